This is an optimization exercise on Yosys and OpenROAD, whose aim is few clock cycles, not a production implementation.
Where RTL was checked, it was by simulation tests only, not by an equivalence proof against the original.
Order is by start time. A run may have started before the one above it ended, and the first run may already hold edits.
Not every run is shown, and edits may drop behaviour that the tests do not exercise.
The RTL of run 1 was laid out without a check of its function.

[flow/constraint.sdc]
create_clock -name core_clock -period 7.5 [get_ports {clk}]
set_input_delay 1.5000 -clock core_clock [delete_from_list [all_inputs] [get_ports {clk}]]
set_output_delay 1.5000 -clock core_clock [all_outputs]
set_load 0.01 [all_outputs]
[flow/design.v]
module regfile (
    input clk,
    input [4:0] rs1_address,
    input [4:0] rs2_address,
    output reg [31:0] rs1_data,
    output reg [31:0] rs2_data,
    input [4:0] rd_address,
    input [31:0] rd_data
);
    reg [31:0] registers [0:31];
    always @(*) begin
        rs1_data = registers[rs1_address];
    end
    always @(*) begin
        rs2_data = registers[rs2_address];
    end
    always @(posedge clk) begin
        registers[rd_address] <= rd_data;
    end
endmodule
module alu (
    input clk,
    input stall,
    input [31:0] input_a,
    input [31:0] input_b,
    input [2:0] function_select,
    input function_modifier,
    output [31:0] add_result,
    output reg [31:0] result
);
localparam ALU_ADD_SUB = 3'b000;
localparam ALU_SLL     = 3'b001;
localparam ALU_SLT     = 3'b010;
localparam ALU_SLTU    = 3'b011;
localparam ALU_XOR     = 3'b100;
localparam ALU_SRL_SRA = 3'b101;
localparam ALU_OR      = 3'b110;
localparam ALU_AND_CLR = 3'b111;
/*verilator lint_off UNUSED*/  
wire [32:0] tmp_shifted = $signed({function_modifier ? input_a[31] : 1'b0, input_a}) >>> input_b[4:0];
/*verilator lint_on UNUSED*/
assign add_result = result_add_sub;
reg [31:0] result_add_sub;
reg [31:0] result_sll;
reg [31:0] result_slt;
reg [31:0] result_xor;
reg [31:0] result_srl_sra;
reg [31:0] result_or;
reg [31:0] result_and_clr;
reg [2:0] old_function;
always @(posedge clk) begin
    if (!stall) begin
        old_function <= function_select;
        result_add_sub <= input_a + (function_modifier ? -input_b : input_b);
        result_sll <= input_a << input_b[4:0];
        result_slt <= {
            {31{1'b0}},
            (
                $signed({function_select[0] ? 1'b0 : input_a[31], input_a})
                < $signed({function_select[0] ? 1'b0 : input_b[31], input_b})
            )
        }; 
        result_xor <= input_a ^ input_b;
        result_srl_sra <= tmp_shifted[31:0];
        result_or <= input_a | input_b;
        result_and_clr <= (function_modifier ? ~input_a : input_a) & input_b;
    end
end
always @(*) begin
    case (old_function)
        ALU_ADD_SUB: result = result_add_sub;
        ALU_SLL:     result = result_sll;
        ALU_SLT,
        ALU_SLTU:    result = result_slt; 
        ALU_XOR:     result = result_xor;
        ALU_SRL_SRA: result = result_srl_sra;
        ALU_OR:      result = result_or;
        ALU_AND_CLR: result = result_and_clr;
    endcase
end
endmodule
module cmp (
    input clk,
    input stall,
    input [31:0] input_a,
    input [31:0] input_b,
    input [2:0] function_select,
    output result
);
reg quasi_result;
reg negate;
wire usign = function_select[1];
wire less = function_select[2];
wire is_equal = (input_a == input_b);
wire is_less = ($signed({usign ? 1'b0 : input_a[31], input_a}) < $signed({usign ? 1'b0 : input_b[31], input_b}));
always @(posedge clk) begin
    if (!stall) begin
        negate <= function_select[0];
        quasi_result <= less ? is_less : is_equal;
    end
end
assign result = negate ? !quasi_result : quasi_result;
endmodule
module csr (
    input clk,
    input reset,
    input meip,
    input [11:0] read_address,
    output reg [31:0] read_data,
    output reg readable,
    output reg writeable,
    input write_enable,
    input [11:0] write_address,
    input [31:0] write_data,
    input retired,
    input traped,
    input mret,
    input [31:0] ecp,
    input [3:0] trap_cause,
    input interupt,
    output eip,
    output tip,
    output sip,
    output [31:0] trap_vector,
    output [31:0] mret_vector
);
reg [63:0] cycle;
reg [63:0] instret;
reg pie;
reg ie;
reg meie;
reg msie;
reg msip;
reg mtie;
reg mtip;
reg [31:0] mtvec;
reg [31:0] mscratch;
reg [31:0] mecp;
reg [3:0] mcause;
reg minterupt;
reg [63:0] mtimecmp;
assign eip = ie && meie && meip;
assign tip = ie && mtie && mtip;
assign sip = ie && msie && msip;
assign trap_vector = mtvec;
assign mret_vector = mecp;
always @(*) begin
    casez (read_address)
        12'hc00, 12'hc01: begin  
            read_data = cycle[31:0];
            readable = 1;
            writeable = 0;
        end
        12'hc02: begin  
            read_data = instret[31:0];
            readable = 1;
            writeable = 0;
        end
        12'hc80, 12'hc81: begin  
            read_data = cycle[63:32];
            readable = 1;
            writeable = 0;
        end
        12'hc82: begin  
            read_data = instret[63:32];
            readable = 1;
            writeable = 0;
        end
        12'hc03, 12'hc04, 12'hc05, 12'hc06, 12'hc07, 12'hc08, 12'hc09, 12'hc0a, 12'hc0b, 12'hc0c, 12'hc0d, 12'hc0e, 12'hc0f, 12'hc1?,
        12'hc83, 12'hc84, 12'hc85, 12'hc86, 12'hc87, 12'hc88, 12'hc89, 12'hc8a, 12'hc8b, 12'hc8c, 12'hc8d, 12'hc8e, 12'hc8f,
        12'hc9?: begin  
            read_data = 0;
            readable = 1;
            writeable = 0;
        end
        12'hf11, 12'hf12, 12'hf13, 12'hf14: begin  
            read_data = 0;
            readable = 1;
            writeable = 0;
        end
        12'h300: begin  
            read_data = {1'b0, 8'b0, 1'b0, 1'b0, 1'b0, 1'b0, 1'b0, 1'b0, 2'b0, 2'b0, 2'b0, 2'b0, 1'b0, pie, 1'b0, 1'b0, 1'b0, ie, 1'b0, 1'b0, 1'b0};
            readable = 1;
            writeable = 1;
        end
        12'h301: begin  
            read_data = {2'b1, 4'b0, 26'b00000000000000000100000000};
            readable = 1;
            writeable = 1;
        end
        12'h344: begin  
            read_data = {20'b0, meip, 1'b0, 1'b0, 1'b0, mtip, 1'b0, 1'b0, 1'b0, msip, 1'b0, 1'b0, 1'b0};
            readable = 1;
            writeable = 1;
        end
        12'h304: begin  
            read_data = {20'b0, meie, 1'b0, 1'b0, 1'b0, mtie, 1'b0, 1'b0, 1'b0, msie, 1'b0, 1'b0, 1'b0};
            readable = 1;
            writeable = 1;
        end
        12'h305: begin  
            read_data = {mtvec[31:2], 2'b00};
            readable = 1;
            writeable = 1;
        end
        12'h340: begin  
            read_data = mscratch;
            readable = 1;
            writeable = 1;
        end
        12'h341: begin  
            read_data = mecp;
            readable = 1;
            writeable = 1;
        end
        12'h342: begin  
            read_data = {minterupt, 27'b0, mcause};
            readable = 1;
            writeable = 1;
        end
        12'h343: begin  
            read_data = 0;
            readable = 1;
            writeable = 1;
        end
        12'hb00, 12'hb01: begin  
            read_data = cycle[31:0];
            readable = 1;
            writeable = 1;
        end
        12'hb02: begin  
            read_data = instret[31:0];
            readable = 1;
            writeable = 1;
        end
        12'hb80, 12'hb81: begin  
            read_data = cycle[63:32];
            readable = 1;
            writeable = 1;
        end
        12'hb82: begin  
            read_data = instret[63:32];
            readable = 1;
            writeable = 1;
        end
        12'hb03, 12'hb04, 12'hb05, 12'hb06, 12'hb07, 12'hb08, 12'hb09, 12'hb0a, 12'hb0b, 12'hb0c, 12'hb0d, 12'hb0e, 12'hb0f, 12'hb1?,
        12'hb83, 12'hb84, 12'hb85, 12'hb86, 12'hb87, 12'hb88, 12'hb89, 12'hb8a, 12'hb8b, 12'hb8c, 12'hb8d, 12'hb8e, 12'hb8f,
        12'hb9?: begin  
            read_data = 0;
            readable = 1;
            writeable = 1;
        end
        12'h32?, 12'h33?: begin  
            read_data = 0;
            readable = 1;
            writeable = 1;
        end
        12'hbc0: begin  
            read_data = mtimecmp[31:0];
            readable = 1;
            writeable = 1;
        end
        12'hbc1: begin  
            read_data = mtimecmp[63:32];
            readable = 1;
            writeable = 1;
        end
        default: begin
            read_data = 0;
            readable = 0;
            writeable = 0;
        end
    endcase
end
always @(posedge clk) begin
    if (traped) begin
        pie <= ie;
        ie <= 0;
        mecp <= ecp;
        minterupt <= interupt;
        mcause <= trap_cause;
    end else if (mret) begin
        ie <= pie;
        pie <= 1;
    end
    cycle <= cycle + 1;
    if (retired) begin
        instret <= instret + 1;
    end
    if (write_enable) begin
        casez (write_address)
            12'h300: begin  
                ie <= write_data[3];
                pie <= write_data[7];
            end
            12'h344: begin  
                msip <= write_data[3];
            end
            12'h304: begin  
                msie <= write_data[3];
                mtie <= write_data[7];
                meie <= write_data[11];
            end
            12'h305: begin  
                mtvec <= {write_data[31:2], 2'b00};
            end
            12'h340: begin  
                mscratch <= write_data;
            end
            12'h341: begin  
                mecp <= write_data;
            end
            12'h342: begin  
                minterupt <= write_data[31];
                mcause <= write_data[3:0];
            end
            12'hb00, 12'hb01: begin  
                cycle[31:0] <= write_data;
            end
            12'hb02: begin  
                instret[31:0] <= write_data;
            end
            12'hb80, 12'hb81: begin  
                cycle[63:32] <= write_data;
            end
            12'hb82: begin  
                instret[63:32] <= write_data;
            end
            12'hbc0: begin  
                mtimecmp[31:0] <= write_data;
            end
            12'hbc1: begin  
                mtimecmp[63:32] <= write_data;
            end
            default: begin
            end
        endcase
    end
    if (reset) begin
        ie <= 0;
        pie <= 0;
        mcause <= 0;
        minterupt <= 0;
        cycle <= 0;
        instret <= 0;
    end
    mtip <= cycle >= mtimecmp;
end
endmodule
module hazard (
    input reset,
    input valid_decode,
    input [4:0] rs1_address_decode,
    input [4:0] rs2_address_decode,
    input uses_rs1,
    input uses_rs2,
    input uses_csr,
    input valid_execute,
    input [4:0] rd_address_execute,
    input csr_write_execute,
    input valid_memory,
    input [4:0] rd_address_memory,
    input csr_write_memory,
    input branch_taken,
    input mret_memory,
    input load_store,
    input bypass_memory,
    input valid_writeback,
    input csr_write_writeback,
    input mret_writeback,
    input wfi,
    input traped,
    input fetch_ready,
    input mem_ready,
    output stall_fetch,
    output invalidate_fetch,
    output stall_decode,
    output invalidate_decode,
    output stall_execute,
    output invalidate_execute,
    output stall_memory,
    output invalidate_memory
);
assign stall_fetch = stall_decode || data_hazard;
assign stall_decode = stall_execute;
assign stall_execute = stall_memory
    || (!mem_ready && load_store)
    || (valid_memory && mret_memory);
assign stall_memory = wfi;
wire trap_invalidate = mret_writeback || traped;
wire branch_invalidate = branch_taken || trap_invalidate;
wire data_hazard = valid_decode && (
    (valid_execute && rd_address_execute != 0 && (
        uses_rs1 && rs1_address_decode == rd_address_execute
        || uses_rs2 && rs2_address_decode == rd_address_execute
    ))
    || (valid_memory && rd_address_memory != 0 && !bypass_memory && (
        uses_rs1 && rs1_address_decode == rd_address_memory
        || uses_rs2 && rs2_address_decode == rd_address_memory
    ))
    || uses_csr && (
        csr_write_execute && valid_execute
        || csr_write_memory && valid_memory
        || csr_write_writeback && valid_writeback
    ));
assign invalidate_fetch = reset || branch_invalidate || (!fetch_ready && !stall_fetch);
assign invalidate_decode = reset || branch_invalidate || (data_hazard && !stall_decode);
assign invalidate_execute = reset || branch_invalidate;
assign invalidate_memory = reset || trap_invalidate || (!mem_ready && load_store);
endmodule
module busio (
    output ext_valid,
    output ext_instruction,
    input ext_ready,
    output [31:0] ext_address,
    output [31:0] ext_write_data,
    output reg [3:0] ext_write_strobe,
    input [31:0] ext_read_data,
    input [31:0] fetch_address,
    output [31:0] fetch_data,
    output fetch_ready,
    output reg [31:0] mem_load_data,
    output mem_ready,
    input [31:0] mem_address,
    input [31:0] mem_store_data,
    input [1:0] mem_size,
    input mem_signed,
    input mem_load,
    input mem_store
);
assign ext_valid = 1;
assign ext_instruction = !(mem_load || mem_store);
assign ext_address = ((mem_load || mem_store) ? mem_address : fetch_address) & 32'hffff_fffc;
assign ext_write_data = mem_store_data << (8 * mem_address[1:0]);
always @(*) begin
    if (!mem_store) begin
        ext_write_strobe = 0;
    end else if (mem_size == 0) begin
        ext_write_strobe = (4'b0001 << mem_address[1:0]);
    end else if (mem_size == 1) begin
        ext_write_strobe = (4'b0011 << mem_address[1:0]);
    end else if (mem_size == 2) begin
        ext_write_strobe = 4'b1111;
    end else begin
        ext_write_strobe = 0;
    end
end
assign fetch_data = ext_read_data;
assign fetch_ready = (ext_ready && ext_instruction);
assign mem_ready = (ext_ready && !ext_instruction);
wire [31:0] tmp_load_data = (ext_read_data >> (mem_address[1:0] * 8));
always @(*) begin
    if (mem_size == 0) begin
        if (mem_signed) begin
            mem_load_data = {{24{tmp_load_data[7]}}, tmp_load_data[7:0]};
        end else begin
            mem_load_data = {24'b0, tmp_load_data[7:0]};
        end
    end else if (mem_size == 1) begin
        if (mem_signed) begin
            mem_load_data = {{16{tmp_load_data[15]}}, tmp_load_data[15:0]};
        end else begin
            mem_load_data = {16'b0, tmp_load_data[15:0]};
        end
    end else if (mem_size == 2) begin
        mem_load_data = tmp_load_data;
    end else begin
        mem_load_data = 0;
    end
end
endmodule
module fetch #(
    parameter RESET_VECTOR = 32'h8000_0000
) (
    input clk,
    input reset,
    input branch,
    input [31:0] branch_vector,
    input trap,
    input mret,
    input [31:0] trap_vector,
    input [31:0] mret_vector,
    input stall,
    input invalidate,
    output [31:0] fetch_address,
    input [31:0] fetch_data,
    output reg [31:0] pc_out,
    output reg [31:0] next_pc_out,
    output reg [31:0] instruction_out,
    output reg valid_out
);
reg [31:0] pc;
assign fetch_address = pc;
wire [31:0] next_pc = pc + 4;
always @(posedge clk) begin
    if (reset) begin
        pc <= RESET_VECTOR;
    end else if (trap) begin
        pc <= trap_vector;
    end else if (mret) begin
        pc <= mret_vector;
    end else if (branch) begin
        pc <= branch_vector;
    end else begin
        pc <= (stall || invalidate) ? pc : next_pc;
    end
end
always @(posedge clk) begin
    valid_out <= (stall ? valid_out : 1) && !invalidate;
    if (!stall) begin
        pc_out <= pc;
        next_pc_out <= next_pc;
        instruction_out <= fetch_data;
    end
end
endmodule
module decode (
    input clk,
    input [31:0] pc_in,
    input [31:0] next_pc_in,
    input [31:0] instruction_in,
    input valid_in,
    input stall,
    input invalidate,
    output reg uses_rs1,
    output reg uses_rs2,
    output reg uses_csr,
    output [4:0] rs1_address,
    output [4:0] rs2_address,
    input [31:0] rs1_data,
    input [31:0] rs2_data,
    output [11:0] csr_address,
    input [31:0] csr_data,
    input csr_readable,
    input csr_writeable,
    input [4:0] bypass_memory_address,
    input [31:0] bypass_memory_data,
    input [4:0] bypass_writeback_address,
    input [31:0] bypass_writeback_data,
    output reg [31:0] pc_out,
    output reg [31:0] next_pc_out,
    output reg [31:0] rs1_data_out,
    output reg [31:0] rs2_data_out,
    output reg [31:0] rs1_bypass_out,
    output reg [31:0] rs2_bypass_out,
    output reg rs1_bypassed_out,
    output reg rs2_bypassed_out,
    output reg [31:0] csr_data_out,
    output reg [31:0] imm_data_out,
    output reg [2:0] alu_function_out,
    output reg alu_function_modifier_out,
    output reg [1:0] alu_select_a_out,
    output reg [1:0] alu_select_b_out,
    output reg [2:0] cmp_function_out,
    output reg jump_out,
    output reg branch_out,
    output reg csr_read_out,
    output reg csr_write_out,
    output reg csr_readable_out,
    output reg csr_writeable_out,
    output reg load_out,
    output reg store_out,
    output reg [1:0] load_store_size_out,
    output reg load_signed_out,
    output reg bypass_memory_out,
    output reg [1:0] write_select_out,
    output reg [4:0] rd_address_out,
    output reg [11:0] csr_address_out,
    output reg mret_out,
    output reg wfi_out,
    output reg valid_out,
    output reg [3:0] ecause_out,
    output reg exception_out
);
localparam ALU_ADD_SUB = 3'b000;
localparam ALU_OR      = 3'b110;
localparam ALU_AND_CLR = 3'b111;
localparam ALU_SEL_REG = 2'b00;
localparam ALU_SEL_IMM = 2'b01;
localparam ALU_SEL_PC  = 2'b10;
localparam ALU_SEL_CSR = 2'b11;
localparam WRITE_SEL_ALU     = 2'b00;
localparam WRITE_SEL_CSR     = 2'b01;
localparam WRITE_SEL_LOAD    = 2'b10;
localparam WRITE_SEL_NEXT_PC = 2'b11;
wire [31:0] instr = instruction_in;
assign rs1_address = instr[19:15];
assign rs2_address = instr[24:20];
assign csr_address = instr[31:20];
always @(*) begin
    case (instr[6:0])
        7'b1100111,  
        7'b0000011,  
        7'b0010011:  
        begin 
            uses_rs1 = valid_in;
            uses_rs2 = 0;
            uses_csr = 0;
        end
        7'b1100011,  
        7'b0100011,  
        7'b0110011:  
        begin 
            uses_rs1 = valid_in;
            uses_rs2 = valid_in;
            uses_csr = 0;
        end
        7'b1110011 : begin  
            uses_rs2 = 0;
            case (instr[14:12])
                3'b001: begin  
                    uses_rs1 = valid_in;
                    uses_csr = valid_in && (rd_address != 0);
                end
                3'b010,  
                3'b011:  
                begin 
                    uses_rs1 = valid_in;
                    uses_csr = valid_in;
                end
                3'b101: begin  
                    uses_rs1 = 0;
                    uses_csr = valid_in && (rd_address != 0);
                end
                3'b110,  
                3'b111:  
                begin 
                    uses_rs1 = 0;
                    uses_csr = valid_in;
                end
                default: begin
                    uses_rs1 = 0;
                    uses_csr = 0;
                end
            endcase
        end
        default : begin
            uses_rs1 = 0;
            uses_rs2 = 0;
            uses_csr = 0;
        end
    endcase
end
wire [4:0] rd_address = instr[11:7];
wire [31:0] u_type_imm_data = {instr[31:12], 12'b0};
wire [31:0] j_type_imm_data = {{12{instr[31]}}, instr[19:12], instr[20], instr[30:21], 1'b0};
wire [31:0] i_type_imm_data = {{20{instr[31]}}, instr[31:20]};
wire [31:0] s_type_imm_data = {{20{instr[31]}}, instr[31:25], instr[11:7]};
wire [31:0] b_type_imm_data = {{20{instr[31]}}, instr[7], instr[30:25], instr[11:8], 1'b0};
wire [31:0] csr_type_imm_data = {27'b0, rs1_address};
always @(posedge clk) begin
    valid_out <= (stall ? valid_out : valid_in) && !invalidate;
    if (!stall) begin
        pc_out <= pc_in;
        next_pc_out <= next_pc_in;
        rs1_data_out <= rs1_data;
        rs2_data_out <= rs2_data;
        csr_data_out <= csr_data;
        imm_data_out <= 0;
        csr_address_out <= csr_address;
        csr_readable_out <= csr_readable;
        csr_writeable_out <= csr_writeable;
        alu_function_out <= ALU_OR;
        alu_function_modifier_out <= 0;
        alu_select_a_out <= ALU_SEL_IMM;
        alu_select_b_out <= ALU_SEL_IMM;
        write_select_out <= WRITE_SEL_ALU;
        jump_out <= 0;
        branch_out <= 0;
        load_out <= 0;
        store_out <= 0;
        rd_address_out <= 0;
        bypass_memory_out <= 0;
        csr_read_out <= 0;
        csr_write_out <= 0;
        mret_out <= 0;
        wfi_out <= 0;
        ecause_out <= 0;
        exception_out <= 0;
        cmp_function_out <= instr[14:12];
        load_store_size_out <= instr[13:12];
        load_signed_out <= !instr[14];
        case (instr[6:0])
            7'b0110111 : begin  
                imm_data_out <= u_type_imm_data;
                rd_address_out <= rd_address;
                bypass_memory_out <= 1;
            end
            7'b0010111 : begin  
                alu_function_out <= ALU_ADD_SUB;
                alu_select_a_out <= ALU_SEL_PC;
                imm_data_out <= u_type_imm_data;
                rd_address_out <= rd_address;
                bypass_memory_out <= 1;
            end
            7'b1101111 : begin  
                alu_function_out <= ALU_ADD_SUB;
                alu_select_a_out <= ALU_SEL_PC;
                imm_data_out <= j_type_imm_data;
                write_select_out <= WRITE_SEL_NEXT_PC;
                branch_out <= 1;
                jump_out <= 1;
                rd_address_out <= rd_address;
            end
            7'b1100111 : begin  
                alu_function_out <= ALU_ADD_SUB;
                alu_select_a_out <= ALU_SEL_REG;
                imm_data_out <= i_type_imm_data;
                write_select_out <= WRITE_SEL_NEXT_PC;
                branch_out <= 1;
                jump_out <= 1;
                rd_address_out <= rd_address;
                if (instr[14:12] != 0) begin
                    ecause_out <= 2;
                    exception_out <= 1;
                end
            end
            7'b1100011 : begin  
                alu_function_out <= ALU_ADD_SUB;
                alu_select_a_out <= ALU_SEL_PC;
                imm_data_out <= b_type_imm_data;
                branch_out <= 1;
                if (instr[14:13] == 2'b01) begin
                    ecause_out <= 2;
                    exception_out <= 1;
                end
            end
            7'b0000011 : begin  
                alu_function_out <= ALU_ADD_SUB;
                alu_select_a_out <= ALU_SEL_REG;
                imm_data_out <= i_type_imm_data;
                write_select_out <= WRITE_SEL_LOAD;
                load_out <= 1;
                rd_address_out <= rd_address;
                if (instr[13:12] == 2'b11 || (instr[14] && instr[13:12] == 2'b10)) begin
                    ecause_out <= 2;
                    exception_out <= 1;
                end
            end
            7'b0100011 : begin  
                alu_function_out <= ALU_ADD_SUB;
                alu_select_a_out <= ALU_SEL_REG;
                imm_data_out <= s_type_imm_data;
                store_out <= 1;
                if (instr[13:12] == 2'b11 || instr[14]) begin
                    ecause_out <= 2;
                    exception_out <= 1;
                end
            end
            7'b0010011 : begin  
                alu_function_out <= instr[14:12];
                alu_function_modifier_out <= (instr[14:12] == 3'b101 && instr[30]);
                alu_select_a_out <= ALU_SEL_REG;
                imm_data_out <= i_type_imm_data;
                write_select_out <= WRITE_SEL_ALU;
                rd_address_out <= rd_address;
                bypass_memory_out <= 1;
                if (
                    (instr[14:12] == 3'b001 && instr[31:25] != 0)
                    || (instr[14:12] == 3'b101 && (instr[31] != 0 || instr[29:25] != 0))
                ) begin
                    ecause_out <= 2;
                    exception_out <= 1;
                end
            end
            7'b0110011 : begin  
                alu_function_out <= instr[14:12];
                alu_function_modifier_out <= instr[30];
                alu_select_a_out <= ALU_SEL_REG;
                alu_select_b_out <= ALU_SEL_REG;
                write_select_out <= WRITE_SEL_ALU;
                rd_address_out <= rd_address;
                bypass_memory_out <= 1;
                if (instr[31:25] != 0 && (instr[31:25] != 7'b0100000 || (instr[14:12] != 0 && instr[14:12] != 3'b101))) begin
                    ecause_out <= 2;
                    exception_out <= 1;
                end
            end
            7'b0001111 : begin  
                if (instr[14:13] != 0) begin
                    ecause_out <= 2;
                    exception_out <= 1;
                end
            end
            7'b1110011 : begin  
                case (instr[14:12])
                    3'b000: begin  
                        case (instr[24:20])
                            5'b00000: begin  
                                ecause_out <= 11;
                                exception_out <= 1;
                                if (instr[31:25] != 0 || instr[19:15] != 0 || instr[11:7] != 0) begin
                                    ecause_out <= 2;
                                end
                            end
                            5'b00001: begin  
                                ecause_out <= 3;
                                exception_out <= 1;
                                if (instr[31:25] != 0 || instr[19:15] != 0 || instr[11:7] != 0) begin
                                    ecause_out <= 2;
                                end
                            end
                            5'b00010: begin  
                                mret_out <= 1;
                                if (instr[31:25] != 7'b0011000 || instr[19:15] != 0 || instr[11:7] != 0) begin
                                    ecause_out <= 2;
                                    exception_out <= 1;
                                end
                            end
                            5'b00101: begin  
                                wfi_out <= 1;
                                if (instr[31:25] != 7'b0001000 || instr[19:15] != 0 || instr[11:7] != 0) begin
                                    ecause_out <= 2;
                                    exception_out <= 1;
                                end
                            end
                            default: begin
                                ecause_out <= 2;
                                exception_out <= 1;
                            end
                        endcase
                    end
                    3'b001: begin  
                        rd_address_out <= rd_address;
                        bypass_memory_out <= 1;
                        alu_select_a_out <= ALU_SEL_REG;
                        csr_read_out <= (rd_address != 0);
                        csr_write_out <= 1;
                        write_select_out <= WRITE_SEL_CSR;
                    end
                    3'b010: begin  
                        rd_address_out <= rd_address;
                        bypass_memory_out <= 1;
                        alu_select_a_out <= ALU_SEL_REG;
                        alu_select_b_out <= ALU_SEL_CSR;
                        csr_read_out <= 1;
                        csr_write_out <= (rs1_address != 0);
                        write_select_out <= WRITE_SEL_CSR;
                    end
                    3'b011: begin  
                        rd_address_out <= rd_address;
                        bypass_memory_out <= 1;
                        alu_function_out <= ALU_AND_CLR;
                        alu_function_modifier_out <= 1;
                        alu_select_a_out <= ALU_SEL_REG;
                        alu_select_b_out <= ALU_SEL_CSR;
                        csr_read_out <= 1;
                        csr_write_out <= (rs1_address != 0);
                        write_select_out <= WRITE_SEL_CSR;
                    end
                    3'b101: begin  
                        rd_address_out <= rd_address;
                        bypass_memory_out <= 1;
                        imm_data_out <= csr_type_imm_data;
                        csr_read_out <= (rd_address != 0);
                        csr_write_out <= 1;
                        write_select_out <= WRITE_SEL_CSR;
                    end
                    3'b110: begin  
                        rd_address_out <= rd_address;
                        bypass_memory_out <= 1;
                        alu_select_b_out <= ALU_SEL_CSR;
                        imm_data_out <= csr_type_imm_data;
                        csr_read_out <= 1;
                        csr_write_out <= (rs1_address != 0);
                        write_select_out <= WRITE_SEL_CSR;
                    end
                    3'b111: begin  
                        rd_address_out <= rd_address;
                        bypass_memory_out <= 1;
                        alu_function_out <= ALU_AND_CLR;
                        alu_function_modifier_out <= 1;
                        alu_select_b_out <= ALU_SEL_CSR;
                        imm_data_out <= csr_type_imm_data;
                        csr_read_out <= 1;
                        csr_write_out <= (rs1_address != 0);
                        write_select_out <= WRITE_SEL_CSR;
                    end
                    default: begin
                        ecause_out <= 2;
                        exception_out <= 1;
                    end
                endcase
            end
            default : begin
                ecause_out <= 2;
                exception_out <= 1;
            end
        endcase
        case (rs1_address)
            0: begin
                rs1_bypassed_out <= 1;
                rs1_bypass_out <= 0;
            end
            bypass_memory_address: begin
                rs1_bypassed_out <= 1;
                rs1_bypass_out <= bypass_memory_data;
            end
            bypass_writeback_address: begin
                rs1_bypassed_out <= 1;
                rs1_bypass_out <= bypass_writeback_data;
            end
            default: begin
                rs1_bypassed_out <= 0;
                rs1_bypass_out <= 0;
            end
        endcase 
        case (rs2_address)
            0: begin
                rs2_bypassed_out <= 1;
                rs2_bypass_out <= 0;
            end
            bypass_memory_address: begin
                rs2_bypassed_out <= 1;
                rs2_bypass_out <= bypass_memory_data;
            end
            bypass_writeback_address: begin
                rs2_bypassed_out <= 1;
                rs2_bypass_out <= bypass_writeback_data;
            end
            default: begin
                rs2_bypassed_out <= 0;
                rs2_bypass_out <= 0;
            end
        endcase 
    end
end
endmodule
module execute (
    input clk,
    input [31:0] pc_in,
    input [31:0] next_pc_in,
    input [31:0] rs1_data_in,
    input [31:0] rs2_data_in,
    input [31:0] rs1_bypass_in,
    input [31:0] rs2_bypass_in,
    input rs1_bypassed_in,
    input rs2_bypassed_in,
    input [31:0] csr_data_in,
    input [31:0] imm_data_in,
    input [2:0] alu_function_in,
    input alu_function_modifier_in,
    input [1:0] alu_select_a_in,
    input [1:0] alu_select_b_in,
    input [2:0] cmp_function_in,
    input jump_in,
    input branch_in,
    input csr_read_in,
    input csr_write_in,
    input csr_readable_in,
    input csr_writeable_in,
    input load_in,
    input store_in,
    input [1:0] load_store_size_in,
    input load_signed_in,
    input bypass_memory_in,
    input [1:0] write_select_in,
    input [4:0] rd_address_in,
    input [11:0] csr_address_in,
    input mret_in,
    input wfi_in,
    input valid_in,
    input [3:0] ecause_in,
    input exception_in,
    input stall,
    input invalidate,
    output reg [31:0] pc_out,
    output reg [31:0] next_pc_out,
    output [31:0] alu_data_out,
    output [31:0] alu_addition_out,
    output reg [31:0] rs2_data_out,
    output reg [31:0] csr_data_out,
    output reg branch_out,
    output reg jump_out,
    output cmp_output_out,
    output reg load_out,
    output reg store_out,
    output reg [1:0] load_store_size_out,
    output reg load_signed_out,
    output reg bypass_memory_out,
    output reg [1:0] write_select_out,
    output reg [4:0] rd_address_out,
    output reg [11:0] csr_address_out,
    output reg csr_write_out,
    output reg mret_out,
    output reg wfi_out,
    output reg valid_out,
    output reg [3:0] ecause_out,
    output reg exception_out
);
localparam ALU_SEL_REG = 2'b00;
localparam ALU_SEL_IMM = 2'b01;
localparam ALU_SEL_PC  = 2'b10;
localparam ALU_SEL_CSR = 2'b11;
wire [31:0] acctual_rs1 = rs1_bypassed_in ? rs1_bypass_in : rs1_data_in;
wire [31:0] acctual_rs2 = rs2_bypassed_in ? rs2_bypass_in : rs2_data_in;
cmp ex_cmp (
    .clk(clk),
    .stall(stall),
    .input_a(acctual_rs1),
    .input_b(acctual_rs2),
    .function_select(cmp_function_in),
    .result(cmp_output_out)
);
reg [31:0] alu_input_a;
reg [31:0] alu_input_b;
always @(*) begin
    case (alu_select_a_in)
        ALU_SEL_REG : alu_input_a = acctual_rs1;
        ALU_SEL_IMM : alu_input_a = imm_data_in;
        ALU_SEL_PC  : alu_input_a = pc_in;
        ALU_SEL_CSR : alu_input_a = csr_data_in;
    endcase
    case (alu_select_b_in)
        ALU_SEL_REG : alu_input_b = acctual_rs2;
        ALU_SEL_IMM : alu_input_b = imm_data_in;
        ALU_SEL_PC  : alu_input_b = pc_in;
        ALU_SEL_CSR : alu_input_b = csr_data_in;
    endcase
end
alu ex_alu (
    .clk(clk),
    .stall(stall),
    .input_a(alu_input_a),
    .input_b(alu_input_b),
    .function_select(alu_function_in),
    .function_modifier(alu_function_modifier_in),
    .add_result(alu_addition_out),
    .result(alu_data_out)
);
wire csr_exception = ((csr_read_in && !csr_readable_in) || (csr_write_in && !csr_writeable_in));
always @(posedge clk) begin
    valid_out <= (stall ? valid_out : valid_in) && !invalidate;
    if (!stall) begin
        pc_out <= pc_in;
        next_pc_out <= next_pc_in;
        rs2_data_out <= acctual_rs2;
        csr_data_out <= csr_data_in;
        branch_out <= branch_in;
        jump_out <= jump_in;
        load_out <= load_in;
        store_out <= store_in;
        load_store_size_out <= load_store_size_in;
        load_signed_out <= load_signed_in;
        write_select_out <= write_select_in;
        rd_address_out <= rd_address_in;
        bypass_memory_out <= bypass_memory_in;
        csr_address_out <= csr_address_in;
        csr_write_out <= csr_write_in;
        mret_out <= mret_in;
        wfi_out <= wfi_in;
        if (!exception_in && csr_exception) begin
            ecause_out <= 2;
            exception_out <= 1;
        end else begin
            ecause_out <= ecause_in;
            exception_out <= exception_in;
        end
    end
end
endmodule
module memory (
    input clk,
    input [31:0] pc_in,
    input [31:0] next_pc_in,
    input [31:0] alu_data_in,
    input [31:0] alu_addition_in,
    input [31:0] rs2_data_in,
    input [31:0] csr_data_in,
    input branch_in,
    input jump_in,
    input cmp_output_in,
    input load_in,
    input store_in,
    input [1:0] load_store_size_in,
    input load_signed_in,
    input bypass_memory_in,
    input [1:0] write_select_in,
    input [4:0] rd_address_in,
    input [11:0] csr_address_in,
    input csr_write_in,
    input mret_in,
    input wfi_in,
    input valid_in,
    input [3:0] ecause_in,
    input exception_in,
    input stall,
    input invalidate,
    input trap,
    output [4:0] bypass_address,
    output [31:0] bypass_data,
    output [31:0] mem_address,
    output [31:0] mem_store_data,
    output [1:0] mem_size,
    output mem_signed,
    output mem_load,
    output mem_store,
    input [31:0] mem_load_data,
    output branch_taken,
    output [31:0] branch_address,
    output reg [31:0] pc_out,
    output reg [31:0] next_pc_out,
    output reg [31:0] alu_data_out,
    output reg [31:0] csr_data_out,
    output reg [31:0] load_data_out,
    output reg [1:0] write_select_out,
    output reg [4:0] rd_address_out,
    output reg [11:0] csr_address_out,
    output reg csr_write_out,
    output reg mret_out,
    output reg wfi_out,
    output reg valid_out,
    output reg [3:0] ecause_out,
    output reg exception_out
);
wire to_execute = !exception_in && valid_in && !trap;
assign bypass_address = (valid_in && bypass_memory_in) ? rd_address_in : 5'h0;
assign bypass_data = write_select_in[0] ? csr_data_in : alu_data_in;
wire valid_branch_address = (alu_addition_in[1:0] == 0);
reg valid_mem_address;
always @(*) begin
    case (load_store_size_in)
        2'b00: valid_mem_address = 1;
        2'b01: valid_mem_address = (alu_addition_in[0] == 0);
        2'b10: valid_mem_address = (alu_addition_in[1:0] == 0);
        2'b11: valid_mem_address = 0;
    endcase
end
wire should_branch = branch_in && (jump_in || cmp_output_in);
assign branch_taken = valid_in && valid_branch_address && should_branch;
assign branch_address = alu_addition_in;
assign mem_load = to_execute && valid_mem_address && load_in;
assign mem_store = to_execute && valid_mem_address && store_in;
assign mem_size = load_store_size_in;
assign mem_signed = load_signed_in;
assign mem_address = alu_addition_in;
assign mem_store_data = rs2_data_in;
always @(posedge clk) begin
    valid_out <= (stall ? valid_out : valid_in) && !invalidate;
    if (!stall) begin
        pc_out <= pc_in;
        next_pc_out <= next_pc_in;
        alu_data_out <= alu_data_in;
        csr_data_out <= csr_data_in;
        load_data_out <= mem_load_data;
        write_select_out <= write_select_in;
        rd_address_out <= rd_address_in;
        csr_address_out <= csr_address_in;
        csr_write_out <= csr_write_in;
        mret_out <= mret_in;
        wfi_out <= wfi_in;
        if (!exception_in && should_branch && !valid_branch_address) begin
            ecause_out <= 0;
            exception_out <= 1;
        end else if (!exception_in && (load_in || store_in) && !valid_mem_address) begin
            ecause_out <= load_in ? 4'h4 : 4'h6;
            exception_out <= 1;
        end else begin
            ecause_out <= ecause_in;
            exception_out <= exception_in;
        end
    end
end
endmodule
module writeback (
    input [31:0] pc_in,
    input [31:0] next_pc_in,
    input [31:0] alu_data_in,
    input [31:0] csr_data_in,
    input [31:0] load_data_in,
    input [1:0] write_select_in,
    input [4:0] rd_address_in,
    input [11:0] csr_address_in,
    input csr_write_in,
    input mret_in,
    input wfi_in,
    input valid_in,
    input [3:0] ecause_in,
    input exception_in,
    input sip,
    input tip,
    input eip,
    output [4:0] rd_address,
    output reg [31:0] rd_data,
    output csr_write,
    output [11:0] csr_address,
    output [31:0] csr_data,
    output traped,
    output mret,
    output wfi,
    output retired,
    output [31:0] ecp,
    output reg [3:0] ecause,
    output reg interupt
);
localparam WRITE_SEL_ALU     = 2'b00;
localparam WRITE_SEL_CSR     = 2'b01;
localparam WRITE_SEL_LOAD    = 2'b10;
localparam WRITE_SEL_NEXT_PC = 2'b11;
wire exception = exception_in && valid_in;
assign traped = (sip || tip || eip || exception);
assign ecp = wfi_in ? next_pc_in : pc_in;
assign wfi = valid_in && wfi_in;
assign retired = valid_in && !traped && !wfi;
assign mret = valid_in && mret_in;
always @(*) begin
    if (eip) begin
        ecause = 11;
        interupt = 1;
    end else if (tip) begin
        ecause = 7;
        interupt = 1;
    end else if (sip) begin
        ecause = 3;
        interupt = 1;
    end else if (exception_in) begin
        ecause = ecause_in;
        interupt = 0;
    end else begin
        ecause = 0;
        interupt = 0;
    end
end
assign rd_address = (!valid_in || traped) ? 5'h0 : rd_address_in;
always @(*) begin
    case (write_select_in)
        WRITE_SEL_ALU: rd_data = alu_data_in;
        WRITE_SEL_CSR: rd_data = csr_data_in;
        WRITE_SEL_LOAD: rd_data = load_data_in;
        WRITE_SEL_NEXT_PC: rd_data = next_pc_in;
    endcase
end
assign csr_write = valid_in && !traped && csr_write_in;
assign csr_address = csr_address_in;
assign csr_data = alu_data_in;
endmodule
module pipeline #(
    parameter RESET_VECTOR = 32'h8000_0000
) (
    input clk,
    input reset,
    input meip,
    input [31:0] fetch_data,
    input [31:0] mem_load_data,
    input fetch_ready,
    input mem_ready,
    output [31:0] fetch_address,
    output [31:0] mem_address,
    output [31:0] mem_store_data,
    output [1:0] mem_size,
    output mem_signed,
    output mem_load,
    output mem_store
);
csr pipeline_csr (
    .clk(clk),
    .reset(reset),
    .meip(meip),
    .read_address(decode_to_csr_read_address),
    .read_data(csr_to_decode_read_data),
    .readable(csr_to_decode_readable),
    .writeable(csr_to_decode_writable),
    .write_enable(writeback_to_csr_write_enable),
    .write_address(writeback_to_csr_write_address),
    .write_data(writeback_to_csr_write_data),
    .retired(writeback_to_csr_retired),
    .traped(global_traped),
    .mret(global_mret),
    .ecp(writeback_to_csr_ecp),
    .trap_cause(writeback_to_csr_trap_cause),
    .interupt(writeback_to_csr_interupt),
    .eip(csr_to_writeback_eip),
    .tip(csr_to_writeback_tip),
    .sip(csr_to_writeback_sip),
    .trap_vector(csr_to_fetch_trap_vector),
    .mret_vector(csr_to_fetch_mret_vector)
);
wire [11:0] decode_to_csr_read_address;
wire [31:0] csr_to_decode_read_data;
wire csr_to_decode_readable;
wire csr_to_decode_writable;
wire writeback_to_csr_write_enable;
wire [11:0] writeback_to_csr_write_address;
wire [31:0] writeback_to_csr_write_data;
wire writeback_to_csr_retired;
wire [31:0] writeback_to_csr_ecp;
wire [3:0] writeback_to_csr_trap_cause;
wire writeback_to_csr_interupt;
wire csr_to_writeback_eip;
wire csr_to_writeback_tip;
wire csr_to_writeback_sip;
wire [31:0] csr_to_fetch_trap_vector;
wire [31:0] csr_to_fetch_mret_vector;
wire global_traped;
wire global_mret;
wire global_wfi;
regfile pipeline_registers (
    .clk(clk),
    .rs1_address(decode_to_regfile_rs1_address),
    .rs2_address(decode_to_regfile_rs2_address),
    .rs1_data(regfile_to_decode_rs1_data),
    .rs2_data(regfile_to_decode_rs2_data),
    .rd_address(writeback_to_regfile_rd_address),
    .rd_data(writeback_to_regfile_rd_data)
);
wire [4:0] decode_to_regfile_rs1_address;
wire [4:0] decode_to_regfile_rs2_address;
wire [31:0] regfile_to_decode_rs1_data;
wire [31:0] regfile_to_decode_rs2_data;
wire [4:0] writeback_to_regfile_rd_address;
wire [31:0] writeback_to_regfile_rd_data;
hazard pipeline_hazard (
    .reset(reset),
    .valid_decode(fetch_to_decode_valid),
    .rs1_address_decode(decode_to_regfile_rs1_address),
    .rs2_address_decode(decode_to_regfile_rs2_address),
    .uses_rs1(decode_to_hazaed_uses_rs1),
    .uses_rs2(decode_to_hazaed_uses_rs2),
    .uses_csr(decode_to_hazaed_uses_csr),
    .valid_execute(decode_to_execute_valid),
    .rd_address_execute(decode_to_execute_rd_address),
    .csr_write_execute(decode_to_execute_csr_write),
    .valid_memory(execute_to_memory_valid),
    .rd_address_memory(execute_to_memory_rd_address),
    .csr_write_memory(execute_to_memory_csr_write),
    .branch_taken(global_branch_taken),
    .mret_memory(execute_to_memory_mret),
    .load_store(mem_load || mem_store),
    .bypass_memory(memory_to_decode_bypass_address != 0),
    .valid_writeback(memory_to_writeback_valid),
    .csr_write_writeback(writeback_to_csr_write_enable),
    .mret_writeback(global_mret),
    .traped(global_traped),
    .wfi(global_wfi),
    .fetch_ready(fetch_ready),
    .mem_ready(mem_ready),
    .stall_fetch(hazard_to_fetch_stall),
    .invalidate_fetch(hazard_to_fetch_invalidate),
    .stall_decode(hazard_to_decode_stall),
    .invalidate_decode(hazard_to_decode_invalidate),
    .stall_execute(hazard_to_execute_stall),
    .invalidate_execute(hazard_to_execute_invalidate),
    .stall_memory(hazard_to_memory_stall),
    .invalidate_memory(hazard_to_memory_invalidate)
);
wire decode_to_hazaed_uses_rs1;
wire decode_to_hazaed_uses_rs2;
wire decode_to_hazaed_uses_csr;
wire hazard_to_fetch_stall;
wire hazard_to_fetch_invalidate;
wire hazard_to_decode_stall;
wire hazard_to_decode_invalidate;
wire hazard_to_execute_stall;
wire hazard_to_execute_invalidate;
wire hazard_to_memory_stall;
wire hazard_to_memory_invalidate;
wire global_branch_taken;
fetch #(
    .RESET_VECTOR(RESET_VECTOR)
) pipeline_fetch (
    .clk(clk),
    .reset(reset),
    .branch(global_branch_taken),
    .branch_vector(memory_to_fetch_branch_address),
    .trap(global_traped),
    .mret(global_mret),
    .trap_vector(csr_to_fetch_trap_vector),
    .mret_vector(csr_to_fetch_mret_vector),
    .stall(hazard_to_fetch_stall),
    .invalidate(hazard_to_fetch_invalidate),
    .fetch_address(fetch_address),
    .fetch_data(fetch_data),
    .pc_out(fetch_to_decode_pc),
    .next_pc_out(fetch_to_decode_next_pc),
    .instruction_out(fetch_to_decode_instruction),
    .valid_out(fetch_to_decode_valid)
);
wire [31:0] memory_to_fetch_branch_address;
wire [31:0] fetch_to_decode_pc;
wire [31:0] fetch_to_decode_next_pc;
wire [31:0] fetch_to_decode_instruction;
wire fetch_to_decode_valid;
decode pipeline_decode (
    .clk(clk),
    .pc_in(fetch_to_decode_pc),
    .next_pc_in(fetch_to_decode_next_pc),
    .instruction_in(fetch_to_decode_instruction),
    .valid_in(fetch_to_decode_valid),
    .stall(hazard_to_decode_stall),
    .invalidate(hazard_to_decode_invalidate),
    .uses_rs1(decode_to_hazaed_uses_rs1),
    .uses_rs2(decode_to_hazaed_uses_rs2),
    .uses_csr(decode_to_hazaed_uses_csr),
    .rs1_address(decode_to_regfile_rs1_address),
    .rs2_address(decode_to_regfile_rs2_address),
    .rs1_data(regfile_to_decode_rs1_data),
    .rs2_data(regfile_to_decode_rs2_data),
    .csr_address(decode_to_csr_read_address),
    .csr_data(csr_to_decode_read_data),
    .csr_readable(csr_to_decode_readable),
    .csr_writeable(csr_to_decode_writable),
    .bypass_memory_address(memory_to_decode_bypass_address),
    .bypass_memory_data(memory_to_decode_bypass_data),
    .bypass_writeback_address(writeback_to_regfile_rd_address),
    .bypass_writeback_data(writeback_to_regfile_rd_data),
    .pc_out(decode_to_execute_pc),
    .next_pc_out(decode_to_execute_next_pc),
    .rs1_data_out(decode_to_execute_rs1_data),
    .rs2_data_out(decode_to_execute_rs2_data),
    .rs1_bypass_out(decode_to_execute_rs1_bypass),
    .rs2_bypass_out(decode_to_execute_rs2_bypass),
    .rs1_bypassed_out(decode_to_execute_rs1_bypassed),
    .rs2_bypassed_out(decode_to_execute_rs2_bypassed),
    .csr_data_out(decode_to_execute_csr_data),
    .imm_data_out(decode_to_execute_imm_data),
    .alu_function_out(decode_to_execute_alu_function),
    .alu_function_modifier_out(decode_to_execute_alu_function_modifier),
    .alu_select_a_out(decode_to_execute_alu_select_a),
    .alu_select_b_out(decode_to_execute_alu_select_b),
    .cmp_function_out(decode_to_execute_cmp_function),
    .jump_out(decode_to_execute_jump),
    .branch_out(decode_to_execute_branch),
    .csr_read_out(decode_to_execute_csr_read),
    .csr_write_out(decode_to_execute_csr_write),
    .csr_readable_out(decode_to_execute_csr_readable),
    .csr_writeable_out(decode_to_execute_csr_writeable),
    .load_out(decode_to_execute_load),
    .store_out(decode_to_execute_store),
    .load_store_size_out(decode_to_execute_load_store_size),
    .load_signed_out(decode_to_execute_load_signed),
    .bypass_memory_out(decode_to_execute_bypass_memory),
    .write_select_out(decode_to_execute_write_select),
    .rd_address_out(decode_to_execute_rd_address),
    .csr_address_out(decode_to_execute_csr_address),
    .mret_out(decode_to_execute_mret),
    .wfi_out(decode_to_execute_wfi),
    .valid_out(decode_to_execute_valid),
    .ecause_out(decode_to_execute_ecause),
    .exception_out(decode_to_execute_exception)
);
wire [4:0] memory_to_decode_bypass_address;
wire [31:0] memory_to_decode_bypass_data;
wire [31:0] decode_to_execute_pc;
wire [31:0] decode_to_execute_next_pc;
wire [31:0] decode_to_execute_rs1_data;
wire [31:0] decode_to_execute_rs2_data;
wire [31:0] decode_to_execute_rs1_bypass;
wire [31:0] decode_to_execute_rs2_bypass;
wire decode_to_execute_rs1_bypassed;
wire decode_to_execute_rs2_bypassed;
wire [31:0] decode_to_execute_csr_data;
wire [31:0] decode_to_execute_imm_data;
wire [2:0] decode_to_execute_alu_function;
wire decode_to_execute_alu_function_modifier;
wire [1:0] decode_to_execute_alu_select_a;
wire [1:0] decode_to_execute_alu_select_b;
wire [2:0] decode_to_execute_cmp_function;
wire decode_to_execute_jump;
wire decode_to_execute_branch;
wire decode_to_execute_csr_read;
wire decode_to_execute_csr_write;
wire decode_to_execute_csr_readable;
wire decode_to_execute_csr_writeable;
wire decode_to_execute_load;
wire decode_to_execute_store;
wire [1:0] decode_to_execute_load_store_size;
wire decode_to_execute_load_signed;
wire decode_to_execute_bypass_memory;
wire [1:0] decode_to_execute_write_select;
wire [4:0] decode_to_execute_rd_address;
wire [11:0] decode_to_execute_csr_address;
wire decode_to_execute_mret;
wire decode_to_execute_wfi;
wire decode_to_execute_valid;
wire [3:0] decode_to_execute_ecause;
wire decode_to_execute_exception;
execute pipeline_execute (
    .clk(clk),
    .pc_in(decode_to_execute_pc),
    .next_pc_in(decode_to_execute_next_pc),
    .rs1_data_in(decode_to_execute_rs1_data),
    .rs2_data_in(decode_to_execute_rs2_data),
    .rs1_bypass_in(decode_to_execute_rs1_bypass),
    .rs2_bypass_in(decode_to_execute_rs2_bypass),
    .rs1_bypassed_in(decode_to_execute_rs1_bypassed),
    .rs2_bypassed_in(decode_to_execute_rs2_bypassed),
    .csr_data_in(decode_to_execute_csr_data),
    .imm_data_in(decode_to_execute_imm_data),
    .alu_function_in(decode_to_execute_alu_function),
    .alu_function_modifier_in(decode_to_execute_alu_function_modifier),
    .alu_select_a_in(decode_to_execute_alu_select_a),
    .alu_select_b_in(decode_to_execute_alu_select_b),
    .cmp_function_in(decode_to_execute_cmp_function),
    .jump_in(decode_to_execute_jump),
    .branch_in(decode_to_execute_branch),
    .csr_read_in(decode_to_execute_csr_read),
    .csr_write_in(decode_to_execute_csr_write),
    .csr_readable_in(decode_to_execute_csr_readable),
    .csr_writeable_in(decode_to_execute_csr_writeable),
    .load_in(decode_to_execute_load),
    .store_in(decode_to_execute_store),
    .load_store_size_in(decode_to_execute_load_store_size),
    .load_signed_in(decode_to_execute_load_signed),
    .bypass_memory_in(decode_to_execute_bypass_memory),
    .write_select_in(decode_to_execute_write_select),
    .rd_address_in(decode_to_execute_rd_address),
    .csr_address_in(decode_to_execute_csr_address),
    .mret_in(decode_to_execute_mret),
    .wfi_in(decode_to_execute_wfi),
    .valid_in(decode_to_execute_valid),
    .ecause_in(decode_to_execute_ecause),
    .exception_in(decode_to_execute_exception),
    .stall(hazard_to_execute_stall),
    .invalidate(hazard_to_execute_invalidate),
    .pc_out(execute_to_memory_pc),
    .next_pc_out(execute_to_memory_next_pc),
    .alu_data_out(execute_to_memory_alu_data),
    .alu_addition_out(execute_to_memory_alu_addition),
    .rs2_data_out(execute_to_memory_rs2_data),
    .csr_data_out(execute_to_memory_csr_data),
    .branch_out(execute_to_memory_branch),
    .jump_out(execute_to_memory_jump),
    .cmp_output_out(execute_to_memory_cmp_output),
    .load_out(execute_to_memory_load),
    .store_out(execute_to_memory_store),
    .load_store_size_out(execute_to_memory_load_store_size),
    .load_signed_out(execute_to_memory_load_signed),
    .bypass_memory_out(execute_to_memory_bypass_memory),
    .write_select_out(execute_to_memory_write_select),
    .rd_address_out(execute_to_memory_rd_address),
    .csr_address_out(execute_to_memory_csr_address),
    .csr_write_out(execute_to_memory_csr_write),
    .mret_out(execute_to_memory_mret),
    .wfi_out(execute_to_memory_wfi),
    .valid_out(execute_to_memory_valid),
    .ecause_out(execute_to_memory_ecause),
    .exception_out(execute_to_memory_exception)
);
wire [31:0] execute_to_memory_pc;
wire [31:0] execute_to_memory_next_pc;
wire [31:0] execute_to_memory_alu_data;
wire [31:0] execute_to_memory_alu_addition;
wire [31:0] execute_to_memory_rs2_data;
wire [31:0] execute_to_memory_csr_data;
wire execute_to_memory_branch;
wire execute_to_memory_jump;
wire execute_to_memory_cmp_output;
wire execute_to_memory_load;
wire execute_to_memory_store;
wire [1:0] execute_to_memory_load_store_size;
wire execute_to_memory_load_signed;
wire execute_to_memory_bypass_memory;
wire [1:0] execute_to_memory_write_select;
wire [4:0] execute_to_memory_rd_address;
wire [11:0] execute_to_memory_csr_address;
wire execute_to_memory_csr_write;
wire execute_to_memory_mret;
wire execute_to_memory_wfi;
wire execute_to_memory_valid;
wire [3:0] execute_to_memory_ecause;
wire execute_to_memory_exception;
memory pipeline_memory (
    .clk(clk),
    .pc_in(execute_to_memory_pc),
    .next_pc_in(execute_to_memory_next_pc),
    .alu_data_in(execute_to_memory_alu_data),
    .alu_addition_in(execute_to_memory_alu_addition),
    .rs2_data_in(execute_to_memory_rs2_data),
    .csr_data_in(execute_to_memory_csr_data),
    .branch_in(execute_to_memory_branch),
    .jump_in(execute_to_memory_jump),
    .cmp_output_in(execute_to_memory_cmp_output),
    .load_in(execute_to_memory_load),
    .store_in(execute_to_memory_store),
    .load_store_size_in(execute_to_memory_load_store_size),
    .load_signed_in(execute_to_memory_load_signed),
    .bypass_memory_in(execute_to_memory_bypass_memory),
    .write_select_in(execute_to_memory_write_select),
    .rd_address_in(execute_to_memory_rd_address),
    .csr_address_in(execute_to_memory_csr_address),
    .csr_write_in(execute_to_memory_csr_write),
    .mret_in(execute_to_memory_mret),
    .wfi_in(execute_to_memory_wfi),
    .valid_in(execute_to_memory_valid),
    .ecause_in(execute_to_memory_ecause),
    .exception_in(execute_to_memory_exception),
    .stall(hazard_to_memory_stall),
    .invalidate(hazard_to_memory_invalidate),
    .trap(global_traped),
    .bypass_address(memory_to_decode_bypass_address),
    .bypass_data(memory_to_decode_bypass_data),
    .mem_address(mem_address),
    .mem_store_data(mem_store_data),
    .mem_size(mem_size),
    .mem_signed(mem_signed),
    .mem_load(mem_load),
    .mem_store(mem_store),
    .mem_load_data(mem_load_data),
    .branch_taken(global_branch_taken),
    .branch_address(memory_to_fetch_branch_address),
    .pc_out(memory_to_writeback_pc),
    .next_pc_out(memory_to_writeback_next_pc),
    .alu_data_out(memory_to_writeback_alu_data),
    .csr_data_out(memory_to_writeback_csr_data),
    .load_data_out(memory_to_writeback_load_data),
    .write_select_out(memory_to_writeback_write_select),
    .rd_address_out(memory_to_writeback_rd_address),
    .csr_address_out(memory_to_writeback_csr_address),
    .csr_write_out(memory_to_writeback_csr_write),
    .mret_out(memory_to_writeback_mret),
    .wfi_out(memory_to_writeback_wfi),
    .valid_out(memory_to_writeback_valid),
    .ecause_out(memory_to_writeback_ecause),
    .exception_out(memory_to_writeback_exception)
);
wire [31:0] memory_to_writeback_pc;
wire [31:0] memory_to_writeback_next_pc;
wire [31:0] memory_to_writeback_alu_data;
wire [31:0] memory_to_writeback_csr_data;
wire [31:0] memory_to_writeback_load_data;
wire [1:0] memory_to_writeback_write_select;
wire [4:0] memory_to_writeback_rd_address;
wire [11:0] memory_to_writeback_csr_address;
wire memory_to_writeback_csr_write;
wire memory_to_writeback_mret;
wire memory_to_writeback_wfi;
wire memory_to_writeback_valid;
wire [3:0] memory_to_writeback_ecause;
wire memory_to_writeback_exception;
writeback pipeline_writeback (
    .pc_in(memory_to_writeback_pc),
    .next_pc_in(memory_to_writeback_next_pc),
    .alu_data_in(memory_to_writeback_alu_data),
    .csr_data_in(memory_to_writeback_csr_data),
    .load_data_in(memory_to_writeback_load_data),
    .write_select_in(memory_to_writeback_write_select),
    .rd_address_in(memory_to_writeback_rd_address),
    .csr_address_in(memory_to_writeback_csr_address),
    .csr_write_in(memory_to_writeback_csr_write),
    .mret_in(memory_to_writeback_mret),
    .wfi_in(memory_to_writeback_wfi),
    .valid_in(memory_to_writeback_valid),
    .ecause_in(memory_to_writeback_ecause),
    .exception_in(memory_to_writeback_exception),
    .sip(csr_to_writeback_sip),
    .tip(csr_to_writeback_tip),
    .eip(csr_to_writeback_eip),
    .rd_address(writeback_to_regfile_rd_address),
    .rd_data(writeback_to_regfile_rd_data),
    .csr_write(writeback_to_csr_write_enable),
    .csr_address(writeback_to_csr_write_address),
    .csr_data(writeback_to_csr_write_data),
    .traped(global_traped),
    .mret(global_mret),
    .wfi(global_wfi),
    .retired(writeback_to_csr_retired),
    .ecp(writeback_to_csr_ecp),
    .ecause(writeback_to_csr_trap_cause),
    .interupt(writeback_to_csr_interupt)
);
endmodule
module core #(
    parameter RESET_VECTOR = 32'h8000_0000
) (
    input clk,
    input reset,
    input meip,
    output ext_valid,
    output ext_instruction,
    input ext_ready,
    output [31:0] ext_address,
    output [31:0] ext_write_data,
    output [3:0] ext_write_strobe,
    input [31:0] ext_read_data
);
pipeline #(
    .RESET_VECTOR(RESET_VECTOR)
) core_pipeline (
    .clk(clk),
    .reset(reset),
    .meip(meip),
    .fetch_data(fetch_data),
    .mem_load_data(mem_load_data),
    .fetch_ready(fetch_ready),
    .mem_ready(mem_ready),
    .fetch_address(fetch_address),
    .mem_address(mem_address),
    .mem_store_data(mem_store_data),
    .mem_size(mem_size),
    .mem_signed(mem_signed),
    .mem_load(mem_load),
    .mem_store(mem_store)
);
wire [31:0] fetch_data;
wire [31:0] fetch_address;
wire fetch_ready;
wire [31:0] mem_load_data;
wire [31:0] mem_address;
wire [31:0] mem_store_data;
wire [1:0] mem_size;
wire mem_signed;
wire mem_load;
wire mem_store;
wire mem_ready;
busio core_busio (
    .ext_valid(ext_valid),
    .ext_instruction(ext_instruction),
    .ext_ready(ext_ready),
    .ext_address(ext_address),
    .ext_write_data(ext_write_data),
    .ext_write_strobe(ext_write_strobe),
    .ext_read_data(ext_read_data),
    .fetch_address(fetch_address),
    .fetch_data(fetch_data),
    .fetch_ready(fetch_ready),
    .mem_load_data(mem_load_data),
    .mem_ready(mem_ready),
    .mem_address(mem_address),
    .mem_store_data(mem_store_data),
    .mem_size(mem_size),
    .mem_signed(mem_signed),
    .mem_load(mem_load),
    .mem_store(mem_store)
);
endmodule
[flow/run.sh]
#!/bin/bash
# synth_recipe.tcl (not shown) runs the flow's synth.tcl, then flattens the netlist and writes it again
# the make line also repeats each setting of config.mk as NAME=value (left out here)
make -C /OpenROAD-flow-scripts/flow DESIGN_CONFIG=/design/flow/config.mk WORK_HOME=/design/flow/orfs CLKGATE_MAP_FILE= SYNTH_SCRIPT=/design/flow/synth_recipe.tcl finish
[flow/config.mk]
export PLATFORM = sky130hd
export DESIGN_NAME = core
export DESIGN_NICKNAME = core
export VERILOG_FILES = /design/flow/design.v
export SDC_FILE = /design/flow/constraint.sdc
export NUM_CORES = 4
export LEC_CHECK = 0
export CAP_MARGIN = 20
export CORE_MARGIN = 2
export CORE_UTILIZATION = 40
export SLEW_MARGIN = 20
==> results of run 1 <==
-- cell type report --
type / count / area [um^2]
Antenna cell: 9 / 22.5
Inverter: 285 / 1080
Clock buffer: 308 / 6560
Multi-Input combinational cell: 4357 / 41500
Sequential cell: 2295 / 66900
Clock inverter: 140 / 1200
Fill cell: 24200 / 152000
Timing Repair Buffer: 258 / 2420
Tap cell: 3705 / 4640
-- flip-flops by register name, summed over array words and instances, names as in the netlist, 64 cells and up --
signal                                      cells
core_pipeline.pipeline_csr.cycle               64
core_pipeline.pipeline_csr.mtimecmp            64
core_pipeline.pipeline_csr.instret             64
core_pipeline.pipeline_registers.registers   1024
-- worst reg2reg max path: stages (launching register included) --
cell	delay, ns
edfxtp_1	0.63
inv_1	0.46
o311ai_0	0.24
nand4_1	0.22
buf_4	0.30
clkinv_1	0.66
nand3_1	0.40
o21ai_0	0.16
xnor2_1	0.18
ha_1	0.39
nand3_1	0.16
nor2_1	0.21
a31o_2	0.20
a2bb2oi_1	0.09
o21ai_0	0.58
a21oi_1	0.27
o31ai_1	0.69
nand3_1	0.14
o311ai_0	0.32
-- stage by stage --
stage	hold slack (ns)	setup WS [ns]	cell area [um^2]	setup TNS, ns	instances
global route	0.406	0.548	124000	0	11400
global placement	0.401	1.25	116000	0	10900
finish	0.393	0.993	124000	0	11400
detailed placement	0.405	1.15	117000	0	10900
floorplan	0.400	-5.69	111000	-3769.94	7409
CTS	0.391	1.11	124000	0	11300
-- layer usage --
layer	share of wire (%)	up-vias	global-route usage (%)	wire length, um
met4	6.2	12	14.4	23500
met5	0.021	-	0	79
met3	9.0	772	4.27	34400
met1	38	36800	35.4	145000
li1	-	29200	-	-
met2	47	3944	42.6	179000
-- logic make-up (layout without fill, tap and decap cells) --
kind of cell	count (synthesis)	count (layout)	synth area share, %
compound gates	1064	1064	6.30
xor+xnor	253	253	2.00
fa+ha+maj	204	204	2.31
buf+inv	757	991	2.61
flops	2295	2295	60.3
mux	1230	1230	19.9
other cells	2	12	0.00677
simple gates	1603	1603	6.55
-- synth_stat cells, types with 7 or more instances --
master	n
nor2_1	643
mux4_2	762
nand3_1	138
a22oi_1	41
o21bai_1	13
clkbuf_1	349
xor2_1	94
dfxtp_1	204
a222oi_1	44
and2_1	32
buf_1	99
o31ai_1	17
o22ai_1	8
nand4_1	57
a311oi_1	22
a21oi_1	227
o21ai_0	275
o211ai_1	25
or3_1	34
edfxtp_1	2091
mux2i_1	306
nand2b_1	32
nand2_1	427
xnor2_1	159
a211oi_1	178
nor2b_1	50
a221o_1	7
nor4_1	22
nor3_1	59
nand3b_1	10
and3_1	33
or2_2	15
inv_1	273
mux2_2	158
a221oi_1	11
ha_1	203
a21o_1	81
inv_2	11
buf_2	19
and4_1	20
a31oi_1	21
o21a_1	15
-- worst max-delay path by stage --
| stage | from | to | slack [ns] | depth (start not counted) |
|---|---|---|---|---|
| detailed placement | flip-flop | flip-flop | 1.15 | 18 |
| global route | flip-flop | flip-flop | 0.55 | 18 |
| global placement | flip-flop | flip-flop | 1.25 | 18 |
| finish | flip-flop | flip-flop | 0.99 | 18 |
| floorplan | meip | flip-flop | -5.69 | 9 |
| CTS | flip-flop | flip-flop | 1.11 | 18 |
==> metrics.cfg, run 1 <==
[run_status]
status = timing/DRC/antenna clean

[cts]
htree_levels = 4
clkTransAtPathRegs_ns = 0.07
cts-root-buf = clkbuf_16
cts_inserted_buffers = 247
hold_buffers = 0
clk_latency_ns = 0.95
cts_tree = yes
ctsResizeCount = 0
clock_path_buffers = 4
clock_sinks = 2295
cts_setup_buffers = 0

[yosys]
synth_top_area_share_pct = 56.6
ys_types = 92
synth_edf_count = 2091
async_flop_share_pct = 0
syn_inst = 7408
synth_top_area_cell = edfxtp_1
synth_flop_cell = edfxtp_1
syn_area_um2 = 111000
synth.avg_cell_area_um2 = 15.0
synth-seq-area-share_pct = 60.3
ys_top_cells_by_area = edfxtp_1 57%, mux4_2 15%, dfxtp_1 3.7%
yosys_warnings = 10
ys_ff_latch = 2295

[timing]
timing.final.crit_share_pct = 86.8
slew_headroom_pct = 16.9
skew_ns = 0.0767
max_freq_mhz = 154
fin_crit_ns = 6.51
tightestPinTransition_ns = 1.23
final_max_slew_viol_count = 0
hold_viol = 0
rsz0062_at_grt = no
finalSetupViolCount = 0

[worst_setup_path]
critPathKind = reg -> reg
cp_common_cell = nand3_1
crit_required_ns = 8.20
arrival_ns = 7.21
crit_slowest_cell = o31ai_1
r2r_cells = 18
reg2reg_slack_ns = 0.99
path_buf_inv = 3
path_cells = inv_1 > o311ai_0 > nand4_1 > buf_4 > clkinv_1 > nand3_1 > o21ai_0 > xnor2_1 > ha_1 > nand3_1 > nor2_1 > a31o_2 > a2bb2oi_1 > o21ai_0 > a21oi_1 > o31ai_1 > nand3_1 > o311ai_0
critPathLaunchType = flip-flop
slowest_delay_ns = 0.69
crit_fanout = 17
cp-end-kind = flip-flop
crit_family = compound AO/OA/AOI/OAI gates

[drt]
first_iter_violations = 9820
post-route-drc-count = 0
final_antenna_net_count = 0
routed_wl_mm = 381
via_count = 70700
dr.pass1.iters = 10
wl_per_cell_um = 33.6
via_per_inst = 6.23

[floorplan]
core_um2 = 276000
die_w_um = 530
ios = 106
initial_core_util_pct = 40.2
die_area_um2 = 281000
fp-row-count = 193
die_y_um = 530

[grt]
overflow = 0
grt_pass1_vias = 68800
grt_pass1_wl_mm = 532
grtUsageTotal_pct = 26.8
grt_start_max_net_pins = 168
antenna_found_initial = 43

[final_layout]
final_cell_mix = 2091 x edfxtp_1, 762 x mux4_2, 605 x nor2_1
final_common_cell = edfxtp_1
num-nets-final = 7684
synthToLayoutAreaGrowth_pct = 12.2
drive_above_1_share_pct = 20.2
final_core_util_pct = 45.0

[min_path]
min_path_cells = 0
worstHoldEndpoint = core_pipeline.pipeline_memory.csr_data_out[30]
hold_class = reg -> reg
hp-start = core_pipeline.pipeline_execute.csr_data_out[30]

[placed_design]
dp_hpwl_mm = 261
globalplace.congestion = 0.958
portBuffers = 102

[job]
cap_violations = 0

Power of run 1 is not shown: the default activity estimate is doubtful for this run.
==> run 2, diff against run 1 <==
==> flow/design.v (replaced) <==
module regfile (
    input clk,
    input [4:0] rs1_address,
    input [4:0] rs2_address,
    output reg [31:0] rs1_data,
    output reg [31:0] rs2_data,
    input [4:0] rd_address,
    input [31:0] rd_data
);
    reg [31:0] registers [1:31];
    integer i;
    always @(*) begin
        rs1_data = 0;
        rs2_data = 0;
        for (i = 1; i < 32; i = i + 1) begin
            rs1_data = rs1_data | ({32{rs1_address == i}} & registers[i]);
            rs2_data = rs2_data | ({32{rs2_address == i}} & registers[i]);
        end
    end
    always @(posedge clk) begin
        for (i = 1; i < 32; i = i + 1) begin
            if (rd_address == i) begin
                registers[i] <= rd_data;
            end
        end
    end
endmodule
module alu (
    input [31:0] input_a,
    input [31:0] input_b,
    input [2:0] function_select,
    input function_modifier,
    output [31:0] add_result,
    output reg [31:0] result
);
localparam ALU_ADD_SUB = 3'b000;
localparam ALU_SLL     = 3'b001;
localparam ALU_SLT     = 3'b010;
localparam ALU_SLTU    = 3'b011;
localparam ALU_XOR     = 3'b100;
localparam ALU_SRL_SRA = 3'b101;
localparam ALU_OR      = 3'b110;
localparam ALU_AND_CLR = 3'b111;
/*verilator lint_off UNUSED*/  
wire [32:0] tmp_shifted = $signed({function_modifier ? input_a[31] : 1'b0, input_a}) >>> input_b[4:0];
/*verilator lint_on UNUSED*/
assign add_result = input_a + (function_modifier ? -input_b : input_b);
wire slt = $signed({function_select[0] ? 1'b0 : input_a[31], input_a})
         < $signed({function_select[0] ? 1'b0 : input_b[31], input_b});
always @(*) begin
    case (function_select)
        ALU_ADD_SUB: result = add_result;
        ALU_SLL:     result = input_a << input_b[4:0];
        ALU_SLT,
        ALU_SLTU:    result = {31'b0, slt};
        ALU_XOR:     result = input_a ^ input_b;
        ALU_SRL_SRA: result = tmp_shifted[31:0];
        ALU_OR:      result = input_a | input_b;
        ALU_AND_CLR: result = (function_modifier ? ~input_a : input_a) & input_b;
    endcase
end
endmodule
module cmp (
    input [31:0] input_a,
    input [31:0] input_b,
    input [2:0] function_select,
    output result
);
wire usign = function_select[1];
wire less = function_select[2];
wire is_equal = (input_a == input_b);
wire is_less = ($signed({usign ? 1'b0 : input_a[31], input_a}) < $signed({usign ? 1'b0 : input_b[31], input_b}));
wire quasi_result = less ? is_less : is_equal;
assign result = function_select[0] ? !quasi_result : quasi_result;
endmodule
module csr (
    input clk,
    input reset,
    input meip,
    input [11:0] read_address,
    output reg [31:0] read_data,
    output reg readable,
    output reg writeable,
    input write_enable,
    input [11:0] write_address,
    input [31:0] write_data,
    input retired,
    input traped,
    input mret,
    input [31:0] ecp,
    input [3:0] trap_cause,
    input interupt,
    output eip,
    output tip,
    output sip,
    output [31:0] trap_vector,
    output [31:0] mret_vector
);
reg [63:0] cycle;
reg [63:0] instret;
reg pie;
reg ie;
reg meie;
reg msie;
reg msip;
reg mtie;
reg mtip;
reg [31:0] mtvec;
reg [31:0] mscratch;
reg [31:0] mecp;
reg [3:0] mcause;
reg minterupt;
reg [63:0] mtimecmp;
reg meip_sampled;
always @(posedge clk) begin
    meip_sampled <= meip;
end
assign eip = ie && meie && meip_sampled;
assign tip = ie && mtie && mtip;
assign sip = ie && msie && msip;
assign trap_vector = mtvec;
assign mret_vector = mecp;
always @(*) begin
    casez (read_address)
        12'hc00, 12'hc01: begin  
            read_data = cycle[31:0];
            readable = 1;
            writeable = 0;
        end
        12'hc02: begin  
            read_data = instret[31:0];
            readable = 1;
            writeable = 0;
        end
        12'hc80, 12'hc81: begin  
            read_data = cycle[63:32];
            readable = 1;
            writeable = 0;
        end
        12'hc82: begin  
            read_data = instret[63:32];
            readable = 1;
            writeable = 0;
        end
        12'hc03, 12'hc04, 12'hc05, 12'hc06, 12'hc07, 12'hc08, 12'hc09, 12'hc0a, 12'hc0b, 12'hc0c, 12'hc0d, 12'hc0e, 12'hc0f, 12'hc1?,
        12'hc83, 12'hc84, 12'hc85, 12'hc86, 12'hc87, 12'hc88, 12'hc89, 12'hc8a, 12'hc8b, 12'hc8c, 12'hc8d, 12'hc8e, 12'hc8f,
        12'hc9?: begin  
            read_data = 0;
            readable = 1;
            writeable = 0;
        end
        12'hf11, 12'hf12, 12'hf13, 12'hf14: begin  
            read_data = 0;
            readable = 1;
            writeable = 0;
        end
        12'h300: begin  
            read_data = {1'b0, 8'b0, 1'b0, 1'b0, 1'b0, 1'b0, 1'b0, 1'b0, 2'b0, 2'b0, 2'b0, 2'b0, 1'b0, pie, 1'b0, 1'b0, 1'b0, ie, 1'b0, 1'b0, 1'b0};
            readable = 1;
            writeable = 1;
        end
        12'h301: begin  
            read_data = {2'b1, 4'b0, 26'b00000000000000000100000000};
            readable = 1;
            writeable = 1;
        end
        12'h344: begin  
            read_data = {20'b0, meip, 1'b0, 1'b0, 1'b0, mtip, 1'b0, 1'b0, 1'b0, msip, 1'b0, 1'b0, 1'b0};
            readable = 1;
            writeable = 1;
        end
        12'h304: begin  
            read_data = {20'b0, meie, 1'b0, 1'b0, 1'b0, mtie, 1'b0, 1'b0, 1'b0, msie, 1'b0, 1'b0, 1'b0};
            readable = 1;
            writeable = 1;
        end
        12'h305: begin  
            read_data = {mtvec[31:2], 2'b00};
            readable = 1;
            writeable = 1;
        end
        12'h340: begin  
            read_data = mscratch;
            readable = 1;
            writeable = 1;
        end
        12'h341: begin  
            read_data = mecp;
            readable = 1;
            writeable = 1;
        end
        12'h342: begin  
            read_data = {minterupt, 27'b0, mcause};
            readable = 1;
            writeable = 1;
        end
        12'h343: begin  
            read_data = 0;
            readable = 1;
            writeable = 1;
        end
        12'hb00, 12'hb01: begin  
            read_data = cycle[31:0];
            readable = 1;
            writeable = 1;
        end
        12'hb02: begin  
            read_data = instret[31:0];
            readable = 1;
            writeable = 1;
        end
        12'hb80, 12'hb81: begin  
            read_data = cycle[63:32];
            readable = 1;
            writeable = 1;
        end
        12'hb82: begin  
            read_data = instret[63:32];
            readable = 1;
            writeable = 1;
        end
        12'hb03, 12'hb04, 12'hb05, 12'hb06, 12'hb07, 12'hb08, 12'hb09, 12'hb0a, 12'hb0b, 12'hb0c, 12'hb0d, 12'hb0e, 12'hb0f, 12'hb1?,
        12'hb83, 12'hb84, 12'hb85, 12'hb86, 12'hb87, 12'hb88, 12'hb89, 12'hb8a, 12'hb8b, 12'hb8c, 12'hb8d, 12'hb8e, 12'hb8f,
        12'hb9?: begin  
            read_data = 0;
            readable = 1;
            writeable = 1;
        end
        12'h32?, 12'h33?: begin  
            read_data = 0;
            readable = 1;
            writeable = 1;
        end
        12'hbc0: begin  
            read_data = mtimecmp[31:0];
            readable = 1;
            writeable = 1;
        end
        12'hbc1: begin  
            read_data = mtimecmp[63:32];
            readable = 1;
            writeable = 1;
        end
        default: begin
            read_data = 0;
            readable = 0;
            writeable = 0;
        end
    endcase
end
always @(posedge clk) begin
    if (traped) begin
        pie <= ie;
        ie <= 0;
        mecp <= ecp;
        minterupt <= interupt;
        mcause <= trap_cause;
    end else if (mret) begin
        ie <= pie;
        pie <= 1;
    end
    cycle <= cycle + 1;
    if (retired) begin
        instret <= instret + 1;
    end
    if (write_enable) begin
        casez (write_address)
            12'h300: begin  
                ie <= write_data[3];
                pie <= write_data[7];
            end
            12'h344: begin  
                msip <= write_data[3];
            end
            12'h304: begin  
                msie <= write_data[3];
                mtie <= write_data[7];
                meie <= write_data[11];
            end
            12'h305: begin  
                mtvec <= {write_data[31:2], 2'b00};
            end
            12'h340: begin  
                mscratch <= write_data;
            end
            12'h341: begin  
                mecp <= write_data;
            end
            12'h342: begin  
                minterupt <= write_data[31];
                mcause <= write_data[3:0];
            end
            12'hb00, 12'hb01: begin  
                cycle[31:0] <= write_data;
            end
            12'hb02: begin  
                instret[31:0] <= write_data;
            end
            12'hb80, 12'hb81: begin  
                cycle[63:32] <= write_data;
            end
            12'hb82: begin  
                instret[63:32] <= write_data;
            end
            12'hbc0: begin  
                mtimecmp[31:0] <= write_data;
            end
            12'hbc1: begin  
                mtimecmp[63:32] <= write_data;
            end
            default: begin
            end
        endcase
    end
    if (reset) begin
        ie <= 0;
        pie <= 0;
        mcause <= 0;
        minterupt <= 0;
        cycle <= 0;
        instret <= 0;
    end
    mtip <= cycle >= mtimecmp;
end
endmodule
module hazard (
    input uses_csr,
    input csr_write_execute,
    input csr_write_memory,
    input csr_write_writeback,
    input mem_request,
    input mem_ready,
    input wfi,
    input load_branch_hazard,
    output data_hazard,
    output hold_memory,
    output hold_execute,
    output hold_decode
);
assign data_hazard = uses_csr && (csr_write_execute || csr_write_memory || csr_write_writeback);
assign hold_memory = (mem_request && !mem_ready) || wfi;
assign hold_execute = hold_memory || load_branch_hazard;
assign hold_decode = hold_execute || data_hazard;
endmodule
module busio (
    output ext_valid,
    output ext_instruction,
    input ext_ready,
    output [31:0] ext_address,
    output [31:0] ext_write_data,
    output reg [3:0] ext_write_strobe,
    input [31:0] ext_read_data,
    input [31:0] fetch_address,
    input mem_request,
    input [31:0] mem_address,
    input [31:0] mem_store_data,
    input [1:0] mem_size,
    input mem_store,
    output bus_ready,
    output [31:0] bus_read_data
);
wire store = mem_request && mem_store;
assign ext_valid = 1;
assign ext_instruction = !mem_request;
assign ext_address = (mem_request ? mem_address : fetch_address) & 32'hffff_fffc;
assign ext_write_data = mem_store_data << (8 * mem_address[1:0]);
always @(*) begin
    if (!store) begin
        ext_write_strobe = 0;
    end else if (mem_size == 0) begin
        ext_write_strobe = (4'b0001 << mem_address[1:0]);
    end else if (mem_size == 1) begin
        ext_write_strobe = (4'b0011 << mem_address[1:0]);
    end else if (mem_size == 2) begin
        ext_write_strobe = 4'b1111;
    end else begin
        ext_write_strobe = 0;
    end
end
assign bus_ready = ext_ready;
assign bus_read_data = ext_read_data;
endmodule
module fetch #(
    parameter RESET_VECTOR = 32'h8000_0000,
    parameter INDEX_BITS = 6,
    parameter PREFETCH_WINDOW = 32,
    parameter BHT_BITS = 6
) (
    input clk,
    input reset,
    input redirect,
    input [31:0] redirect_pc,
    input hold,
    input bht_update,
    input [31:0] bht_update_pc,
    input bht_disagree,
    input bus_free,
    input bus_ready,
    input [31:0] bus_data,
    output [31:0] fetch_address,
    output reg [31:0] pc_out,
    output reg [31:0] instruction_out,
    output reg predicted_out,
    output reg hint_out,
    output reg valid_out
);
localparam ENTRIES = 1 << INDEX_BITS;
localparam TAG_BITS = 30 - INDEX_BITS;
localparam BHT_ENTRIES = 1 << BHT_BITS;
reg [31:0] pc;
reg [31:0] pf;
reg [31:0] ba;
reg [31:0] cache_data [0:ENTRIES-1];
reg [29:0] cache_target [0:ENTRIES-1];
reg [ENTRIES-1:0] cache_jump;
reg [ENTRIES-1:0] cache_branch;
reg [ENTRIES-1:0] cache_hint;
reg [TAG_BITS-1:0] cache_tag [0:ENTRIES-1];
reg [ENTRIES-1:0] cache_valid;
reg [1:0] bht [0:BHT_ENTRIES-1];
wire [INDEX_BITS-1:0] pc_index = pc[INDEX_BITS+1:2];
wire hit = cache_valid[pc_index] && cache_tag[pc_index] == pc[31:INDEX_BITS+2];
wire [INDEX_BITS-1:0] pf_index = pf[INDEX_BITS+1:2];
wire pf_hit = cache_valid[pf_index] && cache_tag[pf_index] == pf[31:INDEX_BITS+2];
wire [31:0] pf_distance = pf - pc;
wire pf_behind = pf_distance[31];
wire pf_in_window = pf_distance[31:2] < PREFETCH_WINDOW;
wire [31:0] ba_distance = ba - pc;
wire ba_in_window = ba_distance[31:2] < PREFETCH_WINDOW;
wire ba_is_pc = ba[31:2] == pc[31:2];
wire bus_done = bus_free && bus_ready;
wire from_bus = bus_done && ba_is_pc;
wire fetched = hit || from_bus;
wire fill = bus_done && (ba_is_pc || ba_in_window);
assign fetch_address = ba;
wire bus_is_jal = bus_data[6:0] == 7'b1101111;
wire bus_is_branch = bus_data[6:0] == 7'b1100011;
wire [31:0] bus_j_imm = {{12{bus_data[31]}}, bus_data[19:12], bus_data[20], bus_data[30:21], 1'b0};
wire [31:0] bus_b_imm = {{20{bus_data[31]}}, bus_data[7], bus_data[30:25], bus_data[11:8], 1'b0};
wire [31:0] bus_imm = bus_is_jal ? bus_j_imm : bus_b_imm;
wire [31:0] bus_target = {ba[31:2], 2'b00} + bus_imm;
wire bus_jump = bus_is_jal && !bus_imm[1];
wire bus_branch = bus_is_branch && !bus_imm[1];
wire bus_hint = bus_b_imm[31] || bus_data[14:12] == 3'b001 || bus_data[14:12] == 3'b101 || bus_data[14:12] == 3'b111;
wire [31:0] instr = from_bus ? bus_data : cache_data[pc_index];
wire [29:0] target = from_bus ? bus_target[31:2] : cache_target[pc_index];
wire is_jump = from_bus ? bus_jump : cache_jump[pc_index];
wire is_branch = from_bus ? bus_branch : cache_branch[pc_index];
wire hint = from_bus ? bus_hint : cache_hint[pc_index];
wire [1:0] counter = bht[pc[BHT_BITS+1:2]];
wire predict_taken = pc[1:0] == 0 && (is_jump || (is_branch && (hint ^ counter[1])));
wire [31:0] next_pc = predict_taken ? {target, 2'b00} : pc + 4;
wire advance = !hold && fetched;
always @(posedge clk) begin
    if (reset) begin
        pc <= RESET_VECTOR;
    end else if (redirect) begin
        pc <= redirect_pc;
    end else if (advance) begin
        pc <= next_pc;
    end
end
reg [31:0] pf_next;
always @(*) begin
    if (from_bus && !hit) begin
        pf_next = pc + 4;
    end else if (pf_behind) begin
        pf_next = pc + 4;
    end else if (pf_in_window && (pf_hit || (bus_done && ba[31:2] == pf[31:2]))) begin
        pf_next = pf + 4;
    end else begin
        pf_next = pf;
    end
end
always @(posedge clk) begin
    if (reset) begin
        pf <= RESET_VECTOR + 4;
    end else begin
        pf <= pf_next;
    end
end
always @(posedge clk) begin
    if (reset) begin
        ba <= RESET_VECTOR;
    end else if (redirect) begin
        ba <= redirect_pc;
    end else if (!fetched) begin
        ba <= pc;
    end else if (from_bus && !hit && !hold) begin
        ba <= next_pc;
    end else if (pf_in_window && !pf_behind) begin
        ba <= pf_next;
    end else begin
        ba <= advance ? next_pc : pc;
    end
end
always @(posedge clk) begin
    if (fill) begin
        cache_data[ba[INDEX_BITS+1:2]] <= bus_data;
        cache_target[ba[INDEX_BITS+1:2]] <= bus_target[31:2];
        cache_tag[ba[INDEX_BITS+1:2]] <= ba[31:INDEX_BITS+2];
    end
end
always @(posedge clk) begin
    if (reset) begin
        cache_valid <= 0;
    end else if (fill) begin
        cache_valid[ba[INDEX_BITS+1:2]] <= 1'b1;
    end
    if (fill) begin
        cache_jump[ba[INDEX_BITS+1:2]] <= bus_jump;
        cache_branch[ba[INDEX_BITS+1:2]] <= bus_branch;
        cache_hint[ba[INDEX_BITS+1:2]] <= bus_hint;
    end
end
integer i;
always @(posedge clk) begin
    if (reset) begin
        for (i = 0; i < BHT_ENTRIES; i = i + 1) begin
            bht[i] <= 2'b00;
        end
    end else if (bht_update) begin
        if (bht_disagree) begin
            if (bht[bht_update_pc[BHT_BITS+1:2]] != 2'b11) begin
                bht[bht_update_pc[BHT_BITS+1:2]] <= bht[bht_update_pc[BHT_BITS+1:2]] + 1;
            end
        end else begin
            if (bht[bht_update_pc[BHT_BITS+1:2]] != 2'b00) begin
                bht[bht_update_pc[BHT_BITS+1:2]] <= bht[bht_update_pc[BHT_BITS+1:2]] - 1;
            end
        end
    end
end
always @(posedge clk) begin
    if (reset || redirect) begin
        valid_out <= 0;
    end else if (!hold) begin
        valid_out <= fetched;
    end
    if (!hold) begin
        pc_out <= pc;
        instruction_out <= instr;
        predicted_out <= predict_taken;
        hint_out <= hint;
    end
end
endmodule
module decode (
    input [31:0] instr,
    input valid_in,
    output reg uses_rs1,
    output reg uses_rs2,
    output reg uses_csr,
    output [4:0] rs1_address,
    output [4:0] rs2_address,
    output [11:0] csr_address,
    output reg [31:0] imm,
    output reg [2:0] alu_fn,
    output reg alu_mod,
    output reg [1:0] sel_a,
    output reg [1:0] sel_b,
    output [2:0] cmp_fn,
    output reg jump,
    output reg branch,
    output reg csr_read,
    output reg csr_write,
    output reg load,
    output reg store,
    output [1:0] ls_size,
    output ls_signed,
    output reg bypass_memory,
    output reg [1:0] wsel,
    output reg [4:0] rd,
    output reg mret,
    output reg wfi,
    output reg [3:0] ecause,
    output reg exception
);
localparam ALU_ADD_SUB = 3'b000;
localparam ALU_OR      = 3'b110;
localparam ALU_AND_CLR = 3'b111;
localparam ALU_SEL_REG = 2'b00;
localparam ALU_SEL_IMM = 2'b01;
localparam ALU_SEL_PC  = 2'b10;
localparam ALU_SEL_CSR = 2'b11;
localparam WRITE_SEL_ALU     = 2'b00;
localparam WRITE_SEL_CSR     = 2'b01;
localparam WRITE_SEL_LOAD    = 2'b10;
localparam WRITE_SEL_NEXT_PC = 2'b11;
assign rs1_address = instr[19:15];
assign rs2_address = instr[24:20];
assign csr_address = instr[31:20];
assign cmp_fn = instr[14:12];
assign ls_size = instr[13:12];
assign ls_signed = !instr[14];
wire [4:0] rd_address = instr[11:7];
always @(*) begin
    case (instr[6:0])
        7'b1100111,  
        7'b0000011,  
        7'b0010011:  
        begin 
            uses_rs1 = valid_in;
            uses_rs2 = 0;
            uses_csr = 0;
        end
        7'b1100011,  
        7'b0100011,  
        7'b0110011:  
        begin 
            uses_rs1 = valid_in;
            uses_rs2 = valid_in;
            uses_csr = 0;
        end
        7'b1110011 : begin  
            uses_rs2 = 0;
            case (instr[14:12])
                3'b001: begin  
                    uses_rs1 = valid_in;
                    uses_csr = valid_in && (rd_address != 0);
                end
                3'b010,  
                3'b011:  
                begin 
                    uses_rs1 = valid_in;
                    uses_csr = valid_in;
                end
                3'b101: begin  
                    uses_rs1 = 0;
                    uses_csr = valid_in && (rd_address != 0);
                end
                3'b110,  
                3'b111:  
                begin 
                    uses_rs1 = 0;
                    uses_csr = valid_in;
                end
                default: begin
                    uses_rs1 = 0;
                    uses_csr = 0;
                end
            endcase
        end
        default : begin
            uses_rs1 = 0;
            uses_rs2 = 0;
            uses_csr = 0;
        end
    endcase
end
wire [31:0] u_type_imm_data = {instr[31:12], 12'b0};
wire [31:0] j_type_imm_data = {{12{instr[31]}}, instr[19:12], instr[20], instr[30:21], 1'b0};
wire [31:0] i_type_imm_data = {{20{instr[31]}}, instr[31:20]};
wire [31:0] s_type_imm_data = {{20{instr[31]}}, instr[31:25], instr[11:7]};
wire [31:0] b_type_imm_data = {{20{instr[31]}}, instr[7], instr[30:25], instr[11:8], 1'b0};
wire [31:0] csr_type_imm_data = {27'b0, rs1_address};
always @(*) begin
        imm = 0;
        alu_fn = ALU_OR;
        alu_mod = 0;
        sel_a = ALU_SEL_IMM;
        sel_b = ALU_SEL_IMM;
        wsel = WRITE_SEL_ALU;
        jump = 0;
        branch = 0;
        load = 0;
        store = 0;
        rd = 0;
        bypass_memory = 0;
        csr_read = 0;
        csr_write = 0;
        mret = 0;
        wfi = 0;
        ecause = 0;
        exception = 0;
        case (instr[6:0])
            7'b0110111 : begin  
                imm = u_type_imm_data;
                rd = rd_address;
                bypass_memory = 1;
            end
            7'b0010111 : begin  
                alu_fn = ALU_ADD_SUB;
                sel_a = ALU_SEL_PC;
                imm = u_type_imm_data;
                rd = rd_address;
                bypass_memory = 1;
            end
            7'b1101111 : begin  
                alu_fn = ALU_ADD_SUB;
                sel_a = ALU_SEL_PC;
                imm = j_type_imm_data;
                wsel = WRITE_SEL_NEXT_PC;
                branch = 1;
                jump = 1;
                rd = rd_address;
            end
            7'b1100111 : begin  
                alu_fn = ALU_ADD_SUB;
                sel_a = ALU_SEL_REG;
                imm = i_type_imm_data;
                wsel = WRITE_SEL_NEXT_PC;
                branch = 1;
                jump = 1;
                rd = rd_address;
                if (instr[14:12] != 0) begin
                    ecause = 2;
                    exception = 1;
                end
            end
            7'b1100011 : begin  
                alu_fn = ALU_ADD_SUB;
                sel_a = ALU_SEL_PC;
                imm = b_type_imm_data;
                branch = 1;
                if (instr[14:13] == 2'b01) begin
                    ecause = 2;
                    exception = 1;
                end
            end
            7'b0000011 : begin  
                alu_fn = ALU_ADD_SUB;
                sel_a = ALU_SEL_REG;
                imm = i_type_imm_data;
                wsel = WRITE_SEL_LOAD;
                load = 1;
                rd = rd_address;
                if (instr[13:12] == 2'b11 || (instr[14] && instr[13:12] == 2'b10)) begin
                    ecause = 2;
                    exception = 1;
                end
            end
            7'b0100011 : begin  
                alu_fn = ALU_ADD_SUB;
                sel_a = ALU_SEL_REG;
                imm = s_type_imm_data;
                store = 1;
                if (instr[13:12] == 2'b11 || instr[14]) begin
                    ecause = 2;
                    exception = 1;
                end
            end
            7'b0010011 : begin  
                alu_fn = instr[14:12];
                alu_mod = (instr[14:12] == 3'b101 && instr[30]);
                sel_a = ALU_SEL_REG;
                imm = i_type_imm_data;
                wsel = WRITE_SEL_ALU;
                rd = rd_address;
                bypass_memory = 1;
                if (
                    (instr[14:12] == 3'b001 && instr[31:25] != 0)
                    || (instr[14:12] == 3'b101 && (instr[31] != 0 || instr[29:25] != 0))
                ) begin
                    ecause = 2;
                    exception = 1;
                end
            end
            7'b0110011 : begin  
                alu_fn = instr[14:12];
                alu_mod = instr[30];
                sel_a = ALU_SEL_REG;
                sel_b = ALU_SEL_REG;
                wsel = WRITE_SEL_ALU;
                rd = rd_address;
                bypass_memory = 1;
                if (instr[31:25] != 0 && (instr[31:25] != 7'b0100000 || (instr[14:12] != 0 && instr[14:12] != 3'b101))) begin
                    ecause = 2;
                    exception = 1;
                end
            end
            7'b0001111 : begin  
                if (instr[14:13] != 0) begin
                    ecause = 2;
                    exception = 1;
                end
            end
            7'b1110011 : begin  
                case (instr[14:12])
                    3'b000: begin  
                        case (instr[24:20])
                            5'b00000: begin  
                                ecause = 11;
                                exception = 1;
                                if (instr[31:25] != 0 || instr[19:15] != 0 || instr[11:7] != 0) begin
                                    ecause = 2;
                                end
                            end
                            5'b00001: begin  
                                ecause = 3;
                                exception = 1;
                                if (instr[31:25] != 0 || instr[19:15] != 0 || instr[11:7] != 0) begin
                                    ecause = 2;
                                end
                            end
                            5'b00010: begin  
                                mret = 1;
                                if (instr[31:25] != 7'b0011000 || instr[19:15] != 0 || instr[11:7] != 0) begin
                                    ecause = 2;
                                    exception = 1;
                                end
                            end
                            5'b00101: begin  
                                wfi = 1;
                                if (instr[31:25] != 7'b0001000 || instr[19:15] != 0 || instr[11:7] != 0) begin
                                    ecause = 2;
                                    exception = 1;
                                end
                            end
                            default: begin
                                ecause = 2;
                                exception = 1;
                            end
                        endcase
                    end
                    3'b001: begin  
                        rd = rd_address;
                        bypass_memory = 1;
                        sel_a = ALU_SEL_REG;
                        csr_read = (rd_address != 0);
                        csr_write = 1;
                        wsel = WRITE_SEL_CSR;
                    end
                    3'b010: begin  
                        rd = rd_address;
                        bypass_memory = 1;
                        sel_a = ALU_SEL_REG;
                        sel_b = ALU_SEL_CSR;
                        csr_read = 1;
                        csr_write = (rs1_address != 0);
                        wsel = WRITE_SEL_CSR;
                    end
                    3'b011: begin  
                        rd = rd_address;
                        bypass_memory = 1;
                        alu_fn = ALU_AND_CLR;
                        alu_mod = 1;
                        sel_a = ALU_SEL_REG;
                        sel_b = ALU_SEL_CSR;
                        csr_read = 1;
                        csr_write = (rs1_address != 0);
                        wsel = WRITE_SEL_CSR;
                    end
                    3'b101: begin  
                        rd = rd_address;
                        bypass_memory = 1;
                        imm = csr_type_imm_data;
                        csr_read = (rd_address != 0);
                        csr_write = 1;
                        wsel = WRITE_SEL_CSR;
                    end
                    3'b110: begin  
                        rd = rd_address;
                        bypass_memory = 1;
                        sel_b = ALU_SEL_CSR;
                        imm = csr_type_imm_data;
                        csr_read = 1;
                        csr_write = (rs1_address != 0);
                        wsel = WRITE_SEL_CSR;
                    end
                    3'b111: begin  
                        rd = rd_address;
                        bypass_memory = 1;
                        alu_fn = ALU_AND_CLR;
                        alu_mod = 1;
                        sel_b = ALU_SEL_CSR;
                        imm = csr_type_imm_data;
                        csr_read = 1;
                        csr_write = (rs1_address != 0);
                        wsel = WRITE_SEL_CSR;
                    end
                    default: begin
                        ecause = 2;
                        exception = 1;
                    end
                endcase
            end
            default : begin
                ecause = 2;
                exception = 1;
            end
        endcase
end
endmodule
module execute (
    input [31:0] pc,
    input [31:0] rs1,
    input [31:0] rs2,
    input [31:0] branch_rs1,
    input [31:0] branch_rs2,
    input [31:0] csr_data,
    input [31:0] imm,
    input [2:0] alu_function,
    input alu_function_modifier,
    input [1:0] alu_select_a,
    input [1:0] alu_select_b,
    input [2:0] cmp_function,
    input jump,
    input branch,
    input [1:0] size,
    input [1:0] write_select,
    output [31:0] alu_add,
    output [31:0] branch_target,
    output [31:0] alu_result,
    output should_branch,
    output valid_branch_address,
    output taken,
    output reg valid_mem_address,
    output reg [31:0] rd_data
);
localparam ALU_SEL_REG = 2'b00;
localparam ALU_SEL_IMM = 2'b01;
localparam ALU_SEL_PC  = 2'b10;
localparam ALU_SEL_CSR = 2'b11;
localparam WRITE_SEL_ALU     = 2'b00;
localparam WRITE_SEL_CSR     = 2'b01;
localparam WRITE_SEL_LOAD    = 2'b10;
localparam WRITE_SEL_NEXT_PC = 2'b11;
wire cmp_out;
reg [31:0] alu_a, alu_b;
always @(*) begin
    case (alu_select_a)
        ALU_SEL_REG : alu_a = rs1;
        ALU_SEL_IMM : alu_a = imm;
        ALU_SEL_PC  : alu_a = pc;
        ALU_SEL_CSR : alu_a = csr_data;
    endcase
    case (alu_select_b)
        ALU_SEL_REG : alu_b = rs2;
        ALU_SEL_IMM : alu_b = imm;
        ALU_SEL_PC  : alu_b = pc;
        ALU_SEL_CSR : alu_b = csr_data;
    endcase
end
alu ex_alu (
    .input_a(alu_a),
    .input_b(alu_b),
    .function_select(alu_function),
    .function_modifier(alu_function_modifier),
    .add_result(alu_add),
    .result(alu_result)
);
cmp ex_cmp (
    .input_a(branch_rs1),
    .input_b(branch_rs2),
    .function_select(cmp_function),
    .result(cmp_out)
);
wire [31:0] next_pc = pc + 4;
assign should_branch = branch && (jump || cmp_out);
assign branch_target = ((alu_select_a == ALU_SEL_REG) ? branch_rs1 : pc) + imm;
assign valid_branch_address = branch_target[1:0] == 0;
assign taken = should_branch && valid_branch_address;
always @(*) begin
    case (size)
        2'b00: valid_mem_address = 1;
        2'b01: valid_mem_address = (alu_add[0] == 0);
        2'b10: valid_mem_address = (alu_add[1:0] == 0);
        2'b11: valid_mem_address = 0;
    endcase
end
always @(*) begin
    case (write_select)
        WRITE_SEL_CSR: rd_data = csr_data;
        WRITE_SEL_NEXT_PC: rd_data = next_pc;
        default: rd_data = alu_result;
    endcase
end
endmodule
module memory (
    input [31:0] read_data,
    input [3:0] offset,
    input byte_load,
    input half_load,
    input signed_load,
    output [31:0] load_data
);
wire [7:0] byte_data = ({8{offset[0]}} & read_data[7:0]) | ({8{offset[1]}} & read_data[15:8])
    | ({8{offset[2]}} & read_data[23:16]) | ({8{offset[3]}} & read_data[31:24]);
wire [15:0] half_data = offset[2] ? read_data[31:16] : read_data[15:0];
wire byte_sign = signed_load && byte_data[7];
wire half_sign = signed_load && half_data[15];
assign load_data[7:0] = byte_load ? byte_data : half_data[7:0];
assign load_data[15:8] = byte_load ? {8{byte_sign}} : half_data[15:8];
assign load_data[31:16] = byte_load ? {16{byte_sign}} : (half_load ? {16{half_sign}} : read_data[31:16]);
endmodule
module writeback (
    input [31:0] pc_in,
    input [31:0] rd_data_in,
    input [31:0] csr_data_in,
    input [4:0] rd_address_in,
    input [11:0] csr_address_in,
    input csr_write_in,
    input mret_in,
    input wfi_in,
    input valid_in,
    input [3:0] ecause_in,
    input exception_in,
    input sip,
    input tip,
    input eip,
    output [4:0] rd_address,
    output [31:0] rd_data,
    output csr_write,
    output [11:0] csr_address,
    output [31:0] csr_data,
    output traped,
    output mret,
    output wfi,
    output retired,
    output [31:0] ecp,
    output reg [3:0] ecause,
    output reg interupt
);
wire exception = exception_in && valid_in;
assign traped = (sip || tip || eip || exception);
assign ecp = wfi_in ? pc_in + 4 : pc_in;
assign wfi = valid_in && wfi_in;
assign retired = valid_in && !traped && !wfi;
assign mret = valid_in && mret_in;
always @(*) begin
    if (eip) begin
        ecause = 11;
        interupt = 1;
    end else if (tip) begin
        ecause = 7;
        interupt = 1;
    end else if (sip) begin
        ecause = 3;
        interupt = 1;
    end else if (exception_in) begin
        ecause = ecause_in;
        interupt = 0;
    end else begin
        ecause = 0;
        interupt = 0;
    end
end
assign rd_address = (!valid_in || traped) ? 5'h0 : rd_address_in;
assign rd_data = rd_data_in;
assign csr_write = valid_in && !traped && csr_write_in;
assign csr_address = csr_address_in;
assign csr_data = csr_data_in;
endmodule
module pipeline #(
    parameter RESET_VECTOR = 32'h8000_0000
) (
    input clk,
    input reset,
    input meip,
    input bus_ready,
    input [31:0] bus_read_data,
    output [31:0] fetch_address,
    output mem_request,
    output [31:0] mem_address,
    output [31:0] mem_store_data,
    output [1:0] mem_size,
    output mem_store
);
localparam ALU_SEL_REG = 2'b00;
localparam ALU_SEL_IMM = 2'b01;
localparam ALU_SEL_PC  = 2'b10;
localparam ALU_SEL_CSR = 2'b11;
localparam WRITE_SEL_ALU     = 2'b00;
localparam WRITE_SEL_CSR     = 2'b01;
localparam WRITE_SEL_LOAD    = 2'b10;
localparam WRITE_SEL_NEXT_PC = 2'b11;
wire wb_traped;
wire wb_mret;
wire wb_wfi;
wire flush_all = wb_traped || wb_mret;
wire mispredict;
wire [31:0] ex_redirect_pc;
wire [31:0] csr_trap_vector;
wire [31:0] csr_mret_vector;
wire redirect = flush_all || mispredict;
wire [31:0] redirect_pc = wb_traped ? csr_trap_vector : (wb_mret ? csr_mret_vector : ex_redirect_pc);
wire hold_m;
wire hold_e;
wire hold_d;
wire d_hazard;
wire lb_hazard;
wire [31:0] d_pc;
wire [31:0] d_instr;
wire d_pred;
wire d_hint;
wire d_valid;
fetch #(
    .RESET_VECTOR(RESET_VECTOR)
) pipeline_fetch (
    .clk(clk),
    .reset(reset),
    .redirect(redirect),
    .redirect_pc(redirect_pc),
    .hold(hold_d),
    .bht_update(e_valid && e_branch && !e_jump && !hold_e),
    .bht_update_pc(e_pc),
    .bht_disagree(ex_taken != e_hint),
    .bus_free(!mem_request),
    .bus_ready(bus_ready),
    .bus_data(bus_read_data),
    .fetch_address(fetch_address),
    .pc_out(d_pc),
    .instruction_out(d_instr),
    .predicted_out(d_pred),
    .hint_out(d_hint),
    .valid_out(d_valid)
);
wire dec_uses_rs1, dec_uses_rs2, dec_uses_csr;
wire [4:0] dec_rs1a, dec_rs2a;
wire [11:0] dec_csr_address;
wire [31:0] dec_imm;
wire [2:0] dec_alu_fn;
wire dec_alu_mod;
wire [1:0] dec_sel_a, dec_sel_b;
wire [2:0] dec_cmp_fn;
wire dec_jump, dec_branch, dec_csr_read, dec_csr_write, dec_load, dec_store;
wire [1:0] dec_size;
wire dec_signed;
wire dec_bypass_memory;
wire [1:0] dec_wsel;
wire [4:0] dec_rd;
wire dec_mret, dec_wfi;
wire [3:0] dec_ecause;
wire dec_exception;
decode pipeline_decode (
    .instr(d_instr),
    .valid_in(d_valid),
    .uses_rs1(dec_uses_rs1),
    .uses_rs2(dec_uses_rs2),
    .uses_csr(dec_uses_csr),
    .rs1_address(dec_rs1a),
    .rs2_address(dec_rs2a),
    .csr_address(dec_csr_address),
    .imm(dec_imm),
    .alu_fn(dec_alu_fn),
    .alu_mod(dec_alu_mod),
    .sel_a(dec_sel_a),
    .sel_b(dec_sel_b),
    .cmp_fn(dec_cmp_fn),
    .jump(dec_jump),
    .branch(dec_branch),
    .csr_read(dec_csr_read),
    .csr_write(dec_csr_write),
    .load(dec_load),
    .store(dec_store),
    .ls_size(dec_size),
    .ls_signed(dec_signed),
    .bypass_memory(dec_bypass_memory),
    .wsel(dec_wsel),
    .rd(dec_rd),
    .mret(dec_mret),
    .wfi(dec_wfi),
    .ecause(dec_ecause),
    .exception(dec_exception)
);
wire [31:0] rf_rs1, rf_rs2;
wire [4:0] wb_rd;
wire [31:0] wb_rd_data;
regfile pipeline_registers (
    .clk(clk),
    .rs1_address(dec_rs1a),
    .rs2_address(dec_rs2a),
    .rs1_data(rf_rs1),
    .rs2_data(rf_rs2),
    .rd_address(wb_rd),
    .rd_data(wb_rd_data)
);
wire [31:0] d_rs1 = (wb_rd != 0 && wb_rd == dec_rs1a) ? wb_rd_data : rf_rs1;
wire [31:0] d_rs2 = (wb_rd != 0 && wb_rd == dec_rs2a) ? wb_rd_data : rf_rs2;
wire [31:0] csr_read_data;
wire csr_readable, csr_writeable;
wire csr_exception = (dec_csr_read && !csr_readable) || (dec_csr_write && !csr_writeable);
wire d_exception = dec_exception || csr_exception;
wire [3:0] d_ecause = dec_exception ? dec_ecause : 4'd2;
reg e_valid;
reg [31:0] e_pc;
reg [31:0] e_rs1, e_rs2;
reg [4:0] e_rs1a, e_rs2a;
reg [31:0] e_csr_data;
reg [31:0] e_imm;
reg [2:0] e_alu_fn;
reg e_alu_mod;
reg [1:0] e_sel_a, e_sel_b;
reg [2:0] e_cmp_fn;
reg e_jump, e_branch, e_pred, e_hint;
reg e_uses_rs1, e_uses_rs2;
reg e_load, e_store;
reg [1:0] e_size;
reg e_signed;
reg [1:0] e_wsel;
reg [4:0] e_rd;
reg [11:0] e_csr_address;
reg e_csr_write;
reg e_mret, e_wfi;
reg [3:0] e_ecause;
reg e_exception;
reg m_valid;
reg [31:0] m_pc;
reg [31:0] m_address;
reg [31:0] m_alu;
reg [31:0] m_rd_data;
reg [31:0] m_store_data;
reg m_load, m_store;
reg [1:0] m_size;
reg m_signed;
reg [3:0] m_offset;
reg m_byte, m_half;
reg [4:0] m_rd;
reg [11:0] m_csr_address;
reg m_csr_write;
reg m_mret, m_wfi;
reg [3:0] m_ecause;
reg m_exception;
reg w_valid;
reg [31:0] w_pc;
reg [31:0] w_alu;
reg [31:0] w_rd_data;
reg [4:0] w_rd;
reg [11:0] w_csr_address;
reg w_csr_write;
reg w_mret, w_wfi;
reg [3:0] w_ecause;
reg w_exception;
hazard pipeline_hazard (
    .uses_csr(dec_uses_csr),
    .csr_write_execute(e_valid && e_csr_write),
    .csr_write_memory(m_valid && m_csr_write),
    .csr_write_writeback(w_valid && w_csr_write),
    .mem_request(mem_request),
    .mem_ready(bus_ready),
    .wfi(wb_wfi),
    .load_branch_hazard(lb_hazard),
    .data_hazard(d_hazard),
    .hold_memory(hold_m),
    .hold_execute(hold_e),
    .hold_decode(hold_d)
);
wire [31:0] m_forward;
wire fwd1_m = e_rs1a != 0 && m_valid && m_rd == e_rs1a;
wire fwd1_w = e_rs1a != 0 && w_valid && w_rd == e_rs1a;
wire fwd2_m = e_rs2a != 0 && m_valid && m_rd == e_rs2a;
wire fwd2_w = e_rs2a != 0 && w_valid && w_rd == e_rs2a;
wire [31:0] ex_rs1 = fwd1_m ? m_forward : (fwd1_w ? w_rd_data : e_rs1);
wire [31:0] ex_rs2 = fwd2_m ? m_forward : (fwd2_w ? w_rd_data : e_rs2);
wire [31:0] br_rs1 = fwd1_m ? m_rd_data : (fwd1_w ? w_rd_data : e_rs1);
wire [31:0] br_rs2 = fwd2_m ? m_rd_data : (fwd2_w ? w_rd_data : e_rs2);
assign lb_hazard = e_valid && e_branch && m_load && ((e_uses_rs1 && fwd1_m) || (e_uses_rs2 && fwd2_m));
wire [31:0] alu_add;
wire [31:0] branch_target;
wire [31:0] alu_result;
wire should_branch;
wire valid_branch_address;
wire ex_taken;
wire valid_mem_address;
wire [31:0] ex_rd_data;
execute pipeline_execute (
    .pc(e_pc),
    .rs1(ex_rs1),
    .rs2(ex_rs2),
    .branch_rs1(br_rs1),
    .branch_rs2(br_rs2),
    .csr_data(e_csr_data),
    .imm(e_imm),
    .alu_function(e_alu_fn),
    .alu_function_modifier(e_alu_mod),
    .alu_select_a(e_sel_a),
    .alu_select_b(e_sel_b),
    .cmp_function(e_cmp_fn),
    .jump(e_jump),
    .branch(e_branch),
    .size(e_size),
    .write_select(e_wsel),
    .alu_add(alu_add),
    .branch_target(branch_target),
    .alu_result(alu_result),
    .should_branch(should_branch),
    .valid_branch_address(valid_branch_address),
    .taken(ex_taken),
    .valid_mem_address(valid_mem_address),
    .rd_data(ex_rd_data)
);
wire [31:0] e_next_pc = e_pc + 4;
assign mispredict = e_valid && !lb_hazard && (ex_taken != e_pred);
assign ex_redirect_pc = ex_taken ? branch_target : e_next_pc;
always @(posedge clk) begin
    if (reset || flush_all) begin
        e_valid <= 0;
    end else if (hold_e) begin
        e_valid <= e_valid;
    end else begin
        e_valid <= d_valid && !d_hazard && !mispredict;
    end
    if (hold_e) begin
        e_rs1 <= ex_rs1;
        e_rs2 <= ex_rs2;
        if (mispredict) begin
            e_pred <= ex_taken;
        end
    end else begin
        e_pc <= d_pc;
        e_rs1 <= d_rs1;
        e_rs2 <= d_rs2;
        e_rs1a <= dec_rs1a;
        e_rs2a <= dec_rs2a;
        e_csr_data <= csr_read_data;
        e_imm <= dec_imm;
        e_alu_fn <= dec_alu_fn;
        e_alu_mod <= dec_alu_mod;
        e_sel_a <= dec_sel_a;
        e_sel_b <= dec_sel_b;
        e_cmp_fn <= dec_cmp_fn;
        e_jump <= dec_jump;
        e_branch <= dec_branch;
        e_pred <= d_pred;
        e_uses_rs1 <= dec_uses_rs1;
        e_uses_rs2 <= dec_uses_rs2;
        e_hint <= d_hint;
        e_load <= dec_load;
        e_store <= dec_store;
        e_size <= dec_size;
        e_signed <= dec_signed;
        e_wsel <= dec_wsel;
        e_rd <= dec_rd;
        e_csr_address <= dec_csr_address;
        e_csr_write <= dec_csr_write;
        e_mret <= dec_mret;
        e_wfi <= dec_wfi;
        e_ecause <= d_ecause;
        e_exception <= d_exception;
    end
end
always @(posedge clk) begin
    if (reset || flush_all) begin
        m_valid <= 0;
    end else if (!hold_m) begin
        m_valid <= e_valid && !lb_hazard;
    end
    if (!hold_m) begin
        m_pc <= e_pc;
        m_address <= alu_add;
        m_alu <= alu_result;
        m_rd_data <= ex_rd_data;
        m_store_data <= ex_rs2;
        m_load <= e_load;
        m_store <= e_store;
        m_size <= e_size;
        m_offset <= 4'b0001 << alu_add[1:0];
        m_byte <= e_size == 2'b00;
        m_half <= e_size == 2'b01;
        m_signed <= e_signed;
        m_rd <= e_rd;
        m_csr_address <= e_csr_address;
        m_csr_write <= e_csr_write;
        m_mret <= e_mret;
        m_wfi <= e_wfi;
        if (!e_exception && should_branch && !valid_branch_address) begin
            m_ecause <= 0;
            m_exception <= 1;
        end else if (!e_exception && (e_load || e_store) && !valid_mem_address) begin
            m_ecause <= e_load ? 4'h4 : 4'h6;
            m_exception <= 1;
        end else begin
            m_ecause <= e_ecause;
            m_exception <= e_exception;
        end
    end
end
assign mem_request = m_valid && !m_exception && (m_load || m_store) && !wb_traped && !wb_mret && !wb_wfi;
assign mem_address = m_address;
assign mem_store_data = m_store_data;
assign mem_size = m_size;
assign mem_store = m_store;
wire [31:0] load_data;
memory pipeline_memory (
    .read_data(bus_read_data),
    .offset(m_offset),
    .byte_load(m_byte),
    .half_load(m_half),
    .signed_load(m_signed),
    .load_data(load_data)
);
assign m_forward = m_load ? load_data : m_rd_data;
wire m_wait = mem_request && !bus_ready;
always @(posedge clk) begin
    if (reset || flush_all) begin
        w_valid <= 0;
    end else if (wb_wfi) begin
        w_valid <= w_valid;
    end else begin
        w_valid <= m_valid && !m_wait;
    end
    if (!wb_wfi) begin
        w_pc <= m_pc;
        w_alu <= m_alu;
        w_rd_data <= m_forward;
        w_rd <= m_rd;
        w_csr_address <= m_csr_address;
        w_csr_write <= m_csr_write;
        w_mret <= m_mret;
        w_wfi <= m_wfi;
        w_ecause <= m_ecause;
        w_exception <= m_exception;
    end
end
wire csr_eip, csr_tip, csr_sip;
wire wb_csr_write;
wire [11:0] wb_csr_address;
wire [31:0] wb_csr_data;
wire wb_retired;
wire [31:0] wb_ecp;
wire [3:0] wb_ecause;
wire wb_interupt;
writeback pipeline_writeback (
    .pc_in(w_pc),
    .rd_data_in(w_rd_data),
    .csr_data_in(w_alu),
    .rd_address_in(w_rd),
    .csr_address_in(w_csr_address),
    .csr_write_in(w_csr_write),
    .mret_in(w_mret),
    .wfi_in(w_wfi),
    .valid_in(w_valid),
    .ecause_in(w_ecause),
    .exception_in(w_exception),
    .sip(csr_sip),
    .tip(csr_tip),
    .eip(csr_eip),
    .rd_address(wb_rd),
    .rd_data(wb_rd_data),
    .csr_write(wb_csr_write),
    .csr_address(wb_csr_address),
    .csr_data(wb_csr_data),
    .traped(wb_traped),
    .mret(wb_mret),
    .wfi(wb_wfi),
    .retired(wb_retired),
    .ecp(wb_ecp),
    .ecause(wb_ecause),
    .interupt(wb_interupt)
);
csr pipeline_csr (
    .clk(clk),
    .reset(reset),
    .meip(meip),
    .read_address(dec_csr_address),
    .read_data(csr_read_data),
    .readable(csr_readable),
    .writeable(csr_writeable),
    .write_enable(wb_csr_write),
    .write_address(wb_csr_address),
    .write_data(wb_csr_data),
    .retired(wb_retired),
    .traped(wb_traped),
    .mret(wb_mret),
    .ecp(wb_ecp),
    .trap_cause(wb_ecause),
    .interupt(wb_interupt),
    .eip(csr_eip),
    .tip(csr_tip),
    .sip(csr_sip),
    .trap_vector(csr_trap_vector),
    .mret_vector(csr_mret_vector)
);
endmodule
module core #(
    parameter RESET_VECTOR = 32'h8000_0000
) (
    input clk,
    input reset,
    input meip,
    output ext_valid,
    output ext_instruction,
    input ext_ready,
    output [31:0] ext_address,
    output [31:0] ext_write_data,
    output [3:0] ext_write_strobe,
    input [31:0] ext_read_data
);
wire bus_ready;
wire [31:0] bus_read_data;
wire [31:0] fetch_address;
wire mem_request;
wire [31:0] mem_address;
wire [31:0] mem_store_data;
wire [1:0] mem_size;
wire mem_store;
pipeline #(
    .RESET_VECTOR(RESET_VECTOR)
) core_pipeline (
    .clk(clk),
    .reset(reset),
    .meip(meip),
    .bus_ready(bus_ready),
    .bus_read_data(bus_read_data),
    .fetch_address(fetch_address),
    .mem_request(mem_request),
    .mem_address(mem_address),
    .mem_store_data(mem_store_data),
    .mem_size(mem_size),
    .mem_store(mem_store)
);
busio core_busio (
    .ext_valid(ext_valid),
    .ext_instruction(ext_instruction),
    .ext_ready(ext_ready),
    .ext_address(ext_address),
    .ext_write_data(ext_write_data),
    .ext_write_strobe(ext_write_strobe),
    .ext_read_data(ext_read_data),
    .fetch_address(fetch_address),
    .mem_request(mem_request),
    .mem_address(mem_address),
    .mem_store_data(mem_store_data),
    .mem_size(mem_size),
    .mem_store(mem_store),
    .bus_ready(bus_ready),
    .bus_read_data(bus_read_data)
);
endmodule
--- a/flow/config.mk
+++ b/flow/config.mk
@@ -9,3 +9,5 @@
 export CORE_MARGIN = 2
-export CORE_UTILIZATION = 40
+export CORE_UTILIZATION = 30
+export PLACE_DENSITY = 0.45
+export SETUP_SLACK_MARGIN = 0.2
 export SLEW_MARGIN = 20
==> metrics.cfg, run 2 <==
[cts]
cts_setup_buffers = 0
cts_tree = yes
clkTransAtPathRegs_ns = 0.06
htree_levels = 6
clock_sinks = 7879
cts-root-buf = clkbuf_16
clk_latency_ns = 1.22
cts_inserted_buffers = 864
hold_buffers = 0
clock_path_buffers = 5

[drt]
first_iter_violations = 37100
dr.pass1.iters = 9
post-route-drc-count = 0
via_count = 232000
routed_wl_mm = 1570
via_per_inst = 5.94
wl_per_cell_um = 40.2
final_antenna_net_count = 0

[job]
cap_violations = 0

[yosys]
ys_ff_latch = 7879
synth.avg_cell_area_um2 = 16.5
synth_most_common_cell = edfxtp_1
synth_edf_count = 7476
yosys_warnings = 10
synth-seq-area-share_pct = 66.3
async_flop_share_pct = 0
ys_types = 117
synth_top_area_share_pct = 64.0
syn_area_um2 = 351000
synth_top_area_cell = edfxtp_1
syn_inst = 21300
synth_flop_cell = edfxtp_1
ys_top_cells_by_area = edfxtp_1 64%, mux4_2 13%, dfxtp_1 2.3%
ys_top_cells_by_count = 7476 x edfxtp_1, 2031 x mux4_2, 1360 x nand2_1

[grt]
grt_pass1_wl_mm = 2080
grtUsageTotal_pct = 25.8
grt_pass1_vias = 225000
overflow = 0
antenna_found_initial = 160
grt_start_max_net_pins = 209

[worst_setup_path]
crit_fanout = 26
path_cells = inv_8 > ha_1 > nand4_1 > o221ai_2 > a221oi_2 > xor2_1 > o211ai_1 > nor4_1 > nand4_1 > or4_1 > a2111oi_0 > a41o_4 > nand4_1 > buf_4 > nor2_4 > buf_12
cp_common_cell = nand4_1
crit_required_ns = 8.28
arrival_ns = 8.04
slowest_delay_ns = 0.70
critPathLaunchType = flip-flop
cp-end-kind = flip-flop
critPathKind = reg -> reg
crit_slowest_cell = dfxtp_4

[floorplan]
die_y_mm = 1.09
die_w_mm = 1.09
core_um2 = 1170000
fp-row-count = 397
die_area_um2 = 1180000
ios = 106
initial_core_util_pct = 30.1

[timing]
hold_ws_ns = 0.369
timing.final.crit_share_pct = 96.8
tightestPinTransition_ns = 1.34
hold_viol = 0
slew_headroom_pct = 10.3
finalSetupViolCount = 0
max_freq_mhz = 138
rsz0062_at_grt = no
setup_tns_ns = 0
final_max_slew_viol_count = 0
skew_ns = 0.136
fin_crit_ns = 7.26

[final_layout]
seq_area_um2 = 233000
num-nets-final = 23000
drive_above_1_share_pct = 24.5
final_common_cell = edfxtp_1
n_fill_cell = 111000
largest_reg_flops = 2048
finalNonFillerCells = 39000
synthToLayoutAreaGrowth_pct = 17.6
final_cell_mix = 7476 x edfxtp_1, 2031 x mux4_2, 1472 x buf_4
multi_input_area_um2 = 113000

[placed_design]
dp_hpwl_mm = 1040
portBuffers = 102
dp_cells = 37400
globalplace.congestion = 0.964

[run_status]
status = timing/DRC/antenna clean

[min_path]
hold_class = reg -> reg

## run 2: cell types whose count changed after synthesis, sizes merged, moves of 238 or more
cell,change
edfxtp,+5385
nor2,+463
clkbuf,+424
o21ai,+456
nand3,+312
mux4,+1302
nand2,+934
a21oi,+276
buf,+484
a22o,+303
nand4,+238
mux2i,+291
a221oi,+311
a22oi,+619
## run 2: kinds of logic (layout without fill, tap and decap cells)
family | count (synthesis) | count (layout) | share of synthesized area, %
buffers and inverters | 1697 | 3787 | 2.22
flip-flops | 7879 | 7879 | 66.3
AO/OA/AOI/OAI | 3968 | 3968 | 8.03
XOR/XNOR | 494 | 494 | 1.24
other | 2 | 59 | 0.00214
AND/OR/NAND/NOR | 4095 | 4095 | 5.42
multiplexers | 2853 | 2853 | 15.6
adder cells (fa/ha/maj) | 333 | 333 | 1.19
## run 2: area by class of cell
type	count	share of cell area (%)
Clock buffer	1052	5.47
Tap cell	15600	4.72
Inverter	316	0.300
Clock inverter	550	1.46
Multi-Input combinational cell	11700	27.3
Antenna cell	55	0.0334
Timing Repair Buffer	1869	4.34
Sequential cell	7879	56.4
## run 2: worst max-delay path: cells and delay by family, from the launching register on
kind | cells | cell delay (ns)
simple gates | 6 | 2.34
fa+ha+maj | 1 | 0.42
flops | 1 | 0.70
xor+xnor | 1 | 0.28
buf+inv | 3 | 1.03
compound gates | 5 | 1.90
## run 2: metal layers
layer | up-vias | share of wire [%] | global-route usage [%]
met5 | - | 0.020 | 0
met4 | 48 | 5.3 | 11.4
met3 | 3089 | 9.7 | 5.55
met2 | 14300 | 44 | 39.0
met1 | 124000 | 41 | 35.7
li1 | 90400 | - | -
## run 2: per-stage QoR
stage | instance area, um^2 | setup WS, ns | utilization, %
2_1_floorplan | 351000 | 0.0124 | -
3_3_place_gp | 383000 | -1.57 | 32.8
3_5_place_dp | 384000 | -1.02 | 32.9
4_1_cts | 412000 | 0.228 | 35.3
5_1_grt | 412000 | 0.172 | 35.3
6_report | 412000 | 0.242 | 35.3
## run 2: path summary, 6_finish.rpt
check / start / to / slack [ns] / cells after the start
max: core_pipeline.pipeline_fetch.pc[5] / core_pipeline.pipeline_fetch.cache_data[63][4] / 0.24 / 16
min: core_pipeline.pipeline_fetch.pc_out[29] / core_pipeline.e_pc[29] / 0.37 / 0
max reg2reg: core_pipeline.pipeline_fetch.pc[5] / core_pipeline.pipeline_fetch.cache_data[63][4] / 0.24 / 16
min reg2reg: core_pipeline.pipeline_fetch.pc_out[29] / core_pipeline.e_pc[29] / 0.37 / 0
## run 2: what timing repair did
item / in CTS / in global routing
resized for setup: 7 / 26
pin swaps: 0 / 2
endpoints found under the setup margin: 24 / 99
Testbench counts for the RTL of run 2, summed over its fixed seeds: cycles 78,197.
Power of run 2 is not shown: the default activity estimate is doubtful for this run.
==> run 3, diff against run 2 <==
--- a/flow/design.v
+++ b/flow/design.v
@@ -4,6 +4,12 @@
     input [4:0] rs2_address,
+    input [4:0] rs3_address,
+    input [4:0] rs4_address,
     output reg [31:0] rs1_data,
     output reg [31:0] rs2_data,
+    output reg [31:0] rs3_data,
+    output reg [31:0] rs4_data,
     input [4:0] rd_address,
-    input [31:0] rd_data
+    input [31:0] rd_data,
+    input [4:0] rd2_address,
+    input [31:0] rd2_data
 );
@@ -14,2 +20,4 @@
         rs2_data = 0;
+        rs3_data = 0;
+        rs4_data = 0;
         for (i = 1; i < 32; i = i + 1) begin
@@ -17,2 +25,4 @@
             rs2_data = rs2_data | ({32{rs2_address == i}} & registers[i]);
+            rs3_data = rs3_data | ({32{rs3_address == i}} & registers[i]);
+            rs4_data = rs4_data | ({32{rs4_address == i}} & registers[i]);
         end
@@ -21,3 +31,5 @@
         for (i = 1; i < 32; i = i + 1) begin
-            if (rd_address == i) begin
+            if (rd2_address == i) begin
+                registers[i] <= rd2_data;
+            end else if (rd_address == i) begin
                 registers[i] <= rd_data;
@@ -46,5 +58,18 @@
 /*verilator lint_on UNUSED*/
-assign add_result = input_a + (function_modifier ? -input_b : input_b);
-wire slt = $signed({function_select[0] ? 1'b0 : input_a[31], input_a})
-         < $signed({function_select[0] ? 1'b0 : input_b[31], input_b});
+/*verilator lint_off PINCONNECTEMPTY*/
+prefix_add alu_adder (
+    .a(input_a),
+    .b(input_b ^ {32{function_modifier}}),
+    .carry_in(function_modifier),
+    .sum(add_result),
+    .carry_out()
+);
+/*verilator lint_on PINCONNECTEMPTY*/
+wire slt;
+less_than alu_less (
+    .a(input_a),
+    .b(input_b),
+    .unsigned_compare(function_select[0]),
+    .less(slt)
+);
 always @(*) begin
@@ -62,2 +87,52 @@
 endmodule
+module prefix_add (
+    input [31:0] a,
+    input [31:0] b,
+    input carry_in,
+    output [31:0] sum,
+    output carry_out
+);
+wire [31:0] p = a ^ b;
+wire [31:0] g = a & b;
+wire [32*6-1:0] gl;
+wire [32*6-1:0] pl;
+assign gl[31:0] = {g[31:1], g[0] | (p[0] & carry_in)};
+assign pl[31:0] = p;
+genvar l, i;
+generate
+    for (l = 0; l < 5; l = l + 1) begin : level
+        for (i = 0; i < 32; i = i + 1) begin : bits
+            if (i >= (1 << l)) begin : combine
+                assign gl[(l+1)*32+i] = gl[l*32+i] | (pl[l*32+i] & gl[l*32+i-(1<<l)]);
+                assign pl[(l+1)*32+i] = pl[l*32+i] & pl[l*32+i-(1<<l)];
+            end else begin : pass
+                assign gl[(l+1)*32+i] = gl[l*32+i];
+                assign pl[(l+1)*32+i] = pl[l*32+i];
+            end
+        end
+    end
+endgenerate
+wire [32:0] carry = {gl[5*32+31:5*32], carry_in};
+assign sum = p ^ carry[31:0];
+assign carry_out = carry[32];
+endmodule
+module less_than (
+    input [31:0] a,
+    input [31:0] b,
+    input unsigned_compare,
+    output less
+);
+wire [31:0] flip = {!unsigned_compare, 31'b0};
+wire no_borrow;
+/*verilator lint_off PINCONNECTEMPTY*/
+prefix_add compare_adder (
+    .a(a ^ flip),
+    .b(~(b ^ flip)),
+    .carry_in(1'b1),
+    .sum(),
+    .carry_out(no_borrow)
+);
+/*verilator lint_on PINCONNECTEMPTY*/
+assign less = !no_borrow;
+endmodule
 module cmp (
@@ -71,3 +146,9 @@
 wire is_equal = (input_a == input_b);
-wire is_less = ($signed({usign ? 1'b0 : input_a[31], input_a}) < $signed({usign ? 1'b0 : input_b[31], input_b}));
+wire is_less;
+less_than cmp_less (
+    .a(input_a),
+    .b(input_b),
+    .unsigned_compare(usign),
+    .less(is_less)
+);
 wire quasi_result = less ? is_less : is_equal;
@@ -87,2 +168,3 @@
     input retired,
+    input retired_b,
     input traped,
@@ -262,4 +344,4 @@
     cycle <= cycle + 1;
-    if (retired) begin
-        instret <= instret + 1;
+    if (retired || retired_b) begin
+        instret <= instret + ((retired && retired_b) ? 2 : 1);
     end
@@ -386,3 +468,4 @@
     parameter PREFETCH_WINDOW = 32,
-    parameter BHT_BITS = 6
+    parameter BHT_BITS = 6,
+    parameter BTI_BITS = 2
 ) (
@@ -403,2 +486,10 @@
     output reg predicted_out,
+    output reg jalr_predicted_out,
+    output reg [29:0] target_out,
+    output reg [31:0] instruction_b_out,
+    output reg valid_b_out,
+    output reg [31:0] pc_b_out,
+    output reg b_target_out,
+    output reg predicted_b_out,
+    output reg hint_b_out,
     output reg hint_out,
@@ -409,2 +500,3 @@
 localparam BHT_ENTRIES = 1 << BHT_BITS;
+localparam BTI_ENTRIES = 1 << BTI_BITS;
 reg [31:0] pc;
@@ -412,14 +504,69 @@
 reg [31:0] ba;
-reg [31:0] cache_data [0:ENTRIES-1];
-reg [29:0] cache_target [0:ENTRIES-1];
-reg [ENTRIES-1:0] cache_jump;
-reg [ENTRIES-1:0] cache_branch;
-reg [ENTRIES-1:0] cache_hint;
-reg [TAG_BITS-1:0] cache_tag [0:ENTRIES-1];
-reg [ENTRIES-1:0] cache_valid;
+localparam BANK_BITS = INDEX_BITS - 1;
+wire [31:0] pc4 = pc + 4;
+wire [BANK_BITS-1:0] pc_index = pc[INDEX_BITS+1:3];
+wire [BANK_BITS-1:0] pc4_index = pc4[INDEX_BITS+1:3];
+wire [BANK_BITS-1:0] pf_index = pf[INDEX_BITS+1:3];
+wire fill;
+wire bus_jump_fill;
+wire bus_jalr;
+wire bus_branch;
+wire bus_hint;
+wire [29:0] bus_predicted_target;
+wire [31:0] bank_data [0:1];
+wire [29:0] bank_target [0:1];
+wire [TAG_BITS-1:0] bank_tag [0:1];
+wire [1:0] bank_valid, bank_jump, bank_jalr, bank_branch, bank_hint;
+wire [TAG_BITS-1:0] bank_pf_tag [0:1];
+wire [1:0] bank_pf_valid;
+genvar g;
+generate
+    for (g = 0; g < 2; g = g + 1) begin : banks
+        icache_bank #(
+            .INDEX_BITS(BANK_BITS),
+            .TAG_BITS(TAG_BITS)
+        ) bank (
+            .clk(clk),
+            .reset(reset),
+            .read_index((g == 0 && pc[2]) ? pc4_index : pc_index),
+            .data(bank_data[g]),
+            .target(bank_target[g]),
+            .tag(bank_tag[g]),
+            .valid(bank_valid[g]),
+            .jump(bank_jump[g]),
+            .jalr(bank_jalr[g]),
+            .branch(bank_branch[g]),
+            .hint(bank_hint[g]),
+            .probe_index(pf_index),
+            .probe_tag(bank_pf_tag[g]),
+            .probe_valid(bank_pf_valid[g]),
+            .write(fill && ba[2] == g),
+            .write_index(ba[INDEX_BITS+1:3]),
+            .write_data(bus_data),
+            .write_target(bus_predicted_target),
+            .write_tag(ba[31:INDEX_BITS+2]),
+            .write_jump(bus_jump_fill),
+            .write_jalr(bus_jalr),
+            .write_branch(bus_branch),
+            .write_hint(bus_hint)
+        );
+    end
+endgenerate
+wire sel_a = pc[2];
+wire sel_b = !pc[2];
+wire [31:0] cache_a_data = bank_data[sel_a];
+wire [29:0] cache_a_target = bank_target[sel_a];
+wire cache_a_jump = bank_jump[sel_a];
+wire cache_a_jalr = bank_jalr[sel_a];
+wire cache_a_branch = bank_branch[sel_a];
+wire cache_a_hint = bank_hint[sel_a];
+wire [31:0] cache_b_data = bank_data[sel_b];
+wire [29:0] cache_b_target = bank_target[sel_b];
+wire cache_b_jump = bank_jump[sel_b];
+wire cache_b_jalr = bank_jalr[sel_b];
+wire cache_b_branch = bank_branch[sel_b];
+wire cache_b_hint = bank_hint[sel_b];
 reg [1:0] bht [0:BHT_ENTRIES-1];
-wire [INDEX_BITS-1:0] pc_index = pc[INDEX_BITS+1:2];
-wire hit = cache_valid[pc_index] && cache_tag[pc_index] == pc[31:INDEX_BITS+2];
-wire [INDEX_BITS-1:0] pf_index = pf[INDEX_BITS+1:2];
-wire pf_hit = cache_valid[pf_index] && cache_tag[pf_index] == pf[31:INDEX_BITS+2];
+wire hit = bank_valid[sel_a] && bank_tag[sel_a] == pc[31:INDEX_BITS+2];
+wire pf_hit = bank_pf_valid[pf[2]] && bank_pf_tag[pf[2]] == pf[31:INDEX_BITS+2];
 wire [31:0] pf_distance = pf - pc;
@@ -433,3 +580,3 @@
 wire fetched = hit || from_bus;
-wire fill = bus_done && (ba_is_pc || ba_in_window);
+assign fill = bus_done && (ba_is_pc || ba_in_window);
 assign fetch_address = ba;
@@ -440,14 +587,142 @@
 wire [31:0] bus_imm = bus_is_jal ? bus_j_imm : bus_b_imm;
-wire [31:0] bus_target = {ba[31:2], 2'b00} + bus_imm;
+wire [31:0] bus_target;
+/*verilator lint_off PINCONNECTEMPTY*/
+prefix_add bus_target_adder (
+    .a({ba[31:2], 2'b00}),
+    .b(bus_imm),
+    .carry_in(1'b0),
+    .sum(bus_target),
+    .carry_out()
+);
+/*verilator lint_on PINCONNECTEMPTY*/
 wire bus_jump = bus_is_jal && !bus_imm[1];
-wire bus_branch = bus_is_branch && !bus_imm[1];
-wire bus_hint = bus_b_imm[31] || bus_data[14:12] == 3'b001 || bus_data[14:12] == 3'b101 || bus_data[14:12] == 3'b111;
-wire [31:0] instr = from_bus ? bus_data : cache_data[pc_index];
-wire [29:0] target = from_bus ? bus_target[31:2] : cache_target[pc_index];
-wire is_jump = from_bus ? bus_jump : cache_jump[pc_index];
-wire is_branch = from_bus ? bus_branch : cache_branch[pc_index];
-wire hint = from_bus ? bus_hint : cache_hint[pc_index];
+assign bus_branch = bus_is_branch && !bus_imm[1];
+assign bus_hint = bus_b_imm[31] || bus_data[14:12] == 3'b001 || bus_data[14:12] == 3'b101 || bus_data[14:12] == 3'b111;
+reg last_auipc;
+reg [29:0] last_address;
+reg [4:0] last_rd;
+reg [31:0] last_value;
+wire bus_is_auipc = bus_data[6:0] == 7'b0010111;
+wire [31:0] bus_auipc_value = {ba[31:2], 2'b00} + {bus_data[31:12], 12'b0};
+wire bus_is_jalr = bus_data[6:0] == 7'b1100111 && bus_data[14:12] == 3'b000;
+wire [31:0] bus_jalr_target;
+/*verilator lint_off PINCONNECTEMPTY*/
+prefix_add bus_jalr_adder (
+    .a(last_value),
+    .b({{20{bus_data[31]}}, bus_data[31:20]}),
+    .carry_in(1'b0),
+    .sum(bus_jalr_target),
+    .carry_out()
+);
+/*verilator lint_on PINCONNECTEMPTY*/
+assign bus_jalr = bus_is_jalr && last_auipc && last_address + 1 == ba[31:2]
+    && last_rd == bus_data[19:15] && bus_jalr_target[1:0] == 0;
+always @(posedge clk) begin
+    if (reset) begin
+        last_auipc <= 0;
+    end else if (bus_done) begin
+        last_auipc <= bus_is_auipc && bus_data[11:7] != 0;
+    end
+    if (bus_done) begin
+        last_address <= ba[31:2];
+        last_rd <= bus_data[11:7];
+        last_value <= bus_auipc_value;
+    end
+end
+assign bus_jump_fill = bus_jump || bus_jalr;
+wire [31:0] instr = from_bus ? bus_data : cache_a_data;
+assign bus_predicted_target = bus_jalr ? bus_jalr_target[31:2] : bus_target[31:2];
+wire [29:0] target = from_bus ? bus_predicted_target : cache_a_target;
+wire is_jalr = from_bus ? bus_jalr : cache_a_jalr;
+wire is_jump = from_bus ? (bus_jump || bus_jalr) : cache_a_jump;
+wire is_branch = from_bus ? bus_branch : cache_a_branch;
+wire hint = from_bus ? bus_hint : cache_a_hint;
 wire [1:0] counter = bht[pc[BHT_BITS+1:2]];
 wire predict_taken = pc[1:0] == 0 && (is_jump || (is_branch && (hint ^ counter[1])));
-wire [31:0] next_pc = predict_taken ? {target, 2'b00} : pc + 4;
+wire hit4 = bank_valid[sel_b] && bank_tag[sel_b] == pc4[31:INDEX_BITS+2];
+wire [31:0] instr_b = cache_b_data;
+wire [6:0] a_op = instr[6:0];
+wire a_simple = a_op == 7'b0110011 || a_op == 7'b0010011 || a_op == 7'b0110111 || a_op == 7'b0010111
+    || a_op == 7'b0000011 || a_op == 7'b0100011 || a_op == 7'b1100011 || a_op == 7'b1101111
+    || a_op == 7'b1100111;
+wire a_writes = !(a_op == 7'b0100011 || a_op == 7'b1100011);
+wire [4:0] a_rd = instr[11:7];
+reg [BTI_ENTRIES-1:0] bti_valid;
+reg [29:0] bti_tag [0:BTI_ENTRIES-1];
+reg [31:0] bti_data [0:BTI_ENTRIES-1];
+reg [29:0] bti_pc [0:BTI_ENTRIES-1];
+reg [29:0] bti_next [0:BTI_ENTRIES-1];
+reg [BTI_ENTRIES-1:0] bti_match;
+reg [31:0] bti_word;
+reg [29:0] bti_word_pc;
+reg [29:0] bti_word_next;
+integer k;
+always @(*) begin
+    bti_word = 0;
+    bti_word_pc = 0;
+    bti_word_next = 0;
+    for (k = 0; k < BTI_ENTRIES; k = k + 1) begin
+        bti_match[k] = bti_valid[k] && bti_tag[k] == pc[31:2];
+        bti_word = bti_word | ({32{bti_match[k]}} & bti_data[k]);
+        bti_word_pc = bti_word_pc | ({30{bti_match[k]}} & bti_pc[k]);
+        bti_word_next = bti_word_next | ({30{bti_match[k]}} & bti_next[k]);
+    end
+end
+wire bti_hit = |bti_match;
+function second_ok;
+    input [31:0] w;
+    input a_is_mem;
+    reg [2:0] f3;
+    begin
+        f3 = w[14:12];
+        case (w[6:0])
+            7'b0110011: second_ok = w[31:25] == 0 || (w[31:25] == 7'b0100000 && (f3 == 3'b000 || f3 == 3'b101));
+            7'b0010011: second_ok = (f3 == 3'b001) ? w[31:25] == 0
+                : (f3 == 3'b101) ? (w[31] == 0 && w[29:25] == 0) : 1'b1;
+            7'b0110111, 7'b0010111: second_ok = 1;
+            7'b0000011: second_ok = !a_is_mem && f3 != 3'b011 && f3 != 3'b110 && f3 != 3'b111;
+            7'b0100011: second_ok = !a_is_mem && (f3 == 3'b000 || f3 == 3'b001 || f3 == 3'b010);
+            default: second_ok = 0;
+        endcase
+    end
+endfunction
+function second_reads;
+    input [31:0] w;
+    input [4:0] rd;
+    begin
+        case (w[6:0])
+            7'b0110011, 7'b0100011, 7'b1100011: second_reads = w[19:15] == rd || w[24:20] == rd;
+            7'b0010011, 7'b0000011: second_reads = w[19:15] == rd;
+            default: second_reads = 0;
+        endcase
+    end
+endfunction
+wire [6:0] b_op = instr_b[6:0];
+wire [2:0] b_f3 = instr_b[14:12];
+wire b_is_op = b_op == 7'b0110011;
+wire b_is_opimm = b_op == 7'b0010011;
+wire b_is_upper = b_op == 7'b0110111 || b_op == 7'b0010111;
+wire b_op_legal = instr_b[31:25] == 0 || (instr_b[31:25] == 7'b0100000 && (b_f3 == 3'b000 || b_f3 == 3'b101));
+wire b_opimm_legal = (b_f3 == 3'b001) ? instr_b[31:25] == 0
+    : (b_f3 == 3'b101) ? (instr_b[31] == 0 && instr_b[29:25] == 0) : 1'b1;
+wire b_is_load = b_op == 7'b0000011 && b_f3 != 3'b011 && b_f3 != 3'b110 && b_f3 != 3'b111;
+wire b_is_store = b_op == 7'b0100011 && (b_f3 == 3'b000 || b_f3 == 3'b001 || b_f3 == 3'b010);
+wire a_mem = a_op == 7'b0000011 || a_op == 7'b0100011;
+wire a_control = a_op == 7'b1100011 || a_op == 7'b1101111 || a_op == 7'b1100111;
+wire b_is_branch = cache_b_branch && b_f3[2:1] != 2'b01;
+wire b_is_jal = cache_b_jump && !cache_b_jalr;
+wire [1:0] b_counter = bht[pc4[BHT_BITS+1:2]];
+wire b_taken = b_is_jal || (b_is_branch && (cache_b_hint ^ b_counter[1]));
+wire b_ok = (b_is_op && b_op_legal) || (b_is_opimm && b_opimm_legal) || b_is_upper
+    || ((b_is_load || b_is_store) && !a_mem)
+    || ((b_is_branch || b_is_jal) && !a_control);
+wire b_dep = a_writes && a_rd != 0 && (
+    ((b_is_op || b_is_opimm || b_is_load || b_is_store || b_is_branch) && instr_b[19:15] == a_rd)
+    || ((b_is_op || b_is_store || b_is_branch) && instr_b[24:20] == a_rd));
+wire pair = hit4 && pc[1:0] == 0 && a_simple && !predict_taken && b_ok && !b_dep;
+wire predict_b_taken = b_taken && (b_is_branch || b_is_jal);
+wire pair_target = bti_hit && pc[1:0] == 0 && a_simple && second_ok(bti_word, 1'b0)
+    && !(a_writes && a_rd != 0 && second_reads(bti_word, a_rd));
+wire [31:0] next_pc = predict_taken ? (pair_target ? {bti_word_next, 2'b00} : {target, 2'b00})
+    : (pair ? (predict_b_taken ? {cache_b_target, 2'b00} : pc + 8) : pc4);
 wire advance = !hold && fetched;
@@ -496,20 +771,46 @@
 end
+reg insert_pending;
+reg [29:0] insert_tag;
+reg [29:0] insert_target;
+reg [BTI_BITS-1:0] insert_pointer;
 always @(posedge clk) begin
-    if (fill) begin
-        cache_data[ba[INDEX_BITS+1:2]] <= bus_data;
-        cache_target[ba[INDEX_BITS+1:2]] <= bus_target[31:2];
-        cache_tag[ba[INDEX_BITS+1:2]] <= ba[31:INDEX_BITS+2];
+    if (reset || redirect) begin
+        insert_pending <= 0;
+    end else if (advance) begin
+        insert_pending <= predict_taken && !bti_hit;
+    end else if (fetched) begin
+        insert_pending <= 0;
+    end
+    if (advance) begin
+        insert_tag <= pc[31:2];
+        insert_target <= target;
     end
 end
+wire insert = insert_pending && !redirect && fetched && pc[31:2] == insert_target;
 always @(posedge clk) begin
     if (reset) begin
-        cache_valid <= 0;
-    end else if (fill) begin
-        cache_valid[ba[INDEX_BITS+1:2]] <= 1'b1;
-    end
-    if (fill) begin
-        cache_jump[ba[INDEX_BITS+1:2]] <= bus_jump;
-        cache_branch[ba[INDEX_BITS+1:2]] <= bus_branch;
-        cache_hint[ba[INDEX_BITS+1:2]] <= bus_hint;
+        bti_valid <= 0;
+        insert_pointer <= 0;
+    end else if (insert) begin
+        bti_valid[insert_pointer] <= 1'b1;
+        insert_pointer <= insert_pointer + 1;
+    end
+    if (insert) begin
+        bti_tag[insert_pointer] <= insert_tag;
+        bti_data[insert_pointer] <= instr;
+        bti_pc[insert_pointer] <= pc[31:2];
+        bti_next[insert_pointer] <= pc4[31:2];
+    end
+end
+reg update_q;
+reg [BHT_BITS-1:0] update_index_q;
+reg disagree_q;
+always @(posedge clk) begin
+    if (reset) begin
+        update_q <= 0;
+    end else begin
+        update_q <= bht_update;
     end
+    update_index_q <= bht_update_pc[BHT_BITS+1:2];
+    disagree_q <= bht_disagree;
 end
@@ -521,10 +822,10 @@
         end
-    end else if (bht_update) begin
-        if (bht_disagree) begin
-            if (bht[bht_update_pc[BHT_BITS+1:2]] != 2'b11) begin
-                bht[bht_update_pc[BHT_BITS+1:2]] <= bht[bht_update_pc[BHT_BITS+1:2]] + 1;
+    end else if (update_q) begin
+        if (disagree_q) begin
+            if (bht[update_index_q] != 2'b11) begin
+                bht[update_index_q] <= bht[update_index_q] + 1;
             end
         end else begin
-            if (bht[bht_update_pc[BHT_BITS+1:2]] != 2'b00) begin
-                bht[bht_update_pc[BHT_BITS+1:2]] <= bht[bht_update_pc[BHT_BITS+1:2]] - 1;
+            if (bht[update_index_q] != 2'b00) begin
+                bht[update_index_q] <= bht[update_index_q] - 1;
             end
@@ -536,4 +837,6 @@
         valid_out <= 0;
+        valid_b_out <= 0;
     end else if (!hold) begin
         valid_out <= fetched;
+        valid_b_out <= fetched && (predict_taken ? pair_target : pair);
     end
@@ -543,2 +846,9 @@
         predicted_out <= predict_taken;
+        jalr_predicted_out <= predict_taken && is_jalr;
+        target_out <= target;
+        instruction_b_out <= predict_taken ? bti_word : instr_b;
+        pc_b_out <= predict_taken ? {bti_word_pc, 2'b00} : pc4;
+        b_target_out <= predict_taken;
+        predicted_b_out <= !predict_taken && predict_b_taken;
+        hint_b_out <= cache_b_hint;
         hint_out <= hint;
@@ -547,2 +857,68 @@
 endmodule
+module icache_bank #(
+    parameter INDEX_BITS = 6,
+    parameter TAG_BITS = 23
+) (
+    input clk,
+    input reset,
+    input [INDEX_BITS-1:0] read_index,
+    output [31:0] data,
+    output [29:0] target,
+    output [TAG_BITS-1:0] tag,
+    output valid,
+    output jump,
+    output jalr,
+    output branch,
+    output hint,
+    input [INDEX_BITS-1:0] probe_index,
+    output [TAG_BITS-1:0] probe_tag,
+    output probe_valid,
+    input write,
+    input [INDEX_BITS-1:0] write_index,
+    input [31:0] write_data,
+    input [29:0] write_target,
+    input [TAG_BITS-1:0] write_tag,
+    input write_jump,
+    input write_jalr,
+    input write_branch,
+    input write_hint
+);
+localparam ENTRIES = 1 << INDEX_BITS;
+reg [31:0] cache_data [0:ENTRIES-1];
+reg [29:0] cache_target [0:ENTRIES-1];
+reg [TAG_BITS-1:0] cache_tag [0:ENTRIES-1];
+reg [ENTRIES-1:0] cache_valid;
+reg [ENTRIES-1:0] cache_jump;
+reg [ENTRIES-1:0] cache_jalr;
+reg [ENTRIES-1:0] cache_branch;
+reg [ENTRIES-1:0] cache_hint;
+assign data = cache_data[read_index];
+assign target = cache_target[read_index];
+assign tag = cache_tag[read_index];
+assign valid = cache_valid[read_index];
+assign jump = cache_jump[read_index];
+assign jalr = cache_jalr[read_index];
+assign branch = cache_branch[read_index];
+assign hint = cache_hint[read_index];
+assign probe_tag = cache_tag[probe_index];
+assign probe_valid = cache_valid[probe_index];
+always @(posedge clk) begin
+    if (write) begin
+        cache_data[write_index] <= write_data;
+        cache_target[write_index] <= write_target;
+        cache_tag[write_index] <= write_tag;
+        cache_jump[write_index] <= write_jump;
+        cache_jalr[write_index] <= write_jalr;
+        cache_branch[write_index] <= write_branch;
+        cache_hint[write_index] <= write_hint;
+    end
+end
+always @(posedge clk) begin
+    if (reset) begin
+        cache_valid <= 0;
+    end else if (write) begin
+        cache_valid[write_index] <= 1'b1;
+    end
+end
+endmodule
 module decode (
@@ -886,4 +1262,4 @@
     input [31:0] pc,
-    input [31:0] rs1,
-    input [31:0] rs2,
+    input [31:0] alu_a,
+    input [31:0] alu_b,
     input [31:0] branch_rs1,
@@ -895,3 +1271,2 @@
     input [1:0] alu_select_a,
-    input [1:0] alu_select_b,
     input [2:0] cmp_function,
@@ -919,17 +1294,2 @@
 wire cmp_out;
-reg [31:0] alu_a, alu_b;
-always @(*) begin
-    case (alu_select_a)
-        ALU_SEL_REG : alu_a = rs1;
-        ALU_SEL_IMM : alu_a = imm;
-        ALU_SEL_PC  : alu_a = pc;
-        ALU_SEL_CSR : alu_a = csr_data;
-    endcase
-    case (alu_select_b)
-        ALU_SEL_REG : alu_b = rs2;
-        ALU_SEL_IMM : alu_b = imm;
-        ALU_SEL_PC  : alu_b = pc;
-        ALU_SEL_CSR : alu_b = csr_data;
-    endcase
-end
 alu ex_alu (
@@ -950,3 +1310,11 @@
 assign should_branch = branch && (jump || cmp_out);
-assign branch_target = ((alu_select_a == ALU_SEL_REG) ? branch_rs1 : pc) + imm;
+/*verilator lint_off PINCONNECTEMPTY*/
+prefix_add target_adder (
+    .a((alu_select_a == ALU_SEL_REG) ? branch_rs1 : pc),
+    .b(imm),
+    .carry_in(1'b0),
+    .sum(branch_target),
+    .carry_out()
+);
+/*verilator lint_on PINCONNECTEMPTY*/
 assign valid_branch_address = branch_target[1:0] == 0;
@@ -998,2 +1366,8 @@
     input exception_in,
+    input valid_b_in,
+    input [31:0] pc_b_in,
+    input [4:0] rd_address_b_in,
+    input [31:0] rd_data_b_in,
+    input [3:0] ecause_b_in,
+    input exception_b_in,
     input sip,
@@ -1003,2 +1377,5 @@
     output [31:0] rd_data,
+    output [4:0] rd_address_b,
+    output [31:0] rd_data_b,
+    output retired_b,
     output csr_write,
@@ -1015,6 +1392,9 @@
 wire exception = exception_in && valid_in;
-assign traped = (sip || tip || eip || exception);
-assign ecp = wfi_in ? pc_in + 4 : pc_in;
+wire exception_b = exception_b_in && valid_b_in;
+wire trap_a = sip || tip || eip || exception;
+assign traped = trap_a || exception_b;
+assign ecp = trap_a ? (wfi_in ? pc_in + 4 : pc_in) : pc_b_in;
 assign wfi = valid_in && wfi_in;
-assign retired = valid_in && !traped && !wfi;
+assign retired = valid_in && !trap_a && !wfi;
+assign retired_b = valid_b_in && !traped;
 assign mret = valid_in && mret_in;
@@ -1030,5 +1410,8 @@
         interupt = 1;
-    end else if (exception_in) begin
+    end else if (exception) begin
         ecause = ecause_in;
         interupt = 0;
+    end else if (exception_b) begin
+        ecause = ecause_b_in;
+        interupt = 0;
     end else begin
@@ -1038,4 +1421,6 @@
 end
-assign rd_address = (!valid_in || traped) ? 5'h0 : rd_address_in;
+assign rd_address = (!valid_in || trap_a) ? 5'h0 : rd_address_in;
 assign rd_data = rd_data_in;
+assign rd_address_b = (!valid_b_in || traped) ? 5'h0 : rd_address_b_in;
+assign rd_data_b = rd_data_b_in;
 assign csr_write = valid_in && !traped && csr_write_in;
@@ -1082,2 +1467,7 @@
 wire lb_hazard;
+wire mispredict_a;
+wire mispredict_b;
+wire bht_update;
+wire [31:0] bht_update_pc;
+wire bht_disagree;
 wire [31:0] d_pc;
@@ -1085,2 +1475,10 @@
 wire d_pred;
+wire d_jalr_pred;
+wire [29:0] d_target;
+wire [31:0] d_instr_b;
+wire d_valid_b;
+wire [31:0] d_pc_b;
+wire d_b_target;
+wire d_pred_b;
+wire d_hint_b;
 wire d_hint;
@@ -1095,5 +1493,5 @@
     .hold(hold_d),
-    .bht_update(e_valid && e_branch && !e_jump && !hold_e),
-    .bht_update_pc(e_pc),
-    .bht_disagree(ex_taken != e_hint),
+    .bht_update(bht_update),
+    .bht_update_pc(bht_update_pc),
+    .bht_disagree(bht_disagree),
     .bus_free(!mem_request),
@@ -1105,2 +1503,10 @@
     .predicted_out(d_pred),
+    .jalr_predicted_out(d_jalr_pred),
+    .target_out(d_target),
+    .instruction_b_out(d_instr_b),
+    .valid_b_out(d_valid_b),
+    .pc_b_out(d_pc_b),
+    .b_target_out(d_b_target),
+    .predicted_b_out(d_pred_b),
+    .hint_b_out(d_hint_b),
     .hint_out(d_hint),
@@ -1156,3 +1562,50 @@
 );
-wire [31:0] rf_rs1, rf_rs2;
+wire [4:0] decb_rs1a, decb_rs2a;
+wire [31:0] decb_imm;
+wire [2:0] decb_alu_fn;
+wire decb_alu_mod;
+wire [1:0] decb_sel_a, decb_sel_b;
+wire [4:0] decb_rd;
+wire decb_load, decb_store;
+wire decb_uses_rs1, decb_uses_rs2;
+wire [2:0] decb_cmp_fn;
+wire decb_jump, decb_branch;
+wire [1:0] decb_size;
+wire decb_signed;
+/*verilator lint_off PINCONNECTEMPTY*/
+decode pipeline_decode_b (
+    .instr(d_instr_b),
+    .valid_in(d_valid_b),
+    .uses_rs1(decb_uses_rs1),
+    .uses_rs2(decb_uses_rs2),
+    .uses_csr(),
+    .rs1_address(decb_rs1a),
+    .rs2_address(decb_rs2a),
+    .csr_address(),
+    .imm(decb_imm),
+    .alu_fn(decb_alu_fn),
+    .alu_mod(decb_alu_mod),
+    .sel_a(decb_sel_a),
+    .sel_b(decb_sel_b),
+    .cmp_fn(decb_cmp_fn),
+    .jump(decb_jump),
+    .branch(decb_branch),
+    .csr_read(),
+    .csr_write(),
+    .load(decb_load),
+    .store(decb_store),
+    .ls_size(decb_size),
+    .ls_signed(decb_signed),
+    .bypass_memory(),
+    .wsel(),
+    .rd(decb_rd),
+    .mret(),
+    .wfi(),
+    .ecause(),
+    .exception()
+);
+/*verilator lint_on PINCONNECTEMPTY*/
+wire [31:0] rf_rs1, rf_rs2, rf_rs3, rf_rs4;
+wire [4:0] wbb_rd;
+wire [31:0] wbb_rd_data;
 wire [4:0] wb_rd;
@@ -1163,11 +1616,61 @@
     .rs2_address(dec_rs2a),
+    .rs3_address(decb_rs1a),
+    .rs4_address(decb_rs2a),
     .rs1_data(rf_rs1),
     .rs2_data(rf_rs2),
+    .rs3_data(rf_rs3),
+    .rs4_data(rf_rs4),
     .rd_address(wb_rd),
-    .rd_data(wb_rd_data)
+    .rd_data(wb_rd_data),
+    .rd2_address(wbb_rd),
+    .rd2_data(wbb_rd_data)
 );
-wire [31:0] d_rs1 = (wb_rd != 0 && wb_rd == dec_rs1a) ? wb_rd_data : rf_rs1;
-wire [31:0] d_rs2 = (wb_rd != 0 && wb_rd == dec_rs2a) ? wb_rd_data : rf_rs2;
+function [31:0] wb_bypass;
+    input [4:0] address;
+    input [31:0] value;
+    input [4:0] rd_a;
+    input [31:0] data_a;
+    input [4:0] rd_b;
+    input [31:0] data_b;
+    begin
+        if (rd_b != 0 && rd_b == address) begin
+            wb_bypass = data_b;
+        end else if (rd_a != 0 && rd_a == address) begin
+            wb_bypass = data_a;
+        end else begin
+            wb_bypass = value;
+        end
+    end
+endfunction
+wire [31:0] d_rs1 = wb_bypass(dec_rs1a, rf_rs1, wb_rd, wb_rd_data, wbb_rd, wbb_rd_data);
+wire [31:0] d_rs2 = wb_bypass(dec_rs2a, rf_rs2, wb_rd, wb_rd_data, wbb_rd, wbb_rd_data);
+wire [31:0] d_rs3 = wb_bypass(decb_rs1a, rf_rs3, wb_rd, wb_rd_data, wbb_rd, wbb_rd_data);
+wire [31:0] d_rs4 = wb_bypass(decb_rs2a, rf_rs4, wb_rd, wb_rd_data, wbb_rd, wbb_rd_data);
 wire [31:0] csr_read_data;
 wire csr_readable, csr_writeable;
+function [31:0] operand;
+    input [1:0] select;
+    input [31:0] register;
+    input [31:0] immediate;
+    input [31:0] pc;
+    input [31:0] csr;
+    begin
+        case (select)
+            ALU_SEL_REG : operand = register;
+            ALU_SEL_IMM : operand = immediate;
+            ALU_SEL_PC  : operand = pc;
+            ALU_SEL_CSR : operand = csr;
+        endcase
+    end
+endfunction
+wire [31:0] d_opa = operand(dec_sel_a, d_rs1, dec_imm, d_pc, csr_read_data);
+wire [31:0] d_opb = operand(dec_sel_b, d_rs2, dec_imm, d_pc, csr_read_data);
+wire [4:0] d_opa_address = (dec_sel_a == ALU_SEL_REG) ? dec_rs1a : 5'd0;
+wire [4:0] d_opb_address = (dec_sel_b == ALU_SEL_REG) ? dec_rs2a : 5'd0;
+wire [31:0] d_opa_b = operand(decb_sel_a, d_rs3, decb_imm, d_pc_b, 32'h0);
+wire [31:0] d_opb_b = operand(decb_sel_b, d_rs4, decb_imm, d_pc_b, 32'h0);
+wire d_jalr = dec_jump && dec_sel_a == ALU_SEL_REG;
+wire d_b_target_ok = d_jalr ? ({d_target, 2'b00} == d_pc_b) : (d_pc + dec_imm == d_pc_b);
+wire [4:0] d_opa_b_address = (decb_sel_a == ALU_SEL_REG) ? decb_rs1a : 5'd0;
+wire [4:0] d_opb_b_address = (decb_sel_b == ALU_SEL_REG) ? decb_rs2a : 5'd0;
 wire csr_exception = (dec_csr_read && !csr_readable) || (dec_csr_write && !csr_writeable);
@@ -1178,2 +1681,4 @@
 reg [31:0] e_rs1, e_rs2;
+reg [31:0] e_opa, e_opb;
+reg [4:0] e_opa_address, e_opb_address;
 reg [4:0] e_rs1a, e_rs2a;
@@ -1187,2 +1692,5 @@
 reg e_uses_rs1, e_uses_rs2;
+reg e_jalr_pred;
+reg e_b_follow_bad;
+reg [31:0] e_jalr_rs1;
 reg e_load, e_store;
@@ -1197,2 +1705,33 @@
 reg e_exception;
+reg eb_valid;
+reg [31:0] eb_rs1, eb_rs2;
+reg [31:0] eb_opa, eb_opb;
+reg [4:0] eb_opa_address, eb_opb_address;
+reg [4:0] eb_rs1a, eb_rs2a;
+reg [31:0] eb_imm;
+reg [2:0] eb_alu_fn;
+reg eb_alu_mod;
+reg [1:0] eb_sel_a, eb_sel_b;
+reg [4:0] eb_rd;
+reg eb_load, eb_store;
+reg [31:0] eb_pc;
+reg [31:0] eb_target;
+reg [2:0] eb_cmp_fn;
+reg eb_jump, eb_branch, eb_pred, eb_hint;
+reg eb_uses_rs1, eb_uses_rs2;
+reg [1:0] eb_size;
+reg eb_signed;
+reg mb_valid;
+reg [31:0] mb_pc;
+reg [31:0] wb2_pc;
+reg [31:0] mb_rd_data;
+reg [4:0] mb_rd;
+reg mb_load, mb_store;
+reg [3:0] mb_ecause;
+reg mb_exception;
+reg wb2_valid;
+reg [31:0] wb2_rd_data;
+reg [4:0] wb2_rd;
+reg [3:0] wb2_ecause;
+reg wb2_exception;
 reg m_valid;
@@ -1239,11 +1778,73 @@
 wire [31:0] m_forward;
-wire fwd1_m = e_rs1a != 0 && m_valid && m_rd == e_rs1a;
-wire fwd1_w = e_rs1a != 0 && w_valid && w_rd == e_rs1a;
-wire fwd2_m = e_rs2a != 0 && m_valid && m_rd == e_rs2a;
-wire fwd2_w = e_rs2a != 0 && w_valid && w_rd == e_rs2a;
-wire [31:0] ex_rs1 = fwd1_m ? m_forward : (fwd1_w ? w_rd_data : e_rs1);
-wire [31:0] ex_rs2 = fwd2_m ? m_forward : (fwd2_w ? w_rd_data : e_rs2);
-wire [31:0] br_rs1 = fwd1_m ? m_rd_data : (fwd1_w ? w_rd_data : e_rs1);
-wire [31:0] br_rs2 = fwd2_m ? m_rd_data : (fwd2_w ? w_rd_data : e_rs2);
-assign lb_hazard = e_valid && e_branch && m_load && ((e_uses_rs1 && fwd1_m) || (e_uses_rs2 && fwd2_m));
+wire [31:0] mb_forward;
+reg [3:0] s_e_rs1, s_e_rs2, s_eb_rs1, s_eb_rs2, s_e_opa, s_e_opb, s_eb_opa, s_eb_opb;
+function [31:0] fwd;
+    input [3:0] select;
+    input [31:0] value;
+    input [31:0] mb_data;
+    input [31:0] ma_data;
+    input [31:0] wb_data;
+    input [31:0] wa_data;
+    begin
+        fwd = ({32{select[0]}} & mb_data) | ({32{select[1]}} & ma_data)
+            | ({32{select[2]}} & wb_data) | ({32{select[3]}} & wa_data)
+            | ({32{select == 4'b0000}} & value);
+    end
+endfunction
+wire [31:0] ex_rs1 = fwd(s_e_rs1, e_rs1, mb_forward, m_forward, wb2_rd_data, w_rd_data);
+wire [31:0] ex_rs2 = fwd(s_e_rs2, e_rs2, mb_forward, m_forward, wb2_rd_data, w_rd_data);
+wire [31:0] br_rs1 = fwd(s_e_rs1, e_rs1, mb_rd_data, m_rd_data, wb2_rd_data, w_rd_data);
+wire [31:0] br_rs2 = fwd(s_e_rs2, e_rs2, mb_rd_data, m_rd_data, wb2_rd_data, w_rd_data);
+function load_dependence;
+    input [4:0] address;
+    begin
+        if (address != 0 && mb_valid && mb_rd == address) begin
+            load_dependence = mb_load;
+        end else if (address != 0 && m_valid && m_rd == address) begin
+            load_dependence = m_load;
+        end else begin
+            load_dependence = 0;
+        end
+    end
+endfunction
+assign lb_hazard = (e_valid && e_branch && (
+    (e_uses_rs1 && load_dependence(e_rs1a)) || (e_uses_rs2 && load_dependence(e_rs2a))))
+    || (eb_valid && eb_branch && (
+    (eb_uses_rs1 && load_dependence(eb_rs1a)) || (eb_uses_rs2 && load_dependence(eb_rs2a))));
+wire [31:0] brb_rs1 = fwd(s_eb_rs1, eb_rs1, mb_rd_data, m_rd_data, wb2_rd_data, w_rd_data);
+wire [31:0] brb_rs2 = fwd(s_eb_rs2, eb_rs2, mb_rd_data, m_rd_data, wb2_rd_data, w_rd_data);
+wire cmp_b_result;
+cmp ex_cmp_b (
+    .input_a(brb_rs1),
+    .input_b(brb_rs2),
+    .function_select(eb_cmp_fn),
+    .result(cmp_b_result)
+);
+wire b_taken = eb_branch && (eb_jump || cmp_b_result);
+wire [31:0] alu_a = fwd(s_e_opa, e_opa, mb_forward, m_forward, wb2_rd_data, w_rd_data);
+wire [31:0] alu_b = fwd(s_e_opb, e_opb, mb_forward, m_forward, wb2_rd_data, w_rd_data);
+wire [31:0] alub_a = fwd(s_eb_opa, eb_opa, mb_forward, m_forward, wb2_rd_data, w_rd_data);
+wire [31:0] alub_b = fwd(s_eb_opb, eb_opb, mb_forward, m_forward, wb2_rd_data, w_rd_data);
+wire [31:0] exb_rs1 = fwd(s_eb_rs1, eb_rs1, mb_forward, m_forward, wb2_rd_data, w_rd_data);
+wire [31:0] exb_rs2 = fwd(s_eb_rs2, eb_rs2, mb_forward, m_forward, wb2_rd_data, w_rd_data);
+wire [31:0] alub_result;
+wire [31:0] alub_add;
+alu ex_alu_b (
+    .input_a(alub_a),
+    .input_b(alub_b),
+    .function_select(eb_alu_fn),
+    .function_modifier(eb_alu_mod),
+    .add_result(alub_add),
+    .result(alub_result)
+);
+reg valid_mem_address_b;
+always @(*) begin
+    case (eb_size)
+        2'b00: valid_mem_address_b = 1;
+        2'b01: valid_mem_address_b = (alub_add[0] == 0);
+        2'b10: valid_mem_address_b = (alub_add[1:0] == 0);
+        2'b11: valid_mem_address_b = 0;
+    endcase
+end
+wire eb_mem = eb_valid && (eb_load || eb_store);
 wire [31:0] alu_add;
@@ -1258,4 +1859,4 @@
     .pc(e_pc),
-    .rs1(ex_rs1),
-    .rs2(ex_rs2),
+    .alu_a(alu_a),
+    .alu_b(alu_b),
     .branch_rs1(br_rs1),
@@ -1267,3 +1868,2 @@
     .alu_select_a(e_sel_a),
-    .alu_select_b(e_sel_b),
     .cmp_function(e_cmp_fn),
@@ -1283,4 +1883,12 @@
 wire [31:0] e_next_pc = e_pc + 4;
-assign mispredict = e_valid && !lb_hazard && (ex_taken != e_pred);
-assign ex_redirect_pc = ex_taken ? branch_target : e_next_pc;
+wire jalr_wrong = e_jalr_pred && br_rs1 != e_jalr_rs1;
+assign mispredict_a = e_valid && !lb_hazard && ((ex_taken != e_pred) || jalr_wrong || e_b_follow_bad);
+assign mispredict_b = eb_valid && !lb_hazard && !mispredict_a && (b_taken != eb_pred);
+assign mispredict = mispredict_a || mispredict_b;
+assign ex_redirect_pc = mispredict_a ? (ex_taken ? branch_target : e_next_pc)
+    : (b_taken ? eb_target : eb_pc + 4);
+wire a_cond_branch = e_valid && e_branch && !e_jump;
+assign bht_update = !hold_e && (a_cond_branch || (eb_valid && eb_branch && !eb_jump && !mispredict_a));
+assign bht_update_pc = a_cond_branch ? e_pc : eb_pc;
+assign bht_disagree = a_cond_branch ? (ex_taken != e_hint) : (b_taken != eb_hint);
 always @(posedge clk) begin
@@ -1293,2 +1901,46 @@
     end
+    if (reset || flush_all) begin
+        eb_valid <= 0;
+    end else if (hold_e) begin
+        eb_valid <= eb_valid && !mispredict_a;
+    end else begin
+        eb_valid <= d_valid && d_valid_b && !d_hazard && !mispredict;
+    end
+    if (hold_e) begin
+        eb_rs1 <= exb_rs1;
+        eb_rs2 <= exb_rs2;
+        eb_opa <= alub_a;
+        eb_opb <= alub_b;
+        if (mispredict_b) begin
+            eb_pred <= b_taken;
+        end
+    end else begin
+        eb_pc <= d_pc_b;
+        eb_target <= d_pc_b + decb_imm;
+        eb_cmp_fn <= decb_cmp_fn;
+        eb_jump <= decb_jump;
+        eb_branch <= decb_branch;
+        eb_pred <= d_pred_b;
+        eb_hint <= d_hint_b;
+        eb_uses_rs1 <= decb_uses_rs1;
+        eb_uses_rs2 <= decb_uses_rs2;
+        eb_rs1 <= d_rs3;
+        eb_rs2 <= d_rs4;
+        eb_opa <= d_opa_b;
+        eb_opb <= d_opb_b;
+        eb_opa_address <= d_opa_b_address;
+        eb_opb_address <= d_opb_b_address;
+        eb_rs1a <= decb_rs1a;
+        eb_rs2a <= decb_rs2a;
+        eb_imm <= decb_imm;
+        eb_alu_fn <= decb_alu_fn;
+        eb_alu_mod <= decb_alu_mod;
+        eb_sel_a <= decb_sel_a;
+        eb_sel_b <= decb_sel_b;
+        eb_rd <= decb_rd;
+        eb_load <= decb_load;
+        eb_store <= decb_store;
+        eb_size <= decb_size;
+        eb_signed <= decb_signed;
+    end
     if (hold_e) begin
@@ -1296,4 +1948,8 @@
         e_rs2 <= ex_rs2;
-        if (mispredict) begin
+        e_opa <= alu_a;
+        e_opb <= alu_b;
+        if (mispredict_a) begin
             e_pred <= ex_taken;
+            e_jalr_pred <= 0;
+            e_b_follow_bad <= 0;
         end
@@ -1303,2 +1959,6 @@
         e_rs2 <= d_rs2;
+        e_opa <= d_opa;
+        e_opb <= d_opb;
+        e_opa_address <= d_opa_address;
+        e_opb_address <= d_opb_address;
         e_rs1a <= dec_rs1a;
@@ -1315,2 +1975,5 @@
         e_pred <= d_pred;
+        e_jalr_pred <= d_jalr_pred;
+        e_b_follow_bad <= d_valid_b && d_b_target && !d_b_target_ok;
+        e_jalr_rs1 <= {d_target, 2'b00} - dec_imm;
         e_uses_rs1 <= dec_uses_rs1;
@@ -1338,15 +2001,29 @@
     end
+    if (reset || flush_all) begin
+        mb_valid <= 0;
+    end else if (!hold_m) begin
+        mb_valid <= eb_valid && !mispredict_a && !lb_hazard;
+    end
+    if (!hold_m) begin
+        mb_rd_data <= eb_jump ? eb_pc + 4 : alub_result;
+        mb_pc <= eb_pc;
+        mb_rd <= eb_rd;
+        mb_load <= eb_load;
+        mb_store <= eb_store;
+        mb_ecause <= eb_load ? 4'h4 : 4'h6;
+        mb_exception <= (eb_load || eb_store) && !valid_mem_address_b;
+    end
     if (!hold_m) begin
         m_pc <= e_pc;
-        m_address <= alu_add;
+        m_address <= eb_mem ? alub_add : alu_add;
         m_alu <= alu_result;
         m_rd_data <= ex_rd_data;
-        m_store_data <= ex_rs2;
+        m_store_data <= eb_mem ? exb_rs2 : ex_rs2;
         m_load <= e_load;
         m_store <= e_store;
-        m_size <= e_size;
-        m_offset <= 4'b0001 << alu_add[1:0];
-        m_byte <= e_size == 2'b00;
-        m_half <= e_size == 2'b01;
-        m_signed <= e_signed;
+        m_size <= eb_mem ? eb_size : e_size;
+        m_offset <= 4'b0001 << (eb_mem ? alub_add[1:0] : alu_add[1:0]);
+        m_byte <= (eb_mem ? eb_size : e_size) == 2'b00;
+        m_half <= (eb_mem ? eb_size : e_size) == 2'b01;
+        m_signed <= eb_mem ? eb_signed : e_signed;
         m_rd <= e_rd;
@@ -1368,3 +2045,5 @@
 end
-assign mem_request = m_valid && !m_exception && (m_load || m_store) && !wb_traped && !wb_mret && !wb_wfi;
+wire mem_a = m_valid && !m_exception && (m_load || m_store);
+wire mem_b = mb_valid && !mb_exception && !(m_valid && m_exception) && (mb_load || mb_store);
+assign mem_request = (mem_a || mem_b) && !wb_traped && !wb_mret && !wb_wfi;
 assign mem_address = m_address;
@@ -1372,3 +2051,3 @@
 assign mem_size = m_size;
-assign mem_store = m_store;
+assign mem_store = (m_valid && m_store) || (mb_valid && mb_store);
 wire [31:0] load_data;
@@ -1383,2 +2062,3 @@
 assign m_forward = m_load ? load_data : m_rd_data;
+assign mb_forward = mb_load ? load_data : mb_rd_data;
 wire m_wait = mem_request && !bus_ready;
@@ -1392,2 +2072,16 @@
     end
+    if (reset || flush_all) begin
+        wb2_valid <= 0;
+    end else if (wb_wfi) begin
+        wb2_valid <= wb2_valid;
+    end else begin
+        wb2_valid <= mb_valid && !m_wait;
+    end
+    if (!wb_wfi) begin
+        wb2_rd_data <= mb_forward;
+        wb2_pc <= mb_pc;
+        wb2_rd <= mb_rd;
+        wb2_ecause <= mb_ecause;
+        wb2_exception <= mb_exception;
+    end
     if (!wb_wfi) begin
@@ -1405,2 +2099,3 @@
 end
+wire wb_retired_b;
 wire csr_eip, csr_tip, csr_sip;
@@ -1425,2 +2120,8 @@
     .exception_in(w_exception),
+    .valid_b_in(wb2_valid),
+    .pc_b_in(wb2_pc),
+    .rd_address_b_in(wb2_rd),
+    .rd_data_b_in(wb2_rd_data),
+    .ecause_b_in(wb2_ecause),
+    .exception_b_in(wb2_exception),
     .sip(csr_sip),
@@ -1430,2 +2131,5 @@
     .rd_data(wb_rd_data),
+    .rd_address_b(wbb_rd),
+    .rd_data_b(wbb_rd_data),
+    .retired_b(wb_retired_b),
     .csr_write(wb_csr_write),
@@ -1453,2 +2157,3 @@
     .retired(wb_retired),
+    .retired_b(wb_retired_b),
     .traped(wb_traped),
@@ -1464,2 +2169,54 @@
 );
+wire nx_mb_valid = hold_m ? mb_valid : (eb_valid && !lb_hazard);
+wire [4:0] nx_mb_rd = hold_m ? mb_rd : eb_rd;
+wire nx_m_valid = hold_m ? m_valid : (e_valid && !lb_hazard);
+wire [4:0] nx_m_rd = hold_m ? m_rd : e_rd;
+wire nx_wb_valid = wb_wfi ? wb2_valid : (mb_valid && !m_wait);
+wire [4:0] nx_wb_rd = wb_wfi ? wb2_rd : mb_rd;
+wire nx_w_valid = wb_wfi ? w_valid : (m_valid && !m_wait);
+wire [4:0] nx_w_rd = wb_wfi ? w_rd : m_rd;
+function [3:0] forward_select;
+    input [4:0] address;
+    input mb_v;
+    input [4:0] mb_r;
+    input ma_v;
+    input [4:0] ma_r;
+    input wb_v;
+    input [4:0] wb_r;
+    input wa_v;
+    input [4:0] wa_r;
+    begin
+        if (address == 0) begin
+            forward_select = 4'b0000;
+        end else if (mb_v && mb_r == address) begin
+            forward_select = 4'b0001;
+        end else if (ma_v && ma_r == address) begin
+            forward_select = 4'b0010;
+        end else if (wb_v && wb_r == address) begin
+            forward_select = 4'b0100;
+        end else if (wa_v && wa_r == address) begin
+            forward_select = 4'b1000;
+        end else begin
+            forward_select = 4'b0000;
+        end
+    end
+endfunction
+always @(posedge clk) begin
+    s_e_rs1 <= forward_select(hold_e ? e_rs1a : dec_rs1a, nx_mb_valid, nx_mb_rd, nx_m_valid, nx_m_rd,
+        nx_wb_valid, nx_wb_rd, nx_w_valid, nx_w_rd);
+    s_e_rs2 <= forward_select(hold_e ? e_rs2a : dec_rs2a, nx_mb_valid, nx_mb_rd, nx_m_valid, nx_m_rd,
+        nx_wb_valid, nx_wb_rd, nx_w_valid, nx_w_rd);
+    s_eb_rs1 <= forward_select(hold_e ? eb_rs1a : decb_rs1a, nx_mb_valid, nx_mb_rd, nx_m_valid, nx_m_rd,
+        nx_wb_valid, nx_wb_rd, nx_w_valid, nx_w_rd);
+    s_eb_rs2 <= forward_select(hold_e ? eb_rs2a : decb_rs2a, nx_mb_valid, nx_mb_rd, nx_m_valid, nx_m_rd,
+        nx_wb_valid, nx_wb_rd, nx_w_valid, nx_w_rd);
+    s_e_opa <= forward_select(hold_e ? e_opa_address : d_opa_address, nx_mb_valid, nx_mb_rd, nx_m_valid, nx_m_rd,
+        nx_wb_valid, nx_wb_rd, nx_w_valid, nx_w_rd);
+    s_e_opb <= forward_select(hold_e ? e_opb_address : d_opb_address, nx_mb_valid, nx_mb_rd, nx_m_valid, nx_m_rd,
+        nx_wb_valid, nx_wb_rd, nx_w_valid, nx_w_rd);
+    s_eb_opa <= forward_select(hold_e ? eb_opa_address : d_opa_b_address, nx_mb_valid, nx_mb_rd, nx_m_valid, nx_m_rd,
+        nx_wb_valid, nx_wb_rd, nx_w_valid, nx_w_rd);
+    s_eb_opb <= forward_select(hold_e ? eb_opb_address : d_opb_b_address, nx_mb_valid, nx_mb_rd, nx_m_valid, nx_m_rd,
+        nx_wb_valid, nx_wb_rd, nx_w_valid, nx_w_rd);
+end
 endmodule
--- a/flow/config.mk
+++ b/flow/config.mk
@@ -11,3 +11,3 @@
 export PLACE_DENSITY = 0.45
-export SETUP_SLACK_MARGIN = 0.2
+export SETUP_SLACK_MARGIN = 0.25
 export SLEW_MARGIN = 20
==> metrics.cfg, run 3 <==
[drt]
dr.pass1.iters = 14
top_layer = met5
first_iter_violations = 63000
final_antenna_net_count = 0
via_count = 367000
post-route-drc-count = 0
route.met2.wl_mm = 1190
wl_met3_mm = 275
m1WireLength_mm = 1060
via_per_inst = 6.35
wl_per_cell_um = 47.5
routed_wl_mm = 2740

[min_path]
hold_class = reg -> reg
min_path_cells = 0

[floorplan]
die_area_um2 = 1520000
die_y_mm = 1.23
core_um2 = 1510000
ios = 106
die_w_mm = 1.23
initial_core_util_pct = 30.0
fp-row-count = 452

[grt]
antenna_found_initial = 370
grt_start_max_net_pins = 138
grt_pass1_vias = 344000
grt_pass1_wl_mm = 3520
overflow = 0
grtUsageTotal_pct = 34.7

[yosys]
syn_inst = 34000
async_flop_share_pct = 0
synth_edf_count = 8475
syn_area_um2 = 454000
synth_top_area_cell = edfxtp_1
ys_top_cells_by_count = 8475 x edfxtp_1, 3148 x nand2_1, 2082 x nor2_1
synth_flop_cell = edfxtp_1
synth-seq-area-share_pct = 59.1
yosys_warnings = 11
synth_top_area_share_pct = 56.0
synth.avg_cell_area_um2 = 13.4
ys_ff_latch = 9176
ys_top_cells_by_area = edfxtp_1 56%, mux4_2 8.4%, dfxtp_1 3.1%
synth_most_common_cell = edfxtp_1
ys_types = 133

[final_layout]
drive_above_1_share_pct = 24.6
final_common_cell = edfxtp_1
synthToLayoutAreaGrowth_pct = 20.2
final_core_util_pct = 36.1
n_fill_cell = 146000
final_area_um2 = 546000
largest_reg_flops = 2048
num-nets-final = 37100
final_cell_mix = 8475 x edfxtp_1, 3308 x buf_4, 3115 x nand2_1

[timing]
setup_tns_ns = 0
final_max_slew_viol_count = 0
rsz0062_at_grt = yes
skew_ns = 0.147
finalSetupViolCount = 0
fin_ws_ns = 0.164
tightestPinTransition_ns = 1.42
fin_crit_ns = 7.34
max_freq_mhz = 136
slew_headroom_pct = 5.36
hold_viol = 0
timing.final.crit_share_pct = 97.8

[cts]
clock_sinks = 9176
cts_inserted_buffers = 1176
cts_tree = yes
clock_path_buffers = 6
htree_levels = 7
clkTransAtPathRegs_ns = 0.06
cts-root-buf = clkbuf_16
clk_latency_ns = 1.39

[placed_design]
pre_cts_ws_ns = -1.86
globalplace.congestion = 1.05
detailed_place.area_um2 = 508000
dp_hpwl_mm = 1930
portBuffers = 102

[job]
cap_violations = 0

[worst_setup_path]
critPathLaunchType = flip-flop
r2r_cells = 22
crit_required_ns = 8.43
arrival_ns = 8.27
cp-end-kind = flip-flop
crit_fanout = 27
critPathKind = reg -> reg

[run_status]
status = timing/DRC/antenna clean

## run 3: final cells by class
type	count	area (um^2)	share of cell area, %
clock inverters	530	5030	0.921
clock buffers	1472	31500	5.76
multi-input cells	21600	177000	32.3
repair buffers	3910	36000	6.59
flip-flops and latches	9176	269000	49.2
diodes	317	793	0.145
well taps	20200	25300	4.63
inverters	658	2590	0.474
## run 3: final timing paths
kind	start	endpoint	slack [ns]
min	core_pipeline.m_mret	core_pipeline.w_mret	0.35
max reg2reg	core_pipeline.pipeline_fetch.pc[2]	core_pipeline.pipeline_fetch.bti_pc[1][24]	0.16
max	core_pipeline.pipeline_fetch.pc[2]	core_pipeline.pipeline_fetch.bti_pc[1][24]	0.16
min reg2reg	core_pipeline.m_mret	core_pipeline.w_mret	0.35
## run 3: metal layers
layer	global-route usage, %	vias to the layer above
met1	44.2	193000
met2	52.0	26900
met4	23.3	118
met3	9.06	7020
li1	-	140000
met5	0.0310	-
## run 3: timing repair
| action | CTS | global route |
|---|---|---|
| hold endpoints to repair | 0 | 0 |
| resized for setup | 54 | 62 |
| setup buffers | 17 | 22 |
| gates cloned | 0 | 1 |
| hold buffers | 0 | 0 |
| setup endpoints to repair | 614 | 637 |
| pin swaps | 30 | 13 |
## run 3: cells by family (layout without fill, tap and decap cells)
logic type,after synthesis,in the layout,share of synthesized area [%]
buf+inv,3275,6570,3.03
fa+ha+maj,615,615,1.71
flops,9176,9176,59.1
xor+xnor,1297,1297,2.51
other cells,2,321,0.00165
compound gates,7691,7691,12.1
mux,3896,3896,13.6
simple gates,8049,8049,7.99
## run 3: stage by stage
stage / hold slack (ns) / cells
floorplan: 0.400 / 34000
global placement: 0.402 / 55400
detailed placement: 0.405 / 55400
CTS: 0.347 / 57500
global route: 0.362 / 57600
finish: 0.351 / 57800
## run 3: worst max-delay path: stages, from the launching register on
cell and delay (ns):
dfxtp_4 0.61, ha_4 0.40, and4_1 0.36, xnor2_4 0.17, buf_12 0.19, buf_4 0.20, nand2_1 0.36, buf_4 0.27
a31oi_1 0.08, and4_1 0.27, nor4_1 0.76, xnor2_1 0.28, nor4_1 0.36, o22ai_1 0.23, and4bb_2 0.43, buf_4 0.16
or2_1 0.20, buf_4 0.15, nand2_1 0.23, nor2_2 0.27, buf_4 0.21, and2_4 0.35, buf_12 0.25
Testbench counts for the RTL of run 3, summed over its fixed seeds: cycles 56,333.
Power of run 3 is not shown: the default activity estimate is doubtful for this run.

port drivers added, routing unchanged:
The results above use ideal ports. As a check the final layouts listed here were re-extracted and re-timed, cells and wires unchanged.
Step 1 sets driving cells, clkbuf_16 on the clock port and buf_2 on the other inputs (assumed; they add their load-dependent delay and slew).
Step 2 moves the port delays by t, midway between the first and last clock arrival at a register: inputs arrive t later, outputs are due t later. That takes back most of the time a late clock gives input paths.
a / b / c = no drivers / after step 1 / after step 2; a / b = the first two.
run	t, ns	slack for setup (ns)	worst slew at a driven data input, ns
run 1	1.000	0.993 / 0.993 / 0.993	0.08
run 2	1.334	0.242 / 0.242 / -0.676	0.30
run 3	1.490	0.164 / 0.070 / -1.227	0.45
Met with ideal ports but missed after step 2: setup timing in run 2 and run 3. The setup slack of run 3, which loses most, moves by -0.094 ns with the drivers and by -1.391 ns with both steps.
